Context: an optimization exercise on an open-source flow, tuned for small area and a short achievable clock period. The choices shown serve that exercise and are no tape-out recipe. At most, simulation tests tie the RTL to the original design; equivalence was not proved. Order is by start time. A run may have started before the one above it ended, and the first run may already hold edits. The series may have gaps, and a smaller design here may also do less where the tests do not look. No functional check of the RTL was part of runs 3, 4, 7 and 8.

==> design.v <==
module video_uut (
    input  wire         clk_i           , 
    input  wire         cen_i           , 
    input  wire         rst_i           , 
    input  wire         vid_sel_i       , 
    input  wire [23:0]  vid_rgb_i       , 
    input  wire [1:0]   vh_blank_i      , 
    input  wire [2:0]   dvh_sync_i      , 
    output wire [2:0]   dvh_sync_o      , 
    output wire [23:0]  vid_rgb_o         
); 
reg HD, VD;   
wire HR, HF, VR, VF;   
reg [11:0] HCNT;   
reg [10:0] VCNT;   
assign HR = ~HD && vh_blank_i[0];   
assign HF = HD && ~vh_blank_i[0];   
assign VR = ~VD && vh_blank_i[1];   
assign VF = VD && ~vh_blank_i[1];   
reg [25:0] frame_counter;
localparam NUM_SNOWFLAKES = 12;
localparam SNOWFLAKE_SIZE = 16;   
reg [10:0] snowflake_x [0:NUM_SNOWFLAKES-1];   
reg [10:0] snowflake_y [0:NUM_SNOWFLAKES-1];   
reg [7:0]  snowflake_rot [0:NUM_SNOWFLAKES-1];   
reg [3:0]  snowflake_speed [0:NUM_SNOWFLAKES-1];   
localparam [23:0] COLOR_SNOWFLAKE = 24'hFF_FF_FF;   
localparam [23:0] COLOR_BG_DARK  = 24'h00_00_20;   
localparam [23:0] COLOR_BG       = 24'h00_00_40;   
localparam [23:0] COLOR_MAZE      = 24'h00_40_80;   
localparam [23:0] COLOR_LETTER_R      = 24'h00_00_FF;   
localparam [23:0] COLOR_LETTER_O      = 24'hFF_A5_00;   
localparam [23:0] COLOR_LETTER_S1     = 24'hFF_00_00;   
localparam [23:0] COLOR_LETTER_S2     = 24'h00_FF_00;   
localparam [23:0] COLOR_GHOST_BLUE   = 24'h00_80_FF;   
localparam [23:0] COLOR_GHOST_RED    = 24'hFF_00_00;   
localparam [23:0] COLOR_GHOST_PINK   = 24'hFF_B0_FF;   
localparam [23:0] COLOR_GHOST_GREEN  = 24'h00_FF_00;   
localparam [23:0] COLOR_GHOST_PURPLE = 24'h80_00_FF;   
localparam [23:0] COLOR_PACMAN    = 24'hFF_FF_00;   
reg [10:0] pixel_x, pixel_y;
reg [10:0] box_x, box_y;
reg        box_dir_x, box_dir_y;   
reg [23:0]  vid_rgb_d1;
reg [2:0]   dvh_sync_d1;
function [23:0] draw_snowflake;
    input [10:0] px, py;   
    input [10:0] sx, sy;   
    input [7:0]  rot;      
    reg [10:0] rel_x, rel_y;
    reg [10:0] abs_x, abs_y;
    begin
        if (px >= sx) begin
            rel_x = px - sx;
            abs_x = px - sx;
        end else begin
            rel_x = sx - px;
            abs_x = sx - px;
        end
        if (py >= sy) begin
            rel_y = py - sy;
            abs_y = py - sy;
        end else begin
            rel_y = sy - py;
            abs_y = sy - py;
        end
        if (abs_x > SNOWFLAKE_SIZE/2 || abs_y > SNOWFLAKE_SIZE/2) begin
            draw_snowflake = 24'h0;   
        end else begin
            if (abs_x < 2 && abs_y < 2) begin
                draw_snowflake = COLOR_SNOWFLAKE;
            end
            else if (abs_y < 2 && abs_x < SNOWFLAKE_SIZE/2) begin
                draw_snowflake = COLOR_SNOWFLAKE;
            end
            else if (abs_x < 2 && abs_y < SNOWFLAKE_SIZE/2) begin
                draw_snowflake = COLOR_SNOWFLAKE;
            end
            else if (abs_x == abs_y && abs_x < SNOWFLAKE_SIZE/2) begin
                draw_snowflake = COLOR_SNOWFLAKE;
            end
            else if ((abs_x + abs_y < 3) && (abs_x > 1 || abs_y > 1)) begin
                draw_snowflake = COLOR_SNOWFLAKE;
            end
            else begin
                draw_snowflake = 24'h0;   
            end
        end
    end
endfunction
wire [23:0] snowflake_color [0:NUM_SNOWFLAKES-1];
genvar i;
generate
    for (i = 0; i < NUM_SNOWFLAKES; i = i + 1) begin : gen_snowflakes
        assign snowflake_color[i] = draw_snowflake(HCNT, VCNT, snowflake_x[i], snowflake_y[i], snowflake_rot[i]);
    end
endgenerate
function [23:0] draw_maze;
    input [10:0] px, py;   
    input signed [10:0] offset_y;   
    reg [10:0] center_x, center_y;
    reg [10:0] letter_start_x;
    reg [10:0] letter_width, letter_height;
    reg [10:0] thickness_outer, thickness_inner, thickness_gap;
    reg [10:0] border_thickness;
    reg [10:0] corner_size;
    begin
        center_x = 960;   
        center_y = 540;   
        draw_maze = 24'h0;   
        border_thickness = 15;   
        corner_size = 30;   
        if (py < border_thickness && px >= corner_size && px < 1920 - corner_size) begin
            draw_maze = COLOR_MAZE;
        end
        if (py >= 1080 - border_thickness && px >= corner_size && px < 1920 - corner_size) begin
            draw_maze = COLOR_MAZE;
        end
        if (px < border_thickness && py >= corner_size && py < 1080 - corner_size) begin
            draw_maze = COLOR_MAZE;
        end
        if (px >= 1920 - border_thickness && py >= corner_size && py < 1080 - corner_size) begin
            draw_maze = COLOR_MAZE;
        end
        if (py >= border_thickness + 10 && py < border_thickness + 15 && px >= corner_size + 10 && px < 1920 - corner_size - 10) begin
            draw_maze = COLOR_MAZE;
        end
        if (py >= 1080 - border_thickness - 15 && py < 1080 - border_thickness - 10 && px >= corner_size + 10 && px < 1920 - corner_size - 10) begin
            draw_maze = COLOR_MAZE;
        end
        if (px >= border_thickness + 10 && px < border_thickness + 15 && py >= corner_size + 10 && py < 1080 - corner_size - 10) begin
            draw_maze = COLOR_MAZE;
        end
        if (px >= 1920 - border_thickness - 15 && px < 1920 - border_thickness - 10 && py >= corner_size + 10 && py < 1080 - corner_size - 10) begin
            draw_maze = COLOR_MAZE;
        end
        if ((px < corner_size && py < border_thickness) || (px < border_thickness && py < corner_size)) begin
            draw_maze = COLOR_MAZE;
        end
        if ((px >= border_thickness + 10 && px < corner_size + 10 && py >= border_thickness + 10 && py < border_thickness + 15) ||
            (px >= border_thickness + 10 && px < border_thickness + 15 && py >= border_thickness + 10 && py < corner_size + 10)) begin
            draw_maze = COLOR_MAZE;
        end
        if ((px >= 1920 - corner_size && py < border_thickness) || (px >= 1920 - border_thickness && py < corner_size)) begin
            draw_maze = COLOR_MAZE;
        end
        if ((px >= 1920 - corner_size - 10 && px < 1920 - border_thickness - 10 && py >= border_thickness + 10 && py < border_thickness + 15) ||
            (px >= 1920 - border_thickness - 15 && px < 1920 - border_thickness - 10 && py >= border_thickness + 10 && py < corner_size + 10)) begin
            draw_maze = COLOR_MAZE;
        end
        if ((px < corner_size && py >= 1080 - border_thickness) || (px < border_thickness && py >= 1080 - corner_size)) begin
            draw_maze = COLOR_MAZE;
        end
        if ((px >= border_thickness + 10 && px < corner_size + 10 && py >= 1080 - border_thickness - 15 && py < 1080 - border_thickness - 10) ||
            (px >= border_thickness + 10 && px < border_thickness + 15 && py >= 1080 - corner_size - 10 && py < 1080 - border_thickness - 10)) begin
            draw_maze = COLOR_MAZE;
        end
        if ((px >= 1920 - corner_size && py >= 1080 - border_thickness) || (px >= 1920 - border_thickness && py >= 1080 - corner_size)) begin
            draw_maze = COLOR_MAZE;
        end
        if ((px >= 1920 - corner_size - 10 && px < 1920 - border_thickness - 10 && py >= 1080 - border_thickness - 15 && py < 1080 - border_thickness - 10) ||
            (px >= 1920 - border_thickness - 15 && px < 1920 - border_thickness - 10 && py >= 1080 - corner_size - 10 && py < 1080 - border_thickness - 10)) begin
            draw_maze = COLOR_MAZE;
        end
        letter_start_x = 200;   
        letter_width = 350;   
        letter_height = 450;   
        thickness_outer = 16;   
        thickness_inner = 16;    
        thickness_gap = 20;      
        if (px >= letter_start_x && px < letter_start_x + letter_width && py >= center_y - letter_height/2 && py < center_y + letter_height/2) begin
            if (((px >= letter_start_x && px < letter_start_x + thickness_outer) ||  
                 (px >= letter_start_x + thickness_outer + thickness_gap && px < letter_start_x + thickness_outer + thickness_gap + thickness_inner)) &&
                (py >= center_y - letter_height/2 && py < center_y + letter_height/2)) begin
                draw_maze = COLOR_LETTER_R;
            end
            if (((py >= center_y - letter_height/2 && py < center_y - letter_height/2 + thickness_outer) ||  
                 (py >= center_y - letter_height/2 + thickness_outer + thickness_gap && py < center_y - letter_height/2 + thickness_outer + thickness_gap + thickness_inner)) &&
                (px >= letter_start_x && px < letter_start_x + letter_width)) begin
                draw_maze = COLOR_LETTER_R;
            end
            if (((px >= letter_start_x + letter_width - thickness_outer && px < letter_start_x + letter_width) ||  
                 (px >= letter_start_x + letter_width - thickness_outer - thickness_gap - thickness_inner && px < letter_start_x + letter_width - thickness_outer - thickness_gap)) &&
                (py >= center_y - letter_height/2 + thickness_outer && py < center_y)) begin
                draw_maze = COLOR_LETTER_R;
            end
            if (((py >= center_y && py < center_y + thickness_outer) ||  
                 (py >= center_y + thickness_outer + thickness_gap && py < center_y + thickness_outer + thickness_gap + thickness_inner)) &&
                (px >= letter_start_x && px < letter_start_x + letter_width)) begin
                draw_maze = COLOR_LETTER_R;
            end
            if (((px >= letter_start_x + letter_width - thickness_outer && px < letter_start_x + letter_width) ||  
                 (px >= letter_start_x + letter_width - thickness_outer - thickness_gap - thickness_inner && px < letter_start_x + letter_width - thickness_outer - thickness_gap)) &&
                (py >= center_y + thickness_outer && py < center_y + letter_height/2)) begin
                draw_maze = COLOR_LETTER_R;
            end
        end
        if (px >= letter_start_x + 430 && px < letter_start_x + 430 + letter_width && py >= center_y - letter_height/2 && py < center_y + letter_height/2) begin
            if (((px >= letter_start_x + 430 && px < letter_start_x + 430 + thickness_outer) ||  
                 (px >= letter_start_x + 430 + thickness_outer + thickness_gap && px < letter_start_x + 430 + thickness_outer + thickness_gap + thickness_inner)) &&
                (py >= center_y - letter_height/2 && py < center_y + letter_height/2)) begin
                draw_maze = COLOR_LETTER_O;
            end
            if (((px >= letter_start_x + 430 + letter_width - thickness_outer && px < letter_start_x + 430 + letter_width) ||  
                 (px >= letter_start_x + 430 + letter_width - thickness_outer - thickness_gap - thickness_inner && px < letter_start_x + 430 + letter_width - thickness_outer - thickness_gap)) &&
                (py >= center_y - letter_height/2 && py < center_y + letter_height/2)) begin
                draw_maze = COLOR_LETTER_O;
            end
            if (((py >= center_y - letter_height/2 && py < center_y - letter_height/2 + thickness_outer) ||  
                 (py >= center_y - letter_height/2 + thickness_outer + thickness_gap && py < center_y - letter_height/2 + thickness_outer + thickness_gap + thickness_inner)) &&
                (px >= letter_start_x + 430 + thickness_outer && px < letter_start_x + 430 + letter_width - thickness_outer)) begin
                draw_maze = COLOR_LETTER_O;
            end
            if (((py >= center_y + letter_height/2 - thickness_outer && py < center_y + letter_height/2) ||  
                 (py >= center_y + letter_height/2 - thickness_outer - thickness_gap - thickness_inner && py < center_y + letter_height/2 - thickness_outer - thickness_gap)) &&
                (px >= letter_start_x + 430 + thickness_outer && px < letter_start_x + 430 + letter_width - thickness_outer)) begin
                draw_maze = COLOR_LETTER_O;
            end
        end
        if (px >= letter_start_x + 860 && px < letter_start_x + 860 + letter_width && py >= center_y - letter_height/2 && py < center_y + letter_height/2) begin
            if (((px >= letter_start_x + 860 && px < letter_start_x + 860 + thickness_outer) ||  
                 (px >= letter_start_x + 860 + thickness_outer + thickness_gap && px < letter_start_x + 860 + thickness_outer + thickness_gap + thickness_inner)) &&
                (py >= center_y - letter_height/2 + thickness_outer && py < center_y)) begin
                draw_maze = COLOR_LETTER_S1;
            end
            if (((py >= center_y - letter_height/2 && py < center_y - letter_height/2 + thickness_outer) ||  
                 (py >= center_y - letter_height/2 + thickness_outer + thickness_gap && py < center_y - letter_height/2 + thickness_outer + thickness_gap + thickness_inner)) &&
                (px >= letter_start_x + 860 + thickness_outer && px < letter_start_x + 860 + letter_width - thickness_outer)) begin
                draw_maze = COLOR_LETTER_S1;
            end
            if (((px >= letter_start_x + 860 + letter_width - thickness_outer && px < letter_start_x + 860 + letter_width) ||  
                 (px >= letter_start_x + 860 + letter_width - thickness_outer - thickness_gap - thickness_inner && px < letter_start_x + 860 + letter_width - thickness_outer - thickness_gap)) &&
                (py >= center_y - letter_height/2 + thickness_outer && py < center_y - letter_height/2 + 60)) begin
                draw_maze = COLOR_LETTER_S1;
            end
            if (((py >= center_y && py < center_y + thickness_outer) ||  
                 (py >= center_y + thickness_outer + thickness_gap && py < center_y + thickness_outer + thickness_gap + thickness_inner)) &&
                (px >= letter_start_x + 860 && px < letter_start_x + 860 + letter_width)) begin
                draw_maze = COLOR_LETTER_S1;
            end
            if (((px >= letter_start_x + 860 + letter_width - thickness_outer && px < letter_start_x + 860 + letter_width) ||  
                 (px >= letter_start_x + 860 + letter_width - thickness_outer - thickness_gap - thickness_inner && px < letter_start_x + 860 + letter_width - thickness_outer - thickness_gap)) &&
                (py >= center_y + thickness_outer && py < center_y + letter_height/2)) begin
                draw_maze = COLOR_LETTER_S1;
            end
            if (((py >= center_y + letter_height/2 - thickness_outer && py < center_y + letter_height/2) ||  
                 (py >= center_y + letter_height/2 - thickness_outer - thickness_gap - thickness_inner && py < center_y + letter_height/2 - thickness_outer - thickness_gap)) &&
                (px >= letter_start_x + 860 && px < letter_start_x + 860 + letter_width - thickness_outer)) begin
                draw_maze = COLOR_LETTER_S1;
            end
        end
        if (px >= letter_start_x + 1290 && px < letter_start_x + 1290 + letter_width && py >= center_y - letter_height/2 && py < center_y + letter_height/2) begin
            if (((px >= letter_start_x + 1290 && px < letter_start_x + 1290 + thickness_outer) ||  
                 (px >= letter_start_x + 1290 + thickness_outer + thickness_gap && px < letter_start_x + 1290 + thickness_outer + thickness_gap + thickness_inner)) &&
                (py >= center_y - letter_height/2 + thickness_outer && py < center_y)) begin
                draw_maze = COLOR_LETTER_S2;
            end
            if (((py >= center_y - letter_height/2 && py < center_y - letter_height/2 + thickness_outer) ||  
                 (py >= center_y - letter_height/2 + thickness_outer + thickness_gap && py < center_y - letter_height/2 + thickness_outer + thickness_gap + thickness_inner)) &&
                (px >= letter_start_x + 1290 + thickness_outer && px < letter_start_x + 1290 + letter_width - thickness_outer)) begin
                draw_maze = COLOR_LETTER_S2;
            end
            if (((px >= letter_start_x + 1290 + letter_width - thickness_outer && px < letter_start_x + 1290 + letter_width) ||  
                 (px >= letter_start_x + 1290 + letter_width - thickness_outer - thickness_gap - thickness_inner && px < letter_start_x + 1290 + letter_width - thickness_outer - thickness_gap)) &&
                (py >= center_y - letter_height/2 + thickness_outer && py < center_y - letter_height/2 + 60)) begin
                draw_maze = COLOR_LETTER_S2;
            end
            if (((py >= center_y && py < center_y + thickness_outer) ||  
                 (py >= center_y + thickness_outer + thickness_gap && py < center_y + thickness_outer + thickness_gap + thickness_inner)) &&
                (px >= letter_start_x + 1290 && px < letter_start_x + 1290 + letter_width)) begin
                draw_maze = COLOR_LETTER_S2;
            end
            if (((px >= letter_start_x + 1290 + letter_width - thickness_outer && px < letter_start_x + 1290 + letter_width) ||  
                 (px >= letter_start_x + 1290 + letter_width - thickness_outer - thickness_gap - thickness_inner && px < letter_start_x + 1290 + letter_width - thickness_outer - thickness_gap)) &&
                (py >= center_y + thickness_outer && py < center_y + letter_height/2)) begin
                draw_maze = COLOR_LETTER_S2;
            end
            if (((py >= center_y + letter_height/2 - thickness_outer && py < center_y + letter_height/2) ||  
                 (py >= center_y + letter_height/2 - thickness_outer - thickness_gap - thickness_inner && py < center_y + letter_height/2 - thickness_outer - thickness_gap)) &&
                (px >= letter_start_x + 1290 && px < letter_start_x + 1290 + letter_width - thickness_outer)) begin
                draw_maze = COLOR_LETTER_S2;
            end
        end
    end
endfunction
function [23:0] draw_pacman;
    input [10:0] px, py;   
    input [10:0] pac_x, pac_y;   
    input [7:0]  mouth_angle;   
    reg signed [11:0] rel_x, rel_y;
    reg [10:0] abs_x, abs_y;
    reg [31:0] dist_sq;   
    reg signed [11:0] mouth_slope;   
    reg [31:0] mouth_check;   
    begin
        rel_x = px - pac_x;
        rel_y = py - pac_y;
        if (rel_x >= 0) begin
            abs_x = rel_x;
        end else begin
            abs_x = -rel_x;
        end
        if (rel_y >= 0) begin
            abs_y = rel_y;
        end else begin
            abs_y = -rel_y;
        end
        dist_sq = rel_x * rel_x + rel_y * rel_y;
        if (dist_sq < 900) begin   
            if (rel_x > 0) begin
                mouth_check = $signed(rel_x) * $signed({1'b0, mouth_angle});
                if ((abs_y << 6) < mouth_check) begin   
                    draw_pacman = 24'h0;   
                end else begin
                    draw_pacman = COLOR_PACMAN;
                end
            end else begin
                draw_pacman = COLOR_PACMAN;
            end
        end else begin
            draw_pacman = 24'h0;   
        end
    end
endfunction
function [23:0] draw_ghost;
    input [10:0] px, py;   
    input [10:0] gx, gy;   
    input [23:0] ghost_color;   
    reg [10:0] rel_x, rel_y;
    reg [10:0] abs_x, abs_y;
    reg signed [10:0] signed_rel_x, signed_rel_y;
    reg [11:0] dist_sq;
    begin
        if (px >= gx) begin
            rel_x = px - gx;
            abs_x = px - gx;
            signed_rel_x = px - gx;
        end else begin
            rel_x = gx - px;
            abs_x = gx - px;
            signed_rel_x = -(gx - px);
        end
        if (py >= gy) begin
            rel_y = py - gy;
            abs_y = py - gy;
            signed_rel_y = py - gy;
        end else begin
            rel_y = gy - py;
            abs_y = gy - py;
            signed_rel_y = -(gy - py);
        end
        draw_ghost = 24'h0;   
        if (abs_x <= 20 && abs_y <= 25) begin
            if (signed_rel_y < -5) begin
                dist_sq = abs_x * abs_x + (signed_rel_y + 5) * (signed_rel_y + 5);
                if (dist_sq < 400) begin   
                    draw_ghost = ghost_color;
                end
            end
            else if (signed_rel_y >= -5 && signed_rel_y < 20) begin
                if (abs_x <= 20) begin
                    draw_ghost = ghost_color;
                end
            end
            else if (signed_rel_y >= 20 && signed_rel_y <= 25) begin
                if ((signed_rel_x >= -20 && signed_rel_x < -12 && signed_rel_y >= 20 && signed_rel_y < 22) ||
                    (signed_rel_x >= -12 && signed_rel_x < -4 && signed_rel_y >= 20 && signed_rel_y < 24) ||
                    (signed_rel_x >= -4 && signed_rel_x < 4 && signed_rel_y >= 20 && signed_rel_y < 25) ||
                    (signed_rel_x >= 4 && signed_rel_x < 12 && signed_rel_y >= 20 && signed_rel_y < 24) ||
                    (signed_rel_x >= 12 && signed_rel_x < 20 && signed_rel_y >= 20 && signed_rel_y < 22)) begin
                    draw_ghost = ghost_color;
                end
            end
            if (((signed_rel_x >= -12 && signed_rel_x <= -6) && (signed_rel_y >= -10 && signed_rel_y <= -4)) ||
                ((signed_rel_x >= 6 && signed_rel_x <= 12) && (signed_rel_y >= -10 && signed_rel_y <= -4))) begin
                draw_ghost = 24'hFF_FF_FF;   
            end
            if (((signed_rel_x >= -10 && signed_rel_x <= -8) && (signed_rel_y >= -8 && signed_rel_y <= -6)) ||
                ((signed_rel_x >= 8 && signed_rel_x <= 10) && (signed_rel_y >= -8 && signed_rel_y <= -6))) begin
                draw_ghost = 24'h00_00_00;   
            end
        end
    end
endfunction
wire [10:0] ghost_x [0:4];
wire [10:0] ghost_y_static;
wire [23:0] maze_color;
wire [23:0] ghost_color [0:4];
assign ghost_x[0] = 150;    
assign ghost_x[1] = 550;    
assign ghost_x[2] = 960;    
assign ghost_x[3] = 1180;   
assign ghost_x[4] = 1650;   
assign ghost_y_static = 150;   
assign maze_color = draw_maze(HCNT, VCNT, 0);   
assign ghost_color[0] = draw_ghost(HCNT, VCNT, ghost_x[0], ghost_y_static, COLOR_GHOST_PINK);    
assign ghost_color[1] = draw_ghost(HCNT, VCNT, ghost_x[1], ghost_y_static, COLOR_GHOST_RED);     
assign ghost_color[2] = draw_ghost(HCNT, VCNT, ghost_x[2], ghost_y_static, COLOR_GHOST_BLUE);    
assign ghost_color[3] = draw_ghost(HCNT, VCNT, ghost_x[3], ghost_y_static, COLOR_GHOST_GREEN);   
assign ghost_color[4] = draw_ghost(HCNT, VCNT, ghost_x[4], ghost_y_static, COLOR_GHOST_PURPLE);  
wire [10:0] pacman_x_static;
wire [10:0] pacman_y_static;
wire [7:0]  pacman_mouth_static;
wire [23:0] pacman_color_static;
assign pacman_x_static = 960;         
assign pacman_y_static = 250;         
assign pacman_mouth_static = 8'd45;   
assign pacman_color_static = draw_pacman(HCNT, VCNT, pacman_x_static, pacman_y_static, pacman_mouth_static);
function [23:0] draw_dots;
    input [10:0] px, py;   
    input [23:0] maze_pixel;   
    begin
        if (maze_pixel == 24'h0 &&   
            px >= 80 && px < 1840 &&   
            py >= 80 && py < 1000 &&
            (px % 50 >= 22 && px % 50 < 28) &&   
            (py % 50 >= 22 && py % 50 < 28)) begin   
            draw_dots = 24'hFF_FF_FF;   
        end else begin
            draw_dots = 24'h0;   
        end
    end
endfunction
wire [23:0] dot_color;
assign dot_color = draw_dots(HCNT, VCNT, maze_color);
integer j;
always @(posedge clk_i) begin
    if (rst_i) begin
        HD <= 1'b0;
        VD <= 1'b0;
        HCNT <= 12'd0;
        VCNT <= 11'd0;
        frame_counter <= 26'd0;
        for (j = 0; j < NUM_SNOWFLAKES; j = j + 1) begin
            snowflake_x[j] <= (j * 160) % 1920;   
            snowflake_y[j] <= (j * 90) % 1080;    
            snowflake_rot[j] <= j * 21;            
            snowflake_speed[j] <= (j % 8) + 1;     
        end
        vid_rgb_d1 <= 24'h00_00_00;
        dvh_sync_d1 <= 3'b000;
    end else if(cen_i) begin
        HD <= vh_blank_i[0];   
        VD <= vh_blank_i[1];   
        if (HF) begin   
            HCNT <= 12'd0;
        end else if (!vh_blank_i[0]) begin   
            HCNT <= HCNT + 1;
        end
        if (VF) begin   
            VCNT <= 11'd0;
            frame_counter <= frame_counter + 1;
            for (j = 0; j < NUM_SNOWFLAKES; j = j + 1) begin
                if (snowflake_y[j] + snowflake_speed[j] >= 1080) begin
                    snowflake_y[j] <= 11'd0;
                    snowflake_x[j] <= (snowflake_x[j] + 137) % 1920;   
                end else begin
                    snowflake_y[j] <= snowflake_y[j] + snowflake_speed[j];
                end
                snowflake_rot[j] <= snowflake_rot[j] + (j % 4) + 1;   
            end
        end else if (HR) begin   
            VCNT <= VCNT + 1;
        end
        vid_rgb_d1 <= 24'h00_00_00;   
        if (dot_color != 24'h0) begin
            vid_rgb_d1 <= dot_color;
        end
        if (maze_color != 24'h0) begin
            vid_rgb_d1 <= maze_color;
        end
        for (j = 0; j < 5; j = j + 1) begin
            if (ghost_color[j] != 24'h0) begin
                vid_rgb_d1 <= ghost_color[j];
            end
        end
        if (pacman_color_static != 24'h0) begin
            vid_rgb_d1 <= pacman_color_static;
        end
        for (j = 0; j < NUM_SNOWFLAKES; j = j + 1) begin
            if (snowflake_color[j] != 24'h0) begin
                vid_rgb_d1 <= snowflake_color[j];
            end
        end
        dvh_sync_d1 <= dvh_sync_i;
    end
end
assign dvh_sync_o  = dvh_sync_d1;
assign vid_rgb_o   = vid_rgb_d1;
endmodule
==> run.sh <==
#!/bin/bash
# synth_recipe.tcl (not shown) runs the flow's synth.tcl, then flattens the netlist and writes it again
# the make line also repeats each setting of config.mk as NAME=value (left out here)
make -C /OpenROAD-flow-scripts/flow DESIGN_CONFIG=/design/flow/config.mk WORK_HOME=/design/flow/orfs CLKGATE_MAP_FILE= SYNTH_SCRIPT=/design/flow/synth_recipe.tcl finish
==> config.mk <==
export PLATFORM = sky130hd
export DESIGN_NAME = video_uut
export DESIGN_NICKNAME = video_uut
export VERILOG_FILES = /design/flow/design.v
export SDC_FILE = /design/flow/constraint.sdc
export NUM_CORES = 4
export LEC_CHECK = 0
export CAP_MARGIN = 20
export CORE_MARGIN = 2
export CORE_UTILIZATION = 40
export SLEW_MARGIN = 20
==> constraint.sdc <==
create_clock -name core_clock -period 12.0 [get_ports {clk_i}]
set_input_delay 2.4000 -clock core_clock [delete_from_list [all_inputs] [get_ports {clk_i}]]
set_output_delay 2.4000 -clock core_clock [all_outputs]
set_load 0.01 [all_outputs]
==> key figures, run 1 <==
Min path
  – Worst min path class: flop to flop
  – Hold path start: snowflake_y[6][3]$_SDFFE_PP1P_

Clock tree
  – Clk latency of the worst-skew pair: 0.64 ns
  – Num CTS Buffers: 43
  – Hold_buf cts: 0
  – Clock-pin slew on the worst setup and hold paths: 0.06 ns
  – Clock tree buffer depth: 3
  – CTS tree: built
  – Root buffer cell: clkbuf_16
  – H-tree Lvls: 2
  – Clk sinks: 294

Place
  – GPL Wtd Cong: 0.975
  – Final HPWL DP: 196000 um
  – Number of port buffers: 34

Routing
  – Drt total wl: 254000 um
  – DRC violations left: 0
  – Routed WL per cell: 21.0 um
  – Routed Antenna Nets: 0
  – Vias post-DR: 70242
  – Via density: 5.79
  – Initial DRT Pass Iterations: 7
  – Iteration-0 DRC count of the detailed router: 6555

Timing
  – Post-layout min period: 11.38 ns
  – Max frequency: 0.0879 GHz
  – Clock skew: 0.0285 ns
  – Fin. Hold Viols: 0
  – Slew headroom: 0.280
  – Final period util: 0.948
  – RSZ-0062 raised after global routing: no
  – Number of slew-limit violations in the final report: 0
  – Tightest Pin Transition: 1.07 ns
  – # setup viols final: 0
  – Final hold slack: 0.484 ns

Global route
  – Total global routing overflow: 0
  – Vias in the first global route: 67767
  – First-pass GRT wire length: 391000 um
  – Grt peak-use layer: met2
  – Met1 Usage GRT: 0.345
  – Met2 Use GR: 0.421
  – Antenna violations before repair: 11
  – GR Layer Usage met3: 0.0365
  – Gr usage total: 0.259
  – Largest net degree at the start of global routing: 79

Logic synthesis
  – Synth Area in Compound Gates: 0.225
  – Adder-cell area share of the yosys netlist: 0.334
  – Seq/Total Area, Yosys: 0.0787
  – Xor/xnor share of the synthesized area: 0.0831
  – YS warnings: 5
  – Syn avg cell area: 7.72 um2
  – Seq cells post-synth: 294
  – Mapped Area: 74800 um2
  – Distinct cells, synth: 132
  – Top FF cell, synth: dfxtp_1
  – Post-synth EDFFs: 0
  – Post-Synth Simple-Gate Area: 0.165
  – Number of cells produced by synthesis: 9690
  – Largest family of logic cells by synthesized area: adder cells
  – Mux cell area share after synthesis: 0.0294
  – Fraction of registers with async set/reset: 0

Worst setup path
  – Delay-heaviest family, CP: adder cells
  – Critical Path AT: 11.92 ns
  – WP buf/inv: 9
  – Startpoint types: flop
  – Critical Path End Type: flop
  – Kind of critical path: flop to flop
  – CP max FO: 8
  – Beginning of the critical path: VCNT[1]$_SDFFE_PP0P_
  – Reg-to-reg slack, setup: 0.62 ns
  – Slowest stage delay, CP: 0.58 ns
  – Slowest cell on crit path: fa_1
  – R2R Path Start: VCNT[1]$_SDFFE_PP0P_
  – Data required time of the worst path: 12.53 ns

Die
  – Initial Util: 0.403
  – Row count: 158
  – Die ar.: 191000 um2
  – Chip height: 436 um
  – I/O Pins: 60
  – Die X-Extent: 436 um
  – Area of the core: 186000 um2

Cells and area
  – Nets: 11280
  – Fraction of layout cells with a size suffix above 1: 0.0522
  – Area grow syn2layout: 6.86%

Status
  – Status: timing/DRC/antenna clean

Flow run
  – Max Cap Viol: 0
==> synthesized netlist by cell type, types with 92 or more instances <==
master	instances	share of area
nor4_1	99	0.0083
xor2_1	149	0.017
clkbuf_1	275	0.014
a21o_1	321	0.032
o21bai_1	126	0.013
ha_1	1028	0.17
a31oi_1	148	0.012
xnor2_1	549	0.064
nand3_1	226	0.015
nor2b_1	92	0.0077
nor3_1	192	0.013
nor2_1	720	0.036
inv_1	1283	0.064
nand2_1	772	0.039
fa_1	607	0.16
o21ai_0	548	0.037
dfxtp_1	294	0.079
a21oi_1	716	0.048
mux2i_1	164	0.022
==> flip-flops by register name, indices dropped and copies added (netlist names) <==
register,flops
snowflake_x,132
snowflake_y,125
HCNT,11
VCNT,11
vid_rgb_d1,10
dvh_sync_d1,3
HD,1
VD,1
==> tightest hold or removal path, stage by stage (launching register included) <==
cell     delay [ns]
dfxtp_1        0.34
nand2_1        0.06
nand2_1        0.04
==> layout make-up <==
cell class / count / area (um2)
Antenna cell: 1 / 2.50
Clock buffer: 63 / 1310
Clock inverter: 12 / 134
Fill cell: 18691 / 106000
Inverter: 1300 / 4890
Multi-Input combinational cell: 7748 / 62800
Sequential cell: 294 / 5940
Tap cell: 2480 / 3100
Timing Repair Buffer: 225 / 1800
==> routing by layer <==
| layer | wire [um] | vias up |
|---|---|---|
| li1 | - | 33266 |
| met1 | 109000 | 33905 |
| met2 | 115000 | 2558 |
| met3 | 18900 | 513 |
| met4 | 11600 | 0 |
| met5 | 0 | - |
==> repair_timing <==
action | CTS | global route
endpoints found under the setup margin | 2 | 10
buffers inserted | 0 | 2
pin swaps | 0 | 2
gates resized for setup | 1 | 20
==> cells in the final DEF, fill, tap and decap left out, drive strengths merged, types with 25 or more instances in the layout <==
cell and n:
nand4 91, o31ai 73, o21ai 568, a221oi 34
a31oi 153, nand2 775, a21o 322, nand2b 81
nor2 723, nor4 100, fa 607, or3 55
nand3 227, buf 192, a21boi 43, or4 31
and3 66, a21oi 720, mux2 47, nor2b 92
a211oi 72, a2111oi 29, o211ai 53, clkbuf 63
inv 1285, o21bai 126, dfxtp 294, o22ai 52
xor2 152, clkdlybuf4s50 33, xnor2 551, nor3 195
or2 32, ha 1028, and2 53, o21a 46
mux2i 166, o311ai 25
==> kinds of logic (layout without fill, tap and decap cells) <==
family	count (synthesis)	after routing
simple gates	2604	2604
compound gates	2585	2585
flops	294	294
fa+ha+maj	1635	1635
buf+inv	1654	1600
mux	213	213
xor+xnor	704	704
other cells	1	8
==> through the flow <==
stage | util | worst slack, ns | cell area (um2) | setup TNS [ns] | cells
2_1_floorplan | - | 0.116 | 74900 | 0 | 9696
3_3_place_gp | 0.422 | 0.0370 | 78400 | 0 | 12045
3_5_place_dp | 0.422 | -0.0256 | 78400 | -0.0256 | 12045
4_1_cts | 0.430 | 0.0721 | 79800 | 0 | 12120
5_1_grt | 0.431 | 0.0303 | 79900 | 0 | 12122
6_report | 0.431 | 0.620 | 79900 | 0 | 12123
==> worst paths after layout <==
path	end	cells past startpoint
hold reg to reg	snowflake_y[6][3]$_SDFFE_PP1P_	2
setup / recovery	vid_rgb_d1[7]$_SDFFE_PP0P_	47
hold / removal	snowflake_y[6][3]$_SDFFE_PP1P_	2
setup reg to reg	vid_rgb_d1[7]$_SDFFE_PP0P_	47
Power of run 1 is not shown: the default activity estimate is doubtful for this run.
==> run 2, diff against run 1 <==
==> design.v (replaced) <==
module video_uut (
    input  wire         clk_i,
    input  wire         cen_i,
    input  wire         rst_i,
    input  wire         vid_sel_i,
    input  wire [23:0]  vid_rgb_i,
    input  wire [1:0]   vh_blank_i,
    input  wire [2:0]   dvh_sync_i,
    output wire [2:0]   dvh_sync_o,
    output wire [23:0]  vid_rgb_o
);
localparam NF = 12;
reg         HD, VD;
reg  [10:0] x, y;
reg  [10:0] sx [0:NF-1];
reg  [10:0] sy [0:NF-1];
reg  [2:0]  sync_q;
reg r7, r6, g7, g6, g5, g4, g31, g20, b7, b6;
wire HR = ~HD &  vh_blank_i[0];
wire HF =  HD & ~vh_blank_i[0];
wire VF =  VD & ~vh_blank_i[1];
wire [11:0] xp7 = {1'b0, x} + 12'd7;
wire [11:0] yp7 = {1'b0, y} + 12'd7;
reg  snow;
integer k;
reg [11:0] ex, ey;
always @* begin
    snow = 1'b0;
    for (k = 0; k < NF; k = k + 1) begin
        ex = xp7 - {1'b0, sx[k]};
        ey = yp7 - {1'b0, sy[k]};
        if (ex[11:4] == 8'd0 && ex[3:0] != 4'd15 && ey[11:4] == 8'd0 && ey[3:0] != 4'd15 &&
            (ex[3:0] == 4'd6 || ex[3:0] == 4'd7 || ex[3:0] == 4'd8 ||
             ey[3:0] == 4'd6 || ey[3:0] == 4'd7 || ey[3:0] == 4'd8 ||
             ex[3:0] == ey[3:0] || ex[3:0] + ey[3:0] == 5'd14))
            snow = 1'b1;
    end
end
wire border = (y < 15) || (y >= 1065) || (x < 15) || (x >= 1905) ||
              ((x >= 25) && (x < 1895) && (y >= 25) && (y < 1055) &&
               !((x >= 30) && (x < 1890) && (y >= 30) && (y < 1050)));
function wall2;    
    input [10:0] v; input [10:0] a;
    wall2 = (v >= a && v < a + 16) || (v >= a + 36 && v < a + 52);
endfunction
function wall2r;   
    input [10:0] v; input [10:0] b;
    wall2r = (v >= b - 16 && v < b) || (v >= b - 52 && v < b - 36);
endfunction
wire ly   = (y >= 315) && (y < 765);
wire yt   = wall2(y, 315);       
wire ym   = wall2(y, 540);       
wire yb   = wall2r(y, 765);      
wire yup  = (y >= 331) && (y < 540);
wire ydn  = (y >= 556) && (y < 765);
wire ystb = (y >= 331) && (y < 375);
wire letR  = ly && ( wall2(x, 200) || ((yt || ym) && x >= 200 && x < 550) ||
                     (wall2r(x, 550) && (yup || ydn)) );
wire letO  = ly && ( wall2(x, 630) || wall2r(x, 980) ||
                     ((yt || yb) && x >= 646 && x < 964) );
wire letS1 = ly && ( (wall2(x, 1060) && yup) || (yt && x >= 1076 && x < 1394) ||
                     (wall2r(x, 1410) && (ystb || ydn)) || (ym && x >= 1060 && x < 1410) ||
                     (yb && x >= 1060 && x < 1394) );
wire letS2 = ly && ( (wall2(x, 1490) && yup) || (yt && x >= 1506 && x < 1824) ||
                     (wall2r(x, 1840) && (ystb || ydn)) || (ym && x >= 1490 && x < 1840) ||
                     (yb && x >= 1490 && x < 1824) );
wire maze = border | letR | letO | letS1 | letS2;
wire [10:0] xm = x % 50;
wire [10:0] ym50 = y % 50;
wire dot = x >= 80 && x < 1840 && y >= 80 && y < 1000 && xm >= 22 && xm < 28 && ym50 >= 22 && ym50 < 28;
reg [2:0] gid;    
reg [10:0] gx;
always @* begin
    gid = 3'd0; gx = 11'd0;
    if (x >= 130 && x <= 170)   begin gid = 3'd1; gx = 11'd150;  end
    if (x >= 530 && x <= 570)   begin gid = 3'd2; gx = 11'd550;  end
    if (x >= 940 && x <= 980)   begin gid = 3'd3; gx = 11'd960;  end
    if (x >= 1160 && x <= 1200) begin gid = 3'd4; gx = 11'd1180; end
    if (x >= 1630 && x <= 1670) begin gid = 3'd5; gx = 11'd1650; end
end
wire gyin = (y >= 125) && (y <= 175);
wire [6:0] gdx_u = x[6:0] - gx[6:0];
wire signed [6:0] gdx = gdx_u;
wire [6:0] gdy_u = y[6:0] - 7'd22;
wire signed [6:0] gdy = gdy_u;
wire [5:0] gax = gdx[6] ? -gdx_u : gdx_u;
wire [6:0] gty_u = 7'd0 - (gdy_u + 7'd5);
wire [4:0] gty = gty_u[4:0];
reg gbody, geye, gpup;
always @* begin
    if (gdy < -5) gbody = ({5'd0, gax} * gax + {5'd0, gty} * gty) < 400;
    else if (gdy < 20) gbody = 1'b1;
    else if (gdx >= -4 && gdx < 4) gbody = gdy < 25;
    else if (gdx >= -12 && gdx < 12) gbody = gdy < 24;
    else if (gdx >= -20 && gdx < 20) gbody = gdy < 22;
    else gbody = 1'b0;
    geye = (gax >= 6 && gax <= 12) && gdy >= -10 && gdy <= -4;
    gpup = (gax >= 8 && gax <= 10) && gdy >= -8 && gdy <= -6;
end
wire gon = (gid != 0) && gyin;
wire [6:0] pdx_u = x[6:0] - 7'd64;
wire signed [6:0] pdx = pdx_u;
wire [6:0] pdy_u = y[6:0] - 7'd122;
wire signed [6:0] pdy = pdy_u;
wire pbox = (x >= 931) && (x <= 989) && (y >= 221) && (y <= 279);
wire [5:0] pay = pdy[6] ? -pdy_u : pdy_u;
wire pin  = (pdx * pdx + pdy * pdy) < 900;
wire pmouth = (pdx > 0) && ({pay, 6'd0} < pdx * 45);
wire pac = pbox && pin && !pmouth;
localparam C_BLK=0, C_WHT=1, C_MAZ=2, C_BLU=3, C_ORG=4, C_RED=5, C_GRN=6, C_PNK=7, C_GBL=9, C_PUR=11, C_YEL=12;
reg [3:0] col;
always @* begin
    col = C_BLK;
    if (dot && !maze) col = C_WHT;
    if (border) col = C_MAZ;
    if (letR)  col = C_BLU;
    if (letO)  col = C_ORG;
    if (letS1) col = C_RED;
    if (letS2) col = C_GRN;
    if (gon && (gbody || geye) && !gpup) begin
        if (geye) col = C_WHT;
        else case (gid)
            3'd1: col = C_PNK;
            3'd2: col = C_RED;
            3'd3: col = C_GBL;
            3'd4: col = C_GRN;
            default: col = C_PUR;
        endcase
    end
    if (pac)  col = C_YEL;
    if (snow) col = C_WHT;
end
wire [23:0] rgb =
    col == C_WHT ? 24'hFFFFFF : col == C_MAZ ? 24'h004080 : col == C_BLU ? 24'h0000FF :
    col == C_ORG ? 24'hFFA500 : col == C_RED ? 24'hFF0000 : col == C_GRN ? 24'h00FF00 :
    col == C_PNK ? 24'hFFB0FF : col == C_GBL ? 24'h0080FF : col == C_PUR ? 24'h8000FF :
    col == C_YEL ? 24'hFFFF00 : 24'h000000;
integer j;
always @(posedge clk_i) begin
    if (rst_i) begin
        HD <= 1'b0; VD <= 1'b0; x <= 11'd0; y <= 11'd0;
        for (j = 0; j < NF; j = j + 1) begin
            sx[j] <= (j * 160) % 1920;
            sy[j] <= (j * 90) % 1080;
        end
        {r7, r6, g7, g6, g5, g4, g31, g20, b7, b6} <= 10'd0;
        sync_q <= 3'd0;
    end else if (cen_i) begin
        HD <= vh_blank_i[0];
        VD <= vh_blank_i[1];
        if (HF) x <= 11'd0;
        else if (!vh_blank_i[0]) x <= x + 11'd1;
        if (VF) begin
            y <= 11'd0;
            for (j = 0; j < NF; j = j + 1) begin
                if ({1'b0, sy[j]} + ((j % 8) + 1) >= 1080) begin
                    sy[j] <= 11'd0;
                    sx[j] <= (sx[j] >= 1783) ? sx[j] - 11'd1783 : sx[j] + 11'd137;
                end else
                    sy[j] <= sy[j] + ((j % 8) + 1);
            end
        end else if (HR) y <= y + 11'd1;
        r7 <= rgb[23]; r6 <= rgb[22]; g7 <= rgb[15]; g6 <= rgb[14]; g5 <= rgb[13];
        g4 <= rgb[12]; g31 <= rgb[11]; g20 <= rgb[10]; b7 <= rgb[7]; b6 <= rgb[6];
        sync_q <= dvh_sync_i;
    end
end
assign dvh_sync_o = sync_q;
assign vid_rgb_o  = {r7, {7{r6}}, g7, g6, g5, g4, g31, g20, g31, g20, b7, {7{b6}}};
endmodule
==> run 2 against run 1 <==
Against the previous run: still clean on timing, DRC and antenna; die area decreased by 45%; sequential share of layout area increased by 5.9 points; via count decreased by 45%.
==> key figures, run 2 <==
Timing
  – Post-layout min period: 11.19 ns
  – Tightest Pin Transition: 0.987 ns
  – # setup viols final: 0
  – Clock skew: 0.0281 ns
  – Max frequency: 0.0893 GHz
  – Final period util: 0.933
  – RSZ-0062 raised after global routing: no
  – Fin. Hold Viols: 0
  – Number of slew-limit violations in the final report: 0
  – Setup TNS: 0 ns
  – Slew headroom: 0.325

Clock tree
  – Clock-pin slew on the worst setup and hold paths: 0.06 ns
  – H-tree Lvls: 2
  – Clk sinks: 294
  – Clk latency of the worst-skew pair: 0.58 ns
  – Root buffer cell: clkbuf_16
  – CTS tree: built
  – Postcts setup bufs: 0
  – Num CTS Buffers: 39
  – Clock tree buffer depth: 3
  – Hold_buf cts: 0

Die
  – Row count: 117
  – Die X-Extent: 323 um
  – Die ar.: 104000 um2
  – Chip height: 323 um
  – I/O Pins: 60
  – Initial Util: 0.402
  – Area of the core: 101000 um2

Worst setup path
  – Critical Path AT: 11.67 ns
  – Slowest stage delay, CP: 0.75 ns
  – Slowest cell on crit path: dfxtp_1
  – Critical Path End Type: flop
  – CP max FO: 13
  – Kind of critical path: flop to flop
  – Data required time of the worst path: 12.48 ns
  – Most frequent CP cell: fa_1
  – R2R Path Start: x[3]$_SDFFE_PP0P_
  – Startpoint types: flop
  – Beginning of the critical path: x[3]$_SDFFE_PP0P_

Place
  – Final HPWL DP: 88700 um
  – Placed cell count: 6805
  – GPL Wtd Cong: 0.965
  – Number of port buffers: 34

Logic synthesis
  – Post-synth top cells: inv_1, ha_1, nor2_1
  – YS warnings: 3
  – Most numerous cell in the Yosys netlist: inv_1
  – Fraction of registers with async set/reset: 0
  – Number of cells produced by synthesis: 5495
  – Area leader, netlist: ha_1
  – Post-synth EDFFs: 0
  – Syn avg cell area: 7.41 um2
  – Top FF cell, synth: dfxtp_1
  – Distinct cells, synth: 112
  – Seq/Total Area, Yosys: 0.145
  – Seq cells post-synth: 294
  – Synth top area cells: ha_1, dfxtp_1, fa_1
  – Mapped Area: 40700 um2
  – Area share of the largest cell type after synthesis: 0.147

Cells and area
  – Nets: 6146
  – Final non-filler cell total: 6872
  – Register area: 5890 um2
  – Diodes inserted: 0
  – Commonest non-fill, non-tap cell in the layout: inv_1
  – Commonest cells after routing, fill and taps aside: inv_1, ha_1, nor2_1
  – Area of the multi-input gates: 31900 um2
  – Regs by FF count: sx x132, sy x125
  – FILL cells: 10438
  – Reg with most FFs: sx
  – Fraction of layout cells with a size suffix above 1: 0.0520
  – Number of flip-flops in the largest register: 132
  – Area grow syn2layout: 8.44%

Min path
  – Worst min path class: flop to flop
  – Hold path start: sy[6][3]$_SDFFE_PP1P_

Global route
  – First-pass GRT wire length: 195000 um
  – Gr usage total: 0.230
  – Vias in the first global route: 36430
  – Total global routing overflow: 0
  – Antenna violations before repair: 2
  – Largest net degree at the start of global routing: 80

Status
  – Status: timing/DRC/antenna clean

Routing
  – Iteration-0 DRC count of the detailed router: 2750
  – DRC violations left: 0
  – Via density: 5.65
  – Initial DRT Pass Iterations: 6
  – Routed Antenna Nets: 0
  – Drt total wl: 122000 um
  – Vias post-DR: 38805
  – Routed WL per cell: 17.7 um

Flow run
  – Max Cap Viol: 0
==> run 2: changes by cell type in the layout (fill, tap and decap cells not counted), sizes merged, moves of 244 or more <==
cell   before  now
ha       1028  479
inv      1285  615
nor2      723  475
a21o      322   78
a21oi     720  309
fa        607  156
nand2     775  459
xnor2     551  251
==> run 2: final timing paths <==
path	to	slack [ns]	cells past startpoint
hold / removal	sy[6][3]$_SDFFE_PP1P_	0.45	2
setup / recovery	g5$_SDFFE_PP0P_	0.81	43
setup reg to reg	g5$_SDFFE_PP0P_	0.81	43
hold reg to reg	sy[6][3]$_SDFFE_PP1P_	0.45	2
==> run 2: layer usage <==
metal | part of all wire | wire (um) | GRT usage
met4 | 0.030 | 3680 | 0.0712
met2 | 0.45 | 54300 | 0.377
met5 | 0 | 0 | 0
met3 | 0.056 | 6810 | 0.0284
met1 | 0.47 | 56900 | 0.314
==> run 2: logic make-up (layout without fill, tap and decap cells) <==
kind of cell | count (synthesis) | after routing | synth area share
AOI/OAI and AO/OA | 1488 | 1488 | 0.240
xor gates and xnor gates | 347 | 347 | 0.0752
adders and majority gates | 637 | 637 | 0.224
buffers and inverters | 808 | 817 | 0.0775
DFF | 294 | 294 | 0.145
muxes | 55 | 55 | 0.0141
and+or+nand+nor | 1866 | 1866 | 0.225
==> run 2: area by class of cell <==
| class | instances | share of cell area |
|---|---|---|
| Timing Repair Buffer | 132 | 0.0244 |
| Tap cell | 1368 | 0.0388 |
| Sequential cell | 294 | 0.133 |
| Multi-Input combinational cell | 4393 | 0.722 |
| Clock inverter | 18 | 0.00425 |
| Inverter | 618 | 0.0525 |
| Clock buffer | 49 | 0.0250 |
==> run 2: worst max-delay path, delay by kind of cell (launching register included) <==
family                   cells  cell delay, ns
adder cells (fa/ha/maj)      7            3.36
buffers and inverters        6            0.81
XOR/XNOR                     2            0.59
multiplexers                 1            0.34
AND/OR/NAND/NOR              9            1.67
flip-flops                   1            0.75
AO/OA/AOI/OAI               18            3.59
==> run 2: through the flow <==
stage	setup WS (ns)	utilization	hold slack [ns]	instance area (um2)
final	0.807	0.436	0.454	44200
after global routing	0.0737	0.436	0.480	44200
after CTS	0.598	0.436	0.457	44100
after detailed placement	0.607	0.423	0.450	42800
after global placement	0.799	0.423	0.443	42800
after floorplan	1.83	-	0.427	40700
==> run 2: timing repair <==
| action | CTS | global route |
|---|---|---|
| setup endpoints to repair | 0 | 10 |
| hold endpoints to repair | 0 | 0 |
| resized for setup | 0 | 3 |
Power of run 2 is not shown: the default activity estimate is doubtful for this run.
==> run 3, diff against run 2 <==
==> design.v (replaced) <==
module video_uut (
    input  wire         clk_i           , 
    input  wire         cen_i           , 
    input  wire         rst_i           , 
    input  wire         vid_sel_i       , 
    input  wire [23:0]  vid_rgb_i       , 
    input  wire [1:0]   vh_blank_i      , 
    input  wire [2:0]   dvh_sync_i      , 
    output wire [2:0]   dvh_sync_o      , 
    output wire [23:0]  vid_rgb_o         
);
localparam NF = 12;
localparam O  = 7;           
reg         HD, VD;
reg  [11:0] X, Y;            
reg  [5:0]  xm, ym;          
reg  [10:0] sxr [0:NF-1];
reg  [10:0] syr [0:NF-1];
reg  [2:0]  sync_q;
reg r7, r6, g7, g6, g5, g4, g31, g20, b7, b6;    
wire HR = ~HD &  vh_blank_i[0];
wire HF =  HD & ~vh_blank_i[0];
wire VF =  VD & ~vh_blank_i[1];
function ge;                 
    input [11:0] a, b;
    integer i;
    reg r;
    begin
        r = 1'b1;
        for (i = 0; i < 12; i = i + 1) r = (a[i] & ~b[i]) | ((a[i] | ~b[i]) & r);
        ge = r;
    end
endfunction
function [11:0] add;         
    input [11:0] a, b;
    input ci;
    integer i;
    reg c;
    begin
        c = ci;
        for (i = 0; i < 12; i = i + 1) begin
            add[i] = a[i] ^ b[i] ^ c;
            c = (a[i] & b[i]) | (a[i] & c) | (b[i] & c);
        end
    end
endfunction
function [11:0] sub;         
    input [11:0] a, b;
    sub = add(a, ~b, 1'b1);
endfunction
function [11:0] inc;         
    input [11:0] a;
    integer i;
    reg c;
    begin
        c = 1'b1;
        for (i = 0; i < 12; i = i + 1) begin
            inc[i] = a[i] ^ c;
            c = a[i] & c;
        end
    end
endfunction
function slt7;               
    input [6:0] a, b;
    slt7 = ~ge({5'd0, ~a[6], a[5:0]}, {5'd0, ~b[6], b[5:0]});
endfunction
function stored;             
    input integer j;
    stored = (j < 8) || (j == 11);
endfunction
reg [10:0] sx [0:NF-1];
reg [10:0] sy [0:NF-1];
integer k;
reg dk, db;
always @* begin
    for (k = 0; k < NF; k = k + 1) begin
        sx[k] = sxr[k];
        sy[k] = syr[k];
    end
    sy[1]  = {syr[1][10:1], 1'b0};
    sy[3]  = {syr[3][10:1], 1'b0};
    sy[5]  = {syr[5][10:1], 1'b0};
    sy[7]  = {syr[7][10:3], syr[7][1], syr[7][1], 1'b0};
    sy[11] = {syr[11][10:1], 1'b0};
    for (k = 0; k < 3; k = k + 1) begin
        db = ge(sy[k], 360);
        dk = db ? ge(sx[k], 503) : ge(sx[k], 640);
        sx[k+8] = add(sx[k], db ? (dk ? 12'd1545 : 12'd1417) : (dk ? 12'd1408 : 12'd1280), 1'b0);
        sy[k+8] = add(sy[k], db ? 12'd1688 : 12'd720, 1'b0);
    end
end
function [4:0] wtest;
    input [11:0] v;
    input [7:0]  vm1;        
    input [10:0] s;
    reg [4:0] t;
    begin
        t = sub({8'd0, v[3:0]}, {8'd0, s[3:0]});
        wtest = {(t[3:0] != 4'd15) && (t[4] ? (vm1 == {1'b0, s[10:4]}) : (v[11:4] == {1'b0, s[10:4]})), t[3:0]};
    end
endfunction
wire [11:0] Xm1f = sub({4'd0, X[11:4]}, 12'd1);
wire [11:0] Ym1f = sub({4'd0, Y[11:4]}, 12'd1);
wire [7:0] Xm1 = Xm1f[7:0];
wire [7:0] Ym1 = Ym1f[7:0];
reg  snow;
reg [4:0] wx, wy;
always @* begin
    snow = 1'b0;
    for (k = 0; k < NF; k = k + 1) begin
        wx = wtest(X, Xm1, sx[k]);
        wy = wtest(Y, Ym1, sy[k]);
        if (wx[4] && wy[4] &&
            (wx[3:0] == 4'd6 || wx[3:0] == 4'd7 || wx[3:0] == 4'd8 ||
             wy[3:0] == 4'd6 || wy[3:0] == 4'd7 || wy[3:0] == 4'd8 ||
             wx[3:0] == wy[3:0] || add({8'd0, wx[3:0]}, {8'd0, wy[3:0]}, 1'b0) == 12'd14))
            snow = 1'b1;
    end
end
wire border = (~ge(Y, 15+O)) || (ge(Y, 1065+O)) || (~ge(X, 15+O)) || (ge(X, 1905+O)) ||
              ((ge(X, 25+O)) && (~ge(X, 1895+O)) && (ge(Y, 25+O)) && (~ge(Y, 1055+O)) &&
               !((ge(X, 30+O)) && (~ge(X, 1890+O)) && (ge(Y, 30+O)) && (~ge(Y, 1050+O))));
function wall2;    
    input [11:0] v; input [11:0] a;
    wall2 = (ge(v, a) && ~ge(v, a + 16)) || (ge(v, a + 36) && ~ge(v, a + 52));
endfunction
function wall2r;   
    input [11:0] v; input [11:0] b;
    wall2r = (ge(v, b - 16) && ~ge(v, b)) || (ge(v, b - 52) && ~ge(v, b - 36));
endfunction
wire ly   = (ge(Y, 315+O)) && (~ge(Y, 765+O));
wire yt   = wall2(Y, 315+O);
wire ym2  = wall2(Y, 540+O);
wire yb   = wall2r(Y, 765+O);
wire yup  = (ge(Y, 331+O)) && (~ge(Y, 540+O));
wire ydn  = (ge(Y, 556+O)) && (~ge(Y, 765+O));
wire ystb = (ge(Y, 331+O)) && (~ge(Y, 375+O));
wire letR  = ly && ( wall2(X, 200+O) || ((yt || ym2) && ge(X, 200+O) && ~ge(X, 550+O)) ||
                     (wall2r(X, 550+O) && (yup || ydn)) );
wire letO  = ly && ( wall2(X, 630+O) || wall2r(X, 980+O) ||
                     ((yt || yb) && ge(X, 646+O) && ~ge(X, 964+O)) );
wire letS1 = ly && ( (wall2(X, 1060+O) && yup) || (yt && ge(X, 1076+O) && ~ge(X, 1394+O)) ||
                     (wall2r(X, 1410+O) && (ystb || ydn)) || (ym2 && ge(X, 1060+O) && ~ge(X, 1410+O)) ||
                     (yb && ge(X, 1060+O) && ~ge(X, 1394+O)) );
wire letS2 = ly && ( (wall2(X, 1490+O) && yup) || (yt && ge(X, 1506+O) && ~ge(X, 1824+O)) ||
                     (wall2r(X, 1840+O) && (ystb || ydn)) || (ym2 && ge(X, 1490+O) && ~ge(X, 1840+O)) ||
                     (yb && ge(X, 1490+O) && ~ge(X, 1824+O)) );
wire maze = border | letR | letO | letS1 | letS2;
wire dot = ge(X, 80+O) && ~ge(X, 1840+O) && ge(Y, 80+O) && ~ge(Y, 1000+O) &&
           ge(xm, 22) && ~ge(xm, 28) && ge(ym, 22) && ~ge(ym, 28);
reg [2:0] gid;               
reg [6:0] gx7;               
always @* begin
    gid = 3'd0; gx7 = 7'd0;
    if (ge(X, 130+O)  && ge(170+O, X))  begin gid = 3'd1; gx7 = (150+O)  % 128; end
    if (ge(X, 530+O)  && ge(570+O, X))  begin gid = 3'd2; gx7 = (550+O)  % 128; end
    if (ge(X, 940+O)  && ge(980+O, X))  begin gid = 3'd3; gx7 = (960+O)  % 128; end
    if (ge(X, 1160+O) && ge(1200+O, X)) begin gid = 3'd4; gx7 = (1180+O) % 128; end
    if (ge(X, 1630+O) && ge(1670+O, X)) begin gid = 3'd5; gx7 = (1650+O) % 128; end
end
wire gyin = ge(Y, 125+O) && ge(175+O, Y);
wire [11:0] gdx_f = sub({5'd0, X[6:0]}, {5'd0, gx7});
wire [6:0] gdx = gdx_f[6:0];             
wire [11:0] gdy_f = sub({5'd0, Y[6:0]}, 12'd29);    
wire [6:0] gdy = gdy_f[6:0];             
wire [11:0] gdxn = sub(12'd0, {5'd0, gdx});
wire [5:0] gax = gdx[6] ? gdxn[5:0] : gdx[5:0];
reg [4:0] glim;
reg gbody, geye, gpup;
always @* begin
    case (gdy)
        7'd122: glim = 5'd19;
        7'd121: glim = 5'd19;
        7'd120: glim = 5'd19;
        7'd119: glim = 5'd19;
        7'd118: glim = 5'd19;
        7'd117: glim = 5'd19;
        7'd116: glim = 5'd18;
        7'd115: glim = 5'd18;
        7'd114: glim = 5'd17;
        7'd113: glim = 5'd17;
        7'd112: glim = 5'd16;
        7'd111: glim = 5'd15;
        7'd110: glim = 5'd15;
        7'd109: glim = 5'd14;
        7'd108: glim = 5'd13;
        7'd107: glim = 5'd11;
        7'd106: glim = 5'd10;
        7'd105: glim = 5'd8;
        7'd104: glim = 5'd6;
        default: glim = 5'd0;
    endcase
    if (slt7(gdy, -7'sd24)) gbody = 1'b0;
    else if (slt7(gdy, -7'sd5)) gbody = ge({7'd0, glim}, {6'd0, gax});
    else if (slt7(gdy, 7'sd20)) gbody = 1'b1;
    else if (!slt7(gdx, -7'sd4) && slt7(gdx, 7'sd4)) gbody = slt7(gdy, 7'sd25);
    else if (!slt7(gdx, -7'sd12) && slt7(gdx, 7'sd12)) gbody = slt7(gdy, 7'sd24);
    else if (!slt7(gdx, -7'sd20) && slt7(gdx, 7'sd20)) gbody = slt7(gdy, 7'sd22);
    else gbody = 1'b0;
    geye = ge({6'd0, gax}, 6) && ge(12, {6'd0, gax}) && !slt7(gdy, -7'sd10) && !slt7(-7'sd4, gdy);
    gpup = ge({6'd0, gax}, 8) && ge(10, {6'd0, gax}) && !slt7(gdy, -7'sd8) && !slt7(-7'sd6, gdy);
end
wire gon = (gid != 0) && gyin;
wire [11:0] pdx_f = sub({5'd0, X[6:0]}, 12'd71);    
wire [6:0] pdx = pdx_f[6:0];             
wire [11:0] pdy_f = sub({5'd0, Y[6:0]}, 12'd1);     
wire [6:0] pdy = pdy_f[6:0];             
wire pbox = ge(X, 931+O) && ge(989+O, X) && ge(Y, 221+O) && ge(279+O, Y);
wire [11:0] pdxn = sub(12'd0, {5'd0, pdx});
wire [11:0] pdyn = sub(12'd0, {5'd0, pdy});
wire [5:0] pay = pdy[6] ? pdyn[5:0] : pdy[5:0];
wire [5:0] pax = pdx[6] ? pdxn[5:0] : pdx[5:0];
reg [4:0] pl, pr;
always @* begin
    case (pay)
        6'd0: begin pl = 5'd29; pr = 5'd0; end
        6'd1: begin pl = 5'd29; pr = 5'd1; end
        6'd2: begin pl = 5'd29; pr = 5'd2; end
        6'd3: begin pl = 5'd29; pr = 5'd4; end
        6'd4: begin pl = 5'd29; pr = 5'd5; end
        6'd5: begin pl = 5'd29; pr = 5'd7; end
        6'd6: begin pl = 5'd29; pr = 5'd8; end
        6'd7: begin pl = 5'd29; pr = 5'd9; end
        6'd8: begin pl = 5'd28; pr = 5'd11; end
        6'd9: begin pl = 5'd28; pr = 5'd12; end
        6'd10: begin pl = 5'd28; pr = 5'd14; end
        6'd11: begin pl = 5'd27; pr = 5'd15; end
        6'd12: begin pl = 5'd27; pr = 5'd17; end
        6'd13: begin pl = 5'd27; pr = 5'd18; end
        6'd14: begin pl = 5'd26; pr = 5'd19; end
        6'd15: begin pl = 5'd25; pr = 5'd21; end
        6'd16: begin pl = 5'd25; pr = 5'd22; end
        6'd17: begin pl = 5'd24; pr = 5'd24; end
        6'd18: begin pl = 5'd23; pr = 5'd23; end
        6'd19: begin pl = 5'd23; pr = 5'd23; end
        6'd20: begin pl = 5'd22; pr = 5'd22; end
        6'd21: begin pl = 5'd21; pr = 5'd21; end
        6'd22: begin pl = 5'd20; pr = 5'd20; end
        6'd23: begin pl = 5'd19; pr = 5'd19; end
        6'd24: begin pl = 5'd17; pr = 5'd17; end
        6'd25: begin pl = 5'd16; pr = 5'd16; end
        6'd26: begin pl = 5'd14; pr = 5'd14; end
        6'd27: begin pl = 5'd13; pr = 5'd13; end
        6'd28: begin pl = 5'd10; pr = 5'd10; end
        6'd29: begin pl = 5'd7; pr = 5'd7; end
        default: begin pl = 5'd0; pr = 5'd0; end
    endcase
end
wire pac = pbox && (pdx[6] ? ge({7'd0, pl}, {6'd0, pax}) : ge({7'd0, pr}, {6'd0, pax}));
localparam C_BLK=0, C_WHT=1, C_MAZ=2, C_BLU=3, C_ORG=4, C_RED=5, C_GRN=6, C_PNK=7, C_GBL=9, C_PUR=11, C_YEL=12;
reg [3:0] col;
always @* begin
    col = C_BLK;
    if (dot && !maze) col = C_WHT;
    if (border) col = C_MAZ;
    if (letR)  col = C_BLU;
    if (letO)  col = C_ORG;
    if (letS1) col = C_RED;
    if (letS2) col = C_GRN;
    if (gon && (gbody || geye) && !gpup) begin
        if (geye) col = C_WHT;
        else case (gid)
            3'd1: col = C_PNK;
            3'd2: col = C_RED;
            3'd3: col = C_GBL;
            3'd4: col = C_GRN;
            default: col = C_PUR;
        endcase
    end
    if (pac)  col = C_YEL;
    if (snow) col = C_WHT;
end
wire [23:0] rgb =
    col == C_WHT ? 24'hFFFFFF : col == C_MAZ ? 24'h004080 : col == C_BLU ? 24'h0000FF :
    col == C_ORG ? 24'hFFA500 : col == C_RED ? 24'hFF0000 : col == C_GRN ? 24'h00FF00 :
    col == C_PNK ? 24'hFFB0FF : col == C_GBL ? 24'h0080FF : col == C_PUR ? 24'h8000FF :
    col == C_YEL ? 24'hFFFF00 : 24'h000000;
wire [11:0] Xi = inc(X), Yi = inc(Y);
wire [11:0] xmi = inc({6'd0, xm}), ymi = inc({6'd0, ym});
wire Xend = X == 2047+O, Yend = Y == 2047+O;
reg  [11:0] syn [0:NF-1];
reg  [11:0] sxn [0:NF-1];
reg         wrap [0:NF-1];
integer j;
always @* begin
    for (j = 0; j < NF; j = j + 1) begin
        wrap[j] = ge(sy[j], 1080 - ((j % 8) + 1));
        syn[j]  = add(sy[j], (j % 8) + 1, 1'b0);
        sxn[j]  = ge(sx[j], 1783) ? add(sx[j], 265, 1'b0) : add(sx[j], 137, 1'b0);
    end
end
always @(posedge clk_i) begin
    if (rst_i) begin
        HD <= 1'b0; VD <= 1'b0;
        X <= O; Y <= O; xm <= 6'd0; ym <= 6'd0;
        for (j = 0; j < NF; j = j + 1) if (stored(j)) begin
            sxr[j] <= (j * 160) % 1920;
            syr[j] <= (j * 90) % 1080;
        end
        {r7, r6, g7, g6, g5, g4, g31, g20, b7, b6} <= 10'd0;
        sync_q <= 3'd0;
    end else if (cen_i) begin
        HD <= vh_blank_i[0];
        VD <= vh_blank_i[1];
        if (HF) begin
            X <= O; xm <= 6'd0;
        end else if (!vh_blank_i[0]) begin
            X  <= Xend ? O : Xi;
            xm <= (xm == 6'd49 || Xend) ? 6'd0 : xmi[5:0];
        end
        if (VF) begin
            Y <= O; ym <= 6'd0;
            for (j = 0; j < NF; j = j + 1) if (stored(j)) begin
                if (wrap[j]) begin
                    syr[j] <= 11'd0;
                    sxr[j] <= sxn[j][10:0];
                end else
                    syr[j] <= syn[j][10:0];
            end
        end else if (HR) begin
            Y  <= Yend ? O : Yi;
            ym <= (ym == 6'd49 || Yend) ? 6'd0 : ymi[5:0];
        end
        r7 <= rgb[23]; r6 <= rgb[22]; g7 <= rgb[15]; g6 <= rgb[14]; g5 <= rgb[13];
        g4 <= rgb[12]; g31 <= rgb[11]; g20 <= rgb[10]; b7 <= rgb[7]; b6 <= rgb[6];
        sync_q <= dvh_sync_i;
    end
end
assign dvh_sync_o = sync_q;
assign vid_rgb_o  = {r7, {7{r6}}, g7, g6, g5, g4, g31, g20, g31, g20, b7, {7{b6}}};
endmodule
==> flow/run.sh (new file) <==
#!/bin/bash
# Standard ORFS layout, except that synthesis skips the adder-extraction step
# (ADDER_MAP_FILE empty), so that ABC maps the whole datapath itself.
# Registers, their names and cell types are those of the standard synthesis.
set -euo pipefail
bash standard.sh ADDER_MAP_FILE= synth > synth.log 2>&1
bash standard.sh > layout.log 2>&1
==> standard.sh (new file) <==
#!/bin/bash
# synth_recipe.tcl (not shown) runs the flow's synth.tcl, then flattens the netlist and writes it again
# the make line also repeats each setting of config.mk as NAME=value (left out here)
make -C /OpenROAD-flow-scripts/flow DESIGN_CONFIG=/design/flow/config.mk WORK_HOME=/design/flow/orfs CLKGATE_MAP_FILE= SYNTH_SCRIPT=/design/flow/synth_recipe.tcl "${@:-finish}"
removed: run.sh
==> run 3 against run 2 <==
Against the previous run: maximum frequency rose by 71%; area after synthesis shrank 27%; worst setup slack better by 4.6 ns; sequential share of layout area rose by 2.4 points; die area fell by 27%; design area is 30% lower; critical path type unchanged; critical path depth decreased by 27; non-clock buffer count decreased by 29; hold slack improved by 0.031 ns; highest routed layer is now met5; register-to-register slack better by 4.6 ns; via count fell by 16%.
==> key figures, run 3 <==
Status
  – Status: timing/DRC/antenna clean

Logic synthesis
  – Seq/Total Area, Yosys: 0.165
  – Post-synth top cells: nor2_1, nand2_1, xnor2_1
  – Area share of the largest cell type after synthesis: 0.165
  – YS warnings: 8
  – Syn avg cell area: 6.80 um2
  – Fraction of registers with async set/reset: 0
  – Mapped Area: 29500 um2
  – Post-synth EDFFs: 0
  – Synth top area cells: dfxtp_1, xnor2_1, nor2_1
  – Most numerous cell in the Yosys netlist: nor2_1
  – Area leader, netlist: dfxtp_1
  – Top FF cell, synth: dfxtp_1
  – Number of cells produced by synthesis: 4343
  – Distinct cells, synth: 108
  – Seq cells post-synth: 243

Cells and area
  – Commonest non-fill, non-tap cell in the layout: nor2_1
  – Nets: 4120
  – Fraction of layout cells with a size suffix above 1: 0.0574
  – Reg with most FFs: sxr
  – Regs by FF count: sxr x99, syr x93
  – Number of flip-flops in the largest register: 99
  – Final non-filler cell total: 5070
  – FILL cells: 7701
  – Commonest cells after routing, fill and taps aside: nor2_1, nand2_1, xnor2_1
  – Diodes inserted: 0
  – Area grow syn2layout: 5.36%

Routing
  – Drt total wl: 115000 um
  – Routed WL per cell: 22.6 um
  – Iteration-0 DRC count of the detailed router: 3962
  – Initial DRT Pass Iterations: 7
  – Routed Antenna Nets: 0
  – DRC violations left: 0
  – Vias post-DR: 32715
  – Via density: 6.45

Clock tree
  – Clk latency of the worst-skew pair: 0.57 ns
  – Clock-pin slew on the worst setup and hold paths: 0.06 ns
  – Root buffer cell: clkbuf_16
  – Clk sinks: 243
  – Hold_buf cts: 0
  – CTS tree: built
  – Clock tree buffer depth: 3
  – Num CTS Buffers: 34
  – Postcts setup bufs: 0
  – Post-cts sizing count: 0
  – H-tree Lvls: 2

Timing
  – # setup viols final: 0
  – Clock skew: 0.0309 ns
  – Final period util: 0.545
  – Slew headroom: 0.196
  – Max frequency: 0.153 GHz
  – Setup TNS: 0 ns
  – Fin. Hold Viols: 0
  – Post-layout min period: 6.54 ns
  – Tightest Pin Transition: 1.20 ns
  – RSZ-0062 raised after global routing: no
  – Number of slew-limit violations in the final report: 0

Worst setup path
  – Slowest cell on crit path: nor4_1
  – Critical Path AT: 6.99 ns
  – Slowest stage delay, CP: 0.92 ns
  – Kind of critical path: flop to flop
  – Startpoint types: flop
  – R2R Path Start: X[8]$_SDFFE_PP0P_
  – RR Endpoint: r7$_SDFFE_PP0P_
  – Reg-to-reg slack, setup: 5.46 ns
  – CP max FO: 27
  – Most frequent CP cell: nor3_1
  – FF-to-FF path depth: 16
  – Critical Path End Type: flop
  – Data required time of the worst path: 12.45 ns
  – WP buf/inv: 1
  – Delay-heaviest family, CP: compound AO/OA/AOI/OAI gates
  – CP Cell Sequence: buf_4 -> nor4_1 -> o2111ai_1 -> o21a_1 -> a21oi_1 -> nor3_1 -> o22ai_1 -> a21boi_0 -> a211oi_1 -> o32a_1 -> a221oi_2 -> nand3_1 -> nor3_1 -> and3_1 -> o21ai_0 -> a311oi_1

Min path
  – Hold path start: g5$_SDFFE_PP0P_
  – Min-Delay Endpoint: g5$_SDFFE_PP0P_
  – Hold Path Cell Cnt: 2
  – Worst min path class: flop to flop

Die
  – Row count: 99
  – Chip height: 276 um
  – Die ar.: 76000 um2
  – Initial Util: 0.404
  – Area of the core: 73100 um2
  – I/O Pins: 60
  – Die X-Extent: 276 um

Global route
  – Gr usage total: 0.291
  – First-pass GRT wire length: 174000 um
  – Largest net degree at the start of global routing: 70
  – Vias in the first global route: 29149
  – Total global routing overflow: 0
  – Antenna violations before repair: 4

Flow run
  – Max Cap Viol: 0

Place
  – GPL Wtd Cong: 1.02
  – Final HPWL DP: 78900 um
  – Number of port buffers: 34
  – Placed cell count: 5010
==> run 3: cell types whose count changed after synthesis, moves of 45 or more <==
cell / previous run / this run
dfxtp_1: 294 / 243
a21oi_1: 308 / 262
fa_1: 156 / 0
ha_1: 479 / 0
clkbuf_1: 124 / 271
xor2_1: 95 / 180
o21a_1: 65 / 20
inv_1: 612 / 65
o21ai_0: 414 / 290
xnor2_1: 250 / 333
nand2_1: 458 / 409
==> run 3: worst reg2reg max path: stages, from the launching register on <==
cell and delay (ns):
dfxtp_2 0.40, buf_4 0.31, nor4_1 0.92, o2111ai_1 0.71, o21a_1 0.31, a21oi_1 0.45, nor3_1 0.20, o22ai_1 0.72
a21boi_0 0.25, a211oi_1 0.10, o32a_1 0.38, a221oi_2 0.38, nand3_1 0.22, nor3_1 0.44, and3_1 0.28, o21ai_0 0.10
a311oi_1 0.26
==> run 3: metal layers <==
metal  part of all wire  wire length, um  global-route usage  vias up
met1               0.43            49700               0.403    15445
met2               0.42            48600               0.441     1646
met3               0.10            11500              0.0552      292
li1                   -                -                   -    15326
met5            0.00036               41                   0        -
met4              0.041             4720               0.115        6
==> run 3: worst max path at each step <==
stage / from / endpoint / slack, ns / cells after the start
final: X[8]$_SDFFE_PP0P_ / r7$_SDFFE_PP0P_ / 5.46 / 16
after global routing: X[8]$_SDFFE_PP0P_ / r7$_SDFFE_PP0P_ / 4.99 / 16
after CTS: X[8]$_SDFFE_PP0P_ / r7$_SDFFE_PP0P_ / 5.65 / 16
after detailed placement: X[8]$_SDFFE_PP0P_ / r7$_SDFFE_PP0P_ / 5.71 / 16
after global placement: X[8]$_SDFFE_PP0P_ / r7$_SDFFE_PP0P_ / 5.72 / 16
after floorplan: syr[0][1]$_SDFFE_PP0P_ / g7$_SDFFE_PP0P_ / 7.58 / 18
==> run 3: area by class of cell <==
cell class,count,area (um2),area share
multi-input combinational,3629,22800,0.732
sequential,243,4890,0.157
tap,959,1200,0.0386
clock buffer,43,925,0.0297
timing repair buffer,103,872,0.0280
inverter,76,285,0.00917
clock inverter,17,174,0.00559
==> run 3: per-stage QoR <==
stage	utilization	worst slack, ns	area [um2]	hold slack [ns]
after global placement	0.411	5.72	30000	0.467
after floorplan	-	7.58	29500	0.452
after detailed placement	0.411	5.71	30000	0.474
after global routing	0.426	4.99	31100	0.523
after CTS	0.426	5.65	31100	0.487
final	0.426	5.46	31100	0.485
==> run 3: logic make-up after synthesis <==
family	after synthesis	share of synthesized area
AND/OR/NAND/NOR	1720	0.283
buffers and inverters	471	0.0661
flip-flops	243	0.165
XOR/XNOR	522	0.158
adder cells (fa/ha/maj)	26	0.00894
AO/OA/AOI/OAI	1296	0.296
multiplexers	65	0.0224
Power of run 3 is not shown: the default activity estimate is doubtful for this run.
==> run 4, diff against run 3 <==
--- a/config.mk
+++ b/config.mk
@@ -7,5 +7,6 @@
 export LEC_CHECK = 0
 export CAP_MARGIN = 20
 export CORE_MARGIN = 2
-export CORE_UTILIZATION = 40
+export CORE_UTILIZATION = 60
+export SETUP_SLACK_MARGIN = 5
 export SLEW_MARGIN = 20
==> run 4 against run 3 <==
Against the previous run: maximum frequency increased by 2.5%; critical path type unchanged; sequential share of layout area increased by 0.20 points; via count increased by 0.76%; still clean on timing, DRC and antenna; wire length decreased by 4.3%; die area decreased by 33%; non-clock buffer count increased by 1; highest routed layer unchanged.
==> key figures, run 4 <==
Status
  – Status: timing/DRC/antenna clean

Worst setup path
  – Data required time of the worst path: 12.54 ns
  – Critical Path End Type: flop
  – Reg-to-reg slack, setup: 5.62 ns
  – Slowest stage delay, CP: 0.74 ns
  – Critical Path AT: 6.92 ns
  – Slowest cell on crit path: a21oi_1
  – Startpoint types: flop
  – Kind of critical path: flop to flop
  – CP max FO: 31
  – CP Cell Sequence: buf_4 -> buf_4 -> o21ai_1 -> a211o_1 -> a21oi_1 -> a311o_1 -> nor3_1 -> o22ai_1 -> a21boi_0 -> a211oi_1 -> o32a_1 -> a221oi_2 -> nand3_1 -> nor3_1 -> and3_1 -> o21ai_0 -> a311oi_1

Routing
  – DRC violations left: 0
  – Initial DRT Pass Iterations: 7
  – Drt total wl: 110000 um
  – Iteration-0 DRC count of the detailed router: 4224
  – Vias post-DR: 32964
  – Routed WL per cell: 23.0 um
  – Routed Antenna Nets: 0
  – Via density: 6.90

Timing
  – Max frequency: 0.157 GHz
  – Fin. Hold Viols: 0
  – # setup viols final: 0
  – Tightest Pin Transition: 1.28 ns
  – Setup TNS: 0 ns
  – Clock skew: 0.0244 ns
  – Post-layout min period: 6.38 ns
  – Slew headroom: 0.141
  – RSZ-0062 raised after global routing: no
  – Number of slew-limit violations in the final report: 0
  – Final period util: 0.532

Logic synthesis
  – Number of cells produced by synthesis: 4343
  – Most numerous cell in the Yosys netlist: nor2_1
  – Post-synth EDFFs: 0
  – YS warnings: 8
  – Synth Area in Compound Gates: 0.296
  – Syn avg cell area: 6.80 um2
  – Post-Synth Simple-Gate Area: 0.283
  – Fraction of registers with async set/reset: 0
  – Mapped Area: 29500 um2
  – Largest family of logic cells by synthesized area: compound AO/OA/AOI/OAI gates
  – Area leader, netlist: dfxtp_1
  – Top FF cell, synth: dfxtp_1
  – Mux cell area share after synthesis: 0.0224
  – Seq cells post-synth: 243
  – Area share of the largest cell type after synthesis: 0.165
  – Distinct cells, synth: 108
  – Seq/Total Area, Yosys: 0.165
  – Synth top area cells: dfxtp_1, xnor2_1, nor2_1
  – Adder-cell area share of the yosys netlist: 0.00894
  – Xor/xnor share of the synthesized area: 0.158
  – Post-synth top cells: nor2_1, nand2_1, xnor2_1

Clock tree
  – Num CTS Buffers: 31
  – Clock tree buffer depth: 3
  – Clock-pin slew on the worst setup and hold paths: 0.06 ns
  – CTS tree: built
  – Hold_buf cts: 0
  – Clk sinks: 243
  – Postcts setup bufs: 0
  – H-tree Lvls: 1
  – Clk latency of the worst-skew pair: 0.63 ns
  – Post-cts sizing count: 0
  – Root buffer cell: clkbuf_16

Cells and area
  – Commonest cells after routing, fill and taps aside: nor2_1, nand2_1, xnor2_1
  – Nets: 4118
  – Number of flip-flops in the largest register: 99
  – Fraction of layout cells with a size suffix above 1: 0.0555
  – Register area: 4890 um2
  – Regs by FF count: sxr x99, syr x93
  – Reg with most FFs: sxr
  – Finished Cell Area: 30700 um2
  – FILL cells: 4730
  – Commonest non-fill, non-tap cell in the layout: nor2_1
  – Area of the multi-input gates: 22800 um2
  – Area grow syn2layout: 4.03%

Die
  – Die ar.: 51000 um2
  – Die X-Extent: 226 um
  – Initial Util: 0.606
  – Row count: 81
  – Area of the core: 48700 um2
  – I/O Pins: 60
  – Chip height: 226 um

Global route
  – Antenna violations before repair: 3
  – Largest net degree at the start of global routing: 69
  – Gr usage total: 0.417
  – Vias in the first global route: 28899
  – First-pass GRT wire length: 168000 um
  – Total global routing overflow: 0

Place
  – Number of port buffers: 34
  – Final HPWL DP: 74300 um
  – Placed Area: 29600 um2
  – GPL Wtd Cong: 1.01

Flow run
  – Max Cap Viol: 0

Min path
  – Worst min path class: flop to flop
## run 4: layer usage
| layer | up-vias | GRT usage | part of all wire |
|---|---|---|---|
| met4 | 2 | 0.222 | 0.060 |
| li1 | 15306 | - | - |
| met5 | - | 0 | 0.00015 |
| met3 | 419 | 0.102 | 0.12 |
| met2 | 1964 | 0.613 | 0.41 |
| met1 | 15273 | 0.560 | 0.41 |
## run 4: cell families (layout without fill, tap and decap cells)
| family | count (synthesis) | in the layout |
|---|---|---|
| simple gates | 1720 | 1720 |
| buf+inv | 471 | 237 |
| other cells | 0 | 2 |
| flops | 243 | 243 |
| fa+ha+maj | 26 | 26 |
| xor+xnor | 522 | 522 |
| compound gates | 1296 | 1296 |
| mux | 65 | 65 |
## run 4: cell type report
type | instances | area share
multi-input cells | 3629 | 0.741
inverters | 76 | 0.00929
clock buffers | 49 | 0.0301
well taps | 664 | 0.0270
clock inverters | 8 | 0.00517
diodes | 2 | 0.000163
repair buffers | 104 | 0.0281
flip-flops and latches | 243 | 0.159
## run 4: final timing paths
check,startpoint,endpoint,depth (start not counted)
setup / recovery,X[1]$_SDFFE_PP1P_,r7$_SDFFE_PP0P_,17
hold / removal,r7$_SDFFE_PP0P_,r7$_SDFFE_PP0P_,2
setup reg to reg,X[1]$_SDFFE_PP1P_,r7$_SDFFE_PP0P_,17
hold reg to reg,r7$_SDFFE_PP0P_,r7$_SDFFE_PP0P_,2
## run 4: per-stage QoR
stage | hold WS (ns) | std cells | worst slack [ns] | utilization
finish | 0.486 | 4775 | 5.62 | 0.630
detailed placement | 0.477 | 4716 | 5.57 | 0.608
global placement | 0.466 | 4716 | 5.82 | 0.608
global route | 0.495 | 4773 | 5.22 | 0.630
floorplan | 0.452 | 4343 | 7.58 | -
CTS | 0.485 | 4773 | 5.57 | 0.630
## run 4: critical path, delay by kind of cell, from the launching register on
family,cells,cell delay (ns)
buf+inv,2,1.01
flops,1,0.31
compound gates,11,3.97
simple gates,4,1.00
Power of run 4 is not shown: the default activity estimate is doubtful for this run.
==> run 5, diff against run 4 <==
--- a/design.v
+++ b/design.v
@@ -14,6 +14,10 @@
 reg         HD, VD;
 reg  [11:0] X, Y;            
 reg  [5:0]  xm, ym;          
+reg         xin, yin;        
+reg         xdot, ydot;      
+reg  [2:0]  gid;  reg gneg; reg [4:0] gmag;
+reg  [1:0]  yid;  reg yneg; reg [4:0] ymag;
 reg  [10:0] sxr [0:NF-1];
 reg  [10:0] syr [0:NF-1];
 reg  [2:0]  sync_q;
@@ -146,107 +150,80 @@
                      (wall2r(X, 1840+O) && (ystb || ydn)) || (ym2 && ge(X, 1490+O) && ~ge(X, 1840+O)) ||
                      (yb && ge(X, 1490+O) && ~ge(X, 1824+O)) );
 wire maze = border | letR | letO | letS1 | letS2;
-wire dot = ge(X, 80+O) && ~ge(X, 1840+O) && ge(Y, 80+O) && ~ge(Y, 1000+O) &&
-           ge(xm, 22) && ~ge(xm, 28) && ge(ym, 22) && ~ge(ym, 28);
-reg [2:0] gid;               
-reg [6:0] gx7;               
-always @* begin
-    gid = 3'd0; gx7 = 7'd0;
-    if (ge(X, 130+O)  && ge(170+O, X))  begin gid = 3'd1; gx7 = (150+O)  % 128; end
-    if (ge(X, 530+O)  && ge(570+O, X))  begin gid = 3'd2; gx7 = (550+O)  % 128; end
-    if (ge(X, 940+O)  && ge(980+O, X))  begin gid = 3'd3; gx7 = (960+O)  % 128; end
-    if (ge(X, 1160+O) && ge(1200+O, X)) begin gid = 3'd4; gx7 = (1180+O) % 128; end
-    if (ge(X, 1630+O) && ge(1670+O, X)) begin gid = 3'd5; gx7 = (1650+O) % 128; end
-end
-wire gyin = ge(Y, 125+O) && ge(175+O, Y);
-wire [11:0] gdx_f = sub({5'd0, X[6:0]}, {5'd0, gx7});
-wire [6:0] gdx = gdx_f[6:0];             
-wire [11:0] gdy_f = sub({5'd0, Y[6:0]}, 12'd29);    
-wire [6:0] gdy = gdy_f[6:0];             
-wire [11:0] gdxn = sub(12'd0, {5'd0, gdx});
-wire [5:0] gax = gdx[6] ? gdxn[5:0] : gdx[5:0];
+wire dot = xdot && ydot;
+wire gon = ((gid != 3'd0) && (gid != 3'd3 || !ge({7'd0, gmag}, 21))) && (yid == 2'd1);
 reg [4:0] glim;
 reg gbody, geye, gpup;
 always @* begin
-    case (gdy)
-        7'd122: glim = 5'd19;
-        7'd121: glim = 5'd19;
-        7'd120: glim = 5'd19;
-        7'd119: glim = 5'd19;
-        7'd118: glim = 5'd19;
-        7'd117: glim = 5'd19;
-        7'd116: glim = 5'd18;
-        7'd115: glim = 5'd18;
-        7'd114: glim = 5'd17;
-        7'd113: glim = 5'd17;
-        7'd112: glim = 5'd16;
-        7'd111: glim = 5'd15;
-        7'd110: glim = 5'd15;
-        7'd109: glim = 5'd14;
-        7'd108: glim = 5'd13;
-        7'd107: glim = 5'd11;
-        7'd106: glim = 5'd10;
-        7'd105: glim = 5'd8;
-        7'd104: glim = 5'd6;
+    case (ymag)
+        5'd6: glim = 5'd19;
+        5'd7: glim = 5'd19;
+        5'd8: glim = 5'd19;
+        5'd9: glim = 5'd19;
+        5'd10: glim = 5'd19;
+        5'd11: glim = 5'd19;
+        5'd12: glim = 5'd18;
+        5'd13: glim = 5'd18;
+        5'd14: glim = 5'd17;
+        5'd15: glim = 5'd17;
+        5'd16: glim = 5'd16;
+        5'd17: glim = 5'd15;
+        5'd18: glim = 5'd15;
+        5'd19: glim = 5'd14;
+        5'd20: glim = 5'd13;
+        5'd21: glim = 5'd11;
+        5'd22: glim = 5'd10;
+        5'd23: glim = 5'd8;
+        5'd24: glim = 5'd6;
         default: glim = 5'd0;
     endcase
-    if (slt7(gdy, -7'sd24)) gbody = 1'b0;
-    else if (slt7(gdy, -7'sd5)) gbody = ge({7'd0, glim}, {6'd0, gax});
-    else if (slt7(gdy, 7'sd20)) gbody = 1'b1;
-    else if (!slt7(gdx, -7'sd4) && slt7(gdx, 7'sd4)) gbody = slt7(gdy, 7'sd25);
-    else if (!slt7(gdx, -7'sd12) && slt7(gdx, 7'sd12)) gbody = slt7(gdy, 7'sd24);
-    else if (!slt7(gdx, -7'sd20) && slt7(gdx, 7'sd20)) gbody = slt7(gdy, 7'sd22);
+    if (yneg && ge({7'd0, ymag}, 25)) gbody = 1'b0;
+    else if (yneg && ge({7'd0, ymag}, 6)) gbody = ge({7'd0, glim}, {7'd0, gmag});
+    else if (yneg || !ge({7'd0, ymag}, 20)) gbody = 1'b1;
+    else if (gneg ? ge(4, {7'd0, gmag}) : ge(3, {7'd0, gmag})) gbody = !ge({7'd0, ymag}, 25);
+    else if (gneg ? ge(12, {7'd0, gmag}) : ge(11, {7'd0, gmag})) gbody = !ge({7'd0, ymag}, 24);
+    else if (gneg ? ge(20, {7'd0, gmag}) : ge(19, {7'd0, gmag})) gbody = !ge({7'd0, ymag}, 22);
     else gbody = 1'b0;
-    geye = ge({6'd0, gax}, 6) && ge(12, {6'd0, gax}) && !slt7(gdy, -7'sd10) && !slt7(-7'sd4, gdy);
-    gpup = ge({6'd0, gax}, 8) && ge(10, {6'd0, gax}) && !slt7(gdy, -7'sd8) && !slt7(-7'sd6, gdy);
+    geye = ge({7'd0, gmag}, 6) && ge(12, {7'd0, gmag}) && yneg && ge({7'd0, ymag}, 4) && ge(10, {7'd0, ymag});
+    gpup = ge({7'd0, gmag}, 8) && ge(10, {7'd0, gmag}) && yneg && ge({7'd0, ymag}, 6) && ge(8, {7'd0, ymag});
 end
-wire gon = (gid != 0) && gyin;
-wire [11:0] pdx_f = sub({5'd0, X[6:0]}, 12'd71);    
-wire [6:0] pdx = pdx_f[6:0];             
-wire [11:0] pdy_f = sub({5'd0, Y[6:0]}, 12'd1);     
-wire [6:0] pdy = pdy_f[6:0];             
-wire pbox = ge(X, 931+O) && ge(989+O, X) && ge(Y, 221+O) && ge(279+O, Y);
-wire [11:0] pdxn = sub(12'd0, {5'd0, pdx});
-wire [11:0] pdyn = sub(12'd0, {5'd0, pdy});
-wire [5:0] pay = pdy[6] ? pdyn[5:0] : pdy[5:0];
-wire [5:0] pax = pdx[6] ? pdxn[5:0] : pdx[5:0];
 reg [4:0] pl, pr;
 always @* begin
-    case (pay)
-        6'd0: begin pl = 5'd29; pr = 5'd0; end
-        6'd1: begin pl = 5'd29; pr = 5'd1; end
-        6'd2: begin pl = 5'd29; pr = 5'd2; end
-        6'd3: begin pl = 5'd29; pr = 5'd4; end
-        6'd4: begin pl = 5'd29; pr = 5'd5; end
-        6'd5: begin pl = 5'd29; pr = 5'd7; end
-        6'd6: begin pl = 5'd29; pr = 5'd8; end
-        6'd7: begin pl = 5'd29; pr = 5'd9; end
-        6'd8: begin pl = 5'd28; pr = 5'd11; end
-        6'd9: begin pl = 5'd28; pr = 5'd12; end
-        6'd10: begin pl = 5'd28; pr = 5'd14; end
-        6'd11: begin pl = 5'd27; pr = 5'd15; end
-        6'd12: begin pl = 5'd27; pr = 5'd17; end
-        6'd13: begin pl = 5'd27; pr = 5'd18; end
-        6'd14: begin pl = 5'd26; pr = 5'd19; end
-        6'd15: begin pl = 5'd25; pr = 5'd21; end
-        6'd16: begin pl = 5'd25; pr = 5'd22; end
-        6'd17: begin pl = 5'd24; pr = 5'd24; end
-        6'd18: begin pl = 5'd23; pr = 5'd23; end
-        6'd19: begin pl = 5'd23; pr = 5'd23; end
-        6'd20: begin pl = 5'd22; pr = 5'd22; end
-        6'd21: begin pl = 5'd21; pr = 5'd21; end
-        6'd22: begin pl = 5'd20; pr = 5'd20; end
-        6'd23: begin pl = 5'd19; pr = 5'd19; end
-        6'd24: begin pl = 5'd17; pr = 5'd17; end
-        6'd25: begin pl = 5'd16; pr = 5'd16; end
-        6'd26: begin pl = 5'd14; pr = 5'd14; end
-        6'd27: begin pl = 5'd13; pr = 5'd13; end
-        6'd28: begin pl = 5'd10; pr = 5'd10; end
-        6'd29: begin pl = 5'd7; pr = 5'd7; end
+    case (ymag)
+        5'd0: begin pl = 5'd29; pr = 5'd0; end
+        5'd1: begin pl = 5'd29; pr = 5'd1; end
+        5'd2: begin pl = 5'd29; pr = 5'd2; end
+        5'd3: begin pl = 5'd29; pr = 5'd4; end
+        5'd4: begin pl = 5'd29; pr = 5'd5; end
+        5'd5: begin pl = 5'd29; pr = 5'd7; end
+        5'd6: begin pl = 5'd29; pr = 5'd8; end
+        5'd7: begin pl = 5'd29; pr = 5'd9; end
+        5'd8: begin pl = 5'd28; pr = 5'd11; end
+        5'd9: begin pl = 5'd28; pr = 5'd12; end
+        5'd10: begin pl = 5'd28; pr = 5'd14; end
+        5'd11: begin pl = 5'd27; pr = 5'd15; end
+        5'd12: begin pl = 5'd27; pr = 5'd17; end
+        5'd13: begin pl = 5'd27; pr = 5'd18; end
+        5'd14: begin pl = 5'd26; pr = 5'd19; end
+        5'd15: begin pl = 5'd25; pr = 5'd21; end
+        5'd16: begin pl = 5'd25; pr = 5'd22; end
+        5'd17: begin pl = 5'd24; pr = 5'd24; end
+        5'd18: begin pl = 5'd23; pr = 5'd23; end
+        5'd19: begin pl = 5'd23; pr = 5'd23; end
+        5'd20: begin pl = 5'd22; pr = 5'd22; end
+        5'd21: begin pl = 5'd21; pr = 5'd21; end
+        5'd22: begin pl = 5'd20; pr = 5'd20; end
+        5'd23: begin pl = 5'd19; pr = 5'd19; end
+        5'd24: begin pl = 5'd17; pr = 5'd17; end
+        5'd25: begin pl = 5'd16; pr = 5'd16; end
+        5'd26: begin pl = 5'd14; pr = 5'd14; end
+        5'd27: begin pl = 5'd13; pr = 5'd13; end
+        5'd28: begin pl = 5'd10; pr = 5'd10; end
+        5'd29: begin pl = 5'd7; pr = 5'd7; end
         default: begin pl = 5'd0; pr = 5'd0; end
     endcase
 end
-wire pac = pbox && (pdx[6] ? ge({7'd0, pl}, {6'd0, pax}) : ge({7'd0, pr}, {6'd0, pax}));
+wire pac = (gid == 3'd3) && (yid == 2'd2) && (gneg ? ge({7'd0, pl}, {7'd0, gmag}) : ge({7'd0, pr}, {7'd0, gmag}));
 localparam C_BLK=0, C_WHT=1, C_MAZ=2, C_BLU=3, C_ORG=4, C_RED=5, C_GRN=6, C_PNK=7, C_GBL=9, C_PUR=11, C_YEL=12;
 reg [3:0] col;
 always @* begin
@@ -289,10 +266,51 @@
         sxn[j]  = ge(sx[j], 1783) ? add(sx[j], 265, 1'b0) : add(sx[j], 137, 1'b0);
     end
 end
+reg [2:0] gid_n; reg gneg_n; reg [4:0] gmag_n;
+reg [1:0] yid_n; reg yneg_n; reg [4:0] ymag_n;
+reg xin_n, yin_n;
+wire [11:0] gmag_i = inc({7'd0, gmag}), ymag_i = inc({7'd0, ymag});
+wire [11:0] gmag_d = sub({7'd0, gmag}, 12'd1), ymag_d = sub({7'd0, ymag}, 12'd1);
+always @* begin
+    gid_n = gid; gneg_n = gneg; gmag_n = gmag;
+    if (gid == 3'd0) begin
+        gneg_n = 1'b1; gmag_n = 5'd20;
+        if (X == 130+O-1) gid_n = 3'd1;
+        if (X == 530+O-1) gid_n = 3'd2;
+        if (X == 931+O-1) begin gid_n = 3'd3; gmag_n = 5'd29; end
+        if (X == 1160+O-1) gid_n = 3'd4;
+        if (X == 1630+O-1) gid_n = 3'd5;
+    end else if (gneg) begin
+        if (gmag == 5'd1) gneg_n = 1'b0;
+        gmag_n = gmag_d[4:0];
+    end else begin
+        if (gmag == (gid == 3'd3 ? 5'd29 : 5'd20)) gid_n = 3'd0;
+        gmag_n = gmag_i[4:0];
+    end
+    yid_n = yid; yneg_n = yneg; ymag_n = ymag;
+    if (yid == 2'd0) begin
+        yneg_n = 1'b1; ymag_n = 5'd25;
+        if (Y == 125+O-1) yid_n = 2'd1;
+        if (Y == 221+O-1) begin yid_n = 2'd2; ymag_n = 5'd29; end
+    end else if (yneg) begin
+        if (ymag == 5'd1) yneg_n = 1'b0;
+        ymag_n = ymag_d[4:0];
+    end else begin
+        if (ymag == (yid == 2'd2 ? 5'd29 : 5'd25)) yid_n = 2'd0;
+        ymag_n = ymag_i[4:0];
+    end
+    xin_n = (X == 80+O-1) ? 1'b1 : (X == 1840+O-1) ? 1'b0 : xin;
+    yin_n = (Y == 80+O-1) ? 1'b1 : (Y == 1000+O-1) ? 1'b0 : yin;
+end
+wire [5:0] xm_n = (xm == 6'd49 || Xend) ? 6'd0 : xmi[5:0];
+wire [5:0] ym_n = (ym == 6'd49 || Yend) ? 6'd0 : ymi[5:0];
 always @(posedge clk_i) begin
     if (rst_i) begin
         HD <= 1'b0; VD <= 1'b0;
         X <= O; Y <= O; xm <= 6'd0; ym <= 6'd0;
+        xin <= 1'b0; yin <= 1'b0; xdot <= 1'b0; ydot <= 1'b0;
+        gid <= 3'd0; gneg <= 1'b0; gmag <= 5'd0;
+        yid <= 2'd0; yneg <= 1'b0; ymag <= 5'd0;
         for (j = 0; j < NF; j = j + 1) if (stored(j)) begin
             sxr[j] <= (j * 160) % 1920;
             syr[j] <= (j * 90) % 1080;
@@ -302,14 +320,15 @@
     end else if (cen_i) begin
         HD <= vh_blank_i[0];
         VD <= vh_blank_i[1];
-        if (HF) begin
-            X <= O; xm <= 6'd0;
+        if (HF || (!vh_blank_i[0] && Xend)) begin
+            X <= O; xm <= 6'd0; xin <= 1'b0; xdot <= 1'b0; gid <= 3'd0;
         end else if (!vh_blank_i[0]) begin
-            X  <= Xend ? O : Xi;
-            xm <= (xm == 6'd49 || Xend) ? 6'd0 : xmi[5:0];
+            X <= Xi; xm <= xm_n; xin <= xin_n;
+            xdot <= xin_n && ge({6'd0, xm_n}, 22) && !ge({6'd0, xm_n}, 28);
+            gid <= gid_n; gneg <= gneg_n; gmag <= gmag_n;
         end
         if (VF) begin
-            Y <= O; ym <= 6'd0;
+            Y <= O; ym <= 6'd0; yin <= 1'b0; ydot <= 1'b0; yid <= 2'd0;
             for (j = 0; j < NF; j = j + 1) if (stored(j)) begin
                 if (wrap[j]) begin
                     syr[j] <= 11'd0;
@@ -318,8 +337,13 @@
                     syr[j] <= syn[j][10:0];
             end
         end else if (HR) begin
-            Y  <= Yend ? O : Yi;
-            ym <= (ym == 6'd49 || Yend) ? 6'd0 : ymi[5:0];
+            if (Yend) begin
+                Y <= O; ym <= 6'd0; yin <= 1'b0; ydot <= 1'b0; yid <= 2'd0;
+            end else begin
+                Y <= Yi; ym <= ym_n; yin <= yin_n;
+                ydot <= yin_n && ge({6'd0, ym_n}, 22) && !ge({6'd0, ym_n}, 28);
+                yid <= yid_n; yneg <= yneg_n; ymag <= ymag_n;
+            end
         end
         r7 <= rgb[23]; r6 <= rgb[22]; g7 <= rgb[15]; g6 <= rgb[14]; g5 <= rgb[13];
         g4 <= rgb[12]; g31 <= rgb[11]; g20 <= rgb[10]; b7 <= rgb[7]; b6 <= rgb[6];
==> flow/run.sh (replaced) <==
#!/bin/bash
# Standard ORFS layout, except that synthesis skips the adder-extraction step
# (ADDER_MAP_FILE empty), so that ABC maps the whole datapath itself.
# Registers, their names and cell types are those of the standard synthesis.
set -euo pipefail
EXTRA="${EXTRA_MAKE_VARS:-}"
bash standard.sh ADDER_MAP_FILE= $EXTRA synth > synth.log 2>&1
bash standard.sh ADDER_MAP_FILE= $EXTRA > layout.log 2>&1
--- a/config.mk
+++ b/config.mk
@@ -5,6 +5,7 @@
 export SDC_FILE = /design/flow/constraint.sdc
 export NUM_CORES = 4
 export LEC_CHECK = 0
+export ABC_AREA = 1
 export CAP_MARGIN = 20
 export CORE_MARGIN = 2
 export CORE_UTILIZATION = 60
==> run 5 against run 4 <==
Against the previous run: global-route usage decreased by 2.7 points; final cell count increased by 4.7%; sequential cell count increased by 36; die area decreased by 14%; register-to-register slack improved by 1.7 ns; count of clock-buffer cells in the layout increased by 5; worst setup slack improved by 0.19 ns; hold slack got worse by 0.037 ns; synthesized cell count increased by 3.1%; sequential share of layout area increased by 4.8 points.
==> key figures, run 5 <==
Routing
  – Routed Antenna Nets: 0
  – Via density: 5.78
  – Vias post-DR: 28926
  – DRC violations left: 0
  – Initial DRT Pass Iterations: 9
  – WL met1: 36500 um
  – Routed WL per cell: 17.6 um
  – Top layer in use: met5
  – Met3 wire length: 9620 um
  – Iteration-0 DRC count of the detailed router: 2904
  – Met2 Wirelength: 37100 um
  – Drt total wl: 87800 um

Die
  – I/O Pins: 60
  – Row count: 75
  – Chip height: 210 um
  – Die ar.: 43900 um2
  – Die X-Extent: 210 um
  – Area of the core: 41900 um2
  – Initial Util: 0.606

Timing
  – Post-layout min period: 6.19 ns
  – Final period util: 0.516
  – Slew headroom: 0.171
  – Max frequency: 0.162 GHz
  – Setup TNS: 0 ns
  – RSZ-0062 raised after global routing: no
  – Final worst setup slack: 5.81 ns
  – Clock skew: 0.0326 ns
  – Number of slew-limit violations in the final report: 0
  – Tightest Pin Transition: 1.24 ns
  – Fin. Hold Viols: 0
  – # setup viols final: 0

Logic synthesis
  – YS warnings: 8
  – Post-synth EDFFs: 0
  – Area share of the largest cell type after synthesis: 0.220
  – Synth top area cells: dfxtp_1, nand2_1, inv_1
  – Mapped Area: 25400 um2
  – Fraction of registers with async set/reset: 0
  – Distinct cells, synth: 69
  – Syn avg cell area: 5.66 um2
  – Area leader, netlist: dfxtp_1
  – Top FF cell, synth: dfxtp_1
  – Number of cells produced by synthesis: 4479
  – Seq/Total Area, Yosys: 0.220
  – Seq cells post-synth: 279
  – Post-synth top cells: nand2_1, inv_1, nor2_1
  – Most numerous cell in the Yosys netlist: nand2_1

Cells and area
  – Area grow syn2layout: 6.42%
  – Commonest cells after routing, fill and taps aside: nand2_1, inv_1, nor2_1
  – Commonest non-fill, non-tap cell in the layout: nand2_1
  – Fraction of layout cells with a size suffix above 1: 0.0567
  – Nets: 4467
  – Number of flip-flops in the largest register: 99
  – Reg with most FFs: sxr
  – FILL cells: 4315
  – Area of the multi-input gates: 16800 um2
  – Register area: 5590 um2
  – Regs by FF count: sxr x99, syr x93

Global route
  – Vias in the first global route: 24977
  – Gr usage total: 0.391
  – Total global routing overflow: 0
  – Largest net degree at the start of global routing: 95
  – First-pass GRT wire length: 135000 um
  – Antenna violations before repair: 1

Clock tree
  – Num CTS Buffers: 36
  – CTS tree: built
  – Clk sinks: 279
  – Clock tree buffer depth: 3
  – Post-cts sizing count: 0
  – H-tree Lvls: 2
  – Root buffer cell: clkbuf_16
  – Clock-pin slew on the worst setup and hold paths: 0.06 ns
  – Hold_buf cts: 0
  – Clk latency of the worst-skew pair: 0.57 ns
  – Postcts setup bufs: 0

Worst setup path
  – Slowest stage delay, CP: 0.80 ns
  – CP max FO: 15
  – Critical Path AT: 6.64 ns
  – Startpoint types: input port
  – Kind of critical path: input port to flop
  – Data required time of the worst path: 12.45 ns
  – FF-to-FF path depth: 24
  – CP Cell Sequence: clkdlybuf4s50_1 -> inv_1 -> nor4_1 -> nand2_1 -> inv_1 -> nor2_1 -> nor2_1 -> clkinv_1 -> nor2_1 -> nand2_1 -> nand3_1 -> o31ai_1 -> o21ai_0
  – Critical Path End Type: flop
  – Most frequent CP cell: nor2_1
  – Slowest cell on crit path: nor4_1

Min path
  – Worst min path class: flop to flop
  – Hold Path Cell Cnt: 1

Flow run
  – Max Cap Viol: 0

Place
  – Number of port buffers: 34
  – GPL Wtd Cong: 0.990
  – Place WS: 5.32 ns
  – Final HPWL DP: 60000 um

Status
  – Status: timing/DRC/antenna clean
## run 5: changes by cell type in the layout (fill, tap and decap cells not counted), sizes merged, moves of 54 or more
cell    change
nand2b     -83
a21oi      -80
o21ai     +102
nor3       -54
inv       +487
xnor2     -294
nor2b      -69
mux2i      -57
nand3     +153
nand2    +1015
a31oi      -55
## run 5: final timing paths
kind                           startpoint                 endpoint  slack, ns
setup reg to reg        X[8]$_SDFFE_PP0P_          b7$_SDFFE_PP0P_       7.27
hold / removal    sxr[2][10]$_SDFFE_PP0P_  sxr[2][10]$_SDFFE_PP0P_       0.45
hold reg to reg   sxr[2][10]$_SDFFE_PP0P_  sxr[2][10]$_SDFFE_PP0P_       0.45
setup / recovery                    cen_i            pr[1]$_DFF_P_       5.81
## run 5: final cells by class
cell class | count | area share
diodes | 2 | 0.000185
clock buffers | 54 | 0.0396
clock inverters | 10 | 0.00320
inverters | 570 | 0.0795
multi-input cells | 3472 | 0.622
flip-flops and latches | 279 | 0.207
well taps | 539 | 0.0250
repair buffers | 75 | 0.0239
## run 5: layer usage
metal	vias to the layer above	GRT usage
met4	2	0.181
met2	1381	0.610
li1	14465	-
met3	293	0.0769
met5	-	0
met1	12785	0.521
## run 5: logic make-up after synthesis
logic type | count (synthesis) | share of synthesized area
AO/OA/AOI/OAI | 788 | 0.176
XOR/XNOR | 172 | 0.0612
buffers and inverters | 728 | 0.118
flip-flops | 279 | 0.220
AND/OR/NAND/NOR | 2512 | 0.424
## run 5: metrics by stage
| stage | area (um2) | util | hold WS (ns) | cells |
|---|---|---|---|---|
| after floorplan | 25400 | - | 0.422 | 4479 |
| after global placement | 25800 | 0.617 | 0.437 | 4935 |
| after detailed placement | 25800 | 0.617 | 0.445 | 4935 |
| after CTS | 27000 | 0.645 | 0.454 | 4999 |
| after global routing | 27000 | 0.645 | 0.478 | 4999 |
| final | 27000 | 0.645 | 0.449 | 5001 |
## run 5: critical path: cells and delay by family
family          cells  cell delay (ns)
simple gates        7             2.12
compound gates      2             0.27
buf+inv             4             1.83
Power of run 5 is not shown: the default activity estimate is doubtful for this run.
==> run 6, diff against run 5 <==
--- a/flow/run.sh
+++ b/flow/run.sh
@@ -3,6 +3,6 @@
 # (ADDER_MAP_FILE empty), so that ABC maps the whole datapath itself.
 # Registers, their names and cell types are those of the standard synthesis.
 set -euo pipefail
-EXTRA="${EXTRA_MAKE_VARS:-}"
+EXTRA="SETUP_SLACK_MARGIN=8"
 bash standard.sh ADDER_MAP_FILE= $EXTRA synth > synth.log 2>&1
 bash standard.sh ADDER_MAP_FILE= $EXTRA > layout.log 2>&1
==> run 6 against run 5 <==
Against the previous run: still clean; sequential cell count unchanged; global-route usage grew 1.1 points; die area stayed put; critical path depth up 8; sequential share of layout area down 1.1 points; count of clock-buffer cells in the layout shrank 6; via count rose by 3.3%; first-iteration DRC count is 23% higher; final cell count is 1.7% higher; critical path type unchanged; largest cell class unchanged.
==> key figures, run 6 <==
Status
  – Status: timing/DRC/antenna clean

Global route
  – Largest net degree at the start of global routing: 50
  – Gr usage total: 0.402
  – Antenna violations before repair: 2
  – GR Layer Usage met3: 0.0801
  – Met2 Use GR: 0.618
  – Total global routing overflow: 0
  – Met1 Usage GRT: 0.528
  – Vias in the first global route: 26157
  – Grt peak-use layer: met2
  – First-pass GRT wire length: 140000 um

Logic synthesis
  – Synth top area cells: dfxtp_1, nand2_1, inv_1
  – Seq/Total Area, Yosys: 0.220
  – Most numerous cell in the Yosys netlist: nand2_1
  – YS warnings: 8
  – Area leader, netlist: dfxtp_1
  – Post-synth EDFFs: 0
  – Fraction of registers with async set/reset: 0
  – Top FF cell, synth: dfxtp_1
  – Syn avg cell area: 5.66 um2
  – Distinct cells, synth: 69
  – Post-synth top cells: nand2_1, inv_1, nor2_1
  – Seq cells post-synth: 279
  – Mapped Area: 25400 um2
  – Area share of the largest cell type after synthesis: 0.220
  – Number of cells produced by synthesis: 4479

Routing
  – Drt total wl: 91700 um
  – Routed Antenna Nets: 0
  – DRC violations left: 0
  – Iteration-0 DRC count of the detailed router: 3572
  – Via density: 5.88
  – Initial DRT Pass Iterations: 6
  – Vias post-DR: 29891
  – Routed WL per cell: 18.0 um

Clock tree
  – H-tree Lvls: 2
  – Hold_buf cts: 0
  – Num CTS Buffers: 35
  – CTS tree: built
  – Root buffer cell: clkbuf_16
  – Clk latency of the worst-skew pair: 0.59 ns
  – Clock-pin slew on the worst setup and hold paths: 0.06 ns
  – Clock tree buffer depth: 3
  – Clk sinks: 279

Die
  – Chip height: 210 um
  – Area of the core: 41900 um2
  – Initial Util: 0.606
  – Die ar.: 43900 um2
  – I/O Pins: 60
  – Row count: 75
  – Die X-Extent: 210 um

Worst setup path
  – Critical Path End Type: flop
  – WP buf/inv: 12
  – Slowest cell on crit path: nor2_4
  – FF-to-FF path depth: 24
  – Slowest stage delay, CP: 0.18 ns
  – CP max FO: 8
  – RR Endpoint: g6$_SDFFE_PP0P_
  – Startpoint types: input port
  – Most frequent CP cell: nor2_4
  – Kind of critical path: input port to flop
  – CP Cell Sequence: buf_12 -> clkinvlp_4 -> buf_8 -> buf_6 -> nor2_4 -> clkinvlp_4 -> buf_12 -> buf_4 -> buf_6 -> nor2_4 -> inv_2 -> nor2_4 -> inv_2 -> nor2_4 -> inv_2 -> nor2_4 -> inv_2 -> nor2_4 -> nand2_2 -> nand3_2 -> nand2_1
  – Delay-heaviest family, CP: buffers and inverters
  – Reg-to-reg slack, setup: 8.10 ns
  – Critical Path AT: 4.57 ns
  – R2R Path Start: Y[7]$_SDFFE_PP0P_
  – Data required time of the worst path: 12.46 ns

Timing
  – Max frequency: 0.243 GHz
  – Clock skew: 0.0327 ns
  – Tightest Pin Transition: 1.24 ns
  – RSZ-0062 raised after global routing: yes
  – # setup viols final: 0
  – Post-layout min period: 4.11 ns
  – Fin. Hold Viols: 0
  – Slew headroom: 0.172
  – Final period util: 0.343
  – Setup TNS: 0 ns
  – Number of slew-limit violations in the final report: 0

Min path
  – Worst min path class: flop to flop
  – Hold path start: sxr[1][6]$_SDFFE_PP0P_
  – Min-Delay Endpoint: sxr[1][6]$_SDFFE_PP0P_
  – Hold Path Cell Cnt: 1

Cells and area
  – Area of the multi-input gates: 17400 um2
  – Util after Layout: 0.683
  – Commonest non-fill, non-tap cell in the layout: nand2_1
  – FILL cells: 3998
  – Fraction of layout cells with a size suffix above 1: 0.110
  – Number of flip-flops in the largest register: 99
  – Regs by FF count: sxr x99, syr x93
  – Reg with most FFs: sxr
  – Area grow syn2layout: 12.6%
  – Register area: 5600 um2
  – Commonest cells after routing, fill and taps aside: nand2_1, inv_1, nor2_1
  – Nets: 4552

Place
  – Number of port buffers: 34
  – GPL Wtd Cong: 0.980
  – Final HPWL DP: 60300 um

Flow run
  – Max Cap Viol: 0
==> run 6: cell counts after synthesis <==
Identical to the previous run, type by type.
==> run 6: per-layer routing <==
metal / share of wire / vias up / routed length (um)
met5: 0 / - / 0
met4: 0.073 / 0 / 6670
met3: 0.12 / 414 / 10600
met2: 0.41 / 1529 / 37800
met1: 0.40 / 13293 / 36600
li1: - / 14655 / -
==> run 6: area by class of cell <==
| class | count | share of cell area |
|---|---|---|
| antenna | 1 | 0.0000876 |
| inverter | 570 | 0.0779 |
| clock buffer | 48 | 0.0345 |
| multi-input combinational | 3472 | 0.608 |
| tap | 539 | 0.0236 |
| clock inverter | 14 | 0.00688 |
| sequential | 279 | 0.196 |
| timing repair buffer | 161 | 0.0531 |
==> run 6: worst register-to-register path, cell delays in order (launching register included) <==
cell and delay (ns):
dfxtp_2 0.59, clkinvlp_4 0.30, nand2_1 0.14, nand2_2 0.21, inv_2 0.31, nand2_1 0.10
o21ai_0 0.10, xor2_1 0.18, nand4_1 0.10, nor3_1 0.28, nand3_1 0.12, nor2_1 0.13
nand2_1 0.17, nand2_1 0.12, nor2_1 0.05, nand2_1 0.07, nor2_2 0.05, nand2_4 0.13
nor2_8 0.07, buf_4 0.15, o21ai_1 0.09, inv_1 0.05, nor2_1 0.13, nor2_1 0.07
a21oi_1 0.11
==> run 6: worst max-delay path by stage <==
stage	startpoint	cells after the start	endpoint	slack [ns]
3_3_place_gp	cen_i	10	pr[2]$_DFF_P_	5.88
4_1_cts	vh_blank_i[1]	18	syr[7][9]$_SDFFE_PP1P_	7.99
5_1_grt	cen_i	16	pr[1]$_DFF_P_	7.79
6_report	cen_i	21	syr[7][9]$_SDFFE_PP1P_	7.89
2_1_floorplan	vh_blank_i[0]	9	pr[2]$_DFF_P_	7.95
3_5_place_dp	cen_i	10	pr[2]$_DFF_P_	5.86
==> run 6: what timing repair did <==
item / in CTS / in global routing
setup buffers: 40 / 49
pin swaps: 16 / 37
resized for setup: 90 / 158
cloned: 2 / 1
setup endpoints to repair: 280 / 103
==> run 6: cell families after synthesis <==
kind of cell / count (synthesis) / share of synthesized area
compound gates: 788 / 0.176
buf+inv: 728 / 0.118
xor+xnor: 172 / 0.0612
flops: 279 / 0.220
simple gates: 2512 / 0.424
==> run 6: stage by stage <==
step	setup slack (ns)	hold WS (ns)	area (um2)	instances
final	7.89	0.462	28600	5084
after floorplan	7.95	0.422	25400	4479
after global placement	5.88	0.441	25900	4929
after detailed placement	5.86	0.442	25900	4929
after CTS	7.99	0.457	27700	5033
after global routing	7.79	0.483	28600	5083
Power of run 6 is not shown: the default activity estimate is doubtful for this run.
==> run 7, diff against run 6 <==
--- a/design.v
+++ b/design.v
@@ -70,7 +70,7 @@
 endfunction
 function stored;             
     input integer j;
-    stored = (j < 8) || (j == 11);
+    stored = (j < 8);
 endfunction
 reg [10:0] sx [0:NF-1];
 reg [10:0] sy [0:NF-1];
@@ -85,12 +85,11 @@
     sy[3]  = {syr[3][10:1], 1'b0};
     sy[5]  = {syr[5][10:1], 1'b0};
     sy[7]  = {syr[7][10:3], syr[7][1], syr[7][1], 1'b0};
-    sy[11] = {syr[11][10:1], 1'b0};
-    for (k = 0; k < 3; k = k + 1) begin
+    for (k = 0; k < 4; k = k + 1) begin
         db = ge(sy[k], 360);
         dk = db ? ge(sx[k], 503) : ge(sx[k], 640);
         sx[k+8] = add(sx[k], db ? (dk ? 12'd1545 : 12'd1417) : (dk ? 12'd1408 : 12'd1280), 1'b0);
-        sy[k+8] = add(sy[k], db ? 12'd1688 : 12'd720, 1'b0);
+        sy[k+8] = add(sy[k], db ? ((k == 3 && sy[3][1]) ? 12'd1686 : 12'd1688) : 12'd720, 1'b0);
     end
 end
 function [4:0] wtest;
==> run 7 against run 6 <==
Against the previous run: still clean; area after synthesis rose by 0.43%; via count about the same; wire length is 0.20% higher; maximum frequency rose by 3.5%; critical path depth fell by 20; count of clock-buffer cells in the layout shrank 11; largest cell class unchanged.
==> key figures, run 7 <==
Status
  – Status: timing/DRC/antenna clean

Die
  – I/O Pins: 60
  – Initial Util: 0.607
  – Die ar.: 44100 um2
  – Row count: 75
  – Die X-Extent: 210 um
  – Chip height: 210 um
  – Area of the core: 41900 um2

Cells and area
  – Area grow syn2layout: 11.8%
  – Reg with most FFs: sxr
  – Nets: 4657
  – Commonest non-fill, non-tap cell in the layout: nand2_1
  – Number of flip-flops in the largest register: 88
  – Commonest cells after routing, fill and taps aside: nand2_1, inv_1, nor2_1
  – Fraction of layout cells with a size suffix above 1: 0.0977
  – Regs by FF count: sxr x88, syr x83

Timing
  – RSZ-0062 raised after global routing: yes
  – # setup viols final: 0
  – Clock skew: 0.0262 ns
  – Final period util: 0.331
  – Max frequency: 0.252 GHz
  – Number of slew-limit violations in the final report: 0
  – Post-layout min period: 3.97 ns
  – Fin. Hold Viols: 0
  – Tightest Pin Transition: 1.24 ns
  – Slew headroom: 0.173
  – Setup TNS: 0 ns

Clock tree
  – H-tree Lvls: 1
  – Clk sinks: 258
  – Clock-pin slew on the worst setup and hold paths: 0.07 ns
  – Num CTS Buffers: 31
  – Clock tree buffer depth: 3
  – Clk latency of the worst-skew pair: 0.62 ns
  – CTS tree: built
  – Root buffer cell: clkbuf_16

Logic synthesis
  – Seq/Total Area, Yosys: 0.203
  – Distinct cells, synth: 81
  – Post-synth EDFFs: 0
  – Syn avg cell area: 5.53 um2
  – Top FF cell, synth: dfxtp_1
  – YS warnings: 8
  – Area leader, netlist: nand2_1
  – Fraction of registers with async set/reset: 0
  – Seq cells post-synth: 258
  – Synth top area cells: nand2_1, dfxtp_1, inv_1
  – Post-synth top cells: nand2_1, inv_1, nor2_1
  – Number of cells produced by synthesis: 4603
  – Most numerous cell in the Yosys netlist: nand2_1
  – Mapped Area: 25500 um2
  – Area share of the largest cell type after synthesis: 0.229

Worst setup path
  – CP Cell Sequence: clkdlybuf4s50_1
  – WP buf/inv: 1
  – Delay-heaviest family, CP: buffers and inverters
  – Startpoint types: flop
  – CP max FO: 8
  – Data required time of the worst path: 9.60 ns
  – WP depth: 1
  – Kind of critical path: flop to output port
  – FF-to-FF path depth: 28
  – Critical Path End Type: output port
  – Slowest cell on crit path: clkdlybuf4s50_1
  – Slowest stage delay, CP: 0.57 ns
  – Critical Path AT: 1.57 ns

Routing
  – Top layer in use: met4
  – Drt total wl: 91900 um
  – Vias post-DR: 29920
  – Met2 Wirelength: 39300 um
  – Iteration-0 DRC count of the detailed router: 2923
  – WL met1: 37300 um
  – Met3 wire length: 10300 um
  – Initial DRT Pass Iterations: 9
  – Via density: 5.77
  – Routed WL per cell: 17.7 um
  – DRC violations left: 0
  – Routed Antenna Nets: 0

Place
  – GPL Wtd Cong: 1.01
  – Final HPWL DP: 62500 um
  – Number of port buffers: 34

Flow run
  – Max Cap Viol: 0

Global route
  – Vias in the first global route: 26223
  – First-pass GRT wire length: 139000 um
  – Gr usage total: 0.397
  – Total global routing overflow: 0
  – Largest net degree at the start of global routing: 65
  – Antenna violations before repair: 1

Min path
  – Worst min path class: flop to flop
  – Hold Path Cell Cnt: 1
## run 7: cell count changes after synthesis, moves of 8 or more
cell,change
a31oi_1,-9
clkinv_1,-9
nand2_1,+185
inv_1,+27
o21ai_0,-50
nor2_1,+23
nor3_1,-19
nand3_2,+12
dfxtp_1,-21
o21ai_1,+9
nand3_1,+36
a21oi_1,-41
o22ai_1,-8
## run 7: cell families (layout without fill, tap and decap cells)
logic type	Yosys count	after routing	share of synthesized area
DFF	258	258	0.203
other	0	1	0
AOI/OAI and AO/OA	703	705	0.161
xor gates and xnor gates	168	168	0.0589
and+or+nand+nor	2732	2733	0.457
buffers and inverters	742	782	0.121
## run 7: through the flow
stage | setup slack [ns] | hold slack [ns] | instances | area (um2) | util
floorplan | 7.98 | 0.422 | 4603 | 25600 | -
global placement | 5.50 | 0.447 | 5053 | 26000 | 0.620
detailed placement | 5.50 | 0.445 | 5053 | 26000 | 0.620
CTS | 7.96 | 0.454 | 5138 | 27600 | 0.657
global route | 7.89 | 0.491 | 5185 | 28500 | 0.679
finish | 8.03 | 0.456 | 5186 | 28500 | 0.679
## run 7: what timing repair did
item                       in CTS  in global routing
gates resized for setup        72                139
buffers inserted               26                 43
pin swaps                      10                 18
setup endpoints to repair     263                102
gates cloned                    4                  4
hold buffers                    0                  0
## run 7: per-layer routing
metal	vias to the layer above	GRT usage
li1	14891	-
met1	13329	0.522
met2	1372	0.625
met3	328	0.0781
met4	0	0.192
met5	-	0
## run 7: path summary, 6_finish.rpt
path	start	slack, ns	to
worst max-delay path	r6$_SDFFE_PP0P_	8.03	vid_rgb_o[17]
worst min-delay path	sxr[0][6]$_SDFFE_PP0P_	0.46	sxr[0][6]$_SDFFE_PP0P_
worst max register to register	X[8]$_SDFFE_PP0P_	8.08	g6$_SDFFE_PP0P_
worst min register to register	sxr[0][6]$_SDFFE_PP0P_	0.46	sxr[0][6]$_SDFFE_PP0P_
## run 7: worst register-to-register path, delay by kind of cell, from the launching register on
family                 cells  cell delay [ns]
AO/OA/AOI/OAI              3             0.46
buffers and inverters      5             0.93
flip-flops                 1             0.34
AND/OR/NAND/NOR           20             2.07
## run 7: area by class of cell
| cell class | instances | area [um2] |
|---|---|---|
| multi-input combinational | 3606 | 17800 |
| fill | 4088 | 13500 |
| sequential | 258 | 5180 |
| inverter | 586 | 2340 |
| timing repair buffer | 138 | 1360 |
| clock buffer | 37 | 828 |
| tap | 539 | 674 |
| clock inverter | 18 | 256 |
| timing repair inverter | 3 | 22.5 |
| antenna | 1 | 2.50 |
Power of run 7 is not shown: the default activity estimate is doubtful for this run.
==> run 8, diff against run 7 <==
--- a/design.v
+++ b/design.v
@@ -18,8 +18,8 @@
 reg         xdot, ydot;      
 reg  [2:0]  gid;  reg gneg; reg [4:0] gmag;
 reg  [1:0]  yid;  reg yneg; reg [4:0] ymag;
-reg  [10:0] sxr [0:NF-1];
-reg  [10:0] syr [0:NF-1];
+wire [10:0] sxr [0:NF-1];     
+wire [10:0] syr [0:NF-1];
 reg  [2:0]  sync_q;
 reg r7, r6, g7, g6, g5, g4, g31, g20, b7, b6;    
 wire HR = ~HD &  vh_blank_i[0];
@@ -154,28 +154,26 @@
 reg [4:0] glim;
 reg gbody, geye, gpup;
 always @* begin
-    case (ymag)
-        5'd6: glim = 5'd19;
-        5'd7: glim = 5'd19;
-        5'd8: glim = 5'd19;
-        5'd9: glim = 5'd19;
-        5'd10: glim = 5'd19;
-        5'd11: glim = 5'd19;
-        5'd12: glim = 5'd18;
-        5'd13: glim = 5'd18;
-        5'd14: glim = 5'd17;
-        5'd15: glim = 5'd17;
-        5'd16: glim = 5'd16;
-        5'd17: glim = 5'd15;
-        5'd18: glim = 5'd15;
-        5'd19: glim = 5'd14;
-        5'd20: glim = 5'd13;
-        5'd21: glim = 5'd11;
-        5'd22: glim = 5'd10;
-        5'd23: glim = 5'd8;
-        5'd24: glim = 5'd6;
-        default: glim = 5'd0;
-    endcase
+    glim = 5'd0;
+    if (ymag == 5'd6) glim = 5'd19;
+    if (ymag == 5'd7) glim = 5'd19;
+    if (ymag == 5'd8) glim = 5'd19;
+    if (ymag == 5'd9) glim = 5'd19;
+    if (ymag == 5'd10) glim = 5'd19;
+    if (ymag == 5'd11) glim = 5'd19;
+    if (ymag == 5'd12) glim = 5'd18;
+    if (ymag == 5'd13) glim = 5'd18;
+    if (ymag == 5'd14) glim = 5'd17;
+    if (ymag == 5'd15) glim = 5'd17;
+    if (ymag == 5'd16) glim = 5'd16;
+    if (ymag == 5'd17) glim = 5'd15;
+    if (ymag == 5'd18) glim = 5'd15;
+    if (ymag == 5'd19) glim = 5'd14;
+    if (ymag == 5'd20) glim = 5'd13;
+    if (ymag == 5'd21) glim = 5'd11;
+    if (ymag == 5'd22) glim = 5'd10;
+    if (ymag == 5'd23) glim = 5'd8;
+    if (ymag == 5'd24) glim = 5'd6;
     if (yneg && ge({7'd0, ymag}, 25)) gbody = 1'b0;
     else if (yneg && ge({7'd0, ymag}, 6)) gbody = ge({7'd0, glim}, {7'd0, gmag});
     else if (yneg || !ge({7'd0, ymag}, 20)) gbody = 1'b1;
@@ -188,39 +186,37 @@
 end
 reg [4:0] pl, pr;
 always @* begin
-    case (ymag)
-        5'd0: begin pl = 5'd29; pr = 5'd0; end
-        5'd1: begin pl = 5'd29; pr = 5'd1; end
-        5'd2: begin pl = 5'd29; pr = 5'd2; end
-        5'd3: begin pl = 5'd29; pr = 5'd4; end
-        5'd4: begin pl = 5'd29; pr = 5'd5; end
-        5'd5: begin pl = 5'd29; pr = 5'd7; end
-        5'd6: begin pl = 5'd29; pr = 5'd8; end
-        5'd7: begin pl = 5'd29; pr = 5'd9; end
-        5'd8: begin pl = 5'd28; pr = 5'd11; end
-        5'd9: begin pl = 5'd28; pr = 5'd12; end
-        5'd10: begin pl = 5'd28; pr = 5'd14; end
-        5'd11: begin pl = 5'd27; pr = 5'd15; end
-        5'd12: begin pl = 5'd27; pr = 5'd17; end
-        5'd13: begin pl = 5'd27; pr = 5'd18; end
-        5'd14: begin pl = 5'd26; pr = 5'd19; end
-        5'd15: begin pl = 5'd25; pr = 5'd21; end
-        5'd16: begin pl = 5'd25; pr = 5'd22; end
-        5'd17: begin pl = 5'd24; pr = 5'd24; end
-        5'd18: begin pl = 5'd23; pr = 5'd23; end
-        5'd19: begin pl = 5'd23; pr = 5'd23; end
-        5'd20: begin pl = 5'd22; pr = 5'd22; end
-        5'd21: begin pl = 5'd21; pr = 5'd21; end
-        5'd22: begin pl = 5'd20; pr = 5'd20; end
-        5'd23: begin pl = 5'd19; pr = 5'd19; end
-        5'd24: begin pl = 5'd17; pr = 5'd17; end
-        5'd25: begin pl = 5'd16; pr = 5'd16; end
-        5'd26: begin pl = 5'd14; pr = 5'd14; end
-        5'd27: begin pl = 5'd13; pr = 5'd13; end
-        5'd28: begin pl = 5'd10; pr = 5'd10; end
-        5'd29: begin pl = 5'd7; pr = 5'd7; end
-        default: begin pl = 5'd0; pr = 5'd0; end
-    endcase
+    pl = 5'd0; pr = 5'd0;
+    if (ymag == 5'd0) begin pl = 5'd29; pr = 5'd0; end
+    if (ymag == 5'd1) begin pl = 5'd29; pr = 5'd1; end
+    if (ymag == 5'd2) begin pl = 5'd29; pr = 5'd2; end
+    if (ymag == 5'd3) begin pl = 5'd29; pr = 5'd4; end
+    if (ymag == 5'd4) begin pl = 5'd29; pr = 5'd5; end
+    if (ymag == 5'd5) begin pl = 5'd29; pr = 5'd7; end
+    if (ymag == 5'd6) begin pl = 5'd29; pr = 5'd8; end
+    if (ymag == 5'd7) begin pl = 5'd29; pr = 5'd9; end
+    if (ymag == 5'd8) begin pl = 5'd28; pr = 5'd11; end
+    if (ymag == 5'd9) begin pl = 5'd28; pr = 5'd12; end
+    if (ymag == 5'd10) begin pl = 5'd28; pr = 5'd14; end
+    if (ymag == 5'd11) begin pl = 5'd27; pr = 5'd15; end
+    if (ymag == 5'd12) begin pl = 5'd27; pr = 5'd17; end
+    if (ymag == 5'd13) begin pl = 5'd27; pr = 5'd18; end
+    if (ymag == 5'd14) begin pl = 5'd26; pr = 5'd19; end
+    if (ymag == 5'd15) begin pl = 5'd25; pr = 5'd21; end
+    if (ymag == 5'd16) begin pl = 5'd25; pr = 5'd22; end
+    if (ymag == 5'd17) begin pl = 5'd24; pr = 5'd24; end
+    if (ymag == 5'd18) begin pl = 5'd23; pr = 5'd23; end
+    if (ymag == 5'd19) begin pl = 5'd23; pr = 5'd23; end
+    if (ymag == 5'd20) begin pl = 5'd22; pr = 5'd22; end
+    if (ymag == 5'd21) begin pl = 5'd21; pr = 5'd21; end
+    if (ymag == 5'd22) begin pl = 5'd20; pr = 5'd20; end
+    if (ymag == 5'd23) begin pl = 5'd19; pr = 5'd19; end
+    if (ymag == 5'd24) begin pl = 5'd17; pr = 5'd17; end
+    if (ymag == 5'd25) begin pl = 5'd16; pr = 5'd16; end
+    if (ymag == 5'd26) begin pl = 5'd14; pr = 5'd14; end
+    if (ymag == 5'd27) begin pl = 5'd13; pr = 5'd13; end
+    if (ymag == 5'd28) begin pl = 5'd10; pr = 5'd10; end
+    if (ymag == 5'd29) begin pl = 5'd7; pr = 5'd7; end
 end
 wire pac = (gid == 3'd3) && (yid == 2'd2) && (gneg ? ge({7'd0, pl}, {7'd0, gmag}) : ge({7'd0, pr}, {7'd0, gmag}));
 localparam C_BLK=0, C_WHT=1, C_MAZ=2, C_BLU=3, C_ORG=4, C_RED=5, C_GRN=6, C_PNK=7, C_GBL=9, C_PUR=11, C_YEL=12;
@@ -303,6 +299,32 @@
 end
 wire [5:0] xm_n = (xm == 6'd49 || Xend) ? 6'd0 : xmi[5:0];
 wire [5:0] ym_n = (ym == 6'd49 || Yend) ? 6'd0 : ymi[5:0];
+wire en_vf = cen_i & VF;
+video_uut_reg #(.W(11), .INIT(11'd0)) u_sx0 (.clk(clk_i), .rst(rst_i), .en(en_vf & wrap[0]), .d(sxn[0][10:0]), .q(sxr[0]));
+video_uut_reg #(.W(11), .INIT(11'd0)) u_sy0 (.clk(clk_i), .rst(rst_i), .en(en_vf), .d(wrap[0] ? 11'd0 : syn[0][10:0]), .q(syr[0]));
+video_uut_reg #(.W(11), .INIT(11'd160)) u_sx1 (.clk(clk_i), .rst(rst_i), .en(en_vf & wrap[1]), .d(sxn[1][10:0]), .q(sxr[1]));
+video_uut_reg #(.W(10), .INIT(10'd45)) u_sy1 (.clk(clk_i), .rst(rst_i), .en(en_vf), .d(wrap[1] ? 10'd0 : syn[1][10:1]), .q(syr[1][10:1]));
+assign syr[1][0] = 1'b0;
+video_uut_reg #(.W(11), .INIT(11'd320)) u_sx2 (.clk(clk_i), .rst(rst_i), .en(en_vf & wrap[2]), .d(sxn[2][10:0]), .q(sxr[2]));
+video_uut_reg #(.W(11), .INIT(11'd180)) u_sy2 (.clk(clk_i), .rst(rst_i), .en(en_vf), .d(wrap[2] ? 11'd0 : syn[2][10:0]), .q(syr[2]));
+video_uut_reg #(.W(11), .INIT(11'd480)) u_sx3 (.clk(clk_i), .rst(rst_i), .en(en_vf & wrap[3]), .d(sxn[3][10:0]), .q(sxr[3]));
+video_uut_reg #(.W(10), .INIT(10'd135)) u_sy3 (.clk(clk_i), .rst(rst_i), .en(en_vf), .d(wrap[3] ? 10'd0 : syn[3][10:1]), .q(syr[3][10:1]));
+assign syr[3][0] = 1'b0;
+video_uut_reg #(.W(11), .INIT(11'd640)) u_sx4 (.clk(clk_i), .rst(rst_i), .en(en_vf & wrap[4]), .d(sxn[4][10:0]), .q(sxr[4]));
+video_uut_reg #(.W(11), .INIT(11'd360)) u_sy4 (.clk(clk_i), .rst(rst_i), .en(en_vf), .d(wrap[4] ? 11'd0 : syn[4][10:0]), .q(syr[4]));
+video_uut_reg #(.W(11), .INIT(11'd800)) u_sx5 (.clk(clk_i), .rst(rst_i), .en(en_vf & wrap[5]), .d(sxn[5][10:0]), .q(sxr[5]));
+video_uut_reg #(.W(10), .INIT(10'd225)) u_sy5 (.clk(clk_i), .rst(rst_i), .en(en_vf), .d(wrap[5] ? 10'd0 : syn[5][10:1]), .q(syr[5][10:1]));
+assign syr[5][0] = 1'b0;
+video_uut_reg #(.W(11), .INIT(11'd960)) u_sx6 (.clk(clk_i), .rst(rst_i), .en(en_vf & wrap[6]), .d(sxn[6][10:0]), .q(sxr[6]));
+video_uut_reg #(.W(11), .INIT(11'd540)) u_sy6 (.clk(clk_i), .rst(rst_i), .en(en_vf), .d(wrap[6] ? 11'd0 : syn[6][10:0]), .q(syr[6]));
+video_uut_reg #(.W(11), .INIT(11'd1120)) u_sx7 (.clk(clk_i), .rst(rst_i), .en(en_vf & wrap[7]), .d(sxn[7][10:0]), .q(sxr[7]));
+video_uut_reg #(.W(9), .INIT(9'd157)) u_sy7 (.clk(clk_i), .rst(rst_i), .en(en_vf), .d(wrap[7] ? 9'd0 : {syn[7][10:3], syn[7][1]}), .q({syr[7][10:3], syr[7][1]}));
+assign syr[7][2] = syr[7][1];
+assign syr[7][0] = 1'b0;
+assign sxr[8] = 11'd0; assign syr[8] = 11'd0;    
+assign sxr[9] = 11'd0; assign syr[9] = 11'd0;    
+assign sxr[10] = 11'd0; assign syr[10] = 11'd0;    
+assign sxr[11] = 11'd0; assign syr[11] = 11'd0;    
 always @(posedge clk_i) begin
     if (rst_i) begin
         HD <= 1'b0; VD <= 1'b0;
@@ -310,10 +332,6 @@
         xin <= 1'b0; yin <= 1'b0; xdot <= 1'b0; ydot <= 1'b0;
         gid <= 3'd0; gneg <= 1'b0; gmag <= 5'd0;
         yid <= 2'd0; yneg <= 1'b0; ymag <= 5'd0;
-        for (j = 0; j < NF; j = j + 1) if (stored(j)) begin
-            sxr[j] <= (j * 160) % 1920;
-            syr[j] <= (j * 90) % 1080;
-        end
         {r7, r6, g7, g6, g5, g4, g31, g20, b7, b6} <= 10'd0;
         sync_q <= 3'd0;
     end else if (cen_i) begin
@@ -328,13 +346,6 @@
         end
         if (VF) begin
             Y <= O; ym <= 6'd0; yin <= 1'b0; ydot <= 1'b0; yid <= 2'd0;
-            for (j = 0; j < NF; j = j + 1) if (stored(j)) begin
-                if (wrap[j]) begin
-                    syr[j] <= 11'd0;
-                    sxr[j] <= sxn[j][10:0];
-                end else
-                    syr[j] <= syn[j][10:0];
-            end
         end else if (HR) begin
             if (Yend) begin
                 Y <= O; ym <= 6'd0; yin <= 1'b0; ydot <= 1'b0; yid <= 2'd0;
@@ -352,3 +363,18 @@
 assign dvh_sync_o = sync_q;
 assign vid_rgb_o  = {r7, {7{r6}}, g7, g6, g5, g4, g31, g20, g31, g20, b7, {7{b6}}};
 endmodule
+module video_uut_reg #(
+    parameter W = 1,
+    parameter [W-1:0] INIT = {W{1'b0}}
+) (
+    input  wire         clk,
+    input  wire         rst,
+    input  wire         en,
+    input  wire [W-1:0] d,
+    output reg  [W-1:0] q
+);
+always @(posedge clk) begin
+    if (rst) q <= INIT;
+    else if (en) q <= d;
+end
+endmodule
--- a/flow/run.sh
+++ b/flow/run.sh
@@ -3,6 +3,6 @@
 # (ADDER_MAP_FILE empty), so that ABC maps the whole datapath itself.
 # Registers, their names and cell types are those of the standard synthesis.
 set -euo pipefail
-EXTRA="SETUP_SLACK_MARGIN=8"
+EXTRA="SETUP_SLACK_MARGIN=8.5"
 bash standard.sh ADDER_MAP_FILE= $EXTRA synth > synth.log 2>&1
 bash standard.sh ADDER_MAP_FILE= $EXTRA > layout.log 2>&1
--- a/config.mk
+++ b/config.mk
@@ -11,3 +11,4 @@
 export CORE_UTILIZATION = 60
 export SETUP_SLACK_MARGIN = 5
 export SLEW_MARGIN = 20
+export SYNTH_HIERARCHICAL = 1
==> run 8 against run 7 <==
Against the previous run: synthesized cell count rose by 13%; global-route usage shrank 0.099 points; worst setup slack better by 0.35 ns; highest routed layer is now met5; hold slack better by 0.0085 ns; area after synthesis is 8.6% higher; critical path depth is 27 higher; count of clock-buffer cells in the layout up 2; first-iteration DRC count up 31%; critical path type is now flop to flop; sequential cell count shrank 15.
==> key figures, run 8 <==
Worst setup path
  – Reg-to-reg slack, setup: 8.38 ns
  – Slowest cell on crit path: dfxtp_4
  – Critical Path AT: 4.13 ns
  – FF-to-FF path depth: 28
  – R2R Path Start: Y[4]$_SDFFE_PP0P_
  – Most frequent CP cell: nor2_4
  – Kind of critical path: flop to flop
  – Delay-heaviest family, CP: simple AND/OR/NAND/NOR gates
  – Data required time of the worst path: 12.50 ns
  – WP depth: 28
  – Crit path capture: b7$_SDFFE_PP0P_
  – Startpoint types: flop
  – WP buf/inv: 6
  – Beginning of the critical path: Y[4]$_SDFFE_PP0P_
  – Critical Path End Type: flop
  – CP max FO: 12
  – RR Endpoint: b7$_SDFFE_PP0P_
  – Slowest stage delay, CP: 0.36 ns

Place
  – GPL Wtd Cong: 0.997
  – Final HPWL DP: 65400 um
  – Number of port buffers: 34

Logic synthesis
  – Top FF cell, synth: dfxtp_1
  – Area share of the largest cell type after synthesis: 0.236
  – Synth top area cells: nand2_1, dfxtp_1, nor2_1
  – Number of cells produced by synthesis: 5204
  – Post-synth EDFFs: 0
  – Seq/Total Area, Yosys: 0.176
  – Area leader, netlist: nand2_1
  – Syn avg cell area: 5.32 um2
  – Seq cells post-synth: 243
  – Distinct cells, synth: 68
  – Post-synth top cells: nand2_1, nor2_1, inv_1
  – Most numerous cell in the Yosys netlist: nand2_1
  – Mapped Area: 27700 um2
  – YS warnings: 32
  – Fraction of registers with async set/reset: 0

Timing
  – Clock skew: 0.0195 ns
  – Setup TNS: 0 ns
  – Number of slew-limit violations in the final report: 0
  – Post-layout min period: 3.62 ns
  – # setup viols final: 0
  – RSZ-0062 raised after global routing: yes
  – Tightest Pin Transition: 0.706 ns
  – Slew headroom: 0.529
  – Fin. Hold Viols: 0
  – Max frequency: 0.276 GHz
  – Final period util: 0.302

Routing
  – Drt total wl: 102000 um
  – Via density: 5.66
  – Vias post-DR: 33367
  – Iteration-0 DRC count of the detailed router: 3823
  – DRC violations left: 0
  – Routed Antenna Nets: 0
  – Routed WL per cell: 17.2 um
  – Initial DRT Pass Iterations: 9

Cells and area
  – Commonest cells after routing, fill and taps aside: nand2_1, nor2_1, inv_1
  – FILL cells: 4355
  – Commonest non-fill, non-tap cell in the layout: nand2_1
  – Area grow syn2layout: 15.4%
  – Nets: 5306
  – Regs by FF count: X x12, Y x12
  – Fraction of layout cells with a size suffix above 1: 0.134

Die
  – Die ar.: 47800 um2
  – I/O Pins: 60
  – Row count: 78
  – Die X-Extent: 219 um
  – Area of the core: 45500 um2
  – Chip height: 219 um
  – Initial Util: 0.608

Global route
  – Gr usage total: 0.396
  – Antenna violations before repair: 1
  – Total global routing overflow: 0
  – Largest net degree at the start of global routing: 75
  – First-pass GRT wire length: 151000 um
  – Vias in the first global route: 28746

Clock tree
  – Num CTS Buffers: 31
  – Clock tree buffer depth: 3
  – Clk sinks: 243
  – Hold_buf cts: 0
  – Root buffer cell: clkbuf_16
  – Clk latency of the worst-skew pair: 0.63 ns
  – Clock-pin slew on the worst setup and hold paths: 0.06 ns
  – H-tree Lvls: 1
  – CTS tree: built

Flow run
  – Max Cap Viol: 0

Min path
  – Worst min path class: flop to flop

Status
  – Status: timing/DRC/antenna clean
run 8: cell types whose count changed after synthesis, moves of 16 or more:
cell / change
xor2_1: +32
inv_1: +159
a21oi_1: -24
nand4_1: -16
buf_6: +25
nand2_1: +188
clkbuf_1: -18
nand3_1: +57
nor3_1: +21
nor2_1: +269
o21ai_0: -60
run 8: what timing repair did:
action / 4_1_cts / 5_1_grt
cloned: 7 / 9
setup buffers: 73 / 66
gates resized for setup: 340 / 270
pin swaps: 24 / 75
setup endpoints to repair: 267 / 119
run 8: metal layers:
| metal | vias to the layer above | global-route usage | routed length [um] |
|---|---|---|---|
| met4 | 2 | 0.214 | 7530 |
| met1 | 14748 | 0.508 | 39400 |
| met3 | 428 | 0.0788 | 12300 |
| met2 | 1739 | 0.624 | 42400 |
| li1 | 16450 | - | - |
| met5 | - | 0 | 12 |
run 8: worst min-delay path by stage:
stage,to,cells past startpoint,start,slack (ns)
after floorplan,u_sx2.q[8]$_SDFFE_PP1P_,2,u_sx2.q[8]$_SDFFE_PP1P_,0.43
after global placement,u_sy4.q[5]$_SDFFE_PP1P_,2,u_sy4.q[5]$_SDFFE_PP1P_,0.44
after detailed placement,u_sy4.q[5]$_SDFFE_PP1P_,2,u_sy4.q[5]$_SDFFE_PP1P_,0.45
after CTS,g5$_SDFFE_PP0P_,2,g5$_SDFFE_PP0P_,0.47
after global routing,g5$_SDFFE_PP0P_,2,g5$_SDFFE_PP0P_,0.48
final,g7$_SDFFE_PP0P_,2,g7$_SDFFE_PP0P_,0.46
run 8: final cells by class:
class                           count  area [um2]  share of cell area
Timing Repair inverter              4        41.3             0.00129
Timing Repair Buffer              218        2080              0.0652
Inverter                          746        2950              0.0925
Clock buffer                       39         846              0.0265
Antenna cell                        1        2.50           0.0000784
Multi-Input combinational cell   4029       19900               0.624
Clock inverter                     19         367              0.0115
Tap cell                          600         751              0.0235
Sequential cell                   243        4970               0.156
run 8: per-stage QoR:
step	hold slack (ns)	instances	utilization	instance area [um2]	setup slack (ns)
2_1_floorplan	0.426	5204	-	27700	7.88
3_3_place_gp	0.440	5685	0.611	27800	5.81
3_5_place_dp	0.453	5685	0.611	27800	5.75
4_1_cts	0.466	5823	0.667	30300	8.41
5_1_grt	0.481	5898	0.702	31900	8.21
6_report	0.464	5899	0.702	31900	8.38
run 8: logic make-up (layout without fill, tap and decap cells):
group	count (synthesis)	count (layout)	share of synthesized area
xor+xnor	204	204	0.0651
buf+inv	938	1026	0.150
flops	243	243	0.176
compound gates	566	566	0.118
other cells	0	1	0
simple gates	3253	3259	0.492
run 8: worst reg2reg max path, delay by kind of cell (launching register included):
family | cells | cell delay (ns)
compound gates | 4 | 0.44
buf+inv | 6 | 0.64
flops | 1 | 0.36
simple gates | 18 | 2.04
Power of run 8 is not shown: the default activity estimate is doubtful for this run.
==> run 9, diff against run 8 <==
--- a/design.v
+++ b/design.v
@@ -18,8 +18,8 @@
 reg         xdot, ydot;      
 reg  [2:0]  gid;  reg gneg; reg [4:0] gmag;
 reg  [1:0]  yid;  reg yneg; reg [4:0] ymag;
-wire [10:0] sxr [0:NF-1];     
-wire [10:0] syr [0:NF-1];
+reg  [10:0] sxr [0:NF-1];
+reg  [10:0] syr [0:NF-1];
 reg  [2:0]  sync_q;
 reg r7, r6, g7, g6, g5, g4, g31, g20, b7, b6;    
 wire HR = ~HD &  vh_blank_i[0];
@@ -299,32 +299,6 @@
 end
 wire [5:0] xm_n = (xm == 6'd49 || Xend) ? 6'd0 : xmi[5:0];
 wire [5:0] ym_n = (ym == 6'd49 || Yend) ? 6'd0 : ymi[5:0];
-wire en_vf = cen_i & VF;
-video_uut_reg #(.W(11), .INIT(11'd0)) u_sx0 (.clk(clk_i), .rst(rst_i), .en(en_vf & wrap[0]), .d(sxn[0][10:0]), .q(sxr[0]));
-video_uut_reg #(.W(11), .INIT(11'd0)) u_sy0 (.clk(clk_i), .rst(rst_i), .en(en_vf), .d(wrap[0] ? 11'd0 : syn[0][10:0]), .q(syr[0]));
-video_uut_reg #(.W(11), .INIT(11'd160)) u_sx1 (.clk(clk_i), .rst(rst_i), .en(en_vf & wrap[1]), .d(sxn[1][10:0]), .q(sxr[1]));
-video_uut_reg #(.W(10), .INIT(10'd45)) u_sy1 (.clk(clk_i), .rst(rst_i), .en(en_vf), .d(wrap[1] ? 10'd0 : syn[1][10:1]), .q(syr[1][10:1]));
-assign syr[1][0] = 1'b0;
-video_uut_reg #(.W(11), .INIT(11'd320)) u_sx2 (.clk(clk_i), .rst(rst_i), .en(en_vf & wrap[2]), .d(sxn[2][10:0]), .q(sxr[2]));
-video_uut_reg #(.W(11), .INIT(11'd180)) u_sy2 (.clk(clk_i), .rst(rst_i), .en(en_vf), .d(wrap[2] ? 11'd0 : syn[2][10:0]), .q(syr[2]));
-video_uut_reg #(.W(11), .INIT(11'd480)) u_sx3 (.clk(clk_i), .rst(rst_i), .en(en_vf & wrap[3]), .d(sxn[3][10:0]), .q(sxr[3]));
-video_uut_reg #(.W(10), .INIT(10'd135)) u_sy3 (.clk(clk_i), .rst(rst_i), .en(en_vf), .d(wrap[3] ? 10'd0 : syn[3][10:1]), .q(syr[3][10:1]));
-assign syr[3][0] = 1'b0;
-video_uut_reg #(.W(11), .INIT(11'd640)) u_sx4 (.clk(clk_i), .rst(rst_i), .en(en_vf & wrap[4]), .d(sxn[4][10:0]), .q(sxr[4]));
-video_uut_reg #(.W(11), .INIT(11'd360)) u_sy4 (.clk(clk_i), .rst(rst_i), .en(en_vf), .d(wrap[4] ? 11'd0 : syn[4][10:0]), .q(syr[4]));
-video_uut_reg #(.W(11), .INIT(11'd800)) u_sx5 (.clk(clk_i), .rst(rst_i), .en(en_vf & wrap[5]), .d(sxn[5][10:0]), .q(sxr[5]));
-video_uut_reg #(.W(10), .INIT(10'd225)) u_sy5 (.clk(clk_i), .rst(rst_i), .en(en_vf), .d(wrap[5] ? 10'd0 : syn[5][10:1]), .q(syr[5][10:1]));
-assign syr[5][0] = 1'b0;
-video_uut_reg #(.W(11), .INIT(11'd960)) u_sx6 (.clk(clk_i), .rst(rst_i), .en(en_vf & wrap[6]), .d(sxn[6][10:0]), .q(sxr[6]));
-video_uut_reg #(.W(11), .INIT(11'd540)) u_sy6 (.clk(clk_i), .rst(rst_i), .en(en_vf), .d(wrap[6] ? 11'd0 : syn[6][10:0]), .q(syr[6]));
-video_uut_reg #(.W(11), .INIT(11'd1120)) u_sx7 (.clk(clk_i), .rst(rst_i), .en(en_vf & wrap[7]), .d(sxn[7][10:0]), .q(sxr[7]));
-video_uut_reg #(.W(9), .INIT(9'd157)) u_sy7 (.clk(clk_i), .rst(rst_i), .en(en_vf), .d(wrap[7] ? 9'd0 : {syn[7][10:3], syn[7][1]}), .q({syr[7][10:3], syr[7][1]}));
-assign syr[7][2] = syr[7][1];
-assign syr[7][0] = 1'b0;
-assign sxr[8] = 11'd0; assign syr[8] = 11'd0;    
-assign sxr[9] = 11'd0; assign syr[9] = 11'd0;    
-assign sxr[10] = 11'd0; assign syr[10] = 11'd0;    
-assign sxr[11] = 11'd0; assign syr[11] = 11'd0;    
 always @(posedge clk_i) begin
     if (rst_i) begin
         HD <= 1'b0; VD <= 1'b0;
@@ -332,6 +306,10 @@
         xin <= 1'b0; yin <= 1'b0; xdot <= 1'b0; ydot <= 1'b0;
         gid <= 3'd0; gneg <= 1'b0; gmag <= 5'd0;
         yid <= 2'd0; yneg <= 1'b0; ymag <= 5'd0;
+        for (j = 0; j < NF; j = j + 1) if (stored(j)) begin
+            sxr[j] <= (j * 160) % 1920;
+            syr[j] <= (j * 90) % 1080;
+        end
         {r7, r6, g7, g6, g5, g4, g31, g20, b7, b6} <= 10'd0;
         sync_q <= 3'd0;
     end else if (cen_i) begin
@@ -346,6 +324,13 @@
         end
         if (VF) begin
             Y <= O; ym <= 6'd0; yin <= 1'b0; ydot <= 1'b0; yid <= 2'd0;
+            for (j = 0; j < NF; j = j + 1) if (stored(j)) begin
+                if (wrap[j]) begin
+                    syr[j] <= 11'd0;
+                    sxr[j] <= sxn[j][10:0];
+                end else
+                    syr[j] <= syn[j][10:0];
+            end
         end else if (HR) begin
             if (Yend) begin
                 Y <= O; ym <= 6'd0; yin <= 1'b0; ydot <= 1'b0; yid <= 2'd0;
@@ -363,18 +348,3 @@
 assign dvh_sync_o = sync_q;
 assign vid_rgb_o  = {r7, {7{r6}}, g7, g6, g5, g4, g31, g20, g31, g20, b7, {7{b6}}};
 endmodule
-module video_uut_reg #(
-    parameter W = 1,
-    parameter [W-1:0] INIT = {W{1'b0}}
-) (
-    input  wire         clk,
-    input  wire         rst,
-    input  wire         en,
-    input  wire [W-1:0] d,
-    output reg  [W-1:0] q
-);
-always @(posedge clk) begin
-    if (rst) q <= INIT;
-    else if (en) q <= d;
-end
-endmodule
==> flow/run.sh (replaced) <==
#!/bin/bash
# Standard ORFS layout, except that synthesis skips the adder-extraction step
# (ADDER_MAP_FILE empty), so that ABC maps the whole datapath itself.
# Registers, their names and cell types are those of the standard synthesis.
set -euo pipefail
EXTRA="SETUP_SLACK_MARGIN=8"
bash standard.sh ADDER_MAP_FILE= $EXTRA synth > synth.log 2>&1
bash standard.sh ADDER_MAP_FILE= $EXTRA > layout.log 2>&1
--- a/config.mk
+++ b/config.mk
@@ -11,4 +11,3 @@
 export CORE_UTILIZATION = 60
 export SETUP_SLACK_MARGIN = 5
 export SLEW_MARGIN = 20
-export SYNTH_HIERARCHICAL = 1
==> run 9 against run 8 <==
Against the previous run: still clean; critical path depth down 9; count of clock-buffer cells in the layout rose by 5; sequential cell count unchanged; synthesized cell count fell by 12%; utilization fell by 3.0 points; via count shrank 10%; worst setup slack worse by 0.34 ns; first-iteration DRC count down 9.8%; hold slack worse by 0.0045 ns; register-to-register slack lost 0.31 ns; design area fell by 13%; largest cell class unchanged.
==> key figures, run 9 <==
Cells and area
  – Reg with most FFs: sxr
  – Commonest cells after routing, fill and taps aside: nand2_1, nor2_1, inv_1
  – Number of flip-flops in the largest register: 88
  – Nets: 4592
  – Area grow syn2layout: 9.92%
  – Fraction of layout cells with a size suffix above 1: 0.0951
  – Commonest non-fill, non-tap cell in the layout: nand2_1
  – FILL cells: 3971
  – Regs by FF count: sxr x88, syr x83

Timing
  – Tightest Pin Transition: 0.935 ns
  – Number of slew-limit violations in the final report: 0
  – RSZ-0062 raised after global routing: yes
  – # setup viols final: 0
  – Slew headroom: 0.376
  – Final period util: 0.330
  – Setup TNS: 0 ns
  – Fin. Hold Viols: 0
  – Post-layout min period: 3.96 ns
  – Max frequency: 0.252 GHz
  – Final hold slack: 0.460 ns
  – Clock skew: 0.0155 ns

Worst setup path
  – Data required time of the worst path: 12.47 ns
  – Slowest cell on crit path: dlygate4sd2_1
  – WP buf/inv: 13
  – Startpoint types: input port
  – Critical Path AT: 4.43 ns
  – Critical Path End Type: flop
  – Most frequent CP cell: buf_4
  – Kind of critical path: input port to flop
  – CP Cell Sequence: dlygate4sd2_1 -> buf_6 -> inv_12 -> nor2_4 -> buf_12 -> inv_8 -> buf_12 -> nor2_4 -> inv_2 -> nor2_4 -> inv_2 -> nor2_4 -> buf_4 -> buf_4 -> buf_4 -> buf_4 -> buf_4 -> xnor2_1 -> o21ai_0
  – Slowest stage delay, CP: 0.24 ns
  – CP max FO: 8
  – Delay-heaviest family, CP: buffers and inverters

Clock tree
  – Num CTS Buffers: 31
  – H-tree Lvls: 1
  – Clock-pin slew on the worst setup and hold paths: 0.07 ns
  – CTS tree: built
  – Clk latency of the worst-skew pair: 0.62 ns
  – Clk sinks: 243
  – Clock tree buffer depth: 3
  – Root buffer cell: clkbuf_16

Die
  – I/O Pins: 60
  – Die X-Extent: 209 um
  – Row count: 74
  – Initial Util: 0.612
  – Die ar.: 43600 um2
  – Chip height: 209 um
  – Area of the core: 41100 um2

Status
  – Status: timing/DRC/antenna clean

Min path
  – Worst min path class: flop to flop

Routing
  – DRC violations left: 0
  – Vias post-DR: 29899
  – Routed Antenna Nets: 0
  – Iteration-0 DRC count of the detailed router: 3449
  – Drt total wl: 90700 um
  – Routed WL per cell: 17.7 um
  – Via density: 5.84
  – Initial DRT Pass Iterations: 6

Global route
  – Largest net degree at the start of global routing: 64
  – First-pass GRT wire length: 140000 um
  – Antenna violations before repair: 4
  – Vias in the first global route: 26146
  – Gr usage total: 0.402
  – Total global routing overflow: 0

Logic synthesis
  – YS warnings: 8
  – Syn avg cell area: 5.52 um2
  – Synth top area cells: nand2_1, dfxtp_1, nor2_1
  – Post-synth top cells: nand2_1, nor2_1, inv_1
  – Seq cells post-synth: 243
  – Seq/Total Area, Yosys: 0.193
  – Area share of the largest cell type after synthesis: 0.215
  – Post-synth EDFFs: 0
  – Most numerous cell in the Yosys netlist: nand2_1
  – Fraction of registers with async set/reset: 0
  – Mapped Area: 25100 um2
  – Top FF cell, synth: dfxtp_1
  – Distinct cells, synth: 70
  – Number of cells produced by synthesis: 4554
  – Area leader, netlist: nand2_1

Place
  – GPL Wtd Cong: 1.01
  – Final HPWL DP: 62800 um
  – Number of port buffers: 34

Flow run
  – Max Cap Viol: 0
==> run 9: cell types whose count changed in the layout (fill, tap and decap cells not counted), sizes merged, moves of 9 or more <==
cell | previous run | this run
nand2 | 1807 | 1506
a21oi | 117 | 172
buf | 208 | 99
clkdlybuf4s50 | 3 | 29
nor2 | 817 | 562
nand3 | 421 | 384
nor3 | 92 | 83
bufinv | 10 | 1
nand4 | 61 | 88
o21ai | 297 | 362
xor2 | 158 | 141
inv | 726 | 555
==> run 9: metrics by stage <==
| stage | util | area, um2 | worst slack (ns) | cells |
|---|---|---|---|---|
| global route | 0.672 | 27600 | 7.91 | 5115 |
| CTS | 0.661 | 27200 | 7.98 | 5095 |
| finish | 0.672 | 27600 | 8.04 | 5120 |
| floorplan | - | 25200 | 7.96 | 4554 |
| detailed placement | 0.622 | 25600 | 6.05 | 4994 |
| global placement | 0.622 | 25600 | 6.04 | 4994 |
==> run 9: metal layers <==
layer  vias up  wire, um  track usage  part of all wire
met1     13264     37000        0.533              0.41
met4         0      5750        0.231             0.063
met2      1555     37200        0.605              0.41
met3       355     10800       0.0836              0.12
met5         -         0            0                 0
li1      14725         -            -                 -
==> run 9: cells by family after synthesis <==
family | after synthesis | share of synthesized area
AO/OA/AOI/OAI | 704 | 0.159
XOR/XNOR | 184 | 0.0644
buffers and inverters | 735 | 0.121
flip-flops | 243 | 0.193
AND/OR/NAND/NOR | 2688 | 0.462
==> run 9: path summary, 6_finish.rpt <==
path | start | endpoint | slack [ns] | cells past startpoint
max | cen_i | syr[2][5]$_SDFFE_PP1P_ | 8.04 | 19
min reg2reg | sxr[1][6]$_SDFFE_PP0P_ | sxr[1][6]$_SDFFE_PP0P_ | 0.46 | 1
min | sxr[1][6]$_SDFFE_PP0P_ | sxr[1][6]$_SDFFE_PP0P_ | 0.46 | 1
max reg2reg | X[10]$_SDFFE_PP0P_ | g31$_SDFFE_PP0P_ | 8.07 | 23
==> run 9: area by class of cell <==
type | instances | area [um2] | area share
multi-input combinational | 3576 | 17600 | 0.636
clock buffer | 44 | 895 | 0.0324
sequential | 243 | 4880 | 0.177
antenna | 5 | 12.5 | 0.000453
tap | 532 | 666 | 0.0241
inverter | 573 | 2270 | 0.0820
clock inverter | 13 | 115 | 0.00416
timing repair buffer | 134 | 1210 | 0.0439
==> run 9: timing repair <==
action / CTS / global route
setup buffers: 42 / 20
cloned: 2 / 0
endpoints found under the setup margin: 221 / 68
hold buffers: 0 / 0
gates resized for setup: 67 / 115
pin swaps: 10 / 11
Power of run 9 is not shown: the default activity estimate is doubtful for this run.
==> run 10, diff against run 9 <==
--- a/config.mk
+++ b/config.mk
@@ -5,7 +5,6 @@
 export SDC_FILE = /design/flow/constraint.sdc
 export NUM_CORES = 4
 export LEC_CHECK = 0
-export ABC_AREA = 1
 export CAP_MARGIN = 20
 export CORE_MARGIN = 2
 export CORE_UTILIZATION = 60
==> run 10 against run 9 <==
Against the previous run: still clean; sequential share of layout area shrank 2.5 points; wire length grew 33%; maximum frequency shrank 4.9%; design area grew 18%; area after synthesis grew 15%; clock skew grew 0.0041 ns; utilization grew 1.2 points; count of clock-buffer cells in the layout shrank 7; sequential cell count is the same; die area grew 15%; global-route usage grew 3.9 points; critical path type is now flop to flop; largest cell class unchanged.
==> key figures, run 10 <==
Status
  – Status: timing/DRC/antenna clean

Logic synthesis
  – Seq/Total Area, Yosys: 0.168
  – Seq cells post-synth: 243
  – Area share of the largest cell type after synthesis: 0.168
  – Number of cells produced by synthesis: 4275
  – Post-synth EDFFs: 0
  – Area leader, netlist: dfxtp_1
  – Most numerous cell in the Yosys netlist: nor2_1
  – Top FF cell, synth: dfxtp_1
  – Mapped Area: 29000 um2
  – Post-synth top cells: nor2_1, nand2_1, xnor2_1
  – Fraction of registers with async set/reset: 0
  – Syn avg cell area: 6.78 um2
  – Synth top area cells: dfxtp_1, xnor2_1, nor2_1
  – Distinct cells, synth: 105
  – YS warnings: 8

Clock tree
  – H-tree Lvls: 1
  – Clk sinks: 243
  – Clock tree buffer depth: 3
  – Hold_buf cts: 0
  – Clock-pin slew on the worst setup and hold paths: 0.06 ns
  – CTS tree: built
  – Root buffer cell: clkbuf_16
  – Num CTS Buffers: 31
  – Clk latency of the worst-skew pair: 0.62 ns

Die
  – Initial Util: 0.607
  – Row count: 80
  – I/O Pins: 60
  – Die X-Extent: 224 um
  – Chip height: 224 um
  – Area of the core: 47700 um2
  – Die ar.: 50100 um2

Worst setup path
  – Startpoint types: flop
  – Reg-to-reg slack, setup: 7.83 ns
  – Critical Path End Type: flop
  – Kind of critical path: flop to flop
  – RR Endpoint: r6$_SDFFE_PP0P_
  – R2R Path Start: X[4]$_SDFFE_PP0P_
  – CP max FO: 35
  – FF-to-FF path depth: 15
  – Critical Path AT: 4.68 ns
  – Data required time of the worst path: 12.51 ns

Global route
  – Largest net degree at the start of global routing: 63
  – First-pass GRT wire length: 175000 um
  – Antenna violations before repair: 6
  – Vias in the first global route: 30309
  – Total global routing overflow: 0
  – Gr usage total: 0.441

Min path
  – Hold Path Cell Cnt: 1
  – Worst min path class: flop to flop
  – Min-Delay Endpoint: xin$_SDFFE_PP0P_
  – Hold path start: xin$_SDFFE_PP0P_

Cells and area
  – FILL cells: 4120
  – Nets: 4150
  – Util after Layout: 0.684
  – Number of flip-flops in the largest register: 88
  – Regs by FF count: sxr x88, syr x83
  – Commonest cells after routing, fill and taps aside: nor2_1, nand2_1, xnor2_1
  – Finished Cell Area: 32700 um2
  – Reg with most FFs: sxr
  – Area grow syn2layout: 12.6%
  – Fraction of layout cells with a size suffix above 1: 0.128
  – Commonest non-fill, non-tap cell in the layout: nor2_1

Routing
  – DRC violations left: 0
  – Iteration-0 DRC count of the detailed router: 5346
  – Vias post-DR: 34225
  – Routed WL per cell: 25.3 um
  – Drt total wl: 120000 um
  – Via density: 7.19
  – Initial DRT Pass Iterations: 9
  – Routed Antenna Nets: 0

Timing
  – Post-layout min period: 4.17 ns
  – Number of slew-limit violations in the final report: 0
  – Tightest Pin Transition: 1.04 ns
  – Final period util: 0.347
  – RSZ-0062 raised after global routing: yes
  – Slew headroom: 0.304
  – Setup TNS: 0 ns
  – Max frequency: 0.240 GHz
  – Clock skew: 0.0196 ns
  – # setup viols final: 0
  – Final hold slack: 0.463 ns
  – Fin. Hold Viols: 0

Place
  – Placed Area: 29000 um2
  – Final HPWL DP: 76600 um
  – GPL Wtd Cong: 1.02
  – Number of port buffers: 34

Flow run
  – Max Cap Viol: 0
## run 10: kinds of logic after synthesis
| group | count (synthesis) | synth area share |
|---|---|---|
| buf+inv | 479 | 0.0685 |
| simple gates | 1702 | 0.290 |
| mux | 70 | 0.0247 |
| flops | 243 | 0.168 |
| compound gates | 1271 | 0.292 |
| xor+xnor | 488 | 0.150 |
| fa+ha+maj | 22 | 0.00764 |
## run 10: layout make-up
type,count,area (um2),area share
multi-input cells,3554,23300,0.714
flip-flops and latches,243,4960,0.152
repair buffers,194,2090,0.0640
clock buffers,37,848,0.0260
well taps,615,769,0.0236
inverters,93,380,0.0116
clock inverters,19,274,0.00839
diodes,3,7.51,0.000230
## run 10: metal layers
layer | routed length, um | track usage
met1 | 44400 | 0.558
met2 | 50500 | 0.674
met3 | 16600 | 0.113
met4 | 8850 | 0.268
met5 | 8 | 0.00587
## run 10: through the flow
step           cells  setup WS (ns)
2_1_floorplan   4275           8.03
3_3_place_gp    4607           6.44
3_5_place_dp    4608           6.36
4_1_cts         4708           7.90
5_1_grt         4755           7.82
6_report        4758           7.83
## run 10: worst max path at each step
stage / startpoint / endpoint / slack (ns) / cells past startpoint
3_5_place_dp: cen_i / sxr[6][3]$_SDFFE_PP0P_ / 6.36 / 9
5_1_grt: X[4]$_SDFFE_PP0P_ / r6$_SDFFE_PP0P_ / 7.82 / 15
2_1_floorplan: vh_blank_i[1] / sxr[5][8]$_SDFFE_PP1P_ / 8.03 / 9
6_report: X[4]$_SDFFE_PP0P_ / r6$_SDFFE_PP0P_ / 7.83 / 15
4_1_cts: Y[9]$_SDFFE_PP0P_ / r6$_SDFFE_PP0P_ / 7.90 / 14
3_3_place_gp: cen_i / sxr[6][7]$_SDFFE_PP1P_ / 6.44 / 10
## run 10: critical path, cell delays in order (launching register included)
cell	delay (ns)
dfxtp_4	0.57
buf_6	0.42
or3_4	0.35
buf_4	0.25
nand2_1	0.14
nand3_1	0.14
o21ai_0	0.10
or4_4	0.52
a2111oi_4	0.31
and4_1	0.23
o211a_1	0.23
a21oi_1	0.06
or4b_4	0.26
nor3_4	0.05
buf_12	0.15
a311oi_1	0.22
## run 10: what timing repair did
action                     4_1_cts  5_1_grt
cloned                           5        8
pin swaps                       21       22
buffers inserted                39       39
setup endpoints to repair      231       80
gates resized for setup        221      160
Power of run 10 is not shown: the default activity estimate is doubtful for this run.
==> run 11, diff against run 10 <==
--- a/config.mk
+++ b/config.mk
@@ -5,8 +5,10 @@
 export SDC_FILE = /design/flow/constraint.sdc
 export NUM_CORES = 4
 export LEC_CHECK = 0
+export ABC_AREA = 1
 export CAP_MARGIN = 20
 export CORE_MARGIN = 2
 export CORE_UTILIZATION = 60
 export SETUP_SLACK_MARGIN = 5
 export SLEW_MARGIN = 20
+export TNS_END_PERCENT = 0
==> run 11 against run 10 <==
Against the previous run: non-clock buffer count down 76; sequential cell count unchanged; critical path depth up 6; worst setup slack better by 0.073 ns; count of clock-buffer cells in the layout up 3; register-to-register slack better by 0.14 ns.
==> key figures, run 11 <==
Worst setup path
  – Most frequent CP cell: nor2_4
  – R2R Path Start: X[4]$_SDFFE_PP0P_
  – Startpoint types: input port
  – Data required time of the worst path: 12.49 ns
  – WP buf/inv: 10
  – CP Cell Sequence: dlygate4sd2_1 -> nor2_2 -> inv_2 -> nor2_4 -> buf_12 -> inv_8 -> buf_12 -> nor2_4 -> inv_2 -> nor2_4 -> inv_2 -> nor2_4 -> inv_2 -> nor2_4 -> inv_1 -> nor2_2 -> inv_1 -> nor2_2 -> nand2_1 -> nand2_1 -> a21oi_1
  – Critical Path AT: 4.59 ns
  – Delay-heaviest family, CP: simple AND/OR/NAND/NOR gates
  – Slowest cell on crit path: dlygate4sd2_1
  – Critical Path End Type: flop
  – FF-to-FF path depth: 22
  – Reg-to-reg slack, setup: 7.97 ns
  – CP max FO: 7
  – Slowest stage delay, CP: 0.27 ns
  – Kind of critical path: input port to flop
  – WP depth: 21
  – RR Endpoint: g20$_SDFFE_PP0P_

Min path
  – Hold path start: sxr[1][6]$_SDFFE_PP0P_
  – Worst min path class: flop to flop
  – Hold Path Cell Cnt: 1
  – Min-Delay Endpoint: sxr[1][6]$_SDFFE_PP0P_

Cells and area
  – Area grow syn2layout: 8.74%
  – Nets: 4576
  – FILL cells: 4174
  – Reg with most FFs: sxr
  – Fraction of layout cells with a size suffix above 1: 0.0847
  – Commonest cells after routing, fill and taps aside: nand2_1, nor2_1, inv_1
  – Commonest non-fill, non-tap cell in the layout: nand2_1
  – Util after Layout: 0.665
  – Register area: 4870 um2
  – Area of the multi-input gates: 17500 um2
  – Regs by FF count: sxr x88, syr x83
  – Number of flip-flops in the largest register: 88

Logic synthesis
  – Area share of the largest cell type after synthesis: 0.215
  – Fraction of registers with async set/reset: 0
  – Area leader, netlist: nand2_1
  – Synth top area cells: nand2_1, dfxtp_1, nor2_1
  – Syn avg cell area: 5.52 um2
  – Seq/Total Area, Yosys: 0.193
  – Mapped Area: 25100 um2
  – Post-synth EDFFs: 0
  – Most numerous cell in the Yosys netlist: nand2_1
  – Post-synth top cells: nand2_1, nor2_1, inv_1
  – Number of cells produced by synthesis: 4554
  – Distinct cells, synth: 70
  – Top FF cell, synth: dfxtp_1
  – YS warnings: 8
  – Seq cells post-synth: 243

Routing
  – Drt total wl: 90400 um
  – Routed Antenna Nets: 0
  – Via density: 5.83
  – Routed WL per cell: 17.7 um
  – Iteration-0 DRC count of the detailed router: 3539
  – Vias post-DR: 29761
  – Initial DRT Pass Iterations: 7
  – DRC violations left: 0

Clock tree
  – Clock tree buffer depth: 3
  – CTS tree: built
  – Clk latency of the worst-skew pair: 0.62 ns
  – H-tree Lvls: 1
  – Clock-pin slew on the worst setup and hold paths: 0.06 ns
  – Root buffer cell: clkbuf_16
  – Num CTS Buffers: 31
  – Hold_buf cts: 0
  – Clk sinks: 243

Timing
  – Setup TNS: 0 ns
  – Fin. Hold Viols: 0
  – Clock skew: 0.0176 ns
  – Post-layout min period: 4.09 ns
  – Slew headroom: 0.377
  – RSZ-0062 raised after global routing: yes
  – Final hold slack: 0.454 ns
  – # setup viols final: 0
  – Tightest Pin Transition: 0.933 ns
  – Number of slew-limit violations in the final report: 0
  – Final worst setup slack: 7.91 ns
  – Final period util: 0.341
  – Max frequency: 0.244 GHz

Global route
  – Largest net degree at the start of global routing: 67
  – Gr usage total: 0.399
  – Antenna violations before repair: 1
  – Vias in the first global route: 25672
  – Total global routing overflow: 0
  – First-pass GRT wire length: 139000 um

Place
  – Number of port buffers: 34
  – GPL Wtd Cong: 0.999
  – Final HPWL DP: 62400 um
  – Place WS: 5.97 ns

Die
  – I/O Pins: 60
  – Area of the core: 41100 um2
  – Die ar.: 43600 um2
  – Initial Util: 0.612
  – Row count: 74
  – Die X-Extent: 209 um
  – Chip height: 209 um

Status
  – Status: timing/DRC/antenna clean

Flow run
  – Max Cap Viol: 0
[run 11: layer usage]
| metal | vias up | routed length [um] | global-route usage |
|---|---|---|---|
| met1 | 13121 | 36700 | 0.529 |
| met3 | 355 | 10700 | 0.0863 |
| met5 | - | 0 | 0 |
| met4 | 0 | 5870 | 0.222 |
| li1 | 14730 | - | - |
| met2 | 1555 | 37100 | 0.600 |
[run 11: repair_timing]
item	CTS	global route
resized for setup	43	79
setup buffers	29	17
gates cloned	2	0
pin swaps	8	11
endpoints found under the setup margin	225	100
[run 11: layout make-up]
class | instances | share of cell area
diodes | 1 | 0.0000915
clock buffers | 40 | 0.0318
clock inverters | 18 | 0.00618
inverters | 573 | 0.0816
multi-input cells | 3576 | 0.639
flip-flops and latches | 243 | 0.178
well taps | 532 | 0.0243
repair buffers | 118 | 0.0388
[run 11: cell families (layout without fill, tap and decap cells)]
| family | after synthesis | count (layout) | synth area share |
|---|---|---|---|
| other | 0 | 1 | 0 |
| xor gates and xnor gates | 184 | 184 | 0.0644 |
| and+or+nand+nor | 2688 | 2688 | 0.462 |
| DFF | 243 | 243 | 0.193 |
| buffers and inverters | 735 | 749 | 0.121 |
| AOI/OAI and AO/OA | 704 | 704 | 0.159 |
[run 11: how the worst max path moves through the flow]
stage,startpoint,end
final,vh_blank_i[1],syr[2][9]$_SDFFE_PP0P_
after global routing,vh_blank_i[1],syr[2][9]$_SDFFE_PP0P_
after global placement,cen_i,sxr[4][2]$_SDFFE_PP0P_
after floorplan,vh_blank_i[1],syr[2][9]$_SDFFE_PP0P_
after CTS,Y[6]$_SDFFE_PP0P_,b7$_SDFFE_PP0P_
after detailed placement,cen_i,sxr[1][6]$_SDFFE_PP0P_
[run 11: stage by stage]
step,area [um2],cells
finish,27300,5101
global route,27300,5100
CTS,27000,5083
detailed placement,25600,4994
global placement,25600,4994
floorplan,25200,4554
Power of run 11 is not shown: the default activity estimate is doubtful for this run.
==> run 12, diff against run 11 <==
--- a/config.mk
+++ b/config.mk
@@ -9,6 +9,6 @@
 export CAP_MARGIN = 20
 export CORE_MARGIN = 2
 export CORE_UTILIZATION = 60
+export PLACE_DENSITY_LB_ADDON = 0.2
 export SETUP_SLACK_MARGIN = 5
 export SLEW_MARGIN = 20
-export TNS_END_PERCENT = 0
==> run 12 against run 11 <==
Against the previous run: still clean on timing, DRC and antenna; first-iteration DRC count fell by 13%; hold slack improved by 0.0063 ns; global-route usage fell by 0.73 points; sequential share of layout area fell by 0.16 points; maximum frequency rose by 3.1%; critical path type is now flop to output port.
==> key figures, run 12 <==
Place
  – Number of port buffers: 34
  – Final HPWL DP: 61500 um
  – GPL Wtd Cong: 1.04

Routing
  – Routed Antenna Nets: 0
  – Vias post-DR: 30050
  – Iteration-0 DRC count of the detailed router: 3078
  – Drt total wl: 88800 um
  – Via density: 5.88
  – Initial DRT Pass Iterations: 6
  – DRC violations left: 0
  – Routed WL per cell: 17.4 um

Global route
  – First-pass GRT wire length: 138000 um
  – Vias in the first global route: 26265
  – Antenna violations before repair: 1
  – Total global routing overflow: 0
  – Gr usage total: 0.392
  – Largest net degree at the start of global routing: 69

Timing
  – Tightest Pin Transition: 0.865 ns
  – Slew headroom: 0.418
  – Number of slew-limit violations in the final report: 0
  – Max frequency: 0.252 GHz
  – Post-layout min period: 3.97 ns
  – # setup viols final: 0
  – Final period util: 0.331
  – Setup TNS: 0 ns
  – RSZ-0062 raised after global routing: yes
  – Clock skew: 0.0164 ns
  – Fin. Hold Viols: 0

Flow run
  – Max Cap Viol: 0

Logic synthesis
  – Mux cell area share after synthesis: 0
  – Post-synth EDFFs: 0
  – Adder-cell area share of the yosys netlist: 0
  – Fraction of registers with async set/reset: 0
  – Seq/Total Area, Yosys: 0.193
  – Largest family of logic cells by synthesized area: simple AND/OR/NAND/NOR gates
  – Most numerous cell in the Yosys netlist: nand2_1
  – Top FF cell, synth: dfxtp_1
  – Number of cells produced by synthesis: 4554
  – Area leader, netlist: nand2_1
  – Synth top area cells: nand2_1, dfxtp_1, nor2_1
  – Synth Area in Compound Gates: 0.159
  – Post-Synth Simple-Gate Area: 0.462
  – Mapped Area: 25100 um2
  – Seq cells post-synth: 243
  – Syn avg cell area: 5.52 um2
  – YS warnings: 8
  – Area share of the largest cell type after synthesis: 0.215
  – Distinct cells, synth: 70
  – Xor/xnor share of the synthesized area: 0.0644
  – Post-synth top cells: nand2_1, nor2_1, inv_1

Clock tree
  – H-tree Lvls: 1
  – Clk latency of the worst-skew pair: 0.60 ns
  – Clock tree buffer depth: 3
  – Clk sinks: 243
  – Hold_buf cts: 0
  – CTS tree: built
  – Root buffer cell: clkbuf_16
  – Clock-pin slew on the worst setup and hold paths: 0.06 ns
  – Num CTS Buffers: 30

Die
  – Chip height: 209 um
  – Row count: 74
  – Die X-Extent: 209 um
  – Initial Util: 0.612
  – Area of the core: 41100 um2
  – Die ar.: 43600 um2
  – I/O Pins: 60

Cells and area
  – Number of flip-flops in the largest register: 88
  – Nets: 4586
  – Regs by FF count: sxr x88, syr x83
  – Fraction of layout cells with a size suffix above 1: 0.0936
  – Area grow syn2layout: 9.98%
  – Reg with most FFs: sxr
  – Commonest cells after routing, fill and taps aside: nand2_1, inv_1, nor2_1
  – Commonest non-fill, non-tap cell in the layout: nand2_1
  – FILL cells: 3979

Worst setup path
  – CP max FO: 8
  – Slowest stage delay, CP: 0.56 ns
  – FF-to-FF path depth: 20
  – Startpoint types: flop
  – RR Endpoint: g5$_SDFFE_PP0P_
  – Slowest cell on crit path: clkdlybuf4s50_1
  – Kind of critical path: flop to output port
  – R2R Path Start: X[5]$_SDFFE_PP0P_
  – Data required time of the worst path: 9.60 ns
  – Critical Path AT: 1.57 ns
  – Delay-heaviest family, CP: buffers and inverters
  – Reg-to-reg slack, setup: 8.16 ns
  – WP buf/inv: 1
  – CP Cell Sequence: clkdlybuf4s50_1
  – Critical Path End Type: output port

Status
  – Status: timing/DRC/antenna clean

Min path
  – Hold Path Cell Cnt: 1
  – Worst min path class: flop to flop
  – Min-Delay Endpoint: sxr[0][6]$_SDFFE_PP0P_
  – Hold path start: sxr[0][6]$_SDFFE_PP0P_
-- run 12: cell counts after synthesis --
No cell type changed its count.
-- run 12: cell families (layout without fill, tap and decap cells) --
group | Yosys count | in the layout
compound gates | 704 | 704
buf+inv | 735 | 756
xor+xnor | 184 | 184
other cells | 0 | 3
flops | 243 | 243
simple gates | 2688 | 2688
-- run 12: worst max path at each step --
| stage | startpoint | to | slack (ns) | depth (start not counted) |
|---|---|---|---|---|
| finish | r6$_SDFFE_PP0P_ | vid_rgb_o[21] | 8.03 | 1 |
| global route | cen_i | syr[2][9]$_SDFFE_PP0P_ | 7.90 | 20 |
| CTS | cen_i | sxr[1][6]$_SDFFE_PP0P_ | 7.96 | 14 |
| detailed placement | cen_i | sxr[1][6]$_SDFFE_PP0P_ | 5.72 | 13 |
| global placement | cen_i | sxr[1][6]$_SDFFE_PP0P_ | 5.80 | 13 |
| floorplan | vh_blank_i[1] | syr[2][9]$_SDFFE_PP0P_ | 7.96 | 18 |
-- run 12: area by class of cell --
| cell class | count | area, um2 | area share |
|---|---|---|---|
| tap | 532 | 666 | 0.0241 |
| antenna | 3 | 7.51 | 0.000271 |
| inverter | 573 | 2230 | 0.0808 |
| timing repair buffer | 129 | 1230 | 0.0443 |
| sequential | 243 | 4880 | 0.177 |
| clock buffer | 41 | 862 | 0.0312 |
| clock inverter | 13 | 139 | 0.00502 |
| multi-input combinational | 3576 | 17600 | 0.638 |
-- run 12: worst reg2reg max path, stage by stage, from the launching register on --
cell,delay [ns]
dfxtp_1,0.31
buf_6,0.20
nand2_1,0.29
inv_1,0.20
nor2_2,0.32
inv_2,0.23
nand2_1,0.12
o21ai_0,0.10
or2_2,0.31
o2111ai_1,0.08
nor2_1,0.08
nand3_1,0.15
nand4_1,0.22
nor2_4,0.21
nand2_1,0.11
nor2_4,0.27
nand3_1,0.15
nand2_1,0.11
nand2_1,0.05
nand3_1,0.11
a21oi_1,0.08
-- run 12: per-stage QoR --
stage          hold WS, ns  worst slack, ns  area, um2  std cells  utilization
6_report             0.460             8.03      27700       5110        0.673
5_1_grt              0.464             7.90      27600       5107        0.672
4_1_cts              0.456             7.96      27000       5079        0.658
3_5_place_dp         0.443             5.72      25600       4995        0.622
3_3_place_gp         0.438             5.80      25600       4995        0.622
2_1_floorplan        0.422             7.96      25200       4554            -
-- run 12: what timing repair did --
item                                    CTS  global route
pin swaps                                 8            14
resized for setup                        61           133
setup buffers                            28            28
endpoints found under the setup margin  245            89
gates cloned                              2             0
-- run 12: per-layer routing --
layer | vias to the layer above | share of wire | GRT usage
met2 | 1620 | 0.42 | 0.613
met4 | 0 | 0.061 | 0.228
met5 | - | 0 | 0
li1 | 14725 | - | -
met1 | 13353 | 0.40 | 0.507
met3 | 352 | 0.12 | 0.0679
Power of run 12 is not shown: the default activity estimate is doubtful for this run.
==> run 13, diff against run 12 <==
--- a/config.mk
+++ b/config.mk
@@ -9,6 +9,6 @@
 export CAP_MARGIN = 20
 export CORE_MARGIN = 2
 export CORE_UTILIZATION = 60
-export PLACE_DENSITY_LB_ADDON = 0.2
+export GPL_ROUTABILITY_DRIVEN = 0
 export SETUP_SLACK_MARGIN = 5
 export SLEW_MARGIN = 20
==> run 13 against run 12 <==
Against the previous run: still clean; hold slack worse by 0.0080 ns; die area did not move; sequential cell count unchanged; non-clock buffer count fell by 9; via count is 0.87% lower; synthesized cell count stayed put; maximum frequency rose by 0.21%; highest routed layer unchanged.
==> key figures, run 13 <==
Logic synthesis
  – YS warnings: 8
  – Top FF cell, synth: dfxtp_1
  – Post-synth top cells: nand2_1, nor2_1, inv_1
  – Synth top area cells: nand2_1, dfxtp_1, nor2_1
  – Mapped Area: 25100 um2
  – Fraction of registers with async set/reset: 0
  – Seq/Total Area, Yosys: 0.193
  – Area share of the largest cell type after synthesis: 0.215
  – Distinct cells, synth: 70
  – Post-synth EDFFs: 0
  – Syn avg cell area: 5.52 um2
  – Most numerous cell in the Yosys netlist: nand2_1
  – Area leader, netlist: nand2_1
  – Number of cells produced by synthesis: 4554
  – Seq cells post-synth: 243

Worst setup path
  – Data required time of the worst path: 9.60 ns
  – Reg-to-reg slack, setup: 8.09 ns
  – R2R Path Start: Y[6]$_SDFFE_PP0P_
  – Slowest cell on crit path: clkdlybuf4s50_1
  – Delay-heaviest family, CP: buffers and inverters
  – RR Endpoint: g31$_SDFFE_PP0P_
  – WP buf/inv: 1
  – Kind of critical path: flop to output port
  – CP Cell Sequence: clkdlybuf4s50_1
  – CP max FO: 8
  – Slowest stage delay, CP: 0.56 ns
  – Critical Path AT: 1.56 ns
  – Critical Path End Type: output port
  – Startpoint types: flop
  – FF-to-FF path depth: 20

Cells and area
  – Fraction of layout cells with a size suffix above 1: 0.0856
  – Util after Layout: 0.669
  – Register area: 4880 um2
  – Nets: 4579
  – Regs by FF count: sxr x88, syr x83
  – Reg with most FFs: sxr
  – Area grow syn2layout: 9.42%
  – Number of flip-flops in the largest register: 88
  – Commonest cells after routing, fill and taps aside: nand2_1, nor2_1, inv_1
  – Area of the multi-input gates: 17500 um2
  – Commonest non-fill, non-tap cell in the layout: nand2_1
  – Diodes inserted: 0
  – Final non-filler cell total: 5100
  – FILL cells: 4124

Min path
  – Hold Path Cell Cnt: 1
  – Min-Delay Endpoint: sxr[0][6]$_SDFFE_PP0P_
  – Worst min path class: flop to flop
  – Hold path start: sxr[0][6]$_SDFFE_PP0P_

Clock tree
  – H-tree Lvls: 1
  – Clk latency of the worst-skew pair: 0.64 ns
  – Clk sinks: 243
  – Root buffer cell: clkbuf_16
  – Clock-pin slew on the worst setup and hold paths: 0.06 ns
  – CTS tree: built
  – Num CTS Buffers: 31
  – Hold_buf cts: 0
  – Clock tree buffer depth: 3

Timing
  – Max frequency: 0.252 GHz
  – Tightest Pin Transition: 0.949 ns
  – Post-layout min period: 3.96 ns
  – Number of slew-limit violations in the final report: 0
  – RSZ-0062 raised after global routing: yes
  – Setup TNS: 0 ns
  – Slew headroom: 0.362
  – Final hold slack: 0.452 ns
  – # setup viols final: 0
  – Fin. Hold Viols: 0
  – Final period util: 0.330
  – Clock skew: 0.0259 ns

Routing
  – Routed WL per cell: 17.7 um
  – WL met1: 36300 um
  – DRC violations left: 0
  – Via density: 5.84
  – Met2 Wirelength: 36900 um
  – Vias post-DR: 29788
  – Routed Antenna Nets: 0
  – Iteration-0 DRC count of the detailed router: 3206
  – Initial DRT Pass Iterations: 10
  – Top layer in use: met4
  – Drt total wl: 90300 um
  – Met3 wire length: 11200 um

Global route
  – Largest net degree at the start of global routing: 70
  – Antenna violations before repair: 1
  – Total global routing overflow: 0
  – Gr usage total: 0.403
  – First-pass GRT wire length: 141000 um
  – Vias in the first global route: 26397

Die
  – Area of the core: 41100 um2
  – Die ar.: 43600 um2
  – Chip height: 209 um
  – I/O Pins: 60
  – Row count: 74
  – Initial Util: 0.612
  – Die X-Extent: 209 um

Status
  – Status: timing/DRC/antenna clean

Place
  – Number of port buffers: 34
  – Placed cell count: 4989
  – Final HPWL DP: 62100 um

Flow run
  – Max Cap Viol: 0
## run 13: changes by cell type in the layout (fill, tap and decap cells not counted), moves of 5 or more
cell	previous run	this run
o21ai_0	297	303
nor2_2	36	27
nor2_1	502	513
buf_6	10	5
nand2_1	1421	1433
nand2_2	66	56
## run 13: logic make-up after synthesis
logic type,after synthesis,synth area share
AOI/OAI and AO/OA,704,0.159
DFF,243,0.193
and+or+nand+nor,2688,0.462
buffers and inverters,735,0.121
xor gates and xnor gates,184,0.0644
## run 13: what timing repair did
| action | CTS | global route |
|---|---|---|
| buffers inserted | 39 | 15 |
| gates resized for setup | 61 | 88 |
| endpoints found under the setup margin | 217 | 49 |
| cloned | 2 | 0 |
| pin swaps | 7 | 7 |
## run 13: area by class of cell
type | count | share of cell area
inverters | 573 | 0.0820
clock inverters | 13 | 0.00787
clock buffers | 42 | 0.0312
well taps | 532 | 0.0242
repair buffers | 120 | 0.0403
repair inverters | 1 | 0.000318
multi-input cells | 3576 | 0.637
flip-flops and latches | 243 | 0.177
## run 13: worst max-delay path by stage
| stage | start | endpoint | slack [ns] | cells after the start |
|---|---|---|---|---|
| 6_report | r6$_SDFFE_PP0P_ | vid_rgb_o[19] | 8.04 | 1 |
| 3_3_place_gp | cen_i | sxr[4][2]$_SDFFE_PP0P_ | 6.01 | 12 |
| 4_1_cts | b6$_SDFFE_PP0P_ | vid_rgb_o[3] | 8.00 | 1 |
| 2_1_floorplan | vh_blank_i[1] | syr[2][9]$_SDFFE_PP0P_ | 7.96 | 18 |
| 3_5_place_dp | cen_i | sxr[4][2]$_SDFFE_PP0P_ | 6.02 | 12 |
| 5_1_grt | vh_blank_i[0] | Y[9]$_SDFFE_PP0P_ | 7.95 | 9 |
## run 13: stage by stage
stage	cell area (um2)	setup slack, ns
finish	27500	8.04
detailed placement	25500	6.02
global route	27500	7.95
floorplan	25200	7.96
CTS	27100	8.00
global placement	25500	6.01
## run 13: routing by layer
metal,GRT usage,vias to the layer above
met5,0,-
li1,-,14723
met4,0.223,0
met3,0.0787,357
met1,0.535,13199
met2,0.614,1509
Power of run 13 is not shown: the default activity estimate is doubtful for this run.

[afterwards: timing with drivers on the ports]
How much do the figures lean on ideal ports? The routed layouts below were timed once more, with nothing changed but the port constraints. Step 1 sets driving cells, clkbuf_16 on the clock port and buf_2 on the other inputs (assumed; they add their load-dependent delay and slew). Step 2 moves the port delays by t, midway between the first and last clock arrival at a register: inputs arrive t later, outputs are due t later. That takes back most of the time a late clock gives input paths. a / b / c = no drivers / after step 1 / after step 2; a / b = the first two.
| run | shift t [ns] | setup WS [ns] | hold WS [ns] |
|---|---|---|---|
| run 1 | 0.705 | 0.620 / 0.620 / 0.620 | 0.484 / 0.484 / 0.484 |
| run 2 | 0.628 | 0.807 / 0.807 / 0.807 | 0.454 / 0.454 / 0.454 |
| run 3 | 0.617 | 5.456 / 5.456 / 5.456 | 0.485 / 0.485 / 0.485 |
| run 4 | 0.684 | 5.617 / 5.617 / 5.617 | 0.486 / 0.486 / 0.486 |
| run 5 | 0.616 | 5.809 / 5.843 / 5.227 | 0.449 / 0.449 / 0.449 |
| run 6 | 0.629 | 7.886 / 7.879 / 7.251 | 0.462 / 0.462 / 0.462 |
| run 7 | 0.671 | 8.025 / 7.963 / 7.402 | 0.456 / 0.456 / 0.456 |
| run 8 | 0.691 | 8.376 / 8.361 / 7.813 | 0.464 / 0.464 / 0.464 |
| run 9 | 0.671 | 8.038 / 7.994 / 7.408 | 0.460 / 0.460 / 0.460 |
| run 10 | 0.677 | 7.834 / 7.834 / 7.410 | 0.463 / 0.463 / 0.463 |
| run 11 | 0.672 | 7.907 / 7.892 / 7.268 | 0.454 / 0.454 / 0.454 |
| run 12 | 0.651 | 8.031 / 7.969 / 7.421 | 0.460 / 0.460 / 0.460 |
| run 13 | 0.681 | 8.039 / 7.979 / 7.463 | 0.452 / 0.452 / 0.452 |
After both steps setup and hold are still met in every run listed. For run 11, which loses most, drivers alone change the setup slack by -0.015 ns; drivers and shift together by -0.639 ns.
